Background: an optimization exercise with open tools, aiming at small area. Do not read the settings as production practice. RTL that was checked went through simulation tests only; none was proved equivalent to the original. The runs stand in the order in which they began. Some may have run side by side, so a run need not build on the results above it, and the first need not be the original design. Some runs may be left out. An edit can pass the tests and still lose a function that they never use. The RTL of run 10 was laid out without a check of its function.

$ cat flow/config.mk
export PLATFORM = sky130hd
export DESIGN_NAME = top_module
export DESIGN_NICKNAME = top_module
export VERILOG_FILES = /design/flow/design.v
export SDC_FILE = /design/flow/constraint.sdc
export NUM_CORES = 4
export LEC_CHECK = 0
export CAP_MARGIN = 20
export CORE_MARGIN = 2
export CORE_UTILIZATION = 40
export SLEW_MARGIN = 20
$ cat flow/constraint.sdc
create_clock -name core_clock -period 10.0 [get_ports {clk}]
set_input_delay 2.0000 -clock core_clock [delete_from_list [all_inputs] [get_ports {clk}]]
set_output_delay 2.0000 -clock core_clock [all_outputs]
set_load 0.01 [all_outputs]
$ cat flow/design.v
module debouncer #(
    parameter COUNT_MAX = 16'hFFFF  
)(
    input wire i_clk,
    input wire i_srst,
    input wire i_btn,
    output reg o_stable_btn
);
    reg [15:0] r_cnt;
    reg r_state;
    always @(posedge i_clk) begin
        if (i_srst) begin
            r_cnt <= 16'd0;
            r_state <= 1'b0;
            o_stable_btn <= 1'b0;
        end
        else if (i_btn == r_state)
            r_cnt <= 16'd0;
        else begin
            r_cnt <= r_cnt + 1'b1;
            if (r_cnt == COUNT_MAX) begin
                r_state <= i_btn;
                o_stable_btn <= i_btn;
            end
        end
    end
endmodule
module one_pulse(
    input wire i_clk,
    input wire i_srst,
    input wire i_signal,
    output wire o_pulse
);
    reg r_signal_dly;
    always @(posedge i_clk) begin
       r_signal_dly <= i_srst ? 1'b0 : i_signal;
    end
    assign o_pulse = i_signal & ~r_signal_dly;
endmodule
module pin_register(
    input wire i_clk,
    input wire i_srst,
    input wire i_rst,
    input wire i_load_en,  
    input wire [3:0] i_sw_val,  
    output reg [3:0] o_stored_pin  
);
    always @(posedge i_clk) begin
        if (i_srst || i_rst) begin
            o_stored_pin <= 4'b0000;
        end else if (i_load_en) begin
            o_stored_pin <= i_sw_val;
        end
    end
endmodule
module pin_verifier(
  input wire i_clk,
  input wire i_srst,
  input wire i_rst,
  input wire [3:0] i_user_pin,  
  input wire [3:0] i_stored_pin,  
  input wire i_valid_pulse,  
  output reg [2:0] o_system_state  
);
  localparam S_IDLE = 3'b000;
  localparam S_OPEN = 3'b001;
  localparam S_WRONG = 3'b010;
  localparam S_LOCKED = 3'b100;
  reg [1:0] r_fail_cnt;
  reg [2:0] r_state;
  always @(posedge i_clk) begin
      if (i_srst || i_rst) begin
          r_state <= S_IDLE;
          r_fail_cnt <= 2'd0;
          o_system_state <= S_IDLE;
      end else begin
          case (r_state)
              S_IDLE: begin
                  if (i_valid_pulse) begin
                      if (i_user_pin == i_stored_pin) begin
                          r_state <= S_OPEN;
                          r_fail_cnt <= 2'd0;
                      end else begin
                          r_fail_cnt <= r_fail_cnt + 1'b1;
                          if (r_fail_cnt >= 2'd2) r_state <= S_LOCKED;
                          else r_state <= S_WRONG;
                      end
                  end
              end
              S_OPEN : o_system_state <= S_OPEN;  
              S_WRONG: r_state <= S_IDLE;  
              S_LOCKED: o_system_state <= S_LOCKED;  
              default: r_state <= S_IDLE;
          endcase  
          if (r_state == S_WRONG) o_system_state <= (r_fail_cnt == 2'd1) ? 3'b010 : 3'b011;
      end
  end          
endmodule
module display_driver(
  input wire i_clk,
  input wire i_srst,
  input wire i_rst,
  input wire [2:0] i_status,        
  output reg [3:0] o_anode,     
  output reg [6:0] o_seg        
);
  reg [17:0] r_refresh_cnt;
  reg [3:0] r_char_code;
  wire [1:0] w_digit_sel = r_refresh_cnt[17:16];
  always @(posedge i_clk) begin
    if (i_srst || i_rst) r_refresh_cnt <= 18'd0;
    else r_refresh_cnt <= r_refresh_cnt + 1'b1;
  end
  always @(*) begin
    case (w_digit_sel)
      2'b00: o_anode = 4'b1110;   
      2'b01: o_anode = 4'b1101;   
      2'b10: o_anode = 4'b1011;   
      2'b11: o_anode = 4'b0111;   
      default: o_anode = 4'b1111;
    endcase
  end
  always @(*) begin
    case (i_status)
      3'b001: begin   
        case (w_digit_sel)
          2'd0: r_char_code = 4'd3;  
          2'd1: r_char_code = 4'd2;  
          2'd2: r_char_code = 4'd1;  
          2'd3: r_char_code = 4'd0;  
        endcase
      end
      3'b100: begin   
        case (w_digit_sel)
          2'd0: r_char_code = 4'hF;  
          2'd1: r_char_code = 4'd5;  
          2'd2: r_char_code = 4'd8;  
          2'd3: r_char_code = 4'd7;  
        endcase
      end
      default: r_char_code = 4'hE;  
    endcase
  end
  always @(*) begin
    case (r_char_code)
      4'd0: o_seg = 7'b1000000;  
      4'd1: o_seg = 7'b0001100;  
      4'd2: o_seg = 7'b0000110;  
      4'd3: o_seg = 7'b0101011;  
      4'd5: o_seg = 7'b1001110;  
      4'd7: o_seg = 7'b1000000;  
      4'd8: o_seg = 7'b1000001;  
      4'hE: o_seg = 7'b0111111;  
      4'hF: o_seg = 7'b1111111;  
      default: o_seg = 7'b1111111; 
    endcase
  end
endmodule
module uart_tx #(
    parameter CLK_FREQ = 100_000_000,
    parameter BAUD_RATE = 9600
)(
    input wire i_clk,
    input wire i_srst,
    input wire i_rst,
    input wire i_start,
    input wire [7:0] i_data,
    output reg o_tx,
    output reg o_busy
);
    localparam BIT_PERIOD = CLK_FREQ / BAUD_RATE;
    reg [3:0] r_bit_index;
    reg [15:0] r_clk_cnt;
    reg [9:0] r_tx_shift;  
    always @(posedge i_clk) begin
        if (i_srst) begin
            o_tx <= 1'b1;
            o_busy <= 1'b0;
            r_bit_index <= 4'd0;
            r_clk_cnt <= 16'd0;
            r_tx_shift <= 10'b1111111111;
        end else if (i_rst) begin
            o_tx <= 1'b1;
            o_busy <= 1'b0;
            r_bit_index <= 4'd0;
            r_clk_cnt <= 16'd0;
        end else begin
            if (i_start && !o_busy) begin
                r_tx_shift <= {1'b1, i_data, 1'b0};   
                o_busy <= 1'b1;
                r_bit_index <= 4'd0;
                r_clk_cnt <= 16'd0;
            end 
            else if (o_busy) begin
                if (r_clk_cnt < BIT_PERIOD - 1) begin
                    r_clk_cnt <= r_clk_cnt + 1'b1;
                end else begin
                    r_clk_cnt <= 16'd0;
                    if (r_bit_index < 10) begin
                        o_tx <= r_tx_shift[r_bit_index];
                        r_bit_index <= r_bit_index + 1'b1;
                    end else begin
                        o_busy <= 1'b0;
                        o_tx <= 1'b1;  
                    end
                end
            end
        end
    end
endmodule
module uart_string_sender(
    input wire i_clk,
    input wire i_srst,
    input wire i_rst,
    input wire [2:0] i_status,
    input wire i_trigger,  
    output wire o_tx,
    output wire o_busy
);
   localparam S_IDLE = 2'd0, S_SEND = 2'd1, S_WAIT = 2'd2;
   reg [1:0] r_state;
   reg [3:0] r_char_idx;
   reg [7:0] r_data_to_send;
   reg r_uart_start;
   reg r_trigger_d1;
   wire w_uart_busy;
   wire w_trigger_pulse = i_trigger && !r_trigger_d1;
   uart_tx #(.CLK_FREQ(100000000), .BAUD_RATE(9600)) tx_inst(
       .i_clk(i_clk), .i_srst(i_srst), .i_rst(i_rst),
       .i_start(r_uart_start), .i_data(r_data_to_send),
       .o_tx(o_tx), .o_busy(w_uart_busy)
   );
   assign o_busy = (r_state != S_IDLE);
   always @(posedge i_clk) begin
       r_trigger_d1 <= i_srst ? 1'b0 : i_trigger;
       if (i_srst) begin
           r_state <= S_IDLE;
           r_uart_start <= 1'b0;
           r_char_idx <= 4'd0;
           r_data_to_send <= 8'd0;
       end else if (i_rst) begin
           r_state <= S_IDLE;
           r_uart_start <= 1'b0;
           r_char_idx <= 4'd0;
       end else begin
           case (r_state)
               S_IDLE: begin
                   r_uart_start <= 1'b0;
                   if (w_trigger_pulse) begin
                      r_char_idx <= 4'd0;
                      r_state <= S_SEND;
                   end
               end 
               S_SEND: begin
                   r_uart_start <= 1'b1;
                   case (i_status)       
                       3'b001: begin  
                       if (r_char_idx <= 4'd11) begin
                           r_uart_start <= 1'b1;
                           case(r_char_idx)
                               4'd0: r_data_to_send <= "S"; 4'd1: r_data_to_send <= "T";
                               4'd2: r_data_to_send <= "A"; 4'd3: r_data_to_send <= "T";
                               4'd4: r_data_to_send <= "U"; 4'd5: r_data_to_send <= "S";
                               4'd6: r_data_to_send <= ":"; 4'd7: r_data_to_send <= "O";
                               4'd8: r_data_to_send <= "P"; 4'd9: r_data_to_send <= "E";
                               4'd10: r_data_to_send <= "N"; 4'd11: r_data_to_send <= ";";
                           endcase
                           r_state <= S_WAIT;
                       end else r_state <= S_IDLE;  
                       end
                       3'b010: begin  
                       if (r_char_idx <= 4'd12) begin
                           r_uart_start <= 1'b1;    
                           case(r_char_idx)
                               4'd0: r_data_to_send <= "S"; 4'd1: r_data_to_send <= "T";
                               4'd2: r_data_to_send <= "A"; 4'd3: r_data_to_send <= "T";
                               4'd4: r_data_to_send <= "U"; 4'd5: r_data_to_send <= "S";
                               4'd6: r_data_to_send <= ":"; 4'd7: r_data_to_send <= "W";
                               4'd8: r_data_to_send <= "R"; 4'd9: r_data_to_send <= "O";
                               4'd10: r_data_to_send <= "N"; 4'd11: r_data_to_send <= "G";
                               4'd12: r_data_to_send <= ";";
                           endcase
                           r_state <= S_WAIT;
                       end else r_state <= S_IDLE;    
                       end
                       3'b100: begin  
                       if (r_char_idx <= 4'd11) begin
                           r_uart_start <= 1'b1;
                           case(r_char_idx)
                               4'd0: r_data_to_send <= "S"; 4'd1: r_data_to_send <= "T";
                               4'd2: r_data_to_send <= "A"; 4'd3: r_data_to_send <= "T";
                               4'd4: r_data_to_send <= "U"; 4'd5: r_data_to_send <= "S";
                               4'd6: r_data_to_send <= ":"; 4'd7: r_data_to_send <= "L";
                               4'd8: r_data_to_send <= "O"; 4'd9: r_data_to_send <= "C";
                               4'd10: r_data_to_send <= "K"; 4'd11: r_data_to_send <= ";";
                               default: r_state <= S_IDLE;       
                           endcase
                           r_state <= S_WAIT;
                       end else r_state <= S_IDLE;     
                       end
                   default: r_state <= S_IDLE; 
                   endcase
               end
               S_WAIT: begin          
                   r_uart_start <= 1'b0;
                   if (!w_uart_busy && !r_uart_start) begin
                       r_char_idx <= r_char_idx + 1'b1;
                       r_state <= S_SEND;
                   end
               end    
           endcase
       end    
   end         
endmodule
module top_module(
    input wire clk,
    input wire rst,  
    input wire btnR, btnL, btnD,  
    input wire [3:0] sw,
    output wire [3:0] an,
    output wire [6:0] seg,
    output wire uart_tx_out
);
    parameter DEBOUNCE_LIMIT = 16'hFFFF;
    wire [3:0] w_stored_pin;
    wire [2:0] w_system_status;
    wire w_deb_L, w_deb_D, w_deb_R;
    wire w_pulse_L, w_pulse_R, w_pulse_D;
    reg r_uart_trigger;
    debouncer #(.COUNT_MAX(DEBOUNCE_LIMIT)) dbL(.i_clk(clk), .i_srst(rst), .i_btn(btnL), .o_stable_btn(w_deb_L));
    one_pulse opL(.i_clk(clk), .i_srst(rst), .i_signal(w_deb_L), .o_pulse(w_pulse_L));
    debouncer #(.COUNT_MAX(DEBOUNCE_LIMIT)) dbD(.i_clk(clk), .i_srst(rst), .i_btn(btnD), .o_stable_btn(w_deb_D));
    one_pulse opD(.i_clk(clk), .i_srst(rst), .i_signal(w_deb_D), .o_pulse(w_pulse_D));
    debouncer #(.COUNT_MAX(DEBOUNCE_LIMIT)) dbR(.i_clk(clk), .i_srst(rst), .i_btn(btnR), .o_stable_btn(w_deb_R));
    one_pulse opR(.i_clk(clk), .i_srst(rst), .i_signal(w_deb_R), .o_pulse(w_pulse_R));
    pin_register master_pin_reg(
         .i_clk(clk), 
         .i_srst(rst),
         .i_rst(w_pulse_R), 
         .i_load_en(w_pulse_L), 
         .i_sw_val(sw), 
         .o_stored_pin(w_stored_pin));
    pin_verifier core_logic(
         .i_clk(clk), 
         .i_srst(rst),
         .i_rst(w_pulse_R), 
         .i_user_pin(sw), 
         .i_stored_pin(w_stored_pin), 
         .i_valid_pulse(w_pulse_D), 
         .o_system_state(w_system_status)); 
    display_driver display_unit(
         .i_clk(clk), 
         .i_srst(rst),
         .i_rst(w_pulse_R), 
         .i_status(w_system_status), 
         .o_anode(an), 
         .o_seg(seg));
    always @(posedge clk) r_uart_trigger <= rst ? 1'b0 : w_pulse_D;
    uart_string_sender uart_logger(
         .i_clk(clk),
         .i_srst(rst),
         .i_rst(w_pulse_R), 
         .i_status(w_system_status),
         .i_trigger(r_uart_trigger),
         .o_tx(uart_tx_out),
         .o_busy());
endmodule
$ cat flow/run.sh
#!/bin/bash
# synth_recipe.tcl (not shown) runs the flow's synth.tcl, then flattens the netlist and writes it again
# the make line also repeats each setting of config.mk as NAME=value (left out here)
make -C /OpenROAD-flow-scripts/flow DESIGN_CONFIG=/design/flow/config.mk WORK_HOME=/design/flow/orfs CLKGATE_MAP_FILE= SYNTH_SCRIPT=/design/flow/synth_recipe.tcl finish
==> results of run 1 <==
metrics by stage:
stage               area [um^2]  setup slack [ns]  instances  util (%)  hold WS [ns]
finish                     7270              4.76        988      46.4         0.452
global route               7270              4.46        988      46.4         0.482
CTS                        7270              4.72        988      46.4         0.458
detailed placement         6680              5.16        956      42.7         0.444
global placement           6680              5.26        956      42.7         0.440
floorplan                  6340              6.03        752         -         0.426
worst max-delay path, delay by kind of cell (launching register included):
family	cells	cell delay, ns
AO/OA/AOI/OAI	4	0.69
adder cells (fa/ha/maj)	1	0.19
buffers and inverters	2	0.65
flip-flops	1	0.59
AND/OR/NAND/NOR	2	0.70
final timing paths:
kind / start / end / slack, ns
min reg2reg: dbD.r_cnt[0]$_SDFF_PP0_ / dbD.r_cnt[0]$_SDFF_PP0_ / 0.45
max: core_logic.o_system_state[0]$_SDFFE_PP0P_ / seg[2] / 4.76
min: dbD.r_cnt[0]$_SDFF_PP0_ / dbD.r_cnt[0]$_SDFF_PP0_ / 0.45
max reg2reg: core_logic.o_system_state[1]$_SDFFE_PP0P_ / uart_logger.r_data_to_send[2]$_SDFFE_PP0P_ / 7.18
cells by family after synthesis:
logic type / share of synthesized area, %
AOI/OAI and AO/OA: 13.4
buffers and inverters: 3.81
xor gates and xnor gates: 10.6
adders and majority gates: 4.15
muxes: 1.80
DFF: 41.1
and+or+nand+nor: 25.2
cell usage after synthesis (9+ instances only):
master,number
inv_1,27
nor2b_1,18
ha_1,21
nand2_1,47
nand4_1,17
xnor2_1,29
nand3_1,28
o21ai_0,27
nor3_1,23
and3_1,9
xor2_1,48
clkbuf_1,26
nor2_1,134
a21oi_1,30
dfxtp_1,130
nand2b_1,15
registers in the layout, summed over array words and instances (netlist names), 2 cells and up:
name and count:
dbD.r_cnt 16, dbL.r_cnt 16, display_unit.r_refresh_cnt 18, dbR.r_cnt 16, uart_logger.tx_inst.r_tx_shift 8, uart_logger.r_state 2
master_pin_reg.o_stored_pin 4, uart_logger.tx_inst.r_bit_index 4, uart_logger.tx_inst.r_clk_cnt 16, uart_logger.r_data_to_send 7, core_logic.r_fail_cnt 2, core_logic.r_state 3
core_logic.o_system_state 3, uart_logger.r_char_idx 4
routing by layer:
metal / routed length [um] / track usage (%) / part of all wire (%) / vias up
met5: 0 / 0 / 0 / -
met2: 6200 / 27.0 / 50 / 51
met3: 351 / 4.18 / 2.8 / 12
met4: 146 / 6.01 / 1.2 / 0
met1: 5720 / 18.3 / 46 / 2369
li1: - / - / - / 2609
final cells by class:
class,count,share of cell area [%]
clock buffers,23,6.58
clock inverters,9,1.45
inverters,27,1.39
multi-input cells,561,48.1
flip-flops and latches,130,35.8
well taps,216,3.72
repair buffers,22,2.96
==> metrics.yaml, run 1 <==
r2r_cells: 5
yosysUniqueCellTypes: 68
gp_congestion: 0.851
htree_levels: 4
drt-pass1-iter-count: 4
diodes: 0
final-setup-viol-count: 0
slew_headroom_pct: 38.5
grt_util_all_layers_pct: 15.5
hp-class: "reg -> reg"
layout-drive-gt1-share_pct: 6.09
timing.final.hold_violations: 0
max_freq_mhz: 191
nFillCells: 1517
path_clk_slew_ns: 0.06
grt_pass1_wl_mm: 21.3
synth_area_um2: 6340
drv_slew: 0
rows: 46
hold_path_depth: 1
drv_cap: 0
dpl.hpwl_mm: 8.42
wirelength_mm: 12.4
final_common_cell: "nor2_1"
vias: 5041
clk_path_buf_depth: 2
antenna_found_initial: 0
layout_common_cells: "134 x nor2_1, 130 x dfxtp_1, 48 x xor2_1, 47 x nand2_1, 30 x a21oi_1"
crit_chain: "nand2b_1, or3_1, a21oi_1, inv_1, ha_1, o211ai_1, a21o_1, o21a_1, clkdlybuf4s50_1"
synth-edff-count: 0
synth_top_cell_area_share_pct: 41.1
start_util_pct: 40.5
die_w_um: 130
dieArea_um2: 16900
synth_cells: 752
cts_setup_buffers: 0
cp-start-kind: "register"
numCtsBuffers: 17
cpPeakStageDelay_ns: 0.59
fin_worst_skew_ns: 0.00872
ios: 21
synth_top_area_cell: "dfxtp_1"
cts_tree: "done"
drc: 0
grt_start_max_net_pins: 37
critical_path_arrival_ns: 3.24
synth-seq-area-share_pct: 41.1
ys_warn_count: 8
ctsHoldBuffers: 0
synth_top_flop_cell: "dfxtp_1"
drtIter0Drc: 348
via_per_inst: 5.10
syn-num-nets: 782
grt_overflow: 0
first_global_vias: 4827
tightest_slew_ns: 0.915
worstPathMaxFanout: 15
ys_top_cells_by_area: "dfxtp_1 41%, nor2_1 7.9%, xor2_1 6.6%"
cts.sinks: 130
status: "no timing/DRC/antenna violations"
layout.nets: 789
ff_latch_area_um2: 2600
coreArea_um2: 15700
clk_latency_ns: 0.41
portBuffers: 20
synth-async-reset-ratio_pct: 0
critPathSlowestCell: "dfxtp_1"
postCtsResizedCells: 0
layout_worst_path_cycle_share_pct: 52.4
required_ns: 8.00
cts_root_buf: "clkbuf_16"
synth_seq_cells: 130
critPathCaptureType: "primary output"
rsz0062_at_grt: "false"
tns_ns: 0
routedWlPerCell_um: 12.6
period_needed_ns: 5.24
synth.avg_cell_area_um2: 8.43
area.growth.synth_to_final_pct: 14.6
path_class: "reg -> out"
multiInputGateArea_um2: 3490
ant_nets: 0
die_y_um: 130
Power of run 1 is not shown: the default activity estimate is doubtful for this run.
==> inputs of run 2 (changes only) <==
==> flow/design.v (replaced) <==
module lfsr_cnt #(
    parameter W = 17,               
    parameter T = 11,               
    parameter [W-1:0] TERM = 0,     
    parameter [W-1:0] DMASK = 0     
)(
    input wire i_clk,
    input wire i_clr,               
    output wire o_term              
);
    localparam [W-1:0] M = {((W+1)/2){2'b10}};
    reg [W-1:0] r_s;
    wire [W-1:0] w_q = r_s ^ M;
    wire w_fb = ~(w_q[W-1] ^ w_q[T-1]);
    always @(posedge i_clk)
        r_s <= i_clr ? M : ({w_q[W-2:0], w_fb} ^ M);
    assign o_term = ((w_q ^ TERM) & DMASK) == {W{1'b0}};
endmodule
module debouncer (
    input wire i_clk,
    input wire i_srst,
    input wire i_btn,
    output reg o_stable_btn,
    output wire o_rise
);
    wire w_mism = i_btn ^ o_stable_btn;
    wire w_term;
    wire w_flip = w_mism & w_term;
    lfsr_cnt #(.W(17), .T(11), .TERM(17'h038ff), .DMASK(17'h1ffce)) cnt (
        .i_clk(i_clk), .i_clr(i_srst | ~w_mism | w_term), .o_term(w_term));
    always @(posedge i_clk)
        o_stable_btn <= ~i_srst & (o_stable_btn ^ w_flip);
    assign o_rise = w_flip & i_btn;
endmodule
module one_pulse(
    input wire i_clk,
    input wire i_srst,
    input wire i_rise,
    output reg o_pulse
);
    always @(posedge i_clk)
        o_pulse <= ~i_srst & i_rise;
endmodule
module pin_register(
    input wire i_clk,
    input wire i_srst,
    input wire i_rst,
    input wire i_load_en,
    input wire [3:0] i_sw_val,
    output reg [3:0] o_stored_pin
);
    always @(posedge i_clk) begin
        if (i_srst || i_rst)
            o_stored_pin <= 4'b0000;
        else if (i_load_en)
            o_stored_pin <= i_sw_val;
    end
endmodule
module pin_verifier(
  input wire i_clk,
  input wire i_srst,
  input wire i_rst,
  input wire i_match,          
  input wire i_valid_pulse,
  output wire o_open,
  output wire o_wrong,
  output wire o_lock
);
  reg r_t, r_w, r_y, r_z;
  wire w_clr = i_srst | i_rst;
  wire w_go = i_valid_pulse & ~r_t & ~r_y;    
  always @(posedge i_clk) begin
    r_t <= ~w_clr & w_go;
    r_w <= ~w_clr & (r_t ? (~r_w & ~r_y & ~r_z) : r_w);
    r_y <= ~w_clr & (w_go ? (i_match | r_z) : r_y);
    r_z <= ~w_clr & (w_go ? (~i_match & (r_w | r_z)) : r_z);
  end
  assign o_wrong = r_w;
  assign o_open = ~r_t & r_y & ~r_z;
  assign o_lock = ~r_t & r_y & r_z;
endmodule
module display_driver(
  input wire i_clk,
  input wire i_srst,
  input wire i_rst,
  input wire i_open,
  input wire i_lock,
  output reg [3:0] o_anode,
  output reg [6:0] o_seg
);
  reg [1:0] r_digit;
  wire w_term;
  wire w_clr = i_srst | i_rst;
  lfsr_cnt #(.W(17), .T(11), .TERM(17'h038ff), .DMASK(17'h1ffce)) prescaler (
      .i_clk(i_clk), .i_clr(w_clr | w_term), .o_term(w_term));
  always @(posedge i_clk)
    r_digit <= w_clr ? 2'd0 : r_digit + {1'b0, w_term};
  always @(*) begin
    case (r_digit)
      2'b00: o_anode = 4'b1110;
      2'b01: o_anode = 4'b1101;
      2'b10: o_anode = 4'b1011;
      default: o_anode = 4'b0111;
    endcase
  end
  always @(*) begin
    if (i_open) begin
      case (r_digit)
        2'd0: o_seg = 7'b0101011;  
        2'd1: o_seg = 7'b0000110;  
        2'd2: o_seg = 7'b0001100;  
        default: o_seg = 7'b1000000;  
      endcase
    end else if (i_lock) begin
      case (r_digit)
        2'd0: o_seg = 7'b1111111;  
        2'd1: o_seg = 7'b1001110;  
        2'd2: o_seg = 7'b1000001;  
        default: o_seg = 7'b1000000;  
      endcase
    end else
      o_seg = 7'b0111111;  
  end
endmodule
module uart_tx (
    input wire i_clk,
    input wire i_srst,
    input wire i_rst,
    input wire i_start,
    input wire [4:0] i_code,
    output wire o_tx,
    output wire o_busy
);
    reg [3:0] r_phase;
    wire w_idle = (r_phase == 4'd1);
    wire w_tick;
    lfsr_cnt #(.W(14), .T(1), .TERM(14'h0539), .DMASK(14'h3fbe)) bit_timer (
        .i_clk(i_clk), .i_clr(w_idle | w_tick), .o_term(w_tick));
    always @(posedge i_clk) begin
        if (i_srst || i_rst) r_phase <= 4'd1;
        else if (w_idle) begin
            if (i_start) r_phase <= 4'd6;
        end else if (w_tick) r_phase <= r_phase + 4'd1;
    end
    wire w_b5 = (i_code[4:1] == 4'b1101);
    wire [7:0] w_byte = {1'b0, ~w_b5 & (|i_code), w_b5, i_code};
    assign o_busy = ~w_idle;
    assign o_tx = r_phase[3] ? w_byte[r_phase[2:0]] : (r_phase != 4'd7);
endmodule
module uart_string_sender(
    input wire i_clk,
    input wire i_srst,
    input wire i_rst,
    input wire i_open,
    input wire i_wrong,
    input wire i_lock,
    input wire i_trigger,
    output wire o_tx
);
   reg r_send, r_wait;
   reg [3:0] r_char_idx;
   reg [4:0] r_code;
   reg r_pend_s;
   reg r_uart_start;
   wire w_uart_busy;
   uart_tx tx_inst(
       .i_clk(i_clk), .i_srst(i_srst), .i_rst(i_rst),
       .i_start(r_uart_start), .i_code(r_code),
       .o_tx(o_tx), .o_busy(w_uart_busy));
   wire w_valid = ((i_open | i_lock) & (r_char_idx <= 4'd11)) |
                  (i_wrong & (r_char_idx <= 4'd12));
   reg [7:0] w_char;
   always @(*) begin
       case (r_char_idx)
           4'd0: w_char = "S"; 4'd1: w_char = "T";
           4'd2: w_char = "A"; 4'd3: w_char = "T";
           4'd4: w_char = "U"; 4'd5: w_char = "S";
           4'd6: w_char = ":";
           4'd7: w_char = i_open ? "O" : i_wrong ? "W" : "L";
           4'd8: w_char = i_open ? "P" : i_wrong ? "R" : "O";
           4'd9: w_char = i_open ? "E" : i_wrong ? "O" : "C";
           4'd10: w_char = i_open ? "N" : i_wrong ? "N" : "K";
           4'd11: w_char = i_wrong ? "G" : ";";
           default: w_char = ";";
       endcase
   end
   wire w_load = r_uart_start & ~w_uart_busy;
   localparam [7:0] C_S = "S";
   always @(posedge i_clk) begin
       if (i_srst) begin
           r_send <= 1'b0;
           r_wait <= 1'b0;
           r_uart_start <= 1'b0;
           r_char_idx <= 4'd0;
           r_code <= 5'd0;
           r_pend_s <= 1'b0;
       end else if (i_rst) begin
           r_send <= 1'b0;
           r_wait <= 1'b0;
           r_uart_start <= 1'b0;
           r_char_idx <= 4'd0;
       end else begin
           r_uart_start <= r_send;
           if (r_send) begin
               r_send <= 1'b0;
               r_wait <= w_valid;
               if (w_valid) begin
                   if (w_uart_busy) r_pend_s <= 1'b1;
                   else begin
                       r_code <= w_char[4:0];
                       r_pend_s <= 1'b0;
                   end
               end
           end else if (r_wait) begin
               if (!w_uart_busy && !r_uart_start) begin
                   r_char_idx <= r_char_idx + 1'b1;
                   r_send <= 1'b1;
                   r_wait <= 1'b0;
               end
           end else if (i_trigger) begin
               r_char_idx <= 4'd0;
               r_send <= 1'b1;
           end
           if (w_load) begin
               if (r_pend_s) r_code <= C_S[4:0];
               r_pend_s <= 1'b0;
           end
       end
   end
endmodule
module top_module(
    input wire clk,
    input wire rst,  
    input wire btnR, btnL, btnD,  
    input wire [3:0] sw,
    output wire [3:0] an,
    output wire [6:0] seg,
    output wire uart_tx_out
);
    wire [3:0] w_stored_pin;
    wire w_open, w_wrong, w_lock;
    wire w_deb_L, w_deb_D, w_deb_R;
    wire w_rise_L, w_rise_D, w_rise_R;
    wire w_pulse_L, w_pulse_R, w_pulse_D;
    reg r_uart_trigger;
    debouncer dbL(.i_clk(clk), .i_srst(rst), .i_btn(btnL), .o_stable_btn(w_deb_L), .o_rise(w_rise_L));
    one_pulse opL(.i_clk(clk), .i_srst(rst), .i_rise(w_rise_L), .o_pulse(w_pulse_L));
    debouncer dbD(.i_clk(clk), .i_srst(rst), .i_btn(btnD), .o_stable_btn(w_deb_D), .o_rise(w_rise_D));
    one_pulse opD(.i_clk(clk), .i_srst(rst), .i_rise(w_rise_D), .o_pulse(w_pulse_D));
    debouncer dbR(.i_clk(clk), .i_srst(rst), .i_btn(btnR), .o_stable_btn(w_deb_R), .o_rise(w_rise_R));
    one_pulse opR(.i_clk(clk), .i_srst(rst), .i_rise(w_rise_R), .o_pulse(w_pulse_R));
    pin_register master_pin_reg(
         .i_clk(clk), .i_srst(rst), .i_rst(w_pulse_R),
         .i_load_en(w_pulse_L), .i_sw_val(sw), .o_stored_pin(w_stored_pin));
    pin_verifier core_logic(
         .i_clk(clk), .i_srst(rst), .i_rst(w_pulse_R),
         .i_match(sw == w_stored_pin), .i_valid_pulse(w_pulse_D),
         .o_open(w_open), .o_wrong(w_wrong), .o_lock(w_lock));
    display_driver display_unit(
         .i_clk(clk), .i_srst(rst), .i_rst(w_pulse_R),
         .i_open(w_open), .i_lock(w_lock), .o_anode(an), .o_seg(seg));
    always @(posedge clk) r_uart_trigger <= ~rst & w_pulse_D;
    uart_string_sender uart_logger(
         .i_clk(clk), .i_srst(rst), .i_rst(w_pulse_R),
         .i_open(w_open), .i_wrong(w_wrong), .i_lock(w_lock),
         .i_trigger(r_uart_trigger), .o_tx(uart_tx_out));
endmodule
--- a/flow/config.mk
+++ b/flow/config.mk
@@ -6,4 +6,5 @@
 export NUM_CORES = 4
 export LEC_CHECK = 0
+export ABC_AREA = 1
 export CAP_MARGIN = 20
 export CORE_MARGIN = 2
==> run 2 against run 1 <==
  * Highest routed layer unchanged
  * Clock-buffer cell count decreased by 3
  * Synthesized area decreased by 28%
  * Sequential share of layout area increased by 5.9 points
  * Largest cell class is now registers
  * Die area decreased by 27%
==> metrics.yaml, run 2 <==
cts_tree: "done"  # unchanged
path_clk_slew_ns: 0.05  # was 0.06 ns
synth-async-reset-ratio_pct: 0  # unchanged
first_global_vias: 3503  # was 4827
cts_setup_buffers: 0  # unchanged
dieArea_um2: 12300  # was 16900 um^2
die_y_um: 111  # was 130 um
synth-seq-area-share_pct: 50.7  # was 41.1%
dpl.hpwl_mm: 6.37  # was 8.42 mm
wirelength_mm: 8.88  # was 12.4 mm
timing.final.hold_violations: 0  # unchanged
clk_latency_ns: 0.40  # was 0.41 ns
drtIter0Drc: 202  # was 348
r2r-end: "uart_logger.r_code[3]$_SDFFE_PP0N_"  # was uart_logger.r_data_to_send[2]$_SDFFE_PP0P_
worst_slack_ns: 5.78  # was 4.76 ns
endpoint: "seg[3]"  # was seg[2]
grt_pass1_wl_mm: 15.4  # was 21.3 mm
r2r_cells: 10  # was 5
drv_slew: 0  # unchanged
vias: 3531  # was 5041
ctsHoldBuffers: 0  # unchanged
routedWlPerCell_um: 12.1  # was 12.6 um
layout.nets: 605  # was 789
max_freq_mhz: 237  # was 191 MHz
diodes: 0  # unchanged
tightest_slew_ns: 0.674  # was 0.915 ns
ys_top_cells_by_area: "dfxtp_1 51%, nand2_1 8.1%, nand3_1 7.4%"  # was dfxtp_1 41%, nor2_1 7.9%, xor2_1 6.6%
area.growth.synth_to_final_pct: 21.4  # was 14.6%
grt_overflow: 0  # unchanged
postCtsResizedCells: 0  # unchanged
layout-drive-gt1-share_pct: 14.6  # was 6.09%
numCtsBuffers: 17  # unchanged
fin_worst_skew_ns: 0.00894  # was 0.00872 ns
synth_seq_cells: 116  # was 130
ys_warn_count: 10  # was 8
nFillCells: 1062  # was 1517
grt_start_max_net_pins: 18  # was 37
rsz0062_at_grt: "false"  # unchanged
tns_ns: 0  # unchanged
via_per_inst: 4.79  # was 5.10
coreArea_um2: 11300  # was 15700 um^2
synth_area_um2: 4580  # was 6340 um^2
layout_worst_path_cycle_share_pct: 42.2  # was 52.4%
synth_common_cells: "116 x dfxtp_1, 99 x nand2_1, 68 x nand3_1"  # was 134 x nor2_1, 130 x dfxtp_1, 48 x xor2_1
synth_top_flop_cell: "dfxtp_1"  # unchanged
path_class: "reg -> out"  # unchanged
hp-class: "reg -> reg"  # unchanged
worstHoldStart: "dbR.cnt.r_s[0]$_SDFF_PP0_"  # was dbD.r_cnt[0]$_SDFF_PP0_
drv_cap: 0  # unchanged
critical_path_arrival_ns: 2.22  # was 3.24 ns
drc: 0  # unchanged
synth-edff-count: 0  # unchanged
r2r_slack_ns: 8.29  # was 7.18 ns
critPathCaptureType: "primary output"  # unchanged
start_util_pct: 40.5  # about the same
synth_most_common_cell: "dfxtp_1"  # was nor2_1
cts_root_buf: "clkbuf_16"  # unchanged
final_common_cell: "dfxtp_1"  # was nor2_1
crit_start: "display_unit.r_digit[0]$_SDFF_PN0_"  # was core_logic.o_system_state[0]$_SDFFE_PP0P_
portBuffers: 20  # unchanged
gp_congestion: 0.885  # was 0.851
dp_slack_ns: 6.12  # was 5.16 ns
ant_nets: 0  # unchanged
layout_common_cells: "116 x dfxtp_1, 99 x nand2_1, 68 x nand3_1, 64 x nor2_1, 49 x inv_1"  # was 134 x nor2_1, 130 x dfxtp_1, 48 x xor2_1, 47 x nand2_1, 30 x a21oi_1
cts.sinks: 116  # was 130
synth.avg_cell_area_um2: 8.38  # was 8.43 um^2
final-setup-viol-count: 0  # unchanged
die_w_um: 111  # was 130 um
htree_levels: 4  # unchanged
stdcell_count: 737  # was 988
syn-num-nets: 571  # was 782
period_needed_ns: 4.22  # was 5.24 ns
ios: 21  # unchanged
yosysUniqueCellTypes: 39  # was 68
clk_path_buf_depth: 2  # unchanged
synth_top_cell_area_share_pct: 50.7  # was 41.1%
rows: 39  # was 46
required_ns: 8.00  # about the same
antenna_found_initial: 0  # unchanged
synth_cells: 547  # was 752
slew_headroom_pct: 55.0  # was 38.5%
worstPathMaxFanout: 5  # was 15
grt_util_all_layers_pct: 15.4  # was 15.5%
drt-pass1-iter-count: 5  # was 4
place_inst: 705  # was 956
regToRegStartpoint: "uart_logger.r_char_idx[0]$_SDFFE_PN0P_"  # was core_logic.o_system_state[1]$_SDFFE_PP0P_
status: "no timing/DRC/antenna violations"  # unchanged
cp-start-kind: "register"  # unchanged
synth_top_area_cell: "dfxtp_1"  # unchanged
-- run 2: changes by cell type after synthesis, moves of 20 or more --
cell	delta
nor2_1	-70
inv_1	+22
nor3_1	-20
xnor2_1	-23
clkbuf_1	-25
nand3_1	+40
nand2_1	+52
xor2_1	-44
-- run 2: worst min path at each step --
stage                                                      endpoint  slack [ns]  cells after the start
global placement    uart_logger.tx_inst.bit_timer.r_s[7]$_SDFF_PP1_        0.36                      1
detailed placement  uart_logger.tx_inst.bit_timer.r_s[7]$_SDFF_PP1_        0.36                      1
CTS                                       dbR.cnt.r_s[1]$_SDFF_PP1_        0.37                      1
floorplan                                 dbR.cnt.r_s[1]$_SDFF_PP1_        0.35                      1
finish                                    dbR.cnt.r_s[1]$_SDFF_PP1_        0.37                      1
global route                              dbR.cnt.r_s[1]$_SDFF_PP1_        0.38                      1
-- run 2: metal layers --
metal / track usage, % / part of all wire (%) / vias to the layer above / wire [um]
li1: - / - / 1845 / -
met1: 19.3 / 52 / 1625 / 4580
met2: 24.8 / 44 / 52 / 3950
met3: 4.26 / 2.7 / 9 / 243
met4: 7.00 / 1.2 / 0 / 105
met5: 0 / 0 / - / 0
-- run 2: cells by family after synthesis --
kind of cell               share of synthesized area, %
adders and majority gates                          4.10
buffers and inverters                              5.79
DFF                                                50.7
and+or+nand+nor                                    31.8
AOI/OAI and AO/OA                                  5.73
xor gates and xnor gates                           1.91
-- run 2: layout make-up --
| type | count | area (um^2) | area share [%] |
|---|---|---|---|
| clock buffer | 20 | 457 | 8.21 |
| multi-input combinational | 364 | 1990 | 35.8 |
| inverter | 62 | 233 | 4.18 |
| tap | 143 | 179 | 3.22 |
| clock inverter | 12 | 179 | 3.22 |
| timing repair buffer | 20 | 200 | 3.60 |
| sequential | 116 | 2320 | 41.7 |
-- run 2: stage by stage --
step	area [um^2]	hold slack, ns	utilization (%)
2_1_floorplan	4580	0.351	-
3_3_place_gp	4930	0.356	43.5
3_5_place_dp	4930	0.363	43.5
4_1_cts	5560	0.372	49.1
5_1_grt	5560	0.380	49.1
6_report	5560	0.369	49.1
-- run 2: worst max-delay path, cell delays in order (launching register included) --
cell	delay (ns)
dfxtp_1	0.43
inv_1	0.13
ha_1	0.24
nor2_1	0.14
inv_1	0.07
nor2_1	0.08
a21oi_1	0.06
nand2_1	0.08
o21ai_0	0.09
clkdlybuf4s50_1	0.49
Power of run 2 is not shown: the default activity estimate is doubtful for this run.
==> inputs of run 3 (changes only) <==
--- a/flow/config.mk
+++ b/flow/config.mk
@@ -10,3 +10,6 @@
 export CORE_MARGIN = 2
 export CORE_UTILIZATION = 40
+export CTS_BUF_LIST = sky130_fd_sc_hd__clkbuf_4
+export CTS_CLUSTER_DIAMETER = 100
+export CTS_CLUSTER_SIZE = 30
 export SLEW_MARGIN = 20
==> run 3 against run 2 <==
  * Clock skew up 0.0076 ns
  * Design area decreased by 5.6%
  * Still clean
  * Routed wire length decreased by 1.3%
  * Synthesized area unchanged
  * Sequential cell count is the same
  * Core utilization decreased by 2.8 points
  * Synthesized cell count unchanged
  * Global-route usage fell by 0.18 points
  * Die area did not move
  * Non-clock buffer count stayed put
  * Final cell count is the same
  * Register-to-register slack hardly changed
==> metrics.yaml, run 3 <==
status: "no timing/DRC/antenna violations"  # unchanged
grt_start_max_net_pins: 18  # unchanged
area.growth.synth_to_final_pct: 14.6  # was 21.4%
gp_congestion: 0.885  # unchanged
synth-edff-count: 0  # unchanged
htree_levels: 4  # unchanged
drv_cap: 0  # unchanged
grt_pass1_wl_mm: 15.3  # was 15.4 mm
clk_latency_ns: 0.52  # was 0.40 ns
numCtsBuffers: 17  # unchanged
syn-num-nets: 571  # unchanged
worstHoldStart: "dbR.cnt.r_s[0]$_SDFF_PP0_"  # unchanged
drc: 0  # unchanged
max_freq_mhz: 230  # was 237 MHz
critPathCaptureType: "primary output"  # unchanged
synth-simple-area-share_pct: 31.8  # unchanged
worst_slack_ns: 5.64  # was 5.78 ns
cts.sinks: 116  # unchanged
synth_top_cell_area_share_pct: 50.7  # unchanged
synth_compound_area_share_pct: 5.73  # unchanged
r2r_slack_ns: 8.29  # about the same
cts_root_buf: "clkbuf_4"  # was clkbuf_16
synth_seq_cells: 116  # unchanged
via_per_inst: 4.83  # was 4.79
path_clk_slew_ns: 0.11  # was 0.05 ns
drtIter0Drc: 200  # was 202
fin_worst_skew_ns: 0.0165  # was 0.00894 ns
dp_slack_ns: 6.12  # unchanged
timing.final.hold_violations: 0  # unchanged
diodes: 0  # unchanged
regToRegStartpoint: "uart_logger.r_char_idx[0]$_SDFFE_PN0P_"  # unchanged
slew_headroom_pct: 54.7  # was 55.0%
path_buf_inv: 3  # unchanged
critical_path_arrival_ns: 2.36  # was 2.22 ns
cp-start-kind: "register"  # unchanged
clk_path_buf_depth: 2  # unchanged
synth-seq-area-share_pct: 50.7  # unchanged
grt_overflow: 0  # unchanged
cts_tree: "done"  # unchanged
crit_chain: "inv_1, ha_1, nor2_1, inv_1, nor2_1, a21oi_1, nand2_1, o21ai_0, clkdlybuf4s50_1"  # unchanged
ctsHoldBuffers: 0  # unchanged
critPathSlowestCell: "clkdlybuf4s50_1"  # unchanged
yosys.area_share.adder_pct: 4.10  # unchanged
synth_top_area_cell: "dfxtp_1"  # unchanged
r2r_cells: 10  # unchanged
layout.nets: 605  # unchanged
coreArea_um2: 11300  # unchanged
synth-async-reset-ratio_pct: 0  # unchanged
crit_start: "display_unit.r_digit[0]$_SDFF_PN0_"  # unchanged
required_ns: 8.00  # about the same
routedWlPerCell_um: 11.9  # was 12.1 um
layout-drive-gt1-share_pct: 14.5  # was 14.6%
synth_most_common_cell: "dfxtp_1"  # unchanged
die_w_um: 111  # unchanged
antenna_found_initial: 0  # unchanged
drv_slew: 0  # unchanged
endpoint: "seg[3]"  # unchanged
drt-pass1-iter-count: 4  # was 5
portBuffers: 20  # unchanged
wirelength_mm: 8.77  # was 8.88 mm
final_common_cell: "dfxtp_1"  # unchanged
hp-class: "reg -> reg"  # unchanged
synth_xor_area_share_pct: 1.91  # unchanged
ys_top_cells_by_area: "dfxtp_1 51%, nand2_1 8.1%, nand3_1 7.4%"  # unchanged
r2r-end: "uart_logger.r_code[3]$_SDFFE_PP0N_"  # unchanged
cpPeakStageDelay_ns: 0.49  # about the same
ios: 21  # unchanged
tns_ns: 0  # unchanged
synth.avg_cell_area_um2: 8.38  # unchanged
synth_area_um2: 4580  # unchanged
tightest_slew_ns: 0.678  # was 0.674 ns
worstPathMaxFanout: 5  # unchanged
layout_worst_path_cycle_share_pct: 43.6  # was 42.2%
period_needed_ns: 4.36  # was 4.22 ns
rows: 39  # unchanged
synthMuxAreaShare_pct: 0  # unchanged
cp.depth: 9  # unchanged
first_global_vias: 3501  # was 3503
yosysUniqueCellTypes: 39  # unchanged
start_util_pct: 40.5  # unchanged
design_area_um2: 5250  # was 5560 um^2
dieArea_um2: 12300  # unchanged
die_y_um: 111  # unchanged
path_class: "reg -> out"  # unchanged
synth_top_family_by_area: "simple AND/OR/NAND/NOR gates"  # unchanged
dpl.hpwl_mm: 6.37  # unchanged
synth_top_flop_cell: "dfxtp_1"  # unchanged
vias: 3558  # was 3531
synth_cells: 547  # unchanged
placedInstanceArea_um2: 4930  # unchanged
postCtsResizedCells: 0  # unchanged
final-setup-viol-count: 0  # unchanged
layout_common_cells: "116 x dfxtp_1, 99 x nand2_1, 68 x nand3_1, 64 x nor2_1, 49 x inv_1"  # unchanged
cp_top_family: "buffers and inverters"  # unchanged
ys_warn_count: 10  # unchanged
cts_setup_buffers: 0  # unchanged
ant_nets: 0  # unchanged
grt_util_all_layers_pct: 15.2  # was 15.4%
rsz0062_at_grt: "false"  # unchanged
synth_common_cells: "116 x dfxtp_1, 99 x nand2_1, 68 x nand3_1"  # unchanged
[run 3: cell counts after synthesis]
Identical to the previous run, type by type.
[run 3: area by class of cell]
| type | count | area (um^2) |
|---|---|---|
| inverters | 62 | 233 |
| flip-flops and latches | 116 | 2320 |
| clock inverters | 14 | 186 |
| fillers | 1106 | 6070 |
| well taps | 143 | 179 |
| multi-input cells | 364 | 1990 |
| clock buffers | 18 | 135 |
| repair buffers | 20 | 200 |
[run 3: how the worst min path moves through the flow]
stage / to / slack (ns) / cells past startpoint
finish: dbR.cnt.r_s[1]$_SDFF_PP1_ / 0.37 / 1
global route: dbR.cnt.r_s[1]$_SDFF_PP1_ / 0.38 / 1
CTS: dbR.cnt.r_s[1]$_SDFF_PP1_ / 0.38 / 1
detailed placement: uart_logger.tx_inst.bit_timer.r_s[7]$_SDFF_PP1_ / 0.36 / 1
global placement: uart_logger.tx_inst.bit_timer.r_s[7]$_SDFF_PP1_ / 0.36 / 1
floorplan: dbR.cnt.r_s[1]$_SDFF_PP1_ / 0.35 / 1
[run 3: cell families (layout without fill, tap and decap cells)]
kind of cell	after synthesis	in the layout
XOR/XNOR	10	10
AO/OA/AOI/OAI	49	49
AND/OR/NAND/NOR	290	290
buffers and inverters	67	114
flip-flops	116	116
adder cells (fa/ha/maj)	15	15
[run 3: layer usage]
metal,GRT usage (%),share of wire [%],vias to the layer above
met2,24.2,45,65
met3,4.92,3.9,5
met1,19.1,50,1636
met4,6.50,0.90,0
li1,-,-,1852
met5,0,0,-
[run 3: through the flow]
step,hold WS (ns),cells,util [%]
final,0.373,737,46.4
after global routing,0.380,737,46.4
after CTS,0.379,737,46.4
after detailed placement,0.363,705,43.5
after global placement,0.356,705,43.5
after floorplan,0.351,547,-
Power of run 3 is not shown: the default activity estimate is doubtful for this run.
==> inputs of run 4 (changes only) <==
==> flow/flow/run.sh (new file) <==
#!/bin/bash
# Own layout flow: the standard ORFS flow (standard.sh) with three changes:
#  - half/full adder cells are not used, so synthesis does not extract adders
#    (it otherwise maps plain AND gates of counter bits into half adders);
#  - clock tree synthesis inserts no dummy load cells;
#  - ports are buffered with buf_1 cells.
# Each tool's output goes to ORFS's own logs under orfs/logs; the make output
# goes to standard.log in the work folder.
set -euo pipefail
PLAT_DU=$(sed -n '/^export DONT_USE_CELLS += /,/^$/p' "$FLOW_HOME/platforms/sky130hd/config.mk" \
  | tr -d '\\' | sed 's/export DONT_USE_CELLS += //' | tr -s ' \n' ' ')
export DONT_USE_CELLS="$PLAT_DU sky130_fd_sc_hd__ha_1 sky130_fd_sc_hd__ha_2 sky130_fd_sc_hd__ha_4 sky130_fd_sc_hd__fa_1 sky130_fd_sc_hd__fa_2 sky130_fd_sc_hd__fa_4"
export CTS_ARGS="-sink_clustering_enable -repair_clock_nets -dont_use_dummy_load -buf_list sky130_fd_sc_hd__clkbuf_4"
export BUFFER_PORTS_ARGS="-buffer_cell sky130_fd_sc_hd__buf_1"
bash standard.sh finish > standard.log 2>&1
==> flow/standard.sh (new file) <==
#!/bin/bash
# synth_recipe.tcl (not shown) runs the flow's synth.tcl, then flattens the netlist and writes it again
# the make line also repeats each setting of config.mk as NAME=value (left out here)
make -C /OpenROAD-flow-scripts/flow DESIGN_CONFIG=/design/flow/config.mk WORK_HOME=/design/flow/orfs CLKGATE_MAP_FILE= SYNTH_SCRIPT=/design/flow/synth_recipe.tcl "${@:-finish}"
--- a/flow/config.mk
+++ b/flow/config.mk
@@ -7,9 +7,8 @@
 export LEC_CHECK = 0
 export ABC_AREA = 1
+export ABC_CLOCK_PERIOD_IN_PS = 10000
 export CAP_MARGIN = 20
 export CORE_MARGIN = 2
 export CORE_UTILIZATION = 40
 export CTS_BUF_LIST = sky130_fd_sc_hd__clkbuf_4
-export CTS_CLUSTER_DIAMETER = 100
-export CTS_CLUSTER_SIZE = 30
 export SLEW_MARGIN = 20
removed: flow/run.sh
==> run 4 against run 3 <==
  * Critical path depth unchanged
  * Maximum frequency increased by 11%
  * Routed wire length decreased by 3.6%
  * Worst setup slack improved by 0.43 ns
  * Via count decreased by 0.87%
  * First-iteration DRC count decreased by 5.5%
  * Sequential cell count unchanged
==> metrics.yaml, run 4 <==
path_clk_slew_ns: 0.10  # was 0.11 ns
layout_common_cells: "116 x dfxtp_1, 99 x nand2_1, 68 x nand3_1, 64 x nor2_1, 49 x inv_1"  # unchanged
numCtsBuffers: 17  # unchanged
layout_worst_path_cycle_share_pct: 39.3  # was 43.6%
synth_cells: 547  # unchanged
diodes: 0  # unchanged
tns_ns: 0  # unchanged
synth_top_area_cell: "dfxtp_1"  # unchanged
crit_chain: "inv_1, ha_1, nor2_1, inv_1, nor2_1, a21oi_1, nand2_1, o21ai_0, buf_1"  # was inv_1, ha_1, nor2_1, inv_1, nor2_1, a21oi_1, nand2_1, o21ai_0, clkdlybuf4s50_1
synth_area_um2: 4580  # unchanged
drv_cap: 0  # unchanged
area.growth.synth_to_final_pct: 7.62  # was 14.6%
synth_most_common_cell: "dfxtp_1"  # unchanged
critPathCaptureType: "primary output"  # unchanged
max_freq_mhz: 255  # was 230 MHz
rows: 39  # unchanged
nFillCells: 1161  # was 1106
ys_warn_count: 10  # unchanged
critPathSlowestCell: "dfxtp_1"  # was clkdlybuf4s50_1
slew_headroom_pct: 57.3  # was 54.7%
synth.avg_cell_area_um2: 8.38  # unchanged
drc: 0  # unchanged
tightest_slew_ns: 0.640  # was 0.678 ns
ant_nets: 0  # unchanged
grt_overflow: 0  # unchanged
final_common_cell: "dfxtp_1"  # unchanged
cts.sinks: 116  # unchanged
drv_slew: 0  # unchanged
period_needed_ns: 3.93  # was 4.36 ns
grt_util_all_layers_pct: 15.1  # was 15.2%
yosysUniqueCellTypes: 39  # unchanged
antenna_found_initial: 0  # unchanged
gp_congestion: 0.911  # was 0.885
grt_start_max_net_pins: 18  # unchanged
grt_pass1_wl_mm: 15.2  # was 15.3 mm
first_global_vias: 3400  # was 3501
ys_top_cells_by_area: "dfxtp_1 51%, nand2_1 8.1%, nand3_1 7.4%"  # unchanged
clk_path_buf_depth: 2  # unchanged
via_per_inst: 4.89  # was 4.83
synth-async-reset-ratio_pct: 0  # unchanged
vias: 3527  # was 3558
cp-start-kind: "register"  # unchanged
cpPeakStageDelay_ns: 0.43  # was 0.49 ns
layout.nets: 605  # unchanged
layout-drive-gt1-share_pct: 12.6  # was 14.5%
synth-seq-area-share_pct: 50.7  # unchanged
final-setup-viol-count: 0  # unchanged
die_y_um: 111  # unchanged
dpl.hpwl_mm: 6.31  # was 6.37 mm
worst_slack_ns: 6.07  # was 5.64 ns
path_class: "reg -> out"  # unchanged
ios: 21  # unchanged
worstPathMaxFanout: 5  # unchanged
timing.final.hold_violations: 0  # unchanged
dieArea_um2: 12300  # unchanged
synth_top_cell_area_share_pct: 50.7  # unchanged
fin_hold_ws_ns: 0.363  # was 0.373 ns
fin_worst_skew_ns: 0.0362  # was 0.0165 ns
coreArea_um2: 11300  # unchanged
synth-edff-count: 0  # unchanged
dp_slack_ns: 6.50  # was 6.12 ns
required_ns: 8.00  # about the same
cts_root_buf: "clkbuf_4"  # unchanged
routedWlPerCell_um: 11.7  # was 11.9 um
die_w_um: 111  # unchanged
cp_top_family: "flip-flops"  # was buffers and inverters
portBuffers: 20  # unchanged
drtIter0Drc: 189  # was 200
cts_tree: "done"  # unchanged
hp-class: "reg -> reg"  # unchanged
wirelength_mm: 8.46  # was 8.77 mm
status: "no timing/DRC/antenna violations"  # unchanged
syn-num-nets: 571  # unchanged
synth_top_flop_cell: "dfxtp_1"  # unchanged
clk_latency_ns: 0.48  # was 0.52 ns
ctsHoldBuffers: 0  # unchanged
drt-pass1-iter-count: 5  # was 4
synth_seq_cells: 116  # unchanged
cts_setup_buffers: 0  # unchanged
start_util_pct: 40.5  # unchanged
synth_common_cells: "116 x dfxtp_1, 99 x nand2_1, 68 x nand3_1"  # unchanged
postCtsResizedCells: 0  # unchanged
path_buf_inv: 3  # unchanged
critical_path_arrival_ns: 1.93  # was 2.36 ns
htree_levels: 4  # unchanged
rsz0062_at_grt: "false"  # unchanged
[run 4: cell counts after synthesis]
No cell type changed its count.
[run 4: final timing paths]
check / start / slack (ns) / cells after the start / end
min reg2reg: display_unit.prescaler.r_s[5]$_SDFF_PP1_ / 0.36 / 1 / display_unit.prescaler.r_s[6]$_SDFF_PP0_
max reg2reg: uart_logger.r_char_idx[0]$_SDFFE_PN0P_ / 8.27 / 10 / uart_logger.r_code[3]$_SDFFE_PP0N_
min: display_unit.prescaler.r_s[5]$_SDFF_PP1_ / 0.36 / 1 / display_unit.prescaler.r_s[6]$_SDFF_PP0_
max: display_unit.r_digit[1]$_SDFF_PN0_ / 6.07 / 9 / seg[3]
[run 4: worst register-to-register path, stage by stage, from the launching register on]
cell and delay, ns:
dfxtp_1 0.37, inv_1 0.12, ha_1 0.29, nand2_1 0.08
nand3_1 0.10, nand3_2 0.13, nor2_4 0.19, inv_2 0.06
nor2_1 0.08, o21ai_1 0.10, a21oi_1 0.14
[run 4: layout make-up]
class | instances | area (um^2) | share of cell area (%)
multi-input combinational | 364 | 1990 | 40.4
clock buffer | 17 | 128 | 2.59
inverter | 62 | 233 | 4.72
timing repair buffer | 20 | 75.1 | 1.52
sequential | 116 | 2320 | 47.1
tap | 143 | 179 | 3.63
[run 4: kinds of logic after synthesis]
| group | synth area share, % |
|---|---|
| adders and majority gates | 4.10 |
| buffers and inverters | 5.79 |
| and+or+nand+nor | 31.8 |
| AOI/OAI and AO/OA | 5.73 |
| xor gates and xnor gates | 1.91 |
| DFF | 50.7 |
[run 4: metal layers]
layer	wire (um)	global-route usage [%]
met5	0	0
met4	150	5.76
met3	394	5.25
met2	3710	22.7
met1	4200	20.1
[run 4: metrics by stage]
stage / instances / cell area (um^2) / util (%)
6_report: 722 / 4930 / 43.6
5_1_grt: 722 / 4930 / 43.6
4_1_cts: 722 / 4930 / 43.6
3_5_place_dp: 705 / 4800 / 42.4
3_3_place_gp: 705 / 4800 / 42.4
2_1_floorplan: 547 / 4580 / -
Power of run 4 is not shown: the default activity estimate is doubtful for this run.
==> inputs of run 5 (changes only) <==
--- a/flow/flow/run.sh
+++ b/flow/flow/run.sh
@@ -10,6 +10,6 @@
 PLAT_DU=$(sed -n '/^export DONT_USE_CELLS += /,/^$/p' "$FLOW_HOME/platforms/sky130hd/config.mk" \
   | tr -d '\\' | sed 's/export DONT_USE_CELLS += //' | tr -s ' \n' ' ')
-export DONT_USE_CELLS="$PLAT_DU sky130_fd_sc_hd__ha_1 sky130_fd_sc_hd__ha_2 sky130_fd_sc_hd__ha_4 sky130_fd_sc_hd__fa_1 sky130_fd_sc_hd__fa_2 sky130_fd_sc_hd__fa_4"
+DU="$PLAT_DU sky130_fd_sc_hd__ha_1 sky130_fd_sc_hd__ha_2 sky130_fd_sc_hd__ha_4 sky130_fd_sc_hd__fa_1 sky130_fd_sc_hd__fa_2 sky130_fd_sc_hd__fa_4"
 export CTS_ARGS="-sink_clustering_enable -repair_clock_nets -dont_use_dummy_load -buf_list sky130_fd_sc_hd__clkbuf_4"
 export BUFFER_PORTS_ARGS="-buffer_cell sky130_fd_sc_hd__buf_1"
-bash standard.sh finish > standard.log 2>&1
+bash standard.sh "DONT_USE_CELLS=$DU" finish > standard.log 2>&1
==> run 5 against run 4 <==
  * First-iteration DRC count is 25% lower
  * Core utilization is 0.12 points higher
  * Synthesized cell count is 0.37% higher
  * Design area is 5.3% lower
  * Non-clock buffer count stayed put
  * Register-to-register slack worse by 0.06 ns
  * Sequential share of layout area is 2.6 points higher
  * Synthesized area is 5.4% lower
  * Critical path type unchanged
==> metrics.yaml, run 5 <==
status: "no timing/DRC/antenna violations"  # unchanged
layout_worst_path_cycle_share_pct: 37.5  # was 39.3%
dieArea_um2: 11700  # was 12300 um^2
final-setup-viol-count: 0  # unchanged
layout.nets: 591  # was 605
diodes: 0  # unchanged
grt_start_max_net_pins: 18  # unchanged
synth_most_common_cell: "nand2_1"  # was dfxtp_1
synth-seq-area-share_pct: 53.6  # was 50.7%
critical_path_arrival_ns: 1.75  # was 1.93 ns
hold_path_depth: 1  # unchanged
cts_root_buf: "clkbuf_4"  # unchanged
worstPathMaxFanout: 8  # was 5
tns_ns: 0  # unchanged
synth_common_cells: "126 x nand2_1, 116 x dfxtp_1, 75 x nor2_1"  # was 116 x dfxtp_1, 99 x nand2_1, 68 x nand3_1
r2r_slack_ns: 8.21  # was 8.27 ns
synth_cells: 549  # was 547
ios: 21  # unchanged
cts_setup_buffers: 0  # unchanged
regToRegStartpoint: "opR.o_pulse$_DFF_P_"  # was uart_logger.r_char_idx[0]$_SDFFE_PN0P_
layout-drive-gt1-share_pct: 8.10  # was 12.6%
drt-pass1-iter-count: 4  # was 5
ant_nets: 0  # unchanged
synth_seq_cells: 116  # unchanged
die_y_um: 108  # was 111 um
via_per_inst: 4.82  # was 4.89
syn-num-nets: 558  # was 571
synth_area_um2: 4330  # was 4580 um^2
wirelength_mm: 8.04  # was 8.46 mm
fin_worst_skew_ns: 0.0346  # was 0.0362 ns
crit_start: "uart_logger.tx_inst.r_phase[2]$_SDFFE_PN0P_"  # was display_unit.r_digit[1]$_SDFF_PN0_
drtIter0Drc: 142  # was 189
rsz0062_at_grt: "false"  # unchanged
gp_congestion: 0.840  # was 0.911
area.growth.synth_to_final_pct: 7.83  # was 7.62%
die_w_um: 108  # was 111 um
grt_util_all_layers_pct: 15.3  # was 15.1%
critPathCaptureType: "primary output"  # unchanged
cp-start-kind: "register"  # unchanged
timing.final.hold_violations: 0  # unchanged
dpl.hpwl_mm: 5.98  # was 6.31 mm
ys_warn_count: 10  # unchanged
htree_levels: 4  # unchanged
vias: 3471  # was 3527
ys_top_cells_by_area: "dfxtp_1 54%, nand2_1 11%, nor2_1 6.5%"  # was dfxtp_1 51%, nand2_1 8.1%, nand3_1 7.4%
synth_top_area_cell: "dfxtp_1"  # unchanged
start_util_pct: 40.5  # about the same
clk_latency_ns: 0.50  # was 0.48 ns
path_class: "reg -> out"  # unchanged
postCtsResizedCells: 0  # unchanged
hp-class: "reg -> reg"  # unchanged
drc: 0  # unchanged
slew_headroom_pct: 53.1  # was 57.3%
clk_path_buf_depth: 2  # unchanged
drv_slew: 0  # unchanged
endpoint: "uart_tx_out"  # was seg[3]
numCtsBuffers: 17  # unchanged
period_needed_ns: 3.75  # was 3.93 ns
routedWlPerCell_um: 11.2  # was 11.7 um
tightest_slew_ns: 0.703  # was 0.640 ns
portBuffers: 20  # unchanged
synth_top_cell_area_share_pct: 53.6  # was 50.7%
synth.avg_cell_area_um2: 7.89  # was 8.38 um^2
drv_cap: 0  # unchanged
rows: 38  # was 39
synth-edff-count: 0  # unchanged
r2r_cells: 5  # was 10
layout_common_cells: "126 x nand2_1, 116 x dfxtp_1, 75 x nor2_1, 59 x inv_1, 33 x nand3_1"  # was 116 x dfxtp_1, 99 x nand2_1, 68 x nand3_1, 64 x nor2_1, 49 x inv_1
synth-async-reset-ratio_pct: 0  # unchanged
first_global_vias: 3280  # was 3400
synth_top_flop_cell: "dfxtp_1"  # unchanged
yosysUniqueCellTypes: 33  # was 39
path_clk_slew_ns: 0.10  # about the same
grt_pass1_wl_mm: 14.2  # was 15.2 mm
max_freq_mhz: 267  # was 255 MHz
cts.sinks: 116  # unchanged
antenna_found_initial: 0  # unchanged
required_ns: 8.00  # about the same
grt_overflow: 0  # unchanged
cts_tree: "done"  # unchanged
ctsHoldBuffers: 0  # unchanged
r2r-end: "core_logic.r_y$_DFF_P_"  # was uart_logger.r_code[3]$_SDFFE_PP0N_
final_common_cell: "nand2_1"  # was dfxtp_1
coreArea_um2: 10700  # was 11300 um^2
==> run 5: cell count changes after synthesis, sizes merged, moves of 3 or more <==
cell   previous run  this run
nand3            69        34
nor3              3        15
nand2           109       138
nand4            10        13
o21ai            16        24
nor2             85        82
ha               15         0
a31oi             1         5
xor2              4         1
inv              62        65
==> run 5: layer usage <==
layer	share of wire, %	vias up	track usage, %
met3	4.8	10	6.21
met4	1.2	0	4.95
met5	0	-	0
met1	48	1591	18.6
met2	46	51	24.7
li1	-	1819	-
==> run 5: kinds of logic (layout without fill, tap and decap cells) <==
| logic type | after synthesis | after routing | share of synthesized area (%) |
|---|---|---|---|
| simple gates | 294 | 294 | 30.9 |
| compound gates | 62 | 62 | 7.74 |
| buf+inv | 71 | 102 | 6.58 |
| xor+xnor | 6 | 6 | 1.21 |
| flops | 116 | 116 | 53.6 |
==> run 5: worst min-delay path by stage <==
stage                                                                from                                               to  slack, ns
final                     uart_logger.tx_inst.bit_timer.r_s[6]$_SDFF_PP0_  uart_logger.tx_inst.bit_timer.r_s[7]$_SDFF_PP1_       0.36
after global routing      uart_logger.tx_inst.bit_timer.r_s[6]$_SDFF_PP0_  uart_logger.tx_inst.bit_timer.r_s[7]$_SDFF_PP1_       0.37
after CTS                 uart_logger.tx_inst.bit_timer.r_s[6]$_SDFF_PP0_  uart_logger.tx_inst.bit_timer.r_s[7]$_SDFF_PP1_       0.36
after detailed placement                        dbL.cnt.r_s[4]$_SDFF_PP0_                        dbL.cnt.r_s[5]$_SDFF_PP1_       0.36
after global placement    uart_logger.tx_inst.bit_timer.r_s[6]$_SDFF_PP0_  uart_logger.tx_inst.bit_timer.r_s[7]$_SDFF_PP1_       0.35
after floorplan                                 dbD.cnt.r_s[0]$_SDFF_PP0_                        dbD.cnt.r_s[1]$_SDFF_PP1_       0.35
==> run 5: per-stage QoR <==
step | util (%) | hold slack (ns) | cell area (um^2) | std cells | worst slack, ns
after floorplan | - | 0.351 | 4330 | 549 | 7.01
after global placement | 42.5 | 0.353 | 4540 | 703 | 6.31
after detailed placement | 42.5 | 0.360 | 4540 | 703 | 6.22
after CTS | 43.7 | 0.359 | 4670 | 720 | 6.21
after global routing | 43.7 | 0.368 | 4670 | 720 | 6.03
final | 43.7 | 0.362 | 4670 | 720 | 6.25
==> run 5: critical path, stage by stage, from the launching register on <==
cell and delay, ns:
dfxtp_1 0.52, o21ai_0 0.13, a21oi_1 0.15, o21ai_0 0.10, a31oi_1 0.18, buf_1 0.19
==> run 5: area by class of cell <==
cell class              count  area, um^2
fillers                  1089        6030
flip-flops and latches    116        2320
multi-input cells         362        1730
inverters                  65         246
well taps                 140         175
clock buffers              17         128
repair buffers             20        75.1
Power of run 5 is not shown: the default activity estimate is doubtful for this run.
==> inputs of run 6 (changes only) <==
==> flow/flow/run.sh (replaced) <==
#!/bin/bash
# Own layout flow: the standard ORFS flow (standard.sh) with these changes:
#  - half/full adder cells are not used, so synthesis does not extract adders
#    (it otherwise maps plain AND gates of counter bits into half adders);
#  - after the standard synthesis, the combinational logic between the
#    registers is mapped again with a stronger ABC script (resyn.tcl); the
#    register cells are left untouched, and the new netlist is proved
#    equivalent to the standard one (cec.sh) before it is used;
#  - clock tree synthesis inserts no dummy load cells;
#  - ports are buffered with buf_1 cells.
# Logs: standard.log (make output), resyn.log (Yosys/ABC), cec.log (proof);
# ORFS's own logs stay under orfs/logs.
set -euo pipefail
W=$PWD
F=$W/flow
export LIBERTY=$FLOW_HOME/platforms/sky130hd/lib/sky130_fd_sc_hd__tt_025C_1v80.lib
export YOSYS=$FLOW_HOME/../tools/install/yosys/bin/yosys
R=$W/orfs/results/sky130hd/top_module/base
PLAT_DU=$(sed -n '/^export DONT_USE_CELLS += /,/^$/p' "$FLOW_HOME/platforms/sky130hd/config.mk" \
  | tr -d '\\' | sed 's/export DONT_USE_CELLS += //' | tr -s ' \n' ' ')
DU="$PLAT_DU sky130_fd_sc_hd__ha_1 sky130_fd_sc_hd__ha_2 sky130_fd_sc_hd__ha_4 sky130_fd_sc_hd__fa_1 sky130_fd_sc_hd__fa_2 sky130_fd_sc_hd__fa_4"
export CTS_ARGS="-sink_clustering_enable -repair_clock_nets -dont_use_dummy_load -buf_list sky130_fd_sc_hd__clkbuf_4"
export BUFFER_PORTS_ARGS="-buffer_cell sky130_fd_sc_hd__buf_1"

bash standard.sh "DONT_USE_CELLS=$DU" synth > standard.log 2>&1

cp "$R/1_2_yosys.v" "$W/std_netlist.v"
ABC_DONT_USE=""
for c in $DU; do ABC_DONT_USE="$ABC_DONT_USE -dont_use $c"; done
if NETLIST_IN="$W/std_netlist.v" NETLIST_OUT="$W/resyn_netlist.v" TOP=$FLOW_TOP \
   ABC_SCRIPT="$F/deep.abc" ABC_DONT_USE="$ABC_DONT_USE" STAT_OUT="$W/resyn_stat.txt" \
   "$YOSYS" -c "$F/resyn.tcl" > resyn.log 2>&1 \
   && bash "$F/cec.sh" "$W/std_netlist.v" "$W/resyn_netlist.v" "$W/cec.log"; then
  echo "resynthesised netlist proved equivalent; using it" >> standard.log
  cp "$W/resyn_netlist.v" "$R/1_2_yosys.v"
  rm -f "$R/1_synth.odb" "$R/1_synth.sdc"
else
  echo "resynthesis not used" >> standard.log
fi

bash standard.sh "DONT_USE_CELLS=$DU" finish >> standard.log 2>&1
==> flow/flow/cec.sh (new file) <==
#!/bin/bash
# cec.sh A.v B.v LOG: proves the two netlists compute the same next state and
# outputs, with every register cut into an input (Q) and an output (D).
set -u
L=$LIBERTY
T=$(mktemp -d "$PWD/cec.XXXX")
python3 "$(dirname "$0")/cutff.py" "$1" $T/a.v && python3 "$(dirname "$0")/cutff.py" "$2" $T/b.v || exit 1
$YOSYS -p "read_liberty -ignore_miss_func $L; read_verilog $T/a.v; rename top_module gold; read_verilog $T/b.v; rename top_module gate; flatten gold gate; delete t:\\\$scopeinfo; opt_clean; miter -equiv -flatten -make_outputs gold gate miter; hierarchy -top miter; sat -verify -prove trigger 0 miter" > "$3" 2>&1
==> flow/flow/cutff.py (new file) <==
# cutff.py IN OUT: replace dfxtp instances with top-level ports (Q -> input, D -> output)
import re,sys
s=open(sys.argv[1]).read()
ins=[];outs=[];assigns=[]
def rep(m):
    name=m.group(2); body=m.group(3)
    pins=dict(re.findall(r'\.(\w+)\(([^()]*)\)',body))
    k=re.sub(r'\W','_',name)
    ins.append(('ffq_'+k, pins['Q'].strip())); outs.append(('ffd_'+k, pins['D'].strip()))
    return ''
s=re.sub(r'(sky130_fd_sc_hd__df\w+)\s+(\\\S+|\w+)\s*\((.*?)\);',rep,s,flags=re.S)
m=re.search(r'module top_module\((.*?)\);',s,re.S)
ports=m.group(1)+''.join(', '+a for a,_ in ins+outs)
s=s[:m.start()]+'module top_module('+ports+');'+s[m.end():]
decl=''.join(f'  input {a};\n  assign {b} = {a};\n' for a,b in ins)+''.join(f'  output {a};\n  assign {a} = {b} ;\n' for a,b in outs)
i=s.index(';',s.index('module top_module'))+1
s=s[:i]+'\n'+decl+s[i:]
open(sys.argv[2],'w').write(s)
==> flow/flow/deep.abc (new file) <==
strash
&get -n
&deepsyn -T 60
&put
dch
map -a
==> flow/flow/resyn.tcl (new file) <==
# Re-map the combinational logic of the standard synthesis netlist with a
# stronger ABC script. Register cells are blackboxes here, so the registers
# (names, count and cell types) stay exactly the standard synthesis's.
yosys -import
set lib $::env(LIBERTY)
read_liberty -ignore_miss_func $lib
foreach c {dfxtp_1 dfxtp_2 dfxtp_4 conb_1} {
  catch { yosys blackbox sky130_fd_sc_hd__$c }
}
read_verilog -defer $::env(NETLIST_IN)
hierarchy -top $::env(TOP)
flatten
delete t:\$scopeinfo
opt_clean
abc -liberty $lib {*}$::env(ABC_DONT_USE) -script $::env(ABC_SCRIPT)
opt_clean -purge
splitnets
opt_clean -purge
hilomap -singleton -hicell sky130_fd_sc_hd__conb_1 HI -locell sky130_fd_sc_hd__conb_1 LO
insbuf -buf sky130_fd_sc_hd__buf_4 A X
tee -o $::env(STAT_OUT) stat -liberty $lib
write_verilog -noattr -nohex -nodec $::env(NETLIST_OUT)
==> run 6 against run 5 <==
  * Largest cell class unchanged
  * Global-route usage fell by 0.13 points
  * Still clean on timing, DRC and antenna
  * Non-clock buffer count grew 1
  * Critical path depth is 5 higher
  * Sequential share of layout area increased by 5.4 points
==> metrics.yaml, run 6 <==
status: "no timing/DRC/antenna violations"  # unchanged
final-setup-viol-count: 0  # unchanged
first_global_vias: 2772  # was 3280
layout_common_cells: "116 x dfxtp_1, 85 x nor2_1, 83 x nand2_1, 56 x clkinv_1, 22 x a21oi_1"  # was 126 x nand2_1, 116 x dfxtp_1, 75 x nor2_1, 59 x inv_1, 33 x nand3_1
dpl.hpwl_mm: 5.17  # was 5.98 mm
ctsHoldBuffers: 0  # unchanged
cts_setup_buffers: 0  # unchanged
cp_top_family: "simple AND/OR/NAND/NOR gates"  # was compound AO/OA/AOI/OAI gates
cts_root_buf: "clkbuf_4"  # unchanged
critPathCaptureType: "register"  # was primary output
ys_warn_count: 10  # unchanged
wirelength_mm: 6.86  # was 8.04 mm
synth_cells: 453  # was 549
ant_nets: 0  # unchanged
area.growth.synth_to_final_pct: 9.67  # was 7.83%
synth_area_um2: 3840  # was 4330 um^2
clk_latency_ns: 0.49  # was 0.50 ns
slew_headroom_pct: 47.9  # was 53.1%
cts.sinks: 116  # unchanged
grt_util_all_layers_pct: 15.2  # was 15.3%
drtIter0Drc: 109  # was 142
clk_path_buf_depth: 2  # unchanged
fin_worst_skew_ns: 0.0426  # was 0.0346 ns
regToRegStartpoint: "opR.o_pulse$_DFF_P_"  # unchanged
path_buf_inv: 4  # was 1
diodes: 0  # unchanged
max_freq_mhz: 233  # was 267 MHz
drt-pass1-iter-count: 4  # unchanged
r2r-end: "uart_logger.r_code[4]$_SDFFE_PP0N_"  # was core_logic.r_y$_DFF_P_
start_util_pct: 41.4  # was 40.5%
final_common_cell: "dfxtp_1"  # was nand2_1
hp-class: "reg -> reg"  # unchanged
die_y_um: 102  # was 108 um
path_class: "in -> reg"  # was reg -> out
routedWlPerCell_um: 11.1  # was 11.2 um
antenna_found_initial: 0  # unchanged
crit_chain: "buf_1, nor2_1, clkinv_1, nor2_1, nand3_1, nor3_1, clkinv_1, nor2_1, clkinv_1, o221a_2"  # was o21ai_0, a21oi_1, o21ai_0, a31oi_1, buf_1
postCtsResizedCells: 0  # unchanged
drv_cap: 0  # unchanged
layout.nets: 502  # was 591
htree_levels: 4  # unchanged
critical_path_arrival_ns: 4.65  # was 1.75 ns
multiInputGateArea_um2: 1310  # was 1730 um^2
rsz0062_at_grt: "false"  # unchanged
ios: 21  # unchanged
die_w_um: 102  # was 108 um
dieArea_um2: 10400  # was 11700 um^2
post-route-util_pct: 45.4  # was 43.7%
drc: 0  # unchanged
grt_pass1_wl_mm: 12.3  # was 14.2 mm
required_ns: 10.36  # was 8.00 ns
layout_worst_path_cycle_share_pct: 42.9  # was 37.5%
period_needed_ns: 4.29  # was 3.75 ns
path_clk_slew_ns: 0.10  # about the same
synth.avg_cell_area_um2: 8.48  # was 7.89 um^2
tightest_slew_ns: 0.775  # was 0.703 ns
cts_tree: "done"  # unchanged
ff_latch_area_um2: 2320  # unchanged
r2r_cells: 9  # was 5
worstHoldStart: "dbL.cnt.r_s[4]$_SDFF_PP0_"  # was uart_logger.tx_inst.bit_timer.r_s[6]$_SDFF_PP0_
r2r_slack_ns: 7.22  # was 8.21 ns
drv_slew: 0  # unchanged
layout-drive-gt1-share_pct: 4.89  # was 8.10%
portBuffers: 20  # unchanged
timing.final.hold_violations: 0  # unchanged
syn-num-nets: 462  # was 558
worstPathMaxFanout: 12  # was 8
vias: 2924  # was 3471
min_to: "dbL.cnt.r_s[5]$_SDFF_PP1_"  # was uart_logger.tx_inst.bit_timer.r_s[7]$_SDFF_PP1_
cpPeakStageDelay_ns: 0.65  # was 0.52 ns
critPathSlowestCell: "nor2_1"  # was dfxtp_1
gp_congestion: 0.827  # was 0.840
nFillCells: 953  # was 1089
cp-start-kind: "input pin"  # was register
rows: 35  # was 38
via_per_inst: 4.72  # was 4.82
grt_start_max_net_pins: 17  # was 18
grt_overflow: 0  # unchanged
tns_ns: 0  # unchanged
hold_path_depth: 1  # unchanged
numCtsBuffers: 17  # unchanged
coreArea_um2: 9280  # was 10700 um^2
[run 6: final cells by class]
cell class | count | area share, %
multi-input combinational | 281 | 31.1
sequential | 116 | 55.1
tap | 129 | 3.83
inverter | 56 | 4.99
clock buffer | 17 | 3.03
timing repair buffer | 21 | 1.96
[run 6: stage by stage]
step / instances / setup slack (ns) / cell area, um^2 / hold WS [ns]
floorplan: 453 / 6.07 / 3840 / 0.352
global placement: 603 / 5.35 / 4090 / 0.355
detailed placement: 603 / 5.22 / 4090 / 0.357
CTS: 620 / 5.76 / 4220 / 0.360
global route: 620 / 5.42 / 4220 / 0.374
finish: 620 / 5.71 / 4220 / 0.363
[run 6: worst max path at each step]
stage | start | end | cells past startpoint
global placement | rst | uart_logger.r_code[4]$_SDFFE_PP0N_ | 10
floorplan | rst | uart_logger.r_code[4]$_SDFFE_PP0N_ | 9
global route | rst | uart_logger.r_code[4]$_SDFFE_PP0N_ | 10
CTS | rst | uart_logger.r_code[4]$_SDFFE_PP0N_ | 10
finish | rst | uart_logger.r_code[4]$_SDFFE_PP0N_ | 10
detailed placement | rst | uart_logger.r_code[4]$_SDFFE_PP0N_ | 10
[run 6: worst register-to-register path, cell delays in order, from the launching register on]
cell and delay, ns:
dfxtp_1 0.31, nor2_1 0.58, clkinv_1 0.46, nor2_1 0.24, nand3_1 0.16, nor3_1 0.40
clkinv_1 0.12, nor2_1 0.11, clkinv_1 0.08, o221a_2 0.22
[run 6: routing by layer]
metal	vias up	share of wire (%)	GRT usage, %	routed length, um
met1	1331	50	19.6	3440
met4	0	0.96	4.92	66
li1	1550	-	-	-
met5	-	0	0	0
met2	36	46	23.4	3120
met3	7	3.4	6.09	230
Power of run 6 is not shown: the default activity estimate is doubtful for this run.
==> inputs of run 7 (changes only) <==
--- a/flow/design.v
+++ b/flow/design.v
@@ -32,4 +32,25 @@
         o_stable_btn <= ~i_srst & (o_stable_btn ^ w_flip);
     assign o_rise = w_flip & i_btn;
+endmodule
+module debouncer_pulse2 (
+    input wire i_clk,
+    input wire i_srst,
+    input wire i_btn,
+    output wire o_pulse,
+    output wire o_pulse_d
+);
+    reg r_a, r_b;
+    wire w_level = r_a | r_b;
+    wire w_mism = i_btn ^ w_level;
+    wire w_term;
+    wire w_flip = w_mism & w_term;
+    lfsr_cnt #(.W(17), .T(11), .TERM(17'h038ff), .DMASK(17'h1ffce)) cnt (
+        .i_clk(i_clk), .i_clr(i_srst | ~w_mism | w_term), .o_term(w_term));
+    always @(posedge i_clk) begin
+        r_a <= ~i_srst & w_level & ~(r_a & r_b & w_flip);
+        r_b <= ~i_srst & (r_a ? ~(r_b & w_flip) : (~r_b & w_flip));
+    end
+    assign o_pulse = ~r_a & r_b;
+    assign o_pulse_d = r_a & ~r_b;
 endmodule
 module one_pulse(
@@ -240,12 +261,11 @@
     wire [3:0] w_stored_pin;
     wire w_open, w_wrong, w_lock;
-    wire w_deb_L, w_deb_D, w_deb_R;
-    wire w_rise_L, w_rise_D, w_rise_R;
+    wire w_deb_L, w_deb_R;
+    wire w_rise_L, w_rise_R;
     wire w_pulse_L, w_pulse_R, w_pulse_D;
-    reg r_uart_trigger;
     debouncer dbL(.i_clk(clk), .i_srst(rst), .i_btn(btnL), .o_stable_btn(w_deb_L), .o_rise(w_rise_L));
     one_pulse opL(.i_clk(clk), .i_srst(rst), .i_rise(w_rise_L), .o_pulse(w_pulse_L));
-    debouncer dbD(.i_clk(clk), .i_srst(rst), .i_btn(btnD), .o_stable_btn(w_deb_D), .o_rise(w_rise_D));
-    one_pulse opD(.i_clk(clk), .i_srst(rst), .i_rise(w_rise_D), .o_pulse(w_pulse_D));
+    wire w_trigger;
+    debouncer_pulse2 dbD(.i_clk(clk), .i_srst(rst), .i_btn(btnD), .o_pulse(w_pulse_D), .o_pulse_d(w_trigger));
     debouncer dbR(.i_clk(clk), .i_srst(rst), .i_btn(btnR), .o_stable_btn(w_deb_R), .o_rise(w_rise_R));
     one_pulse opR(.i_clk(clk), .i_srst(rst), .i_rise(w_rise_R), .o_pulse(w_pulse_R));
@@ -260,8 +280,7 @@
          .i_clk(clk), .i_srst(rst), .i_rst(w_pulse_R),
          .i_open(w_open), .i_lock(w_lock), .o_anode(an), .o_seg(seg));
-    always @(posedge clk) r_uart_trigger <= ~rst & w_pulse_D;
     uart_string_sender uart_logger(
          .i_clk(clk), .i_srst(rst), .i_rst(w_pulse_R),
          .i_open(w_open), .i_wrong(w_wrong), .i_lock(w_lock),
-         .i_trigger(r_uart_trigger), .o_tx(uart_tx_out));
-endmodule
+         .i_trigger(w_trigger), .o_tx(uart_tx_out));
+endmodule
==> run 7 against run 6 <==
  * Still clean on timing, DRC and antenna
  * Worst setup slack better by 0.33 ns
  * Final cell count shrank 0.97%
  * Highest routed layer unchanged
  * Routed wire length up 3.1%
==> metrics.yaml, run 7 <==
status: "no timing/DRC/antenna violations"  # unchanged
cts_setup_buffers: 0  # unchanged
dieArea_um2: 10300  # was 10400 um^2
layout.nets: 496  # was 502
drt-pass1-iter-count: 4  # unchanged
area.growth.synth_to_final_pct: 9.75  # was 9.67%
final-setup-viol-count: 0  # unchanged
portBuffers: 20  # unchanged
r2r_slack_ns: 7.65  # was 7.22 ns
grt_pass1_wl_mm: 12.4  # was 12.3 mm
via_per_inst: 4.71  # was 4.72
cts_tree: "done"  # unchanged
rsz0062_at_grt: "false"  # unchanged
ios: 21  # unchanged
wirelength_mm: 7.07  # was 6.86 mm
r2r-end: "uart_logger.tx_inst.r_phase[3]$_SDFFE_PN0P_"  # was uart_logger.r_code[4]$_SDFFE_PP0N_
regToRegStartpoint: "uart_logger.tx_inst.r_phase[1]$_SDFFE_PN0P_"  # was opR.o_pulse$_DFF_P_
layout-drive-gt1-share_pct: 4.95  # was 4.89%
dpl.hpwl_mm: 5.12  # was 5.17 mm
clk_path_buf_depth: 2  # unchanged
critPathCaptureType: "primary output"  # was register
slew_headroom_pct: 61.1  # was 47.9%
final_common_cell: "dfxtp_1"  # unchanged
numCtsBuffers: 17  # unchanged
ctsHoldBuffers: 0  # unchanged
hold_path_depth: 1  # unchanged
fin_worst_skew_ns: 0.0340  # was 0.0426 ns
tightest_slew_ns: 0.581  # was 0.775 ns
vias: 2895  # was 2924
path_class: "reg -> out"  # was in -> reg
clk_latency_ns: 0.48  # was 0.49 ns
layout_common_cells: "115 x dfxtp_1, 93 x nor2_1, 75 x nand2_1, 47 x clkinv_1, 24 x a21oi_1"  # was 116 x dfxtp_1, 85 x nor2_1, 83 x nand2_1, 56 x clkinv_1, 22 x a21oi_1
required_ns: 8.00  # was 10.36 ns
ys_warn_count: 10  # unchanged
htree_levels: 4  # unchanged
routedWlPerCell_um: 11.5  # was 11.1 um
postCtsResizedCells: 0  # unchanged
period_needed_ns: 3.97  # was 4.29 ns
tns_ns: 0  # unchanged
gp_congestion: 0.787  # was 0.827
crit_start: "core_logic.r_y$_DFF_P_"  # was rst
worstPathMaxFanout: 6  # was 12
cts.sinks: 115  # was 116
hp-class: "reg -> reg"  # unchanged
rows: 35  # unchanged
drc: 0  # unchanged
drv_slew: 0  # unchanged
synth.avg_cell_area_um2: 8.52  # was 8.48 um^2
ant_nets: 0  # unchanged
r2r_cells: 9  # unchanged
synth_cells: 447  # was 453
synth_area_um2: 3810  # was 3840 um^2
drv_cap: 0  # unchanged
grt_util_all_layers_pct: 15.5  # was 15.2%
min_to: "dbD.cnt.r_s[13]$_SDFF_PP1_"  # was dbL.cnt.r_s[5]$_SDFF_PP1_
stdcell_count: 614  # was 620
place_inst: 597  # was 603
nFillCells: 929  # was 953
die_y_um: 102  # about the same
path_clk_slew_ns: 0.10  # about the same
drtIter0Drc: 70  # was 109
grt_overflow: 0  # unchanged
antenna_found_initial: 0  # unchanged
first_global_vias: 2802  # was 2772
critical_path_arrival_ns: 1.97  # was 4.65 ns
syn-num-nets: 456  # was 462
max_freq_mhz: 252  # was 233 MHz
die_w_um: 102  # about the same
diodes: 0  # unchanged
timing.final.hold_violations: 0  # unchanged
cp-start-kind: "register"  # was input pin
cts_root_buf: "clkbuf_4"  # unchanged
grt_start_max_net_pins: 17  # unchanged
layout_worst_path_cycle_share_pct: 39.7  # was 42.9%
start_util_pct: 41.2  # was 41.4%
worstHoldStart: "dbD.cnt.r_s[12]$_SDFF_PP0_"  # was dbL.cnt.r_s[4]$_SDFF_PP0_
ff_latch_area_um2: 2300  # was 2320 um^2
coreArea_um2: 9240  # was 9280 um^2
multiInputGateArea_um2: 1330  # was 1310 um^2
-- run 7: per-layer routing --
metal	vias to the layer above	GRT usage [%]	routed length, um	share of wire (%)
met3	13	4.83	261	3.7
met4	0	7.48	109	1.5
met1	1287	20.2	3770	53
li1	1550	-	-	-
met2	45	23.2	2930	41
met5	-	0	0	0
-- run 7: through the flow --
step	setup WS, ns	cell area [um^2]	utilization, %	hold slack, ns
finish	6.03	4180	45.3	0.350
CTS	5.97	4180	45.3	0.361
detailed placement	5.91	4050	43.9	0.359
global placement	6.06	4050	43.9	0.357
floorplan	6.09	3810	-	0.352
global route	5.80	4180	45.3	0.386
-- run 7: critical path, stage by stage, from the launching register on --
cell and delay [ns]:
dfxtp_1 0.35, clkinv_1 0.08, nor2_1 0.37, clkinv_1 0.15, nor2_1 0.27, a31oi_1 0.13
buf_1 0.15
-- run 7: area by class of cell --
cell class | count | share of cell area [%]
inverters | 47 | 4.22
well taps | 129 | 3.86
multi-input cells | 285 | 31.8
clock buffers | 17 | 3.05
repair buffers | 21 | 1.97
flip-flops and latches | 115 | 55.1
-- run 7: worst max-delay path by stage --
stage,cells after the start,slack [ns],endpoint
4_1_cts,6,5.97,seg[2]
2_1_floorplan,10,6.09,uart_logger.r_code[3]$_SDFFE_PP0N_
3_3_place_gp,12,6.06,uart_logger.r_code[3]$_SDFFE_PP0N_
3_5_place_dp,12,5.91,uart_logger.r_code[3]$_SDFFE_PP0N_
6_report,6,6.03,seg[2]
5_1_grt,6,5.80,seg[2]
Power of run 7 is not shown: the default activity estimate is doubtful for this run.
==> inputs of run 8 (changes only) <==
--- a/flow/config.mk
+++ b/flow/config.mk
@@ -10,5 +10,5 @@
 export CAP_MARGIN = 20
 export CORE_MARGIN = 2
-export CORE_UTILIZATION = 40
-export CTS_BUF_LIST = sky130_fd_sc_hd__clkbuf_4
+export CORE_UTILIZATION = 70
+export PLACE_DENSITY = 0.85
 export SLEW_MARGIN = 20
==> run 8 against run 7 <==
  * Core utilization is 34 points higher
  * Final cell count down 8.0%
  * Highest routed layer unchanged
  * Non-clock buffer count is 1 lower
  * Worst hold slack better by 0.013 ns
  * Global-route usage increased by 12 points
  * Maximum frequency is 1.2% lower
  * Via count rose by 9.3%
  * Register-to-register slack worse by 0.33 ns
  * Design area fell by 1.2%
  * Sequential cell count did not move
  * Critical path depth increased by 4
  * Worst setup slack worse by 0.049 ns
==> metrics.yaml, run 8 <==
postCtsResizedCells: 0  # unchanged
synth.avg_cell_area_um2: 8.39  # was 8.52 um^2
first_global_vias: 3067  # was 2802
clk_path_buf_depth: 2  # unchanged
worstPathMaxFanout: 13  # was 6
drt-pass1-iter-count: 5  # was 4
syn-num-nets: 467  # was 456
cp-start-kind: "input pin"  # was register
grt_util_all_layers_pct: 27.1  # was 15.5%
layout-drive-gt1-share_pct: 4.24  # was 4.95%
layout.nets: 506  # was 496
critPathSlowestCell: "nor2_1"  # unchanged
grt_pass1_wl_mm: 12.9  # was 12.4 mm
max_freq_mhz: 249  # was 252 MHz
drv_slew: 0  # unchanged
synth_area_um2: 3840  # was 3810 um^2
cp_top_family: "simple AND/OR/NAND/NOR gates"  # unchanged
ys_warn_count: 10  # unchanged
final-setup-viol-count: 0  # unchanged
area.growth.synth_to_final_pct: 7.56  # was 9.75%
nFillCells: 362  # was 929
vias: 3164  # was 2895
timing.final.hold_violations: 0  # unchanged
tns_ns: 0  # unchanged
wirelength_mm: 7.42  # was 7.07 mm
ctsHoldBuffers: 0  # unchanged
ios: 21  # unchanged
path_clk_slew_ns: 0.08  # was 0.10 ns
status: "no timing/DRC/antenna violations"  # unchanged
dpl.hpwl_mm: 5.34  # was 5.12 mm
final_common_cell: "dfxtp_1"  # unchanged
grt_start_max_net_pins: 17  # unchanged
antenna_found_initial: 0  # unchanged
diodes: 0  # unchanged
ant_nets: 0  # unchanged
cts.sinks: 115  # unchanged
cts_tree: "done"  # unchanged
period_needed_ns: 4.02  # was 3.97 ns
tightest_slew_ns: 0.757  # was 0.581 ns
layout_common_cells: "115 x dfxtp_1, 95 x nor2_1, 70 x nand2_1, 53 x clkinv_1, 28 x a21oi_1"  # was 115 x dfxtp_1, 93 x nor2_1, 75 x nand2_1, 47 x clkinv_1, 24 x a21oi_1
cpPeakStageDelay_ns: 0.59  # was 0.37 ns
rows: 26  # was 35
path_class: "in -> reg"  # was reg -> out
drv_cap: 0  # unchanged
r2r_slack_ns: 7.32  # was 7.65 ns
layout_worst_path_cycle_share_pct: 40.2  # was 39.7%
die_y_um: 78.1  # was 102 um
clk_latency_ns: 0.49  # was 0.48 ns
drc: 0  # unchanged
critPathCaptureType: "register"  # was primary output
gp_congestion: 0.867  # was 0.787
grt_overflow: 0  # unchanged
numCtsBuffers: 17  # unchanged
via_per_inst: 5.60  # was 4.71
cts_root_buf: "clkbuf_4"  # unchanged
rsz0062_at_grt: "false"  # unchanged
critical_path_arrival_ns: 4.41  # was 1.97 ns
die_w_um: 78.1  # was 102 um
hp-class: "reg -> reg"  # unchanged
slew_headroom_pct: 49.3  # was 61.1%
cts_setup_buffers: 0  # unchanged
synth_cells: 458  # was 447
ff_latch_area_um2: 2300  # unchanged
htree_levels: 4  # unchanged
portBuffers: 20  # unchanged
multiInputGateArea_um2: 1340  # was 1330 um^2
fin_worst_skew_ns: 0.0263  # was 0.0340 ns
dieArea_um2: 6100  # was 10300 um^2
crit_chain: "buf_1, nor2_1, clkinv_1, nor2_1, nand2_1, nor2_1, clkinv_1, a21oi_1, clkinv_1, o31ai_1"  # was clkinv_1, nor2_1, clkinv_1, nor2_1, a31oi_1, buf_1
drtIter0Drc: 213  # was 70
required_ns: 10.40  # was 8.00 ns
path_buf_inv: 4  # was 3
routedWlPerCell_um: 13.1  # was 11.5 um
start_util_pct: 73.8  # was 41.2%
coreArea_um2: 5200  # was 9240 um^2
run 8: worst register-to-register path, delay by kind of cell (launching register included):
kind,cells,cell delay (ns)
AOI/OAI and AO/OA,2,0.38
and+or+nand+nor,4,1.14
DFF,1,0.30
buffers and inverters,3,0.77
run 8: path summary, 6_finish.rpt:
kind	cells after the start	endpoint	startpoint
hold / removal	1	dbD.cnt.r_s[1]$_SDFF_PP1_	dbD.cnt.r_s[0]$_SDFF_PP0_
setup / recovery	10	uart_logger.r_code[3]$_SDFFE_PP0N_	rst
setup reg to reg	9	uart_logger.r_code[3]$_SDFFE_PP0N_	opR.o_pulse$_DFF_P_
hold reg to reg	1	dbD.cnt.r_s[1]$_SDFF_PP1_	dbD.cnt.r_s[0]$_SDFF_PP0_
run 8: routing by layer:
| layer | track usage (%) | up-vias | routed length, um |
|---|---|---|---|
| met5 | 0 | - | 0 |
| met2 | 44.9 | 107 | 3640 |
| met1 | 32.6 | 1457 | 3200 |
| met4 | 11.9 | 0 | 133 |
| li1 | - | 1577 | - |
| met3 | 8.39 | 23 | 438 |
run 8: area by class of cell:
class	count	area share, %
flip-flops and latches	115	55.7
well taps	70	2.12
repair buffers	20	1.82
multi-input cells	290	32.4
inverters	53	4.82
clock buffers	17	3.09
run 8: stage by stage:
step / cell area, um^2 / utilization, % / worst slack (ns) / std cells / hold slack, ns
finish: 4130 / 79.4 / 5.98 / 565 / 0.363
floorplan: 3840 / - / 6.23 / 458 / 0.352
global route: 4130 / 79.4 / 5.53 / 565 / 0.359
CTS: 4130 / 79.4 / 6.00 / 565 / 0.355
global placement: 4000 / 76.9 / 5.72 / 548 / 0.353
detailed placement: 4000 / 76.9 / 5.52 / 548 / 0.355
Power of run 8 is not shown: the default activity estimate is doubtful for this run.
==> inputs of run 9 (changes only) <==
==> flow/flow/run.sh (replaced) <==
#!/bin/bash
# Own layout flow: the standard ORFS flow (standard.sh) with these changes:
#  - half/full adder cells are not used, so synthesis does not extract adders
#    (it otherwise maps plain AND gates of counter bits into half adders);
#  - after the standard synthesis, the combinational logic between the
#    registers is mapped again with a stronger ABC script (resyn.tcl, with
#    ABC's deepsyn) from several random seeds; the smallest result that is
#    proved equivalent to the standard netlist (cec.sh) is used. The
#    register cells are left untouched;
#  - clock tree synthesis inserts no dummy load cells;
#  - ports are buffered with buf_1 cells.
# Logs: standard.log (make output), resyn_S.log (Yosys/ABC, seed S),
# cec.log (proof); ORFS's own logs stay under orfs/logs.
set -euo pipefail
W=$PWD
F=$W/flow
export LIBERTY=$FLOW_HOME/platforms/sky130hd/lib/sky130_fd_sc_hd__tt_025C_1v80.lib
export YOSYS=$FLOW_HOME/../tools/install/yosys/bin/yosys
R=$W/orfs/results/sky130hd/top_module/base
PLAT_DU=$(sed -n '/^export DONT_USE_CELLS += /,/^$/p' "$FLOW_HOME/platforms/sky130hd/config.mk" \
  | tr -d '\\' | sed 's/export DONT_USE_CELLS += //' | tr -s ' \n' ' ')
DU="$PLAT_DU sky130_fd_sc_hd__ha_1 sky130_fd_sc_hd__ha_2 sky130_fd_sc_hd__ha_4 sky130_fd_sc_hd__fa_1 sky130_fd_sc_hd__fa_2 sky130_fd_sc_hd__fa_4"
export CTS_ARGS="-sink_clustering_enable -repair_clock_nets -dont_use_dummy_load -buf_list sky130_fd_sc_hd__clkbuf_4"
export BUFFER_PORTS_ARGS="-buffer_cell sky130_fd_sc_hd__buf_1"

bash standard.sh "DONT_USE_CELLS=$DU" synth > standard.log 2>&1

cp "$R/1_2_yosys.v" "$W/std_netlist.v"
ABC_DONT_USE=""
for c in $DU; do ABC_DONT_USE="$ABC_DONT_USE -dont_use $c"; done
export ABC_DONT_USE

resyn() {
  local s=$1
  printf 'strash\n&get -n\n&deepsyn -T 40 -S %s\n&put\ndch\nmap -a\n' "$s" > "$W/deep_$s.abc"
  NETLIST_IN="$W/std_netlist.v" NETLIST_OUT="$W/resyn_$s.v" TOP=$FLOW_TOP \
    ABC_SCRIPT="$W/deep_$s.abc" STAT_OUT="$W/resyn_stat_$s.txt" \
    "$YOSYS" -c "$F/resyn.tcl" > "$W/resyn_$s.log" 2>&1 || true
}
for batch in "1 2 3 4" "5 6 7 8"; do
  for s in $batch; do resyn $s & done
  wait
done

used=0
for s in $(for s in 1 2 3 4 5 6 7 8; do
             a=$(awk '/Chip area/ {print $NF}' "$W/resyn_stat_$s.txt" 2>/dev/null || true)
             [ -n "$a" ] && echo "$a $s"
           done | sort -n | awk '{print $2}'); do
  if bash "$F/cec.sh" "$W/std_netlist.v" "$W/resyn_$s.v" "$W/cec.log"; then
    echo "resynthesised netlist (seed $s) proved equivalent; using it" >> standard.log
    cp "$W/resyn_$s.v" "$R/1_2_yosys.v"
    rm -f "$R/1_synth.odb" "$R/1_synth.sdc"
    used=1
    break
  fi
done
[ $used = 1 ] || echo "resynthesis not used" >> standard.log

bash standard.sh "DONT_USE_CELLS=$DU" finish >> standard.log 2>&1
--- a/flow/config.mk
+++ b/flow/config.mk
@@ -10,5 +10,5 @@
 export CAP_MARGIN = 20
 export CORE_MARGIN = 2
-export CORE_UTILIZATION = 70
-export PLACE_DENSITY = 0.85
+export CORE_UTILIZATION = 40
+export CTS_BUF_LIST = sky130_fd_sc_hd__clkbuf_4
 export SLEW_MARGIN = 20
removed: flow/flow/deep.abc
==> run 9 against run 8 <==
  * Still clean on timing, DRC and antenna
  * Via count fell by 9.1%
  * Sequential share of layout area barely moved
  * Final cell count rose by 3.9%
  * First-iteration DRC count fell by 65%
  * Clock skew rose by 0.0057 ns
  * Worst hold slack improved by 0.0093 ns
  * Sequential cell count did not move
  * Synthesized cell count fell by 4.1%
  * Core utilization fell by 34 points
  * Clock-buffer cell count did not move
  * Worst setup slack got worse by 0.37 ns
  * Die area rose by 69%
==> metrics.yaml, run 9 <==
status: "no timing/DRC/antenna violations"  # unchanged
required_ns: 10.32  # was 10.40 ns
ys_warn_count: 10  # unchanged
timing.final.hold_violations: 0  # unchanged
final_common_cell: "dfxtp_1"  # unchanged
slew_headroom_pct: 45.7  # was 49.3%
grt_pass1_wl_mm: 11.6  # was 12.9 mm
period_needed_ns: 4.39  # was 4.02 ns
syn-num-nets: 448  # was 467
synth.avg_cell_area_um2: 8.64  # was 8.39 um^2
gp_congestion: 0.763  # was 0.867
hp-class: "reg -> reg"  # unchanged
final-setup-viol-count: 0  # unchanged
rsz0062_at_grt: "false"  # unchanged
clk_path_buf_depth: 2  # unchanged
critical_path_arrival_ns: 4.70  # was 4.41 ns
area.growth.synth_to_final_pct: 9.01  # was 7.56%
clk_latency_ns: 0.49  # about the same
postCtsResizedCells: 0  # unchanged
cts_root_buf: "clkbuf_4"  # unchanged
portBuffers: 20  # unchanged
numCtsBuffers: 17  # unchanged
die_y_um: 101  # was 78.1 um
diodes: 0  # unchanged
cts.sinks: 115  # unchanged
dieArea_um2: 10300  # was 6100 um^2
first_global_vias: 2699  # was 3067
layout_worst_path_cycle_share_pct: 43.9  # was 40.2%
routedWlPerCell_um: 11.5  # was 13.1 um
fin_worst_skew_ns: 0.0320  # was 0.0263 ns
die_w_um: 101  # was 78.1 um
htree_levels: 4  # unchanged
dpl.hpwl_mm: 4.98  # was 5.34 mm
max_freq_mhz: 228  # was 249 MHz
grt_overflow: 0  # unchanged
path_class: "in -> reg"  # unchanged
cts_setup_buffers: 0  # unchanged
r2r_slack_ns: 7.01  # was 7.32 ns
coreArea_um2: 9200  # was 5200 um^2
tightest_slew_ns: 0.811  # was 0.757 ns
cts_tree: "done"  # unchanged
drv_slew: 0  # unchanged
drtIter0Drc: 75  # was 213
layout.nets: 487  # was 506
vias: 2877  # was 3164
worstPathMaxFanout: 13  # unchanged
tns_ns: 0  # unchanged
path_clk_slew_ns: 0.07  # was 0.08 ns
rows: 35  # was 26
drc: 0  # unchanged
ant_nets: 0  # unchanged
drt-pass1-iter-count: 4  # was 5
synth_cells: 439  # was 458
grt_util_all_layers_pct: 14.5  # was 27.1%
synth_area_um2: 3790  # was 3840 um^2
critPathCaptureType: "register"  # unchanged
ios: 21  # unchanged
grt_start_max_net_pins: 17  # unchanged
layout-drive-gt1-share_pct: 5.04  # was 4.24%
layout_common_cells: "115 x dfxtp_1, 88 x nor2_1, 71 x nand2_1, 44 x clkinv_1, 26 x a21oi_1"  # was 115 x dfxtp_1, 95 x nor2_1, 70 x nand2_1, 53 x clkinv_1, 28 x a21oi_1
start_util_pct: 41.2  # was 73.8%
drv_cap: 0  # unchanged
antenna_found_initial: 0  # unchanged
ctsHoldBuffers: 0  # unchanged
cp-start-kind: "input pin"  # unchanged
via_per_inst: 4.90  # was 5.60
wirelength_mm: 6.77  # was 7.42 mm
-- run 9: layout make-up --
| cell class | count | area, um^2 |
|---|---|---|
| clock buffer | 17 | 128 |
| sequential | 115 | 2300 |
| fill | 941 | 5060 |
| tap | 111 | 139 |
| inverter | 44 | 165 |
| multi-input combinational | 280 | 1320 |
| timing repair buffer | 20 | 75.1 |
-- run 9: worst max-delay path, cell delays in order --
cell,delay [ns]
buf_1,0.14
nor2_1,0.64
clkinv_1,0.50
nor2_1,0.24
o211ai_1,0.16
o21ai_0,0.12
nand2_1,0.12
clkinv_1,0.11
nand2_1,0.08
a2111oi_0,0.44
a221oi_1,0.14
-- run 9: path summary, 6_finish.rpt --
path,from,to,cells past startpoint
setup / recovery,rst,uart_logger.r_code[4]$_SDFFE_PP0N_,11
hold / removal,dbD.cnt.r_s[4]$_SDFF_PP0_,dbD.cnt.r_s[5]$_SDFF_PP1_,1
setup reg to reg,opR.o_pulse$_DFF_P_,uart_logger.r_code[4]$_SDFFE_PP0N_,10
hold reg to reg,dbD.cnt.r_s[4]$_SDFF_PP0_,dbD.cnt.r_s[5]$_SDFF_PP1_,1
-- run 9: routing by layer --
metal,part of all wire (%),GRT usage (%),vias to the layer above
li1,-,-,1543
met1,50,18.1,1300
met2,45,22.4,28
met3,3.8,6.28,6
met4,1.1,4.99,0
met5,0,0,-
-- run 9: through the flow --
| stage | instances | setup WS, ns | utilization [%] | hold WS (ns) | cell area [um^2] |
|---|---|---|---|---|---|
| floorplan | 439 | 6.04 | - | 0.352 | 3790 |
| global placement | 570 | 5.34 | 43.6 | 0.355 | 4010 |
| detailed placement | 570 | 5.09 | 43.6 | 0.358 | 4010 |
| CTS | 587 | 5.59 | 44.9 | 0.377 | 4130 |
| global route | 587 | 5.26 | 44.9 | 0.388 | 4130 |
| finish | 587 | 5.61 | 44.9 | 0.372 | 4130 |
Power of run 9 is not shown: the default activity estimate is doubtful for this run.
==> inputs of run 10 (changes only) <==
--- a/flow/design.v
+++ b/flow/design.v
@@ -148,19 +148,22 @@
     input wire i_srst,
     input wire i_rst,
-    input wire i_start,
+    input wire i_req,
     input wire [4:0] i_code,
     output wire o_tx,
-    output wire o_busy
+    output wire o_busy,
+    output wire o_avail
 );
     reg [3:0] r_phase;
     wire w_idle = (r_phase == 4'd1);
+    wire w_pre = (r_phase == 4'd5);
     wire w_tick;
     lfsr_cnt #(.W(14), .T(1), .TERM(14'h0539), .DMASK(14'h3fbe)) bit_timer (
-        .i_clk(i_clk), .i_clr(w_idle | w_tick), .o_term(w_tick));
+        .i_clk(i_clk), .i_clr(w_idle | w_pre | w_tick), .o_term(w_tick));
+    assign o_avail = w_idle | ((r_phase == 4'd0) & w_tick);
     always @(posedge i_clk) begin
         if (i_srst || i_rst) r_phase <= 4'd1;
-        else if (w_idle) begin
-            if (i_start) r_phase <= 4'd6;
-        end else if (w_tick) r_phase <= r_phase + 4'd1;
+        else if (o_avail) r_phase <= i_req ? 4'd5 : 4'd1;
+        else if (w_pre) r_phase <= 4'd6;
+        else if (w_tick) r_phase <= r_phase + 4'd1;
     end
     wire w_b5 = (i_code[4:1] == 4'b1101);
@@ -183,10 +186,10 @@
    reg [4:0] r_code;
    reg r_pend_s;
-   reg r_uart_start;
-   wire w_uart_busy;
+   wire w_uart_busy, w_uart_avail;
+   wire w_clr = i_srst | i_rst;
    uart_tx tx_inst(
        .i_clk(i_clk), .i_srst(i_srst), .i_rst(i_rst),
-       .i_start(r_uart_start), .i_code(r_code),
-       .o_tx(o_tx), .o_busy(w_uart_busy));
+       .i_req(r_send), .i_code(r_code),
+       .o_tx(o_tx), .o_busy(w_uart_busy), .o_avail(w_uart_avail));
    wire w_valid = ((i_open | i_lock) & (r_char_idx <= 4'd11)) |
                   (i_wrong & (r_char_idx <= 4'd12));
@@ -206,45 +209,33 @@
        endcase
    end
-   wire w_load = r_uart_start & ~w_uart_busy;
-   localparam [7:0] C_S = "S";
    always @(posedge i_clk) begin
        if (i_srst) begin
+           r_code <= 5'd0;
+           r_pend_s <= 1'b0;
+       end else if (r_send && !i_rst) begin
+           if (w_uart_avail) begin
+               if (w_valid || r_pend_s) r_code <= w_char[4:0];
+               r_pend_s <= 1'b0;
+           end else if (w_valid)
+               r_pend_s <= 1'b1;
+       end
+   end
+   always @(posedge i_clk) begin
+       if (w_clr) begin
            r_send <= 1'b0;
            r_wait <= 1'b0;
-           r_uart_start <= 1'b0;
            r_char_idx <= 4'd0;
-           r_code <= 5'd0;
-           r_pend_s <= 1'b0;
-       end else if (i_rst) begin
+       end else if (r_send) begin
            r_send <= 1'b0;
-           r_wait <= 1'b0;
-           r_uart_start <= 1'b0;
+           r_wait <= w_valid;
+       end else if (r_wait) begin
+           if (!w_uart_busy) begin
+               r_char_idx <= r_char_idx + 1'b1;
+               r_send <= 1'b1;
+               r_wait <= 1'b0;
+           end
+       end else if (i_trigger) begin
            r_char_idx <= 4'd0;
-       end else begin
-           r_uart_start <= r_send;
-           if (r_send) begin
-               r_send <= 1'b0;
-               r_wait <= w_valid;
-               if (w_valid) begin
-                   if (w_uart_busy) r_pend_s <= 1'b1;
-                   else begin
-                       r_code <= w_char[4:0];
-                       r_pend_s <= 1'b0;
-                   end
-               end
-           end else if (r_wait) begin
-               if (!w_uart_busy && !r_uart_start) begin
-                   r_char_idx <= r_char_idx + 1'b1;
-                   r_send <= 1'b1;
-                   r_wait <= 1'b0;
-               end
-           end else if (i_trigger) begin
-               r_char_idx <= 4'd0;
-               r_send <= 1'b1;
-           end
-           if (w_load) begin
-               if (r_pend_s) r_code <= C_S[4:0];
-               r_pend_s <= 1'b0;
-           end
+           r_send <= 1'b1;
        end
    end
==> run 10 against run 9 <==
  * Core utilization hardly changed
  * Synthesized cell count is 2.1% higher
  * Clock skew is 0.0052 ns higher
==> metrics.yaml, run 10 <==
max_freq_mhz: 252  # was 228 MHz
dp_slack_ns: 5.61  # was 5.09 ns
drtIter0Drc: 129  # was 75
diodes: 0  # unchanged
drv_cap: 0  # unchanged
antenna_found_initial: 0  # unchanged
ios: 21  # unchanged
die_w_um: 101  # about the same
coreArea_um2: 9200  # unchanged
multiInputGateArea_um2: 1300  # was 1320 um^2
worst_slack_ns: 6.02  # was 5.61 ns
dpl.hpwl_mm: 5.17  # was 4.98 mm
final_common_cell: "dfxtp_1"  # unchanged
clk_latency_ns: 0.50  # was 0.49 ns
dieArea_um2: 10300  # about the same
gp_congestion: 0.829  # was 0.763
period_needed_ns: 3.98  # was 4.39 ns
hold_path_depth: 1  # unchanged
cp-start-kind: "register"  # was input pin
ant_nets: 0  # unchanged
start_util_pct: 41.2  # about the same
ctsHoldBuffers: 0  # unchanged
critPathCaptureType: "primary output"  # was register
critical_path_arrival_ns: 1.98  # was 4.70 ns
fin_worst_skew_ns: 0.0372  # was 0.0320 ns
synth_area_um2: 3790  # about the same
grt_util_all_layers_pct: 15.2  # was 14.5%
via_per_inst: 4.98  # was 4.90
drv_slew: 0  # unchanged
drt-pass1-iter-count: 5  # was 4
path_clk_slew_ns: 0.09  # was 0.07 ns
die_y_um: 101  # about the same
path_class: "reg -> out"  # was in -> reg
first_global_vias: 2829  # was 2699
tns_ns: 0  # unchanged
ys_warn_count: 10  # unchanged
slew_headroom_pct: 54.8  # was 45.7%
drc: 0  # unchanged
syn-num-nets: 457  # was 448
routedWlPerCell_um: 11.7  # was 11.5 um
synth.avg_cell_area_um2: 8.46  # was 8.64 um^2
portBuffers: 20  # unchanged
layout_worst_path_cycle_share_pct: 39.8  # was 43.9%
cts_tree: "done"  # unchanged
area.growth.synth_to_final_pct: 9.02  # was 9.01%
numCtsBuffers: 17  # unchanged
vias: 2968  # was 2877
grt_overflow: 0  # unchanged
synth_cells: 448  # was 439
rsz0062_at_grt: "false"  # unchanged
worstPathMaxFanout: 6  # was 13
grt_pass1_wl_mm: 12.3  # was 11.6 mm
cts_root_buf: "clkbuf_4"  # unchanged
timing.final.hold_violations: 0  # unchanged
layout.nets: 496  # was 487
rows: 35  # unchanged
grt_start_max_net_pins: 17  # unchanged
tightest_slew_ns: 0.673  # was 0.811 ns
ff_latch_area_um2: 2280  # was 2300 um^2
htree_levels: 4  # unchanged
wirelength_mm: 6.97  # was 6.77 mm
status: "no timing/DRC/antenna violations"  # unchanged
cts_setup_buffers: 0  # unchanged
postCtsResizedCells: 0  # unchanged
cts.sinks: 114  # was 115
hp-class: "reg -> reg"  # unchanged
layout_common_cells: "114 x dfxtp_1, 88 x nor2_1, 71 x nand2_1, 54 x clkinv_1, 28 x a21oi_1"  # was 115 x dfxtp_1, 88 x nor2_1, 71 x nand2_1, 44 x clkinv_1, 26 x a21oi_1
clk_path_buf_depth: 2  # unchanged
r2r_cells: 5  # was 10
nFillCells: 928  # was 941
layout-drive-gt1-share_pct: 4.95  # was 5.04%
required_ns: 8.00  # was 10.32 ns
final-setup-viol-count: 0  # unchanged
[run 10: routing by layer]
layer	up-vias	part of all wire, %	track usage, %
met3	13	3.9	7.32
met5	-	0	0
met4	0	1.4	4.99
li1	1551	-	-
met1	1355	47	17.9
met2	49	48	24.6
[run 10: metrics by stage]
step	hold WS [ns]	std cells	utilization, %	instance area [um^2]
after floorplan	0.352	448	-	3790
after global placement	0.356	579	43.5	4000
after detailed placement	0.358	579	43.5	4000
after CTS	0.369	596	44.9	4130
after global routing	0.379	596	44.9	4130
final	0.370	596	44.9	4130
[run 10: worst max-delay path: stages (launching register included)]
cell and delay (ns):
dfxtp_1 0.36, clkinv_1 0.09, nor2_1 0.31, clkinv_1 0.14, nor2_1 0.34, a31oi_1 0.13
buf_1 0.15
[run 10: final timing paths]
check                                                  startpoint                                              end  slack [ns]
setup / recovery                           core_logic.r_y$_DFF_P_                                           seg[2]        6.02
hold / removal    uart_logger.tx_inst.bit_timer.r_s[8]$_SDFF_PP0_  uart_logger.tx_inst.bit_timer.r_s[9]$_SDFF_PP1_        0.37
setup reg to reg                              opR.o_pulse$_DFF_P_         display_unit.prescaler.r_s[0]$_SDFF_PP0_        7.57
hold reg to reg   uart_logger.tx_inst.bit_timer.r_s[8]$_SDFF_PP0_  uart_logger.tx_inst.bit_timer.r_s[9]$_SDFF_PP1_        0.37
[run 10: layout make-up]
class                           instances  share of cell area (%)
Sequential cell                       114                    55.3
Multi-Input combinational cell        280                    31.6
Inverter                               54                    4.91
Tap cell                              111                    3.36
Clock buffer                           17                    3.09
Timing Repair Buffer                   20                    1.82
Power of run 10 is not shown: the default activity estimate is doubtful for this run.
==> inputs of run 11 (changes only) <==
--- a/flow/design.v
+++ b/flow/design.v
@@ -182,5 +182,5 @@
     output wire o_tx
 );
-   reg r_send, r_wait;
+   reg r_send;
    reg [3:0] r_char_idx;
    reg [4:0] r_code;
@@ -221,17 +221,16 @@
        end
    end
+   wire w_idle = (r_char_idx == 4'd15);
    always @(posedge i_clk) begin
        if (w_clr) begin
            r_send <= 1'b0;
-           r_wait <= 1'b0;
-           r_char_idx <= 4'd0;
+           r_char_idx <= 4'd15;
        end else if (r_send) begin
            r_send <= 1'b0;
-           r_wait <= w_valid;
-       end else if (r_wait) begin
+           if (!w_valid) r_char_idx <= 4'd15;
+       end else if (!w_idle) begin
            if (!w_uart_busy) begin
                r_char_idx <= r_char_idx + 1'b1;
                r_send <= 1'b1;
-               r_wait <= 1'b0;
            end
        end else if (i_trigger) begin
==> run 11 against run 10 <==
  * Via count is 1.7% lower
  * Sequential share of layout area is 0.18 points lower
  * Maximum frequency is 1.7% higher
  * Final cell count is 0.17% higher
  * Core utilization is 0.24 points lower
  * Clock-buffer cell count stayed put
  * Routed wire length is 2.0% higher
  * Highest routed layer unchanged
==> metrics.yaml, run 11 <==
grt_start_max_net_pins: 17  # unchanged
crit_chain: "clkinv_1, nor2_1, clkinv_1, nor2_1, a31oi_1, buf_1"  # unchanged
wirelength_mm: 7.11  # was 6.97 mm
ant_nets: 0  # unchanged
synth_cells: 449  # was 448
ios: 21  # unchanged
cts_tree: "done"  # unchanged
syn-num-nets: 458  # was 457
path_class: "reg -> out"  # unchanged
path_clk_slew_ns: 0.09  # about the same
ys_warn_count: 10  # unchanged
dp_slack_ns: 5.55  # was 5.61 ns
clk_latency_ns: 0.45  # was 0.50 ns
critPathSlowestCell: "dfxtp_1"  # unchanged
synth_area_um2: 3770  # was 3790 um^2
synth.avg_cell_area_um2: 8.39  # was 8.46 um^2
cts_setup_buffers: 0  # unchanged
grt_util_all_layers_pct: 15.4  # was 15.2%
nFillCells: 933  # was 928
start_util_pct: 41.0  # was 41.2%
dieArea_um2: 10200  # was 10300 um^2
coreArea_um2: 9200  # unchanged
numCtsBuffers: 17  # unchanged
status: "no timing/DRC/antenna violations"  # unchanged
grtUsageMet3_pct: 6.24  # was 7.32%
tns_ns: 0  # unchanged
cts.sinks: 113  # was 114
grt_overflow: 0  # unchanged
final-setup-viol-count: 0  # unchanged
period_needed_ns: 3.91  # was 3.98 ns
rows: 35  # unchanged
drv_slew: 0  # unchanged
drt-pass1-iter-count: 5  # unchanged
layout_worst_path_cycle_share_pct: 39.1  # was 39.8%
top_usage_layer: "met2"  # unchanged
fin_worst_skew_ns: 0.0258  # was 0.0372 ns
antenna_found_initial: 0  # unchanged
path_buf_inv: 3  # unchanged
rsz0062_at_grt: "false"  # unchanged
critPathCaptureType: "primary output"  # unchanged
grt_pass1_wl_mm: 12.2  # was 12.3 mm
via_per_inst: 4.89  # was 4.98
first_global_vias: 2751  # was 2829
slew_headroom_pct: 58.1  # was 54.8%
drv_cap: 0  # unchanged
layout.nets: 497  # was 496
area.growth.synth_to_final_pct: 9.07  # was 9.02%
design_area_um2: 4110  # was 4130 um^2
cp_top_family: "simple AND/OR/NAND/NOR gates"  # unchanged
vias: 2917  # was 2968
clk_path_buf_depth: 2  # unchanged
grt.met2_usage_pct: 24.3  # was 24.6%
drtIter0Drc: 72  # was 129
grt_use_met1_pct: 19.4  # was 17.9%
final_common_cell: "dfxtp_1"  # unchanged
dpl.hpwl_mm: 5.29  # was 5.17 mm
ctsHoldBuffers: 0  # unchanged
htree_levels: 4  # unchanged
placedInstanceArea_um2: 3980  # was 4000 um^2
timing.final.hold_violations: 0  # unchanged
critical_path_arrival_ns: 1.91  # was 1.98 ns
routedWlPerCell_um: 11.9  # was 11.7 um
tightest_slew_ns: 0.627  # was 0.673 ns
cp-start-kind: "register"  # unchanged
postCtsResizedCells: 0  # unchanged
drc: 0  # unchanged
max_freq_mhz: 256  # was 252 MHz
layout-drive-gt1-share_pct: 4.12  # was 4.95%
gp_congestion: 0.781  # was 0.829
worst_slack_ns: 6.09  # was 6.02 ns
required_ns: 8.00  # about the same
die_w_um: 101  # about the same
cts_root_buf: "clkbuf_4"  # unchanged
cpPeakStageDelay_ns: 0.35  # was 0.36 ns
worstPathMaxFanout: 5  # was 6
die_y_um: 101  # about the same
diodes: 0  # unchanged
layout_common_cells: "113 x dfxtp_1, 88 x nor2_1, 79 x nand2_1, 49 x clkinv_1, 30 x a21oi_1"  # was 114 x dfxtp_1, 88 x nor2_1, 71 x nand2_1, 54 x clkinv_1, 28 x a21oi_1
hp-class: "reg -> reg"  # unchanged
portBuffers: 20  # unchanged
[run 11: worst paths after layout]
path	cells past startpoint	startpoint	slack, ns	to
worst max register to register	10	uart_logger.tx_inst.r_phase[0]$_SDFFE_PN1P_	7.56	uart_logger.r_code[3]$_SDFFE_PP0P_
worst min-delay path	1	display_unit.prescaler.r_s[5]$_SDFF_PP1_	0.37	display_unit.prescaler.r_s[6]$_SDFF_PP0_
worst min register to register	1	display_unit.prescaler.r_s[5]$_SDFF_PP1_	0.37	display_unit.prescaler.r_s[6]$_SDFF_PP0_
worst max-delay path	6	core_logic.r_y$_DFF_P_	6.09	seg[2]
[run 11: layer usage]
layer / vias to the layer above / share of wire, %
li1: 1550 / -
met1: 1327 / 50
met2: 36 / 45
met3: 4 / 3.5
met4: 0 / 0.87
met5: - / 0
[run 11: area by class of cell]
cell class                 count  area [um^2]  area share (%)
multi-input combinational    287         1320            32.1
sequential                   113         2260            55.1
timing repair buffer          20         75.1            1.83
inverter                      49          184            4.48
clock buffer                  17          128            3.11
tap                          111          139            3.38
[run 11: worst register-to-register path, stage by stage (launching register included)]
cell      delay (ns)
dfxtp_1         0.44
clkinv_1        0.12
nor3_1          0.42
nor2_1          0.27
clkinv_1        0.19
nand3_1         0.15
nor2_1          0.17
nand2_1         0.17
nor2_1          0.21
clkinv_1        0.11
o21ai_0         0.14
[run 11: stage by stage]
step	utilization, %	cells	hold slack, ns
4_1_cts	44.7	597	0.374
2_1_floorplan	-	449	0.352
5_1_grt	44.7	597	0.372
3_3_place_gp	43.3	580	0.356
6_report	44.7	597	0.369
3_5_place_dp	43.3	580	0.356
Power of run 11 is not shown: the default activity estimate is doubtful for this run.
==> inputs of run 12 (changes only) <==
--- a/flow/design.v
+++ b/flow/design.v
@@ -115,11 +115,13 @@
   lfsr_cnt #(.W(17), .T(11), .TERM(17'h038ff), .DMASK(17'h1ffce)) prescaler (
       .i_clk(i_clk), .i_clr(w_clr | w_term), .o_term(w_term));
-  always @(posedge i_clk)
-    r_digit <= w_clr ? 2'd0 : r_digit + {1'b0, w_term};
+  always @(posedge i_clk) begin
+    if (w_clr) r_digit <= 2'b00;
+    else if (w_term) r_digit <= {r_digit[0], ~r_digit[1]};
+  end
   always @(*) begin
     case (r_digit)
       2'b00: o_anode = 4'b1110;
       2'b01: o_anode = 4'b1101;
-      2'b10: o_anode = 4'b1011;
+      2'b11: o_anode = 4'b1011;
       default: o_anode = 4'b0111;
     endcase
@@ -128,14 +130,14 @@
     if (i_open) begin
       case (r_digit)
-        2'd0: o_seg = 7'b0101011;  
-        2'd1: o_seg = 7'b0000110;  
-        2'd2: o_seg = 7'b0001100;  
+        2'b00: o_seg = 7'b0101011;  
+        2'b01: o_seg = 7'b0000110;  
+        2'b11: o_seg = 7'b0001100;  
         default: o_seg = 7'b1000000;  
       endcase
     end else if (i_lock) begin
       case (r_digit)
-        2'd0: o_seg = 7'b1111111;  
-        2'd1: o_seg = 7'b1001110;  
-        2'd2: o_seg = 7'b1000001;  
+        2'b00: o_seg = 7'b1111111;  
+        2'b01: o_seg = 7'b1001110;  
+        2'b11: o_seg = 7'b1000001;  
         default: o_seg = 7'b1000000;  
       endcase
--- a/flow/flow/run.sh
+++ b/flow/flow/run.sh
@@ -5,5 +5,5 @@
 #  - after the standard synthesis, the combinational logic between the
 #    registers is mapped again with a stronger ABC script (resyn.tcl, with
-#    ABC's deepsyn) from several random seeds; the smallest result that is
+#    ABC's deepsyn) from 12 random seeds; the smallest result that is
 #    proved equivalent to the standard netlist (cec.sh) is used. The
 #    register cells are left untouched;
@@ -33,10 +33,10 @@
 resyn() {
   local s=$1
-  printf 'strash\n&get -n\n&deepsyn -T 40 -S %s\n&put\ndch\nmap -a\n' "$s" > "$W/deep_$s.abc"
+  printf 'strash\n&get -n\n&deepsyn -T 45 -S %s\n&put\ndch\nmap -a\n' "$s" > "$W/deep_$s.abc"
   NETLIST_IN="$W/std_netlist.v" NETLIST_OUT="$W/resyn_$s.v" TOP=$FLOW_TOP \
     ABC_SCRIPT="$W/deep_$s.abc" STAT_OUT="$W/resyn_stat_$s.txt" \
     "$YOSYS" -c "$F/resyn.tcl" > "$W/resyn_$s.log" 2>&1 || true
 }
-for batch in "1 2 3 4" "5 6 7 8"; do
+for batch in "1 2 3 4" "5 6 7 8" "9 10 11 12"; do
   for s in $batch; do resyn $s & done
   wait
@@ -44,5 +44,5 @@
 
 used=0
-for s in $(for s in 1 2 3 4 5 6 7 8; do
+for s in $(for s in 1 2 3 4 5 6 7 8 9 10 11 12; do
              a=$(awk '/Chip area/ {print $NF}' "$W/resyn_stat_$s.txt" 2>/dev/null || true)
              [ -n "$a" ] && echo "$a $s"
==> run 12 against run 11 <==
  * Register-to-register slack gained 0.19 ns
  * Synthesized cell count shrank 0.67%
  * Die area decreased by 0.35%
  * Clock-buffer cell count unchanged
  * Maximum frequency shrank 0.75%
  * Highest routed layer unchanged
==> metrics.yaml, run 12 <==
final-setup-viol-count: 0  # unchanged
via_per_inst: 4.90  # was 4.89
drc: 0  # unchanged
timing.final.hold_violations: 0  # unchanged
period_needed_ns: 3.94  # was 3.91 ns
wirelength_mm: 6.71  # was 7.11 mm
final_common_cell: "dfxtp_1"  # unchanged
clk_latency_ns: 0.47  # was 0.45 ns
synth.avg_cell_area_um2: 8.41  # was 8.39 um^2
first_global_vias: 2742  # was 2751
drt-pass1-iter-count: 4  # was 5
path_clk_slew_ns: 0.10  # was 0.09 ns
r2r-end: "dbD.cnt.r_s[5]$_SDFF_PP1_"  # was uart_logger.r_code[3]$_SDFFE_PP0P_
slew_headroom_pct: 61.3  # was 58.1%
postCtsResizedCells: 0  # unchanged
tns_ns: 0  # unchanged
rsz0062_at_grt: "false"  # unchanged
place_inst: 578  # was 580
gp_congestion: 0.790  # was 0.781
drv_slew: 0  # unchanged
drtIter0Drc: 116  # was 72
critical_path_arrival_ns: 1.94  # was 1.91 ns
worstPathMaxFanout: 6  # was 5
post-route-util_pct: 44.8  # was 44.7%
drv_cap: 0  # unchanged
stdcell_count: 595  # was 597
antenna_found_initial: 0  # unchanged
grt_pass1_wl_mm: 11.9  # was 12.2 mm
diodes: 0  # unchanged
layout_common_cells: "113 x dfxtp_1, 90 x nor2_1, 73 x nand2_1, 56 x clkinv_1, 26 x o21ai_0"  # was 113 x dfxtp_1, 88 x nor2_1, 79 x nand2_1, 49 x clkinv_1, 30 x a21oi_1
cts_root_buf: "clkbuf_4"  # unchanged
endpoint: "seg[3]"  # was seg[2]
vias: 2918  # was 2917
r2r_cells: 7  # was 10
critPathCaptureType: "primary output"  # unchanged
ctsHoldBuffers: 0  # unchanged
regToRegStartpoint: "dbD.cnt.r_s[16]$_SDFF_PP0_"  # was uart_logger.tx_inst.r_phase[0]$_SDFFE_PN1P_
dpl.hpwl_mm: 4.85  # was 5.29 mm
path_class: "reg -> out"  # unchanged
ios: 21  # unchanged
grt_util_all_layers_pct: 14.9  # was 15.4%
cts_setup_buffers: 0  # unchanged
routedWlPerCell_um: 11.3  # was 11.9 um
die_w_um: 101  # about the same
area.growth.synth_to_final_pct: 9.30  # was 9.07%
die_y_um: 101  # about the same
cts.sinks: 113  # unchanged
layout_worst_path_cycle_share_pct: 39.4  # was 39.1%
layout-drive-gt1-share_pct: 5.17  # was 4.12%
fin_worst_skew_ns: 0.0423  # was 0.0258 ns
ant_nets: 0  # unchanged
start_util_pct: 41.0  # about the same
required_ns: 8.00  # about the same
synth_area_um2: 3750  # was 3770 um^2
crit_start: "core_logic.r_y$_DFF_P_"  # unchanged
hp-class: "reg -> reg"  # unchanged
rows: 35  # unchanged
cts_tree: "done"  # unchanged
grt_overflow: 0  # unchanged
syn-num-nets: 455  # was 458
ys_warn_count: 10  # unchanged
cp-start-kind: "register"  # unchanged
fin_hold_ws_ns: 0.354  # was 0.369 ns
grt_start_max_net_pins: 17  # unchanged
r2r_slack_ns: 7.75  # was 7.56 ns
layout.nets: 495  # was 497
max_freq_mhz: 254  # was 256 MHz
portBuffers: 20  # unchanged
coreArea_um2: 9150  # was 9200 um^2
status: "no timing/DRC/antenna violations"  # unchanged
tightest_slew_ns: 0.579  # was 0.627 ns
numCtsBuffers: 17  # unchanged
synth_cells: 446  # was 449
dieArea_um2: 10200  # about the same
htree_levels: 4  # unchanged
clk_path_buf_depth: 2  # unchanged
## run 12: metal layers
metal  global-route usage [%]  up-vias  wire length [um]
met1                     18.8     1331              3300
met5                        0        -                 0
met4                     7.59        0                65
li1                         -     1548                 -
met2                     22.6       35              3150
met3                     5.34        4               199
## run 12: worst max-delay path, cell delays in order, from the launching register on
cell and delay (ns):
dfxtp_1 0.33, clkinv_1 0.10, nor2_1 0.29, clkinv_1 0.19, nor2_1 0.33, a32oi_1 0.08
buf_1 0.15
## run 12: area by class of cell
cell class	instances	area (um^2)
fill	910	5050
sequential	113	2260
multi-input combinational	277	1280
inverter	56	210
tap	111	139
clock buffer	17	128
timing repair buffer	21	82.6
## run 12: through the flow
| step | worst slack [ns] | instance area, um^2 |
|---|---|---|
| 5_1_grt | 5.81 | 4100 |
| 6_report | 6.06 | 4100 |
| 3_3_place_gp | 6.27 | 3970 |
| 2_1_floorplan | 6.51 | 3750 |
| 4_1_cts | 6.01 | 4100 |
| 3_5_place_dp | 6.18 | 3970 |
## run 12: worst min-delay path by stage
stage	endpoint	slack [ns]	startpoint	cells after the start
after floorplan	dbD.cnt.r_s[1]$_SDFF_PP1_	0.35	dbD.cnt.r_s[0]$_SDFF_PP0_	1
after global placement	dbR.cnt.r_s[5]$_SDFF_PP1_	0.36	dbR.cnt.r_s[4]$_SDFF_PP0_	1
after detailed placement	dbD.cnt.r_s[5]$_SDFF_PP1_	0.36	dbD.cnt.r_s[4]$_SDFF_PP0_	1
after CTS	dbD.cnt.r_s[7]$_SDFF_PP1_	0.36	dbD.cnt.r_s[6]$_SDFF_PP0_	1
after global routing	dbD.cnt.r_s[7]$_SDFF_PP1_	0.38	dbD.cnt.r_s[6]$_SDFF_PP0_	1
final	dbD.cnt.r_s[7]$_SDFF_PP1_	0.35	dbD.cnt.r_s[6]$_SDFF_PP0_	1
Power of run 12 is not shown: the default activity estimate is doubtful for this run.
==> inputs of run 13 (changes only) <==
--- a/flow/design.v
+++ b/flow/design.v
@@ -2,4 +2,5 @@
     parameter W = 17,               
     parameter T = 11,               
+    parameter [W-1:0] S0 = 0,       
     parameter [W-1:0] TERM = 0,     
     parameter [W-1:0] DMASK = 0     
@@ -14,5 +15,5 @@
     wire w_fb = ~(w_q[W-1] ^ w_q[T-1]);
     always @(posedge i_clk)
-        r_s <= i_clr ? M : ({w_q[W-2:0], w_fb} ^ M);
+        r_s <= i_clr ? (S0 ^ M) : ({w_q[W-2:0], w_fb} ^ M);
     assign o_term = ((w_q ^ TERM) & DMASK) == {W{1'b0}};
 endmodule
@@ -27,5 +28,5 @@
     wire w_term;
     wire w_flip = w_mism & w_term;
-    lfsr_cnt #(.W(17), .T(11), .TERM(17'h038ff), .DMASK(17'h1ffce)) cnt (
+    lfsr_cnt #(.W(17), .T(11), .S0(17'd118856), .TERM(17'd89430), .DMASK(17'd124287)) cnt (
         .i_clk(i_clk), .i_clr(i_srst | ~w_mism | w_term), .o_term(w_term));
     always @(posedge i_clk)
@@ -45,5 +46,5 @@
     wire w_term;
     wire w_flip = w_mism & w_term;
-    lfsr_cnt #(.W(17), .T(11), .TERM(17'h038ff), .DMASK(17'h1ffce)) cnt (
+    lfsr_cnt #(.W(17), .T(11), .S0(17'd118856), .TERM(17'd89430), .DMASK(17'd124287)) cnt (
         .i_clk(i_clk), .i_clr(i_srst | ~w_mism | w_term), .o_term(w_term));
     always @(posedge i_clk) begin
@@ -113,5 +114,5 @@
   wire w_term;
   wire w_clr = i_srst | i_rst;
-  lfsr_cnt #(.W(17), .T(11), .TERM(17'h038ff), .DMASK(17'h1ffce)) prescaler (
+  lfsr_cnt #(.W(17), .T(11), .S0(17'd118856), .TERM(17'd89430), .DMASK(17'd124287)) prescaler (
       .i_clk(i_clk), .i_clr(w_clr | w_term), .o_term(w_term));
   always @(posedge i_clk) begin
@@ -160,5 +161,5 @@
     wire w_pre = (r_phase == 4'd5);
     wire w_tick;
-    lfsr_cnt #(.W(14), .T(1), .TERM(14'h0539), .DMASK(14'h3fbe)) bit_timer (
+    lfsr_cnt #(.W(14), .T(1), .S0(14'd6087), .TERM(14'd7654), .DMASK(14'd14078)) bit_timer (
         .i_clk(i_clk), .i_clr(w_idle | w_pre | w_tick), .o_term(w_tick));
     assign o_avail = w_idle | ((r_phase == 4'd0) & w_tick);
==> run 13 against run 12 <==
  * Highest routed layer unchanged
  * Maximum frequency down 4.6%
  * Synthesized cell count down 3.1%
  * Global-route usage down 0.097 points
  * Still clean on timing, DRC and antenna
  * Via count down 1.5%
  * Sequential cell count unchanged
==> metrics.yaml, run 13 <==
layout_worst_path_cycle_share_pct: 41.3  # was 39.4%
area.growth.synth_to_final_pct: 9.17  # was 9.30%
drt-pass1-iter-count: 4  # unchanged
ios: 21  # unchanged
final-setup-viol-count: 0  # unchanged
postCtsResizedCells: 0  # unchanged
status: "no timing/DRC/antenna violations"  # unchanged
dieArea_um2: 10100  # was 10200 um^2
drc: 0  # unchanged
slew_headroom_pct: 49.1  # was 61.3%
max_freq_mhz: 242  # was 254 MHz
fin_worst_skew_ns: 0.0394  # was 0.0423 ns
cts_setup_buffers: 0  # unchanged
via_per_inst: 4.96  # was 4.90
ant_nets: 0  # unchanged
numCtsBuffers: 17  # unchanged
wirelength_mm: 6.70  # was 6.71 mm
grt_overflow: 0  # unchanged
ys_warn_count: 10  # unchanged
start_util_pct: 40.7  # was 41.0%
coreArea_um2: 9150  # unchanged
path_class: "reg -> out"  # unchanged
synth_cells: 432  # was 446
diodes: 0  # unchanged
critPathCaptureType: "primary output"  # unchanged
worstPathMaxFanout: 6  # unchanged
period_needed_ns: 4.13  # was 3.94 ns
drv_cap: 0  # unchanged
rsz0062_at_grt: "false"  # unchanged
cts.sinks: 113  # unchanged
critical_path_arrival_ns: 2.13  # was 1.94 ns
gp_congestion: 0.779  # was 0.790
die_w_um: 101  # about the same
layout-drive-gt1-share_pct: 4.90  # was 5.17%
portBuffers: 20  # unchanged
routedWlPerCell_um: 11.6  # was 11.3 um
cts_root_buf: "clkbuf_4"  # unchanged
grt_util_all_layers_pct: 14.8  # was 14.9%
drv_slew: 0  # unchanged
clk_latency_ns: 0.50  # was 0.47 ns
layout.nets: 480  # was 495
final_common_cell: "dfxtp_1"  # unchanged
r2r_slack_ns: 7.49  # was 7.75 ns
grt_start_max_net_pins: 17  # unchanged
die_y_um: 101  # about the same
synth.avg_cell_area_um2: 8.63  # was 8.41 um^2
layout_common_cells: "113 x dfxtp_1, 89 x nand2_1, 62 x nor2_1, 45 x clkinv_1"  # was 113 x dfxtp_1, 90 x nor2_1, 73 x nand2_1, 56 x clkinv_1, 26 x o21ai_0
syn-num-nets: 441  # was 455
cp-start-kind: "register"  # unchanged
ctsHoldBuffers: 0  # unchanged
hp-class: "reg -> reg"  # unchanged
vias: 2875  # was 2918
dpl.hpwl_mm: 4.85  # about the same
rows: 35  # unchanged
antenna_found_initial: 0  # unchanged
clk_path_buf_depth: 2  # unchanged
drtIter0Drc: 74  # was 116
first_global_vias: 2760  # was 2742
tightest_slew_ns: 0.761  # was 0.579 ns
required_ns: 8.00  # about the same
cts_tree: "done"  # unchanged
grt_pass1_wl_mm: 11.8  # was 11.9 mm
tns_ns: 0  # unchanged
path_clk_slew_ns: 0.09  # was 0.10 ns
timing.final.hold_violations: 0  # unchanged
htree_levels: 4  # unchanged
synth_area_um2: 3730  # was 3750 um^2
-- run 13: path summary, 6_finish.rpt --
path,from,endpoint,cells past startpoint
worst max-delay path,core_logic.r_y$_DFF_P_,seg[3],6
worst min-delay path,uart_logger.tx_inst.bit_timer.r_s[11]$_SDFF_PP1_,uart_logger.tx_inst.bit_timer.r_s[12]$_SDFF_PP1_,1
worst max register to register,core_logic.r_y$_DFF_P_,uart_logger.r_code[4]$_SDFFE_PP0P_,10
worst min register to register,uart_logger.tx_inst.bit_timer.r_s[11]$_SDFF_PP1_,uart_logger.tx_inst.bit_timer.r_s[12]$_SDFF_PP1_,1
-- run 13: metrics by stage --
stage / area, um^2 / hold WS, ns / util, % / std cells / worst slack (ns)
after floorplan: 3730 / 0.352 / - / 432 / 6.60
final: 4070 / 0.364 / 44.4 / 580 / 5.87
after detailed placement: 3940 / 0.357 / 43.0 / 563 / 5.87
after global routing: 4070 / 0.388 / 44.4 / 580 / 5.63
after CTS: 4070 / 0.369 / 44.4 / 580 / 5.83
after global placement: 3940 / 0.354 / 43.0 / 563 / 5.97
-- run 13: worst max-delay path, cell delays in order, from the launching register on --
cell,delay [ns]
dfxtp_1,0.38
clkinv_1,0.09
nor2_1,0.36
clkinv_1,0.19
nor2_1,0.37
a31oi_1,0.13
buf_1,0.15
-- run 13: area by class of cell --
| class | instances | area, um^2 |
|---|---|---|
| fillers | 940 | 5080 |
| flip-flops and latches | 113 | 2260 |
| clock buffers | 17 | 128 |
| well taps | 111 | 139 |
| repair buffers | 20 | 75.1 |
| inverters | 45 | 169 |
| multi-input cells | 274 | 1290 |
-- run 13: routing by layer --
metal  track usage [%]  share of wire (%)  vias to the layer above
li1                  -                  -                     1515
met1              17.8                 49                     1313
met2              23.6                 46                       37
met3              5.55                4.1                       10
met4              6.95                1.4                        0
met5                 0                  0                        -
Power of run 13 is not shown: the default activity estimate is doubtful for this run.
==> inputs of run 14 (changes only) <==
--- a/flow/design.v
+++ b/flow/design.v
@@ -49,9 +49,9 @@
         .i_clk(i_clk), .i_clr(i_srst | ~w_mism | w_term), .o_term(w_term));
     always @(posedge i_clk) begin
-        r_a <= ~i_srst & w_level & ~(r_a & r_b & w_flip);
-        r_b <= ~i_srst & (r_a ? ~(r_b & w_flip) : (~r_b & w_flip));
+        r_a <= ~i_srst & (r_b | (r_a & ~w_flip));
+        r_b <= ~i_srst & ~r_a & (r_b | w_flip);
     end
     assign o_pulse = ~r_a & r_b;
-    assign o_pulse_d = r_a & ~r_b;
+    assign o_pulse_d = r_a & r_b;
 endmodule
 module one_pulse(
==> run 14 against run 13 <==
  * Core utilization is essentially flat
  * Die area about the same
  * Clock skew increased by 0.011 ns
  * Sequential cell count unchanged
  * Worst hold slack better by 0.0030 ns
  * Global-route usage down 0.99 points
  * Worst setup slack gained 0.17 ns
  * Synthesized area barely moved
  * Register-to-register slack improved by 0.18 ns
  * First-iteration DRC count rose by 32%
  * Critical endpoint is now seg[2]
==> metrics.yaml, run 14 <==
status: "no timing/DRC/antenna violations"  # unchanged
ant_nets: 0  # unchanged
clk_latency_ns: 0.49  # was 0.50 ns
tightest_slew_ns: 0.598  # was 0.761 ns
die_y_um: 101  # about the same
tns_ns: 0  # unchanged
synth.avg_cell_area_um2: 8.64  # was 8.63 um^2
ios: 21  # unchanged
max_freq_mhz: 253  # was 242 MHz
fin_worst_skew_ns: 0.0505  # was 0.0394 ns
ys_warn_count: 10  # unchanged
portBuffers: 20  # unchanged
grt_util_all_layers_pct: 13.8  # was 14.8%
routedWlPerCell_um: 10.9  # was 11.6 um
via_per_inst: 4.80  # was 4.96
layout-drive-gt1-share_pct: 5.56  # was 4.90%
path_clk_slew_ns: 0.11  # was 0.09 ns
drv_cap: 0  # unchanged
htree_levels: 4  # unchanged
first_global_vias: 2611  # was 2760
cts_tree: "done"  # unchanged
critical_path_arrival_ns: 1.96  # was 2.13 ns
postCtsResizedCells: 0  # unchanged
cp-start-kind: "register"  # unchanged
r2r_slack_ns: 7.67  # was 7.49 ns
timing.final.hold_violations: 0  # unchanged
layout_common_cells: "113 x dfxtp_1, 83 x nand2_1, 71 x nor2_1, 48 x clkinv_1, 25 x o21ai_0"  # was 113 x dfxtp_1, 89 x nand2_1, 62 x nor2_1, 45 x clkinv_1
grt_overflow: 0  # unchanged
diodes: 0  # unchanged
critPathSlowestCell: "nor2_1"  # was dfxtp_1
cpPeakStageDelay_ns: 0.35  # was 0.38 ns
period_needed_ns: 3.96  # was 4.13 ns
start_util_pct: 40.7  # about the same
drc: 0  # unchanged
nFillCells: 910  # was 940
layout.nets: 479  # was 480
final-setup-viol-count: 0  # unchanged
hp-class: "reg -> reg"  # unchanged
dpl.hpwl_mm: 4.65  # was 4.85 mm
gp_congestion: 0.815  # was 0.779
antenna_found_initial: 0  # unchanged
worstPathMaxFanout: 6  # unchanged
cp_top_family: "simple AND/OR/NAND/NOR gates"  # unchanged
drt-pass1-iter-count: 4  # unchanged
numCtsBuffers: 17  # unchanged
synth_cells: 431  # was 432
area.growth.synth_to_final_pct: 9.17  # about the same
multiInputGateArea_um2: 1280  # was 1290 um^2
clk_path_buf_depth: 2  # unchanged
vias: 2777  # was 2875
path_buf_inv: 4  # was 3
required_ns: 8.00  # about the same
wirelength_mm: 6.31  # was 6.70 mm
layout_worst_path_cycle_share_pct: 39.6  # was 41.3%
ff_latch_area_um2: 2260  # unchanged
final_common_cell: "dfxtp_1"  # unchanged
rows: 35  # unchanged
ctsHoldBuffers: 0  # unchanged
drv_slew: 0  # unchanged
rsz0062_at_grt: "false"  # unchanged
syn-num-nets: 440  # was 441
synth_area_um2: 3720  # was 3730 um^2
cts.sinks: 113  # unchanged
grt_pass1_wl_mm: 11.1  # was 11.8 mm
dieArea_um2: 10100  # about the same
slew_headroom_pct: 60.0  # was 49.1%
die_w_um: 101  # about the same
grt_start_max_net_pins: 17  # unchanged
drtIter0Drc: 98  # was 74
path_class: "reg -> out"  # unchanged
coreArea_um2: 9150  # unchanged
cts_root_buf: "clkbuf_4"  # unchanged
cts_setup_buffers: 0  # unchanged
critPathCaptureType: "primary output"  # unchanged
crit_chain: "clkinv_1, nor2_1, clkinv_1, nor2_1, clkinv_1, nand2_1, o21ai_0, buf_1"  # was clkinv_1, nor2_1, clkinv_1, nor2_1, a31oi_1, buf_1
cp_common_cell: "clkinv_1"
==> run 14: final cells by class <==
type                            instances  share of cell area (%)
Timing Repair Buffer                   20                    1.85
Multi-Input combinational cell        270                    31.5
Clock buffer                           17                    3.14
Inverter                               48                    4.43
Sequential cell                       113                    55.6
Tap cell                              111                    3.42
==> run 14: path summary, 6_finish.rpt <==
path / cells past startpoint / endpoint / from
hold / removal: 1 / dbL.cnt.r_s[10]$_SDFF_PP0_ / dbL.cnt.r_s[9]$_SDFF_PP1_
hold reg to reg: 1 / dbL.cnt.r_s[10]$_SDFF_PP0_ / dbL.cnt.r_s[9]$_SDFF_PP1_
setup reg to reg: 13 / uart_logger.r_code[1]$_SDFFE_PP0P_ / core_logic.r_y$_DFF_P_
setup / recovery: 8 / seg[2] / core_logic.r_y$_DFF_P_
==> run 14: metrics by stage <==
stage / worst slack (ns) / util [%] / std cells / hold WS (ns) / cell area [um^2]
final: 6.04 / 44.4 / 579 / 0.367 / 4070
after detailed placement: 5.90 / 43.0 / 562 / 0.356 / 3940
after floorplan: 6.58 / - / 431 / 0.352 / 3720
after global routing: 5.81 / 44.4 / 579 / 0.370 / 4070
after CTS: 6.00 / 44.4 / 579 / 0.366 / 4070
after global placement: 6.02 / 43.0 / 562 / 0.353 / 3940
==> run 14: per-layer routing <==
layer  vias up  global-route usage (%)  share of wire, %
met2        28                    20.0                44
li1       1497                       -                 -
met1      1241                    18.3                51
met3        11                    6.24               3.8
met5         -                       0                 0
met4         0                    5.06               1.6
Power of run 14 is not shown: the default activity estimate is doubtful for this run.
==> inputs of run 15 (changes only) <==
--- a/flow/flow/run.sh
+++ b/flow/flow/run.sh
@@ -5,5 +5,5 @@
 #  - after the standard synthesis, the combinational logic between the
 #    registers is mapped again with a stronger ABC script (resyn.tcl, with
-#    ABC's deepsyn) from 12 random seeds; the smallest result that is
+#    ABC's deepsyn) from 20 random seeds; the smallest result that is
 #    proved equivalent to the standard netlist (cec.sh) is used. The
 #    register cells are left untouched;
@@ -33,10 +33,10 @@
 resyn() {
   local s=$1
-  printf 'strash\n&get -n\n&deepsyn -T 45 -S %s\n&put\ndch\nmap -a\n' "$s" > "$W/deep_$s.abc"
+  printf 'strash\n&get -n\n&deepsyn -T 35 -S %s\n&put\ndch\nmap -a\n' "$s" > "$W/deep_$s.abc"
   NETLIST_IN="$W/std_netlist.v" NETLIST_OUT="$W/resyn_$s.v" TOP=$FLOW_TOP \
     ABC_SCRIPT="$W/deep_$s.abc" STAT_OUT="$W/resyn_stat_$s.txt" \
     "$YOSYS" -c "$F/resyn.tcl" > "$W/resyn_$s.log" 2>&1 || true
 }
-for batch in "1 2 3 4" "5 6 7 8" "9 10 11 12"; do
+for batch in "1 2 3 4" "5 6 7 8" "9 10 11 12" "13 14 15 16" "17 18 19 20"; do
   for s in $batch; do resyn $s & done
   wait
@@ -44,5 +44,5 @@
 
 used=0
-for s in $(for s in 1 2 3 4 5 6 7 8 9 10 11 12; do
+for s in $(for s in $(seq 1 20); do
              a=$(awk '/Chip area/ {print $NF}' "$W/resyn_stat_$s.txt" 2>/dev/null || true)
              [ -n "$a" ] && echo "$a $s"
==> run 15 against run 14 <==
  * Register-to-register slack worse by 0.23 ns
  * Synthesized cell count rose by 0.93%
  * Design area is 0.31% lower
  * Core utilization up 0.076 points
  * Critical path depth is 2 lower
  * Worst setup slack better by 0.041 ns
  * Via count increased by 1.4%
  * Die area is 0.33% lower
==> metrics.yaml, run 15 <==
rsz0062_at_grt: "false"  # unchanged
cp-start-kind: "register"  # unchanged
synth_area_um2: 3710  # was 3720 um^2
layout_common_cells: "113 x dfxtp_1, 83 x nand2_1, 73 x nor2_1, 49 x clkinv_1, 23 x o21ai_0"  # was 113 x dfxtp_1, 83 x nand2_1, 71 x nor2_1, 48 x clkinv_1, 25 x o21ai_0
layout_worst_path_cycle_share_pct: 39.2  # was 39.6%
grt_util_all_layers_pct: 14.1  # was 13.8%
synth_cells: 435  # was 431
diodes: 0  # unchanged
cts_root_buf: "clkbuf_4"  # unchanged
numCtsBuffers: 17  # unchanged
ys_warn_count: 10  # unchanged
cts_tree: "done"  # unchanged
cp_top_family: "simple AND/OR/NAND/NOR gates"  # unchanged
max_freq_mhz: 255  # was 253 MHz
routedWlPerCell_um: 10.7  # was 10.9 um
layout-drive-gt1-share_pct: 4.87  # was 5.56%
via_per_inst: 4.83  # was 4.80
gp_congestion: 0.786  # was 0.815
antenna_found_initial: 0  # unchanged
ctsHoldBuffers: 0  # unchanged
period_needed_ns: 3.92  # was 3.96 ns
path_clk_slew_ns: 0.09  # was 0.11 ns
drt-pass1-iter-count: 5  # was 4
dieArea_um2: 10100  # about the same
wirelength_mm: 6.27  # was 6.31 mm
critPathSlowestCell: "dfxtp_1"  # was nor2_1
layout.nets: 483  # was 479
fin_worst_skew_ns: 0.0281  # was 0.0505 ns
grt_pass1_wl_mm: 11.2  # was 11.1 mm
area.growth.synth_to_final_pct: 9.20  # was 9.17%
path_buf_inv: 3  # was 4
postCtsResizedCells: 0  # unchanged
cts.sinks: 113  # unchanged
syn-num-nets: 444  # was 440
start_util_pct: 40.8  # was 40.7%
rows: 35  # unchanged
grt_start_max_net_pins: 17  # unchanged
clk_path_buf_depth: 2  # unchanged
timing.final.hold_violations: 0  # unchanged
vias: 2816  # was 2777
htree_levels: 4  # unchanged
die_y_um: 100  # was 101 um
tightest_slew_ns: 0.739  # was 0.598 ns
final_common_cell: "dfxtp_1"  # unchanged
ios: 21  # unchanged
clk_latency_ns: 0.47  # was 0.49 ns
grt_overflow: 0  # unchanged
worstPathMaxFanout: 6  # unchanged
path_class: "reg -> out"  # unchanged
first_global_vias: 2660  # was 2611
dpl.hpwl_mm: 4.75  # was 4.65 mm
cpPeakStageDelay_ns: 0.36  # was 0.35 ns
crit_chain: "clkinv_1, nor2_1, clkinv_1, nor2_1, a31oi_1, buf_1"  # was clkinv_1, nor2_1, clkinv_1, nor2_1, clkinv_1, nand2_1, o21ai_0, buf_1
ant_nets: 0  # unchanged
die_w_um: 100  # was 101 um
drc: 0  # unchanged
final-setup-viol-count: 0  # unchanged
coreArea_um2: 9110  # was 9150 um^2
required_ns: 8.00  # about the same
critical_path_arrival_ns: 1.92  # was 1.96 ns
drv_cap: 0  # unchanged
hp-class: "reg -> reg"  # unchanged
cts_setup_buffers: 0  # unchanged
critPathCaptureType: "primary output"  # unchanged
drtIter0Drc: 130  # was 98
status: "no timing/DRC/antenna violations"  # unchanged
synth.avg_cell_area_um2: 8.53  # was 8.64 um^2
slew_headroom_pct: 50.7  # was 60.0%
portBuffers: 20  # unchanged
drv_slew: 0  # unchanged
tns_ns: 0  # unchanged
## run 15: final timing paths
path                                                                       from                                 end  slack, ns  cells after the start
worst max-delay path                                     core_logic.r_y$_DFF_P_                              seg[3]       6.08                      6
worst min-delay path                                  dbR.cnt.r_s[0]$_SDFF_PP0_           dbR.cnt.r_s[1]$_SDFF_PP1_       0.36                      1
worst min register to register                        dbR.cnt.r_s[0]$_SDFF_PP0_           dbR.cnt.r_s[1]$_SDFF_PP1_       0.36                      1
worst max register to register  uart_logger.tx_inst.bit_timer.r_s[7]$_SDFF_PP0_  uart_logger.r_code[0]$_SDFFE_PP0P_       7.44                     12
## run 15: area by class of cell
type	count	area, um^2
flip-flops and latches	113	2260
inverters	49	184
fillers	922	5050
well taps	111	139
clock buffers	17	128
multi-input cells	273	1270
repair buffers	20	75.1
## run 15: worst register-to-register path, cell delays in order, from the launching register on
cell      delay (ns)
dfxtp_1         0.33
nor2_1          0.10
nand3_1         0.07
nor4_1          0.17
nand4_1         0.15
nand2_1         0.22
clkinv_1        0.30
nor4_1          0.35
clkinv_1        0.17
nor2_1          0.12
clkinv_1        0.17
nand2_1         0.20
o22ai_1         0.09
## run 15: metrics by stage
step           setup WS, ns  hold WS [ns]  area [um^2]  std cells  utilization (%)
3_5_place_dp           5.63         0.355         3930        566             43.1
4_1_cts                6.03         0.368         4050        583             44.5
6_report               6.08         0.360         4050        583             44.5
5_1_grt                5.79         0.379         4050        583             44.5
2_1_floorplan          6.46         0.352         3710        435                -
3_3_place_gp           5.77         0.353         3930        566             43.1
## run 15: metal layers
| layer | global-route usage, % | vias to the layer above | wire length, um |
|---|---|---|---|
| met3 | 6.20 | 4 | 353 |
| met4 | 5.58 | 0 | 53 |
| met5 | 0 | - | 0 |
| met2 | 21.9 | 59 | 2810 |
| li1 | - | 1504 | - |
| met1 | 17.3 | 1249 | 3050 |
Power of run 15 is not shown: the default activity estimate is doubtful for this run.

## what the ideal ports hide
Ports are ideal in the flow. The routed layouts listed here were re-timed in OpenROAD. Step 1 (the two cells are an assumption about what drives the block):
set clk [get_ports {clk}]
set_driving_cell -lib_cell sky130_fd_sc_hd__clkbuf_16 $clk
set_driving_cell -lib_cell sky130_fd_sc_hd__buf_2 [delete_from_list [all_inputs] $clk]
Step 2 adds t to the input delays and takes it off the output delays; t is the mean of the earliest and latest rising clock arrival at the registers after step 1. Input paths then give back, and output paths get back, about the clock's delay inside the block. Three values: ideal, step 1, step 2; two values: the first two.
run	t, ns	setup slack, ns	worst setup path at the end	clock arrival spread, ns	cell pins on the clock port's net
run 1	0.445	4.763 / 4.721 / 5.166	register to output	0.009 / 0.009	1
run 2	0.433	5.780 / 5.746 / 6.115	input to register	0.009 / 0.009	1
run 3	0.538	5.644 / 5.617 / 6.124	input to register	0.019 / 0.019	1
run 4	0.495	6.074 / 6.044 / 6.534	input to register	0.039 / 0.039	1
run 5	0.508	6.252 / 6.222 / 6.214	input to register	0.035 / 0.035	1
run 6	0.489	5.707 / 5.704 / 5.215	input to register	0.055 / 0.054	1
run 7	0.495	6.032 / 6.003 / 5.902	input to register	0.037 / 0.038	1
run 8	0.508	5.982 / 5.980 / 5.473	input to register	0.027 / 0.027	1
run 9	0.492	5.611 / 5.612 / 5.120	input to register	0.053 / 0.053	1
run 10	0.505	6.024 / 5.994 / 5.657	input to register	0.045 / 0.046	1
run 11	0.473	6.089 / 6.059 / 5.630	input to register	0.033 / 0.033	1
run 12	0.484	6.059 / 6.029 / 6.199	input to register	0.043 / 0.043	1
run 13	0.500	5.871 / 5.841 / 5.834	input to register	0.051 / 0.051	1
run 14	0.495	6.042 / 6.013 / 5.898	input to register	0.051 / 0.051	1
run 15	0.488	6.083 / 6.054 / 5.624	input to register	0.030 / 0.030	1
After both steps setup and hold are still met in every run listed. The setup slack of run 8, which loses most, moves by -0.002 ns with the drivers and by -0.509 ns with both steps.
